Source: an optimization exercise on an open RTL-to-GDS flow (aim: a short achievable clock period and few clock cycles). Production flows keep margins and buffers that such runs may drop. Where RTL was checked, it was by simulation tests only, not by an equivalence proof against the original. Runs are listed by start time; runs that overlapped did not see each other's results, and the first one shown may already differ from the original design. The series may have gaps, and a smaller design here may also do less where the tests do not look. The RTL of run 3 was laid out without a check of its function. Power is estimated from default activity; no workload was simulated.

==> flow/design.v <==
localparam
    ZERO        = 32'd0,
    OPAND       = 5'd0,
    OPOR        = 5'd1,
    OPXOR       = 5'd2,
    OPADD       = 5'd3,
    OPSUB       = 5'd4,
    OPSLT       = 5'd5,
    OPSLTU      = 5'd6,
    OPSLL       = 5'd7,
    OPSRL       = 5'd8,
    OPSRA       = 5'd9,
    OPLUI       = 5'd10,
    OPMUL       = 5'd11,
    OPMULH      = 5'd12,
    OPMULHU     = 5'd13,
    OPMULHSU    = 5'd14,
    OPDIV       = 5'd15,
    OPDIVU      = 5'd16,
    OPREM       = 5'd17,
    OPREMU      = 5'd18,
    OPNULL      = 5'd31,  
    OPC_LOAD        = 7'b0000011,
    OPC_OPIMM       = 7'b0010011,
    OPC_STORE       = 7'b0100011,
    OPC_RTYPE       = 7'b0110011,
    OPC_BRANCH      = 7'b1100011,
    OPC_JALR        = 7'b1100111,
    OPC_JAL         = 7'b1101111,
    OPC_LUI         = 7'b0110111,
    FUNCT7_ADD      = 7'b0000000,
    FUNCT7_SUB      = 7'b0100000,
    FUNCT7_SLT      = 7'b0000000,
    FUNCT7_OR       = 7'b0000000,
    FUNCT7_AND      = 7'b0000000,
    FUNCT3_LW       = 3'b010,
    FUNCT3_SW       = 3'b010,
    FUNCT3_ADD      = 3'b000,
    FUNCT3_SUB      = 3'b000,
    FUNCT3_SLT      = 3'b010,
    FUNCT3_OR       = 3'b110,
    FUNCT3_AND      = 3'b111,
    FUNCT3_BEQ      = 3'b000,
    FUNCT3_JALR     = 3'b000,
    TEXT_ADDRESS    = 32'h0040_0000,
    DATA_ADDRESS    = 32'h1001_0000,
    STACK_ADDRESS   = 32'h1001_03FC,
    GP              = DATA_ADDRESS;
module mux4 (
   input  wire [31:0] entr0, entr1, entr2, entr3,
   input  wire [1:0]  sel,
   output reg  [31:0] saida
);
always @(*)
begin
   case (sel)
      2'b00:
         saida <= entr0;
      2'b01:
         saida <= entr1;
      2'b10:
         saida <= entr2;
      2'b11:
         saida <= entr3;
   endcase
end
endmodule
module adder (
   input  wire [31:0] iA,
   input  wire [31:0] iB,
   output reg  [31:0] out
);
always @(*)
begin
   out <= iA + iB;
end
endmodule
module ALU (
    input        [4:0]  iControl,
    input signed [31:0] iA, iB,
    output logic [31:0] oResult,
    output logic        Zero
    );
localparam
    ZERO        = 32'd0,
    OPAND       = 5'd0,
    OPOR        = 5'd1,
    OPXOR       = 5'd2,
    OPADD       = 5'd3,
    OPSUB       = 5'd4,
    OPSLT       = 5'd5,
    OPSLTU      = 5'd6,
    OPSLL       = 5'd7,
    OPSRL       = 5'd8,
    OPSRA       = 5'd9,
    OPLUI       = 5'd10,
    OPMUL       = 5'd11,
    OPMULH      = 5'd12,
    OPMULHU     = 5'd13,
    OPMULHSU    = 5'd14,
    OPDIV       = 5'd15,
    OPDIVU      = 5'd16,
    OPREM       = 5'd17,
    OPREMU      = 5'd18,
    OPNULL      = 5'd31,  
    OPC_LOAD        = 7'b0000011,
    OPC_OPIMM       = 7'b0010011,
    OPC_STORE       = 7'b0100011,
    OPC_RTYPE       = 7'b0110011,
    OPC_BRANCH      = 7'b1100011,
    OPC_JALR        = 7'b1100111,
    OPC_JAL         = 7'b1101111,
    OPC_LUI         = 7'b0110111,
    FUNCT7_ADD      = 7'b0000000,
    FUNCT7_SUB      = 7'b0100000,
    FUNCT7_SLT      = 7'b0000000,
    FUNCT7_OR       = 7'b0000000,
    FUNCT7_AND      = 7'b0000000,
    FUNCT3_LW       = 3'b010,
    FUNCT3_SW       = 3'b010,
    FUNCT3_ADD      = 3'b000,
    FUNCT3_SUB      = 3'b000,
    FUNCT3_SLT      = 3'b010,
    FUNCT3_OR       = 3'b110,
    FUNCT3_AND      = 3'b111,
    FUNCT3_BEQ      = 3'b000,
    FUNCT3_JALR     = 3'b000,
    TEXT_ADDRESS    = 32'h0040_0000,
    DATA_ADDRESS    = 32'h1001_0000,
    STACK_ADDRESS   = 32'h1001_03FC,
    GP              = DATA_ADDRESS;
    assign Zero = (oResult==32'b0);
always @(*)
begin
    case (iControl)
        OPAND:
            oResult  = iA & iB;
        OPOR:
            oResult  = iA | iB;
        OPADD:
            oResult  = iA + iB;
        OPSUB:
            oResult  = iA - iB;
        OPSLT:
            oResult  = {31'b0, iA < iB};
        OPLUI:
            oResult  = iB;
        default:
            oResult  = ZERO;
    endcase
end
endmodule
module ImmGen (
    input        [31:0] iInstrucao,
    output logic [31:0] oImm
);
localparam
    ZERO        = 32'd0,
    OPAND       = 5'd0,
    OPOR        = 5'd1,
    OPXOR       = 5'd2,
    OPADD       = 5'd3,
    OPSUB       = 5'd4,
    OPSLT       = 5'd5,
    OPSLTU      = 5'd6,
    OPSLL       = 5'd7,
    OPSRL       = 5'd8,
    OPSRA       = 5'd9,
    OPLUI       = 5'd10,
    OPMUL       = 5'd11,
    OPMULH      = 5'd12,
    OPMULHU     = 5'd13,
    OPMULHSU    = 5'd14,
    OPDIV       = 5'd15,
    OPDIVU      = 5'd16,
    OPREM       = 5'd17,
    OPREMU      = 5'd18,
    OPNULL      = 5'd31,  
    OPC_LOAD        = 7'b0000011,
    OPC_OPIMM       = 7'b0010011,
    OPC_STORE       = 7'b0100011,
    OPC_RTYPE       = 7'b0110011,
    OPC_BRANCH      = 7'b1100011,
    OPC_JALR        = 7'b1100111,
    OPC_JAL         = 7'b1101111,
    OPC_LUI         = 7'b0110111,
    FUNCT7_ADD      = 7'b0000000,
    FUNCT7_SUB      = 7'b0100000,
    FUNCT7_SLT      = 7'b0000000,
    FUNCT7_OR       = 7'b0000000,
    FUNCT7_AND      = 7'b0000000,
    FUNCT3_LW       = 3'b010,
    FUNCT3_SW       = 3'b010,
    FUNCT3_ADD      = 3'b000,
    FUNCT3_SUB      = 3'b000,
    FUNCT3_SLT      = 3'b010,
    FUNCT3_OR       = 3'b110,
    FUNCT3_AND      = 3'b111,
    FUNCT3_BEQ      = 3'b000,
    FUNCT3_JALR     = 3'b000,
    TEXT_ADDRESS    = 32'h0040_0000,
    DATA_ADDRESS    = 32'h1001_0000,
    STACK_ADDRESS   = 32'h1001_03FC,
    GP              = DATA_ADDRESS;
always @ (*)
    case (iInstrucao[6:0])
        OPC_LOAD,
        OPC_OPIMM,
        OPC_JALR:
            oImm <= {{20{iInstrucao[31]}}, iInstrucao[31:20]};
        OPC_STORE:
            oImm <= {{20{iInstrucao[31]}}, iInstrucao[31:25], iInstrucao[11:7]};
        OPC_BRANCH:
            oImm <= {{20{iInstrucao[31]}}, iInstrucao[7], iInstrucao[30:25], iInstrucao[11:8], 1'b0};
        OPC_JAL:
            oImm <= {{12{iInstrucao[31]}}, iInstrucao[19:12], iInstrucao[20], iInstrucao[30:21], 1'b0};
        OPC_LUI:
            oImm <= {iInstrucao[31:12], {12{1'b0}}};		
        default:
            oImm <= ZERO;
    endcase
endmodule
module ControleULA (
   input  wire [1:0] opULA,
   input  wire [2:0] funct3,
   input  wire [6:0] funct7,
   output reg  [4:0] codULA
);
localparam
    ZERO        = 32'd0,
    OPAND       = 5'd0,
    OPOR        = 5'd1,
    OPXOR       = 5'd2,
    OPADD       = 5'd3,
    OPSUB       = 5'd4,
    OPSLT       = 5'd5,
    OPSLTU      = 5'd6,
    OPSLL       = 5'd7,
    OPSRL       = 5'd8,
    OPSRA       = 5'd9,
    OPLUI       = 5'd10,
    OPMUL       = 5'd11,
    OPMULH      = 5'd12,
    OPMULHU     = 5'd13,
    OPMULHSU    = 5'd14,
    OPDIV       = 5'd15,
    OPDIVU      = 5'd16,
    OPREM       = 5'd17,
    OPREMU      = 5'd18,
    OPNULL      = 5'd31,  
    OPC_LOAD        = 7'b0000011,
    OPC_OPIMM       = 7'b0010011,
    OPC_STORE       = 7'b0100011,
    OPC_RTYPE       = 7'b0110011,
    OPC_BRANCH      = 7'b1100011,
    OPC_JALR        = 7'b1100111,
    OPC_JAL         = 7'b1101111,
    OPC_LUI         = 7'b0110111,
    FUNCT7_ADD      = 7'b0000000,
    FUNCT7_SUB      = 7'b0100000,
    FUNCT7_SLT      = 7'b0000000,
    FUNCT7_OR       = 7'b0000000,
    FUNCT7_AND      = 7'b0000000,
    FUNCT3_LW       = 3'b010,
    FUNCT3_SW       = 3'b010,
    FUNCT3_ADD      = 3'b000,
    FUNCT3_SUB      = 3'b000,
    FUNCT3_SLT      = 3'b010,
    FUNCT3_OR       = 3'b110,
    FUNCT3_AND      = 3'b111,
    FUNCT3_BEQ      = 3'b000,
    FUNCT3_JALR     = 3'b000,
    TEXT_ADDRESS    = 32'h0040_0000,
    DATA_ADDRESS    = 32'h1001_0000,
    STACK_ADDRESS   = 32'h1001_03FC,
    GP              = DATA_ADDRESS;
always @(*)
begin
   case (opULA)
      2'b00:
         codULA <= OPADD;    
      2'b01:
         codULA <= OPSUB;    
      2'b10:
         case (funct3)            
            3'b000:
            begin
               if (funct7 == 7'b0)
                  codULA <= OPADD;
               else
                  codULA <= OPSUB;
            end
            3'b010:
                  codULA    <= OPSLT;
            3'b110:
                  codULA    <= OPOR;
            3'b111:
                  codULA    <= OPAND;
            default:
                  codULA    <= OPNULL;
         endcase
      2'b11:
         codULA <= OPLUI;    
      default:
         codULA <= OPNULL;
   endcase
end
endmodule
module Controle (
   input  wire [6:0] opcode,
   output reg        Mem2Reg, LeMem, EscreveMem, Branch, OrigULA, EscreveReg,
   output reg        Jal, Jalr,
   output reg  [1:0] opULA
);
localparam
    ZERO        = 32'd0,
    OPAND       = 5'd0,
    OPOR        = 5'd1,
    OPXOR       = 5'd2,
    OPADD       = 5'd3,
    OPSUB       = 5'd4,
    OPSLT       = 5'd5,
    OPSLTU      = 5'd6,
    OPSLL       = 5'd7,
    OPSRL       = 5'd8,
    OPSRA       = 5'd9,
    OPLUI       = 5'd10,
    OPMUL       = 5'd11,
    OPMULH      = 5'd12,
    OPMULHU     = 5'd13,
    OPMULHSU    = 5'd14,
    OPDIV       = 5'd15,
    OPDIVU      = 5'd16,
    OPREM       = 5'd17,
    OPREMU      = 5'd18,
    OPNULL      = 5'd31,  
    OPC_LOAD        = 7'b0000011,
    OPC_OPIMM       = 7'b0010011,
    OPC_STORE       = 7'b0100011,
    OPC_RTYPE       = 7'b0110011,
    OPC_BRANCH      = 7'b1100011,
    OPC_JALR        = 7'b1100111,
    OPC_JAL         = 7'b1101111,
    OPC_LUI         = 7'b0110111,
    FUNCT7_ADD      = 7'b0000000,
    FUNCT7_SUB      = 7'b0100000,
    FUNCT7_SLT      = 7'b0000000,
    FUNCT7_OR       = 7'b0000000,
    FUNCT7_AND      = 7'b0000000,
    FUNCT3_LW       = 3'b010,
    FUNCT3_SW       = 3'b010,
    FUNCT3_ADD      = 3'b000,
    FUNCT3_SUB      = 3'b000,
    FUNCT3_SLT      = 3'b010,
    FUNCT3_OR       = 3'b110,
    FUNCT3_AND      = 3'b111,
    FUNCT3_BEQ      = 3'b000,
    FUNCT3_JALR     = 3'b000,
    TEXT_ADDRESS    = 32'h0040_0000,
    DATA_ADDRESS    = 32'h1001_0000,
    STACK_ADDRESS   = 32'h1001_03FC,
    GP              = DATA_ADDRESS;
always @(*)
begin
   Jal         <= 1'b0;
   Jalr        <= 1'b0;
   case (opcode)
      OPC_RTYPE:  begin        
         EscreveReg  <= 1'b1;
         Mem2Reg     <= 1'b0;
         LeMem       <= 1'b0;
         EscreveMem  <= 1'b0;
         Branch      <= 1'b0;
         OrigULA     <= 1'b0;
         opULA       <= 2'b10;
      end
      OPC_OPIMM:  begin        
         EscreveReg  <= 1'b1;
         Mem2Reg     <= 1'b0;
         LeMem       <= 1'b0;
         EscreveMem  <= 1'b0;
         Branch      <= 1'b0;
         OrigULA     <= 1'b1;
         opULA       <= 2'b00;
      end
      OPC_LUI:    begin        
         EscreveReg  <= 1'b1;
         Mem2Reg     <= 1'b0;
         LeMem       <= 1'b0;
         EscreveMem  <= 1'b0;
         Branch      <= 1'b0;
         OrigULA     <= 1'b1;
         opULA       <= 2'b11;
      end
      OPC_LOAD:   begin        
         EscreveReg  <= 1'b1;
         Mem2Reg     <= 1'b1;
         LeMem       <= 1'b1;
         EscreveMem  <= 1'b0;
         Branch      <= 1'b0;
         OrigULA     <= 1'b1;
         opULA       <= 2'b00;
      end
      OPC_STORE:  begin        
         EscreveReg  <= 1'b0;
         Mem2Reg     <= 1'b0;
         LeMem       <= 1'b0;
         EscreveMem  <= 1'b1;
         Branch      <= 1'b0;
         OrigULA     <= 1'b1;
         opULA       <= 2'b00;
      end
      OPC_BRANCH: begin        
         EscreveReg  <= 1'b0;
         Mem2Reg     <= 1'b0;
         LeMem       <= 1'b0;
         EscreveMem  <= 1'b0;
         Branch      <= 1'b1;
         OrigULA     <= 1'b0;
         opULA       <= 2'b01;
      end
      OPC_JALR:   begin        
         EscreveReg  <= 1'b1;
         Mem2Reg     <= 1'b0;
         LeMem       <= 1'b0;
         EscreveMem  <= 1'b0;
         Branch      <= 1'b0;
         OrigULA     <= 1'b1;
         opULA       <= 2'b00;
         Jalr        <= 1'b1;
      end
      OPC_JAL:    begin        
         EscreveReg  <= 1'b1;
         Mem2Reg     <= 1'b0;
         LeMem       <= 1'b0;
         EscreveMem  <= 1'b0;
         Branch      <= 1'b0;
         OrigULA     <= 1'b0;
         opULA       <= 2'b00;
         Jal         <= 1'b1;     
      end
      default:    begin
         EscreveReg  <= 1'b0;
         Mem2Reg     <= 1'b0;
         LeMem       <= 1'b0;
         EscreveMem  <= 1'b0;
         Branch      <= 1'b0;
         OrigULA     <= 1'b0;
         opULA       <= 2'b00;
      end
   endcase
end
endmodule
module Registers (
    input wire          iCLK, iRST, iRegWrite,
    input wire  [4:0]   iReadRegister1, iReadRegister2, iWriteRegister,
    input wire  [31:0]  iWriteData,
    output wire [31:0]  oReadData1, oReadData2,
    input wire  [4:0]   iRegDispSelect,      
    output wire [31:0]  oRegDisp             
    );
localparam
    ZERO        = 32'd0,
    OPAND       = 5'd0,
    OPOR        = 5'd1,
    OPXOR       = 5'd2,
    OPADD       = 5'd3,
    OPSUB       = 5'd4,
    OPSLT       = 5'd5,
    OPSLTU      = 5'd6,
    OPSLL       = 5'd7,
    OPSRL       = 5'd8,
    OPSRA       = 5'd9,
    OPLUI       = 5'd10,
    OPMUL       = 5'd11,
    OPMULH      = 5'd12,
    OPMULHU     = 5'd13,
    OPMULHSU    = 5'd14,
    OPDIV       = 5'd15,
    OPDIVU      = 5'd16,
    OPREM       = 5'd17,
    OPREMU      = 5'd18,
    OPNULL      = 5'd31,  
    OPC_LOAD        = 7'b0000011,
    OPC_OPIMM       = 7'b0010011,
    OPC_STORE       = 7'b0100011,
    OPC_RTYPE       = 7'b0110011,
    OPC_BRANCH      = 7'b1100011,
    OPC_JALR        = 7'b1100111,
    OPC_JAL         = 7'b1101111,
    OPC_LUI         = 7'b0110111,
    FUNCT7_ADD      = 7'b0000000,
    FUNCT7_SUB      = 7'b0100000,
    FUNCT7_SLT      = 7'b0000000,
    FUNCT7_OR       = 7'b0000000,
    FUNCT7_AND      = 7'b0000000,
    FUNCT3_LW       = 3'b010,
    FUNCT3_SW       = 3'b010,
    FUNCT3_ADD      = 3'b000,
    FUNCT3_SUB      = 3'b000,
    FUNCT3_SLT      = 3'b010,
    FUNCT3_OR       = 3'b110,
    FUNCT3_AND      = 3'b111,
    FUNCT3_BEQ      = 3'b000,
    FUNCT3_JALR     = 3'b000,
    TEXT_ADDRESS    = 32'h0040_0000,
    DATA_ADDRESS    = 32'h1001_0000,
    STACK_ADDRESS   = 32'h1001_03FC,
    GP              = DATA_ADDRESS;
reg [31:0] registers[31:0];
parameter SPR=5'd2;                          
integer i;
assign oReadData1 = registers[iReadRegister1];
assign oReadData2 = registers[iReadRegister2];
assign oRegDisp   = registers[iRegDispSelect];
always @(posedge iCLK or posedge iRST)
begin
    if (iRST)
        begin            
            for (i = 0; i <= 31; i = i + 1)
                registers[i] <= (i == {27'b0, SPR}) ? STACK_ADDRESS : 32'b0;
        end
    else
        begin
            if(iRegWrite && (iWriteRegister != 5'b0))
                    registers[iWriteRegister] <= iWriteData;
        end
end
endmodule
module Uniciclo (
    input  logic        clockCPU,
    input  logic        reset,
    input  logic [4:0]  RegIn,
    output logic [31:0] PC,
    input  logic [31:0] Instr,
    output logic [31:0] MemAddr, MemWrData,
    output logic        MemWrEn,
    input  logic [31:0] MemRdData,
    output logic [31:0] RegOut
    );
localparam
    ZERO        = 32'd0,
    OPAND       = 5'd0,
    OPOR        = 5'd1,
    OPXOR       = 5'd2,
    OPADD       = 5'd3,
    OPSUB       = 5'd4,
    OPSLT       = 5'd5,
    OPSLTU      = 5'd6,
    OPSLL       = 5'd7,
    OPSRL       = 5'd8,
    OPSRA       = 5'd9,
    OPLUI       = 5'd10,
    OPMUL       = 5'd11,
    OPMULH      = 5'd12,
    OPMULHU     = 5'd13,
    OPMULHSU    = 5'd14,
    OPDIV       = 5'd15,
    OPDIVU      = 5'd16,
    OPREM       = 5'd17,
    OPREMU      = 5'd18,
    OPNULL      = 5'd31,  
    OPC_LOAD        = 7'b0000011,
    OPC_OPIMM       = 7'b0010011,
    OPC_STORE       = 7'b0100011,
    OPC_RTYPE       = 7'b0110011,
    OPC_BRANCH      = 7'b1100011,
    OPC_JALR        = 7'b1100111,
    OPC_JAL         = 7'b1101111,
    OPC_LUI         = 7'b0110111,
    FUNCT7_ADD      = 7'b0000000,
    FUNCT7_SUB      = 7'b0100000,
    FUNCT7_SLT      = 7'b0000000,
    FUNCT7_OR       = 7'b0000000,
    FUNCT7_AND      = 7'b0000000,
    FUNCT3_LW       = 3'b010,
    FUNCT3_SW       = 3'b010,
    FUNCT3_ADD      = 3'b000,
    FUNCT3_SUB      = 3'b000,
    FUNCT3_SLT      = 3'b010,
    FUNCT3_OR       = 3'b110,
    FUNCT3_AND      = 3'b111,
    FUNCT3_BEQ      = 3'b000,
    FUNCT3_JALR     = 3'b000,
    TEXT_ADDRESS    = 32'h0040_0000,
    DATA_ADDRESS    = 32'h1001_0000,
    STACK_ADDRESS   = 32'h1001_03FC,
    GP              = DATA_ADDRESS;
wire [6:0] opcode = Instr[6:0];
wire [2:0] funct3 = Instr[14:12];
wire [6:0] funct7 = Instr[31:25];
wire [4:0] rs1    = Instr[19:15];
wire [4:0] rs2    = Instr[24:20];
wire [4:0] rd     = Instr[11:7];
wire Mem2Reg, LeMem, EscreveMem, Branch, OrigULA, EscreveReg, Jal, Jalr;
wire [1:0] ALUop;
wire [4:0] codULA;
wire [31:0] Imm;
wire [31:0] DadoEscrita, PCEscrita, OperadorULA;
wire [31:0] PC4, PCImm;
wire Zero;
wire [31:0] SaidaULA;
wire [31:0] Dado1, Dado2;
wire [31:0] MemData = MemRdData;
wire [31:0] RegMonitorado;
Registers bancoReg (
   .iCLK(clockCPU), .iRST(reset), .iRegWrite(EscreveReg), .iReadRegister1(rs1),
   .iReadRegister2(rs2), .iWriteData(DadoEscrita), .iWriteRegister(rd),
   .oReadData1(Dado1), .oReadData2(Dado2),
   .iRegDispSelect(RegIn), .oRegDisp(RegOut)       
);
Controle controle (
   .opcode(opcode), .Mem2Reg(Mem2Reg), .LeMem(LeMem), .EscreveMem(EscreveMem),
   .Branch(Branch), .OrigULA(OrigULA), .EscreveReg(EscreveReg), .Jal(Jal), .Jalr(Jalr),
   .opULA(ALUop)
);
ControleULA controleULA (
   .opULA(ALUop), .funct3(funct3), .funct7(funct7), .codULA(codULA)
);
ImmGen GeraImm(.iInstrucao(Instr), .oImm(Imm));
mux4 muxOrigULA (.entr0(Dado2), .entr1(Imm), .entr2(32'b0), .entr3(32'b0),
                 .sel({1'b0, OrigULA}), .saida(OperadorULA));
mux4 muxEscrReg (.entr0(SaidaULA), .entr1(MemData), .entr2(PC4), .entr3(32'b0),
                 .sel({Jal | Jalr, Mem2Reg}), .saida(DadoEscrita));
mux4 muxOrigPC  (.entr0(PC4), .entr1(PCImm), .entr2({SaidaULA[31:1], 1'b0}), .entr3(32'b0),
                 .sel({Jalr, (Branch & Zero) | Jal}), .saida(PCEscrita));
adder SomaPC4   (.iA(PC), .iB(32'd4), .out(PC4));
adder SomaPCImm (.iA(PC), .iB(Imm), .out(PCImm));
ALU ULA (
   .iControl(codULA), .iA(Dado1), .iB(OperadorULA), .oResult(SaidaULA), .Zero(Zero)
);
assign MemAddr   = SaidaULA;
assign MemWrData = Dado2;
assign MemWrEn   = EscreveMem;
always @(posedge clockCPU  or posedge reset)
begin
if(reset)
   PC <= 32'h0040_0000;
else
   PC <= PCEscrita;
end
endmodule
==> flow/run.sh <==
#!/bin/bash
# synth_recipe.tcl (not shown) runs the flow's synth.tcl, then flattens the netlist and writes it again
# the make line also repeats each setting of config.mk as NAME=value (left out here)
make -C /OpenROAD-flow-scripts/flow DESIGN_CONFIG=/design/flow/config.mk WORK_HOME=/design/flow/orfs CLKGATE_MAP_FILE= SYNTH_SCRIPT=/design/flow/synth_recipe.tcl finish
==> flow/config.mk <==
export PLATFORM = sky130hd
export DESIGN_NAME = Uniciclo
export DESIGN_NICKNAME = Uniciclo
export VERILOG_FILES = /design/flow/design.v
export SDC_FILE = /design/flow/constraint.sdc
export NUM_CORES = 8
export LEC_CHECK = 0
export CAP_MARGIN = 20
export CORE_MARGIN = 2
export CORE_UTILIZATION = 30
export PLACE_DENSITY = 0.45
export SETUP_SLACK_MARGIN = 0.6
export SLEW_MARGIN = 20
==> flow/constraint.sdc <==
create_clock -name core_clock -period 10.0 [get_ports {clockCPU}]
set_input_delay 2.0000 -clock core_clock [delete_from_list [all_inputs] [get_ports {clockCPU}]]
set_output_delay 2.0000 -clock core_clock [all_outputs]
set_load 0.01 [all_outputs]
==> results of run 1 <==
## flip-flops by register name (all words and copies together), names as in the netlist
name                cells
PC                     32
bancoReg.registers   1024
## cells by family (layout without fill, tap and decap cells)
kind of cell,after synthesis,count (layout)
AO/OA/AOI/OAI,3186,3186
AND/OR/NAND/NOR,2097,2097
flip-flops,1056,1056
buffers and inverters,862,1642
adder cells (fa/ha/maj),131,131
XOR/XNOR,78,78
multiplexers,15,15
other,0,21
## path summary, 6_finish.rpt
check                                       endpoint                 startpoint  slack, ns
max reg2reg                                   PC[23]  bancoReg.registers[26][0]       3.40
min                        bancoReg.registers[0][23]  bancoReg.registers[0][23]       0.44
min in group asynchronous                      PC[6]                      reset       1.56
max in group asynchronous  bancoReg.registers[7][17]                      reset       6.55
max                                      MemAddr[25]                  Instr[19]       0.64
min reg2reg                bancoReg.registers[0][23]  bancoReg.registers[0][23]       0.44
## critical path, stage by stage
cell,delay [ns]
dlygate4sd2_1,0.24
buf_12,0.15
nand2b_4,0.15
buf_12,0.11
buf_12,0.14
nor2_4,0.09
buf_12,0.14
a22o_1,0.24
a221oi_2,0.19
nand3_1,0.12
or4_4,0.58
o21ai_4,0.18
buf_6,0.17
inv_1,0.07
buf_4,0.14
ha_1,0.21
or2_4,0.27
o221ai_4,0.20
a211oi_2,0.10
buf_4,0.17
a311o_1,0.31
buf_4,0.17
o21bai_4,0.19
a211oi_2,0.11
o2111a_1,0.28
a2111o_1,0.43
buf_2,0.18
## metal layers
layer | vias to the layer above | track usage [%] | part of all wire [%] | routed length (um)
li1 | 29475 | - | - | -
met1 | 37685 | 58.4 | 39 | 199000
met2 | 6633 | 64.9 | 40 | 204000
met3 | 2255 | 17.6 | 13 | 64900
met4 | 50 | 30.0 | 8.6 | 43900
met5 | - | 0.312 | 0.091 | 467
## cells in the final DEF (no fill, tap or decap), drive strengths merged, types with 17 or more instances in the layout
cell type and instances:
nand2 1208, diode 21, dlygate4sd2 17, buf 1061
o21ai 1147, nor2 277, a221o 19, nor4 24
nor3 53, a21o 28, inv 149, ha 128
o22a 23, clkdlybuf4s50 168, a221oi 416, dfrtp 1045
a22oi 623, nand3 188, and3 18, nand2b 26
a211oi 24, or4 31, nand4 170, clkbuf 185
clkinv 30, a22o 418, nor2b 21, o21a 35
xnor2 48, xor2 30, o32a 64, a21oi 258
## cell type report
cell class	count	area share (%)
Sequential cell	1056	31.6
Tap cell	2805	4.20
Multi-Input combinational cell	5507	43.3
Clock buffer	181	4.53
Timing Repair Buffer	1259	14.6
Inverter	137	0.620
Clock inverter	65	1.02
Antenna cell	21	0.0629
## power by group
group | switching (mW) | total (mW) | internal (mW)
clock network | 2.26 | 5.27 | 3.01
registers | 0.198 | 4.56 | 4.37
logic | 1.04 | 1.65 | 0.616
## synthesized netlist by cell type (16+ instances only)
master    number  share of area (%)
nand2_1     1208                7.2
o21ai_0     1137                9.0
dfrtp_1     1045                 41
clkbuf_1     669                4.0
a22oi_1      623                7.4
a22o_1       418                5.8
a221oi_1     415                5.7
nor2_1       276                1.6
a21oi_1      258                2.0
nand3_1      188                1.5
nand4_1      170                1.7
inv_1        136               0.81
ha_1         128                2.5
o32a_1        64                1.0
nor3_1        53               0.42
xnor2_1       48               0.66
o21a_1        35               0.42
buf_1         34               0.20
or4_1         31               0.37
xor2_1        30               0.42
a21o_1        28               0.33
nand2b_1      26               0.26
nor4_1        24               0.24
a211oi_1      23               0.27
o22a_1        23               0.32
nor2b_1       21               0.21
a221o_1       19               0.30
and3_1        18               0.18
buf_2         18               0.14
o211ai_1      16               0.19
## what timing repair did
action / in CTS / in global routing
pin swaps: 68 / 81
setup buffers: 55 / 25
gates resized for setup: 305 / 136
gates cloned: 4 / 1
endpoints found under the setup margin: 30 / 26
==> results.toml, run 1 <==
[floorplan]
fp.dieH_um = 463
die_x_um = 463
start_util_pct = 30.2
core_area_sq_um = 210000
dieArea_sq_um = 215000
core.rowCount = 168
ioPinCount = 200

[placed_design]
dpl.hpwl_mm = 348
place_inst = 10677
io_buffers = 199
post-place-ws_ns = -0.841
gp_congestion = 1.05
placed_cell_area_sq_um = 76300

[sta]
hold_violations = 0
slew_headroom_pct = 12.3
rsz0062_at_grt = "true"
whs_ns = 0.440
tns_ns = 0
setup_viol = 0
post-route-period-util_pct = 93.6
tightest_slew_ns = 1.31
clock_skew_ns = 0.0389
slew_violations = 0
fmax_mhz = 107
layout_setup_ws_ns = 0.640
fin_crit_ns = 9.36

[grt]
grt_overflow_total = 0
track_usage_pct = 46.1
grt_max_degree = 156
grt_pass1_vias = 71360
grt_pass1_wl_mm = 674
antenna_found_initial = 55

[power_and_ir_drop]
power_leakage_nw = 35.4
vdd_drop_max_mv = 0.202
powerDensity_nw_per_um2 = 137
p_total_mw = 11.5

[synthesis]
syn-mean-instance-area_sq_um = 8.52
synth_xor_area_share_pct = 1.08
synth_seq_cells = 1056
netlist_area_sq_um = 63300
yosysSeqAreaShare_pct = 41.8
synthCells = 7425
synth_edf_count = 0
yosys.cell_types.count = 90
ys.flop_type = "dfrtp_1"
synth_fa_ha_area_share_pct = 2.63
ys_warn_count = 9
async_reset_ff_share_pct = 100
synthMuxAreaShare_pct = 0.241
synth_top_family_by_area = "compound AO/OA/AOI/OAI gates"
synth_compound_area_share_pct = 34.5
synth-simple-area-share_pct = 14.6

[clocking]
clk_pin_slew_ns = 0.06
cts-htree-levels = 4
cts_tree = "done"
clock_sinks = 1056
worstSkewPairLatency_ns = 0.86
numCtsBuffers = 134
holdBufCountCts = 0
cts_max_path_buffers = 3
cts_root_buffer = "clkbuf_16"

[detailed_routing]
drc = 0
drt-initial-drc-count = 12570
drtAntennaViolNets = 0
via_per_inst = 6.90
wl_per_cell_um = 46.4
wirelength_mm = 512
vias = 76098
firstDrtPassIters = 15

[setup_path]
cp-start-kind = "primary input"
crit_required_ns = 8.00
critPathMaxFanout = 6
end_kind = "output pin"
path_class = "primary input to output pin"
cp.arrival_ns = 7.36
reg2reg_depth = 28

[run_status]
outcome = "no timing/DRC/antenna violations"

[finish]
final-instance-count-excl-fill = 11031
ff_latch_area_sq_um = 26400
fillCellCount = 20990
syn2layout_area_growth_pct = 32.1
fin_util_pct = 39.9
final_area_sq_um = 83600
final_nets = 8297
multi_input_area_sq_um = 36200
drive_above_1_share_pct = 20.7

[run]
maxCapViolCount = 0

[min_path]
worstHoldPathCells = 0
hp-class = "flip-flop to flip-flop"
Testbench counts, summed over its fixed seeds: cycles 83,995.
==> run 2: changes to the inputs <==
--- a/flow/design.v
+++ b/flow/design.v
@@ -588,3 +588,21 @@
     GP              = DATA_ADDRESS;
-wire [6:0] opcode = Instr[6:0];
+reg         e_valid;
+reg  [31:0] e_a, e_b, e_sd;             
+reg         e_fwa, e_fwb, e_fws;        
+reg  [31:0] e_link;                     
+reg  [31:0] e_tgt;                      
+reg  [31:0] e_ptgt;                     
+reg         e_pred;                     
+reg  [4:0]  e_rd;
+reg         e_wr, e_load, e_store, e_beq, e_jal, e_jalr;
+reg         e_add, e_sub, e_and, e_or, e_slt, e_selb, e_link_sel;
+reg  [9:0]  e_pcidx;                    
+reg         m_valid;
+reg  [31:0] m_res;
+reg  [4:0]  m_rd;
+reg         m_wr, m_load, m_store;
+reg  [31:0] m_addr, m_wdata;
+reg  [31:0] rf [1:31];
+reg  [31:1] rf_ok;
+wire [6:0] opc    = Instr[6:0];
 wire [2:0] funct3 = Instr[14:12];
@@ -594,48 +612,227 @@
 wire [4:0] rd     = Instr[11:7];
-wire Mem2Reg, LeMem, EscreveMem, Branch, OrigULA, EscreveReg, Jal, Jalr;
-wire [1:0] ALUop;
-wire [4:0] codULA;
-wire [31:0] Imm;
-wire [31:0] DadoEscrita, PCEscrita, OperadorULA;
-wire [31:0] PC4, PCImm;
-wire Zero;
-wire [31:0] SaidaULA;
-wire [31:0] Dado1, Dado2;
-wire [31:0] MemData = MemRdData;
-wire [31:0] RegMonitorado;
-Registers bancoReg (
-   .iCLK(clockCPU), .iRST(reset), .iRegWrite(EscreveReg), .iReadRegister1(rs1),
-   .iReadRegister2(rs2), .iWriteData(DadoEscrita), .iWriteRegister(rd),
-   .oReadData1(Dado1), .oReadData2(Dado2),
-   .iRegDispSelect(RegIn), .oRegDisp(RegOut)       
-);
-Controle controle (
-   .opcode(opcode), .Mem2Reg(Mem2Reg), .LeMem(LeMem), .EscreveMem(EscreveMem),
-   .Branch(Branch), .OrigULA(OrigULA), .EscreveReg(EscreveReg), .Jal(Jal), .Jalr(Jalr),
-   .opULA(ALUop)
-);
-ControleULA controleULA (
-   .opULA(ALUop), .funct3(funct3), .funct7(funct7), .codULA(codULA)
-);
-ImmGen GeraImm(.iInstrucao(Instr), .oImm(Imm));
-mux4 muxOrigULA (.entr0(Dado2), .entr1(Imm), .entr2(32'b0), .entr3(32'b0),
-                 .sel({1'b0, OrigULA}), .saida(OperadorULA));
-mux4 muxEscrReg (.entr0(SaidaULA), .entr1(MemData), .entr2(PC4), .entr3(32'b0),
-                 .sel({Jal | Jalr, Mem2Reg}), .saida(DadoEscrita));
-mux4 muxOrigPC  (.entr0(PC4), .entr1(PCImm), .entr2({SaidaULA[31:1], 1'b0}), .entr3(32'b0),
-                 .sel({Jalr, (Branch & Zero) | Jal}), .saida(PCEscrita));
-adder SomaPC4   (.iA(PC), .iB(32'd4), .out(PC4));
-adder SomaPCImm (.iA(PC), .iB(Imm), .out(PCImm));
-ALU ULA (
-   .iControl(codULA), .iA(Dado1), .iB(OperadorULA), .oResult(SaidaULA), .Zero(Zero)
-);
-assign MemAddr   = SaidaULA;
-assign MemWrData = Dado2;
-assign MemWrEn   = EscreveMem;
-always @(posedge clockCPU  or posedge reset)
-begin
-if(reset)
-   PC <= 32'h0040_0000;
-else
-   PC <= PCEscrita;
+wire d_r     = (opc == OPC_RTYPE);
+wire d_addi  = (opc == OPC_OPIMM);
+wire d_lui   = (opc == OPC_LUI);
+wire d_lw    = (opc == OPC_LOAD);
+wire d_sw    = (opc == OPC_STORE);
+wire d_beq   = (opc == OPC_BRANCH);
+wire d_jal   = (opc == OPC_JAL);
+wire d_jalr  = (opc == OPC_JALR);
+wire d_wr    = d_r | d_addi | d_lui | d_lw | d_jal | d_jalr;
+wire d_use1  = d_r | d_addi | d_lw | d_sw | d_beq | d_jalr;
+wire d_use2  = d_r | d_sw | d_beq;
+wire d_useimm = d_addi | d_lui | d_lw | d_sw | d_jalr;
+wire d_radd  = d_r & (funct3 == 3'b000) & (funct7 == 7'b0);
+wire d_rsub  = d_r & (funct3 == 3'b000) & (funct7 != 7'b0);
+wire d_add   = d_addi | d_lw | d_sw | d_radd;
+wire d_and   = d_r & (funct3 == 3'b111);
+wire d_or    = d_r & (funct3 == 3'b110);
+wire d_slt   = d_r & (funct3 == 3'b010);
+wire d_ret   = d_jalr & (rd == 5'd0) & (rs1 == 5'd1);
+wire d_call  = (d_jal | d_jalr) & (rd == 5'd1);
+wire [31:0] immI = {{20{Instr[31]}}, Instr[31:20]};
+wire [31:0] immS = {{20{Instr[31]}}, Instr[31:25], Instr[11:7]};
+wire [31:0] immB = {{20{Instr[31]}}, Instr[7], Instr[30:25], Instr[11:8], 1'b0};
+wire [31:0] immJ = {{12{Instr[31]}}, Instr[19:12], Instr[20], Instr[30:21], 1'b0};
+wire [31:0] immU = {Instr[31:12], 12'b0};
+wire [31:0] d_imm = d_sw  ? immS :
+                    d_lui ? immU : immI;
+wire [31:0] d_bimm = d_jal ? immJ : immB;
+wire [31:0] d_link = PC + 32'd4;
+wire [31:0] d_tgt  = PC + d_bimm;
+wire [31:0] m_wb   = m_load ? MemRdData : m_res;
+wire        m_wen  = m_valid & m_wr & (m_rd != 5'd0);
+function [31:0] rf_read;
+    input [4:0] r;
+    begin
+        if (r == 5'd0)
+            rf_read = 32'b0;
+        else if (rf_ok[r])
+            rf_read = rf[r];
+        else if (r == 5'd2)
+            rf_read = STACK_ADDRESS;
+        else
+            rf_read = 32'b0;
+    end
+endfunction
+wire [31:0] d_rv1 = (m_wen && m_rd == rs1) ? m_wb : rf_read(rs1);
+wire [31:0] d_rv2 = (m_wen && m_rd == rs2) ? m_wb : rf_read(rs2);
+wire e_ldhz = e_valid & e_load & (e_rd != 5'd0);
+wire d_stall = e_ldhz & ((d_use1 & (rs1 == e_rd)) | (d_use2 & (rs2 == e_rd)));
+wire e_fwd_ok = e_valid & e_wr & (e_rd != 5'd0);
+reg  [63:0] btb_v;
+reg  [3:0]  btb_tag [0:63];
+reg  [9:0]  btb_tgt [0:63];
+reg  [1:0]  btb_ctr [0:63];
+wire [5:0]  f_idx = PC[7:2];
+wire        btb_hit = btb_v[f_idx] & (btb_tag[f_idx] == PC[11:8]);
+wire        btb_taken = btb_hit & btb_ctr[f_idx][1];
+reg  [31:0] ras [0:3];
+reg  [1:0]  ras_sp;                     
+reg  [2:0]  ras_n;                      
+wire [1:0]  ras_top_i = ras_sp - 2'd1;
+wire [31:0] ras_top = ras[ras_top_i];
+wire        f_pred_ret = d_ret & (ras_n != 3'd0);
+wire        f_pred = f_pred_ret | btb_taken;
+wire [31:0] f_ptgt = f_pred_ret ? ras_top : {PC[31:12], btb_tgt[f_idx], 2'b00};
+wire [31:0] A  = e_fwa ? m_res : e_a;
+wire [31:0] B  = e_fwb ? m_res : e_b;
+wire [31:0] SD = e_fws ? m_res : e_sd;
+wire [31:0] sum  = A + B;
+wire [31:0] diff = A - B;
+wire        lt   = (A[31] != B[31]) ? A[31] : diff[31];
+wire [31:0] res = ({32{e_add}}  & sum)  |
+                  ({32{e_sub}}  & diff) |
+                  ({32{e_and}}  & (A & B)) |
+                  ({32{e_or}}   & (A | B)) |
+                  ({32{e_slt}}  & {31'b0, lt}) |
+                  ({32{e_selb}} & B) |
+                  ({32{e_link_sel}} & e_link);
+wire        eq     = (A == B);
+wire        tgt_ok = (e_ptgt == e_tgt);
+wire [31:0] jx   = A ^ B ^ e_ptgt;
+wire [31:0] jc   = (A & B) | ((A ^ B) & ~e_ptgt);
+wire        j_ok = (jx[31:1] == {jc[30:1], A[0] & B[0]}) & (e_ptgt[0] == 1'b0);
+wire        e_taken = e_jal | e_jalr | (e_beq & eq);
+wire        e_tok   = e_jalr ? j_ok : tgt_ok;
+wire        e_mis   = e_valid & (e_taken ? ~(e_pred & e_tok) : e_pred);
+wire [31:0] e_jtgt  = {sum[31:1], 1'b0};
+wire [31:0] e_ntgt  = e_jalr ? e_jtgt : (e_taken ? e_tgt : e_link);
+wire d_adv = ~e_mis & ~d_stall;         
+always @(posedge clockCPU or posedge reset)
+begin
+    if (reset)
+        PC <= TEXT_ADDRESS;
+    else if (e_mis)
+        PC <= e_ntgt;
+    else if (d_stall)
+        PC <= PC;
+    else if (f_pred)
+        PC <= f_ptgt;
+    else
+        PC <= d_link;
+end
+always @(posedge clockCPU or posedge reset)
+begin
+    if (reset) begin
+        e_valid <= 1'b0;
+        m_valid <= 1'b0;
+    end else begin
+        e_valid <= d_adv;
+        m_valid <= e_valid;
+    end
+end
+always @(posedge clockCPU)
+begin
+    e_a      <= d_rv1;
+    e_b      <= d_useimm ? d_imm : d_rv2;
+    e_sd     <= d_rv2;
+    e_fwa    <= e_fwd_ok & (e_rd == rs1);
+    e_fwb    <= e_fwd_ok & (e_rd == rs2) & ~d_useimm;
+    e_fws    <= e_fwd_ok & (e_rd == rs2);
+    e_link   <= d_link;
+    e_tgt    <= d_tgt;
+    e_ptgt   <= f_ptgt;
+    e_pred   <= f_pred;
+    e_rd     <= rd;
+    e_wr     <= d_wr;
+    e_load   <= d_lw;
+    e_store  <= d_sw;
+    e_beq    <= d_beq;
+    e_jal    <= d_jal;
+    e_jalr   <= d_jalr;
+    e_add    <= d_add;
+    e_sub    <= d_rsub;
+    e_and    <= d_and;
+    e_or     <= d_or;
+    e_slt    <= d_slt;
+    e_selb   <= d_lui;
+    e_link_sel <= d_jal | d_jalr;
+    e_pcidx  <= PC[11:2];
+    m_res    <= res;
+    m_rd     <= e_rd;
+    m_wr     <= e_wr;
+    m_load   <= e_load;
+    m_store  <= e_store;
+    if (e_load | e_store)
+        m_addr <= sum;
+    if (e_store)
+        m_wdata <= SD;
+end
+assign MemAddr   = m_addr;
+assign MemWrData = m_wdata;
+assign MemWrEn   = m_valid & m_store;
+always @(posedge clockCPU)
+begin
+    if (m_wen)
+        rf[m_rd] <= m_wb;
+end
+always @(posedge clockCPU or posedge reset)
+begin
+    if (reset)
+        rf_ok <= 31'b0;
+    else if (m_wen)
+        rf_ok[m_rd] <= 1'b1;
+end
+always @(posedge clockCPU)
+    RegOut <= rf_read(RegIn);
+reg        u_v, u_taken;
+reg  [9:0] u_pcidx;
+reg  [9:0] u_tgt;
+always @(posedge clockCPU or posedge reset)
+begin
+    if (reset)
+        u_v <= 1'b0;
+    else
+        u_v <= e_valid & (e_beq | e_jal | e_jalr);
+end
+always @(posedge clockCPU)
+begin
+    u_taken <= e_taken;
+    u_pcidx <= e_pcidx;
+    u_tgt   <= e_ntgt[11:2];
+end
+wire [5:0] u_idx = u_pcidx[5:0];
+wire [3:0] u_tag = u_pcidx[9:6];
+wire       u_hit = btb_v[u_idx] & (btb_tag[u_idx] == u_tag);
+always @(posedge clockCPU or posedge reset)
+begin
+    if (reset)
+        btb_v <= 64'b0;
+    else if (u_v & u_taken)
+        btb_v[u_idx] <= 1'b1;
+end
+always @(posedge clockCPU)
+begin
+    if (u_v) begin
+        if (u_taken) begin
+            btb_tag[u_idx] <= u_tag;
+            btb_tgt[u_idx] <= u_tgt;
+            btb_ctr[u_idx] <= u_hit ? ((btb_ctr[u_idx] == 2'b11) ? 2'b11 : btb_ctr[u_idx] + 2'b01) : 2'b11;
+        end else if (u_hit) begin
+            btb_ctr[u_idx] <= (btb_ctr[u_idx] == 2'b00) ? 2'b00 : btb_ctr[u_idx] - 2'b01;
+        end
+    end
+end
+wire ras_push = d_adv & d_call;
+wire ras_pop  = d_adv & d_ret & (ras_n != 3'd0);
+always @(posedge clockCPU or posedge reset)
+begin
+    if (reset) begin
+        ras_sp <= 2'd0;
+        ras_n  <= 3'd0;
+    end else if (ras_push & ~ras_pop) begin
+        ras_sp <= ras_sp + 2'd1;
+        ras_n  <= (ras_n == 3'd4) ? 3'd4 : ras_n + 3'd1;
+    end else if (ras_pop & ~ras_push) begin
+        ras_sp <= ras_sp - 2'd1;
+        ras_n  <= ras_n - 3'd1;
+    end
+end
+always @(posedge clockCPU)
+begin
+    if (ras_push & ras_pop)
+        ras[ras_top_i] <= d_link;
+    else if (ras_push)
+        ras[ras_sp] <= d_link;
 end
==> results.toml, run 2 <==
[run_status]
outcome = "no timing/DRC/antenna violations"

[floorplan]
ioPinCount = 200
dieArea_sq_um = 438000
die_x_um = 662
fp.dieH_um = 662
core.rowCount = 241
core_area_sq_um = 431000
start_util_pct = 30.1

[synthesis]
syn-mean-instance-area_sq_um = 16.3
synth_top_area_cell = "edfxtp_1"
yosys.cell_types.count = 88
ys_warn_count = 1
ys.flop_type = "edfxtp_1"
synth_edf_count = 2208
yosysSeqAreaShare_pct = 58.6
netlist_top_cells_area = "edfxtp_1 (51%), mux4_2 (20%), dfxtp_1 (4.9%)"
synthCells = 7973
synthTopCellsByCount = "edfxtp_1 (2208), mux4_2 (1165), mux2i_1 (429)"
synth_top_area_share_pct = 51.1
async_reset_ff_share_pct = 5.08
netlist_area_sq_um = 130000
synth_seq_cells = 2659
synth_most_common_cell = "edfxtp_1"

[power_and_ir_drop]
power_frac_seq_pct = 39.6
internal_power_mw = 22.9
power_leakage_nw = 50.0
powerDensity_nw_per_um2 = 230
clkPwrFrac_pct = 33.9
combPwrFrac_pct = 26.6
p_total_mw = 34.4
switching_share_pct = 33.5
vdd_drop_max_mv = 0.225
switchingPower_mw = 11.5

[sta]
whs_ns = 0.324
tightest_slew_ns = 1.24
setup_viol = 0
fmax_mhz = 137
tns_ns = 0
layout_setup_ws_ns = 2.71
fin_crit_ns = 7.29
slew_violations = 0
rsz0062_at_grt = "false"
clock_skew_ns = 0.0417
hold_violations = 0
post-route-period-util_pct = 72.9
slew_headroom_pct = 14.8

[detailed_routing]
wirelength_mm = 492
drt-initial-drc-count = 9064
wl_per_cell_um = 34.7
drc = 0
firstDrtPassIters = 6
via_per_inst = 5.74
drtAntennaViolNets = 0
vias = 81365

[setup_path]
critPathMostFrequentCell = "buf_4"
cp.arrival_ns = 7.92
cpLargestDelayFamily = "buffers and inverters"
cp.buffers_inverters = 8
crit_slowest_cell = "nor4_1"
cp-start-kind = "flip-flop"
path_class = "flip-flop to flip-flop"
end_kind = "flip-flop"
r2r_end = "ras[1][21]"
crit_required_ns = 10.64
critical_path.startpoint = "e_fwb"
r2r-start = "e_fwb"
reg2reg_depth = 19
path_cells = "buf_4 -> mux2_2 -> inv_1 -> ha_1 -> nor4_1 -> nand3_1 -> o31ai_4 -> buf_4 -> o211ai_1 -> buf_4 -> nand2_1 -> buf_4 -> inv_1 -> nand4_1 -> inv_1 -> ha_1 -> or3b_2 -> a21oi_4 -> buf_4"
cp_slowest_stage_delay_ns = 0.68
critPathMaxFanout = 35
r2r_slack_ns = 2.71

[clocking]
cts-resized-gates = 0
cts_root_buffer = "clkbuf_16"
clk_pin_slew_ns = 0.06
cts_tree = "done"
worstSkewPairLatency_ns = 0.94
post_cts_buffers = 0
numCtsBuffers = 314
clock_sinks = 2659
cts_max_path_buffers = 4
cts-htree-levels = 5
holdBufCountCts = 0

[grt]
grt_pass1_wl_mm = 677
grt_max_degree = 117
grt_pass1_vias = 81237
antenna_found_initial = 27
grt_overflow_total = 0
track_usage_pct = 22.0

[finish]
mostFrequentLayoutCells = "edfxtp_1 (2208), mux4_2 (1165), mux2i_1 (426)"
largest_register_ffs = 992
final-instance-count-excl-fill = 14169
regMostFlops = "rf"
final_area_sq_um = 149000
fin_util_pct = 34.7
reg_top3 = "rf x992, btb_tgt x640, btb_tag x256"
final_common_cell = "edfxtp_1"
drive_above_1_share_pct = 26.2
syn2layout_area_growth_pct = 15.2
final_nets = 8449

[placed_design]
place_inst = 13582
post-place-ws_ns = 2.74
dpl.hpwl_mm = 314
gp_congestion = 0.885
placed_cell_area_sq_um = 139000
io_buffers = 199

[min_path]
min_to = "u_pcidx[0]"
min_from = "e_pcidx[0]"
hp-class = "flip-flop to flip-flop"
worstHoldPathCells = 0

[run]
maxCapViolCount = 0
## run 2: cell types whose count changed in the layout (fill, tap and decap cells not counted), sizes merged, moves of 543 or more
cell / before / now
a22oi: 623 / 80
buf: 1061 / 292
dfrtp: 1045 / 134
edfxtp: 0 / 2208
mux4: 0 / 1165
nand2: 1208 / 359
o21ai: 1147 / 168
## run 2: final cells by class
class | count | area [sq um]
timing repair buffer | 477 | 4190
tap | 5710 | 7140
clock inverter | 162 | 1750
antenna | 9 | 22.5
multi-input combinational | 4530 | 50900
sequential | 2659 | 76100
clock buffer | 415 | 8590
inverter | 207 | 787
fill | 40611 | 281000
## run 2: power groups by stage
stage / sequential [mW] / combinational [mW] / clock, mW
after global routing: 13.6 / 9.55 / 12.3
final: 13.6 / 9.14 / 11.7
after global placement: 13.8 / 9.07 / 0
after detailed placement: 13.8 / 9.10 / 0
after floorplan: 13.6 / 5.33 / 0
after CTS: 13.6 / 9.13 / 11.9
## run 2: layer usage
layer | wire length [um] | up-vias | GRT usage [%]
li1 | - | 33061 | -
met3 | 34400 | 814 | 3.49
met2 | 229000 | 3824 | 35.0
met5 | 73 | - | 0
met1 | 205000 | 43652 | 29.9
met4 | 23500 | 14 | 9.33
## run 2: worst max-delay path by stage
stage	end	slack, ns	cells after the start
after floorplan	ras[2][0]	2.45	14
after global placement	ras[1][19]	2.79	19
after detailed placement	ras[1][21]	2.74	19
after CTS	ras[1][21]	2.73	19
after global routing	ras[1][21]	2.38	19
final	ras[1][21]	2.71	19
## run 2: kinds of logic (layout without fill, tap and decap cells)
family                     Yosys count  in the layout  share of synthesized area, %
and+or+nand+nor                   1167           1167                          4.08
AOI/OAI and AO/OA                 1258           1258                          6.90
muxes                             1709           1709                          24.5
adders and majority gates          189            189                          2.02
buffers and inverters              784           1261                          2.50
xor gates and xnor gates           207            207                          1.40
other                                0              9                             0
DFF                               2659           2659                          58.6
Testbench counts for the RTL of run 2, summed over its fixed seeds: cycles 95,078.
==> run 3: changes to the inputs <==
--- a/flow/design.v
+++ b/flow/design.v
@@ -592,3 +592,4 @@
 reg  [31:0] e_link;                     
-reg  [31:0] e_tgt;                      
+reg  [31:0] e_pc;                       
+reg  [31:0] e_bimm;                     
 reg  [31:0] e_ptgt;                     
@@ -596,3 +597,3 @@
 reg  [4:0]  e_rd;
-reg         e_wr, e_load, e_store, e_beq, e_jal, e_jalr;
+reg         e_wr, e_load, e_store, e_beq, e_jal, e_jalr, e_call, e_ret;
 reg         e_add, e_sub, e_and, e_or, e_slt, e_selb, e_link_sel;
@@ -602,3 +603,3 @@
 reg  [4:0]  m_rd;
-reg         m_wr, m_load, m_store;
+reg         m_wr, m_load, m_we;
 reg  [31:0] m_addr, m_wdata;
@@ -639,7 +640,8 @@
                     d_lui ? immU : immI;
-wire [31:0] d_bimm = d_jal ? immJ : immB;
+wire [31:0] d_bimm = Instr[3] ? immJ : immB;
 wire [31:0] d_link = PC + 32'd4;
-wire [31:0] d_tgt  = PC + d_bimm;
+wire [9:0]  d_tidx = PC[11:2] + d_bimm[11:2];
+wire [31:0] d_tgt  = {PC[31:12], d_tidx, 2'b00};
 wire [31:0] m_wb   = m_load ? MemRdData : m_res;
-wire        m_wen  = m_valid & m_wr & (m_rd != 5'd0);
+wire        m_wen  = m_valid & m_wr;            
 function [31:0] rf_read;
@@ -659,20 +661,21 @@
 wire [31:0] d_rv2 = (m_wen && m_rd == rs2) ? m_wb : rf_read(rs2);
-wire e_ldhz = e_valid & e_load & (e_rd != 5'd0);
+wire e_ldhz  = e_valid & e_load & e_wr;
 wire d_stall = e_ldhz & ((d_use1 & (rs1 == e_rd)) | (d_use2 & (rs2 == e_rd)));
-wire e_fwd_ok = e_valid & e_wr & (e_rd != 5'd0);
-reg  [63:0] btb_v;
-reg  [3:0]  btb_tag [0:63];
-reg  [9:0]  btb_tgt [0:63];
-reg  [1:0]  btb_ctr [0:63];
-wire [5:0]  f_idx = PC[7:2];
-wire        btb_hit = btb_v[f_idx] & (btb_tag[f_idx] == PC[11:8]);
+wire e_fwd_ok = e_valid & e_wr;
+reg  [15:0] btb_v;
+reg  [5:0]  btb_tag [0:15];
+reg  [9:0]  btb_tgt [0:15];
+reg  [1:0]  btb_ctr [0:15];
+wire [3:0]  f_idx = PC[5:2];
+wire        btb_hit = btb_v[f_idx] & (btb_tag[f_idx] == PC[11:6]);
 wire        btb_taken = btb_hit & btb_ctr[f_idx][1];
-reg  [31:0] ras [0:3];
-reg  [1:0]  ras_sp;                     
-reg  [2:0]  ras_n;                      
-wire [1:0]  ras_top_i = ras_sp - 2'd1;
-wire [31:0] ras_top = ras[ras_top_i];
-wire        f_pred_ret = d_ret & (ras_n != 3'd0);
-wire        f_pred = f_pred_ret | btb_taken;
-wire [31:0] f_ptgt = f_pred_ret ? ras_top : {PC[31:12], btb_tgt[f_idx], 2'b00};
+reg  [31:0] ras [0:1];
+reg         ras_sp;                     
+reg  [1:0]  ras_n;                      
+wire [31:0] ras_top = ras[~ras_sp];
+wire        f_sure = d_jal | (d_beq & (rs1 == rs2));
+wire        f_pred_ret = d_ret & (ras_n != 2'd0);
+wire        f_pred = f_sure | f_pred_ret | btb_taken;
+wire [31:0] f_btgt = f_pred_ret ? ras_top : {PC[31:12], btb_tgt[f_idx], 2'b00};
+wire [31:0] f_ptgt = f_sure ? d_tgt : f_btgt;
 wire [31:0] A  = e_fwa ? m_res : e_a;
@@ -691,3 +694,6 @@
 wire        eq     = (A == B);
-wire        tgt_ok = (e_ptgt == e_tgt);
+wire [31:0] e_tgt  = e_pc + e_bimm;
+wire [31:0] tx     = e_pc ^ e_bimm ^ e_ptgt;
+wire [31:0] tc     = (e_pc & e_bimm) | ((e_pc ^ e_bimm) & ~e_ptgt);
+wire        tgt_ok = (tx == {tc[30:0], 1'b0});
 wire [31:0] jx   = A ^ B ^ e_ptgt;
@@ -719,2 +725,3 @@
         m_valid <= 1'b0;
+        m_we    <= 1'b0;
     end else begin
@@ -722,2 +729,3 @@
         m_valid <= e_valid;
+        m_we    <= e_valid & e_store;
     end
@@ -733,3 +741,4 @@
     e_link   <= d_link;
-    e_tgt    <= d_tgt;
+    e_pc     <= PC;
+    e_bimm   <= d_bimm;
     e_ptgt   <= f_ptgt;
@@ -737,3 +746,3 @@
     e_rd     <= rd;
-    e_wr     <= d_wr;
+    e_wr     <= d_wr & (rd != 5'd0);
     e_load   <= d_lw;
@@ -743,2 +752,4 @@
     e_jalr   <= d_jalr;
+    e_call   <= d_call;
+    e_ret    <= d_ret;
     e_add    <= d_add;
@@ -755,3 +766,2 @@
     m_load   <= e_load;
-    m_store  <= e_store;
     if (e_load | e_store)
@@ -763,3 +773,3 @@
 assign MemWrData = m_wdata;
-assign MemWrEn   = m_valid & m_store;
+assign MemWrEn   = m_we;
 always @(posedge clockCPU)
@@ -786,3 +796,3 @@
     else
-        u_v <= e_valid & (e_beq | e_jal | e_jalr);
+        u_v <= e_valid & (e_beq | e_jalr) & ~e_ret;
 end
@@ -794,4 +804,4 @@
 end
-wire [5:0] u_idx = u_pcidx[5:0];
-wire [3:0] u_tag = u_pcidx[9:6];
+wire [3:0] u_idx = u_pcidx[3:0];
+wire [5:0] u_tag = u_pcidx[9:4];
 wire       u_hit = btb_v[u_idx] & (btb_tag[u_idx] == u_tag);
@@ -800,3 +810,3 @@
     if (reset)
-        btb_v <= 64'b0;
+        btb_v <= 16'b0;
     else if (u_v & u_taken)
@@ -816,4 +826,4 @@
 end
-wire ras_push = d_adv & d_call;
-wire ras_pop  = d_adv & d_ret & (ras_n != 3'd0);
+wire ras_push = e_valid & e_call;
+wire ras_pop  = e_valid & e_ret & (ras_n != 2'd0);
 always @(posedge clockCPU or posedge reset)
@@ -821,10 +831,10 @@
     if (reset) begin
-        ras_sp <= 2'd0;
-        ras_n  <= 3'd0;
+        ras_sp <= 1'b0;
+        ras_n  <= 2'd0;
     end else if (ras_push & ~ras_pop) begin
-        ras_sp <= ras_sp + 2'd1;
-        ras_n  <= (ras_n == 3'd4) ? 3'd4 : ras_n + 3'd1;
+        ras_sp <= ~ras_sp;
+        ras_n  <= (ras_n == 2'd2) ? 2'd2 : ras_n + 2'd1;
     end else if (ras_pop & ~ras_push) begin
-        ras_sp <= ras_sp - 2'd1;
-        ras_n  <= ras_n - 3'd1;
+        ras_sp <= ~ras_sp;
+        ras_n  <= ras_n - 2'd1;
     end
@@ -834,5 +844,5 @@
     if (ras_push & ras_pop)
-        ras[ras_top_i] <= d_link;
+        ras[~ras_sp] <= e_link;
     else if (ras_push)
-        ras[ras_sp] <= d_link;
+        ras[ras_sp] <= e_link;
 end
==> flow/flow/run.sh (new file) <==
#!/bin/bash
set -euo pipefail
MARGIN=6.8
sed -E "s/SETUP_SLACK_MARGIN=[^ ]+/SETUP_SLACK_MARGIN=${MARGIN}/" standard.sh > std_margin.sh
grep -q "SETUP_SLACK_MARGIN=${MARGIN}" std_margin.sh
bash std_margin.sh > flow_make.log 2>&1
==> flow/standard.sh (new file) <==
#!/bin/bash
# synth_recipe.tcl (not shown) runs the flow's synth.tcl, then flattens the netlist and writes it again
# the make line also repeats each setting of config.mk as NAME=value (left out here)
make -C /OpenROAD-flow-scripts/flow DESIGN_CONFIG=/design/flow/config.mk WORK_HOME=/design/flow/orfs CLKGATE_MAP_FILE= SYNTH_SCRIPT=/design/flow/synth_recipe.tcl "${@:-finish}"
removed: flow/run.sh
==> results.toml, run 3 <==
[grt]
grt_pass1_vias = 66338
track_usage_pct = 25.0
antenna_found_initial = 24
grt_overflow_total = 0
grt_pass1_wl_mm = 563
grt_max_degree = 58

[setup_path]
critPathMaxFanout = 5
end_kind = "flip-flop"
path_class = "flip-flop to flip-flop"
cp.arrival_ns = 5.13
crit_required_ns = 10.80
cp-start-kind = "flip-flop"

[synthesis]
synth_seq_cells = 1820
async_reset_ff_share_pct = 4.73
synthCells = 6337
ys.flop_type = "edfxtp_1"
yosysSeqAreaShare_pct = 53.3
ys_warn_count = 1
synth_top_area_share_pct = 44.2
syn-mean-instance-area_sq_um = 15.1
synth_top_area_cell = "edfxtp_1"
yosys.cell_types.count = 89
synth_most_common_cell = "edfxtp_1"
netlist_area_sq_um = 95600
netlist_top_cells_area = "edfxtp_1 (44%), mux4_2 (21%), dfxtp_1 (6.8%)"
synthTopCellsByCount = "edfxtp_1 (1408), mux4_2 (875), mux2i_1 (381)"
synth_edf_count = 1408

[floorplan]
core_area_sq_um = 318000
dieArea_sq_um = 323000
fp.dieH_um = 568
die_x_um = 568
start_util_pct = 30.1
core.rowCount = 207
ioPinCount = 200

[detailed_routing]
wirelength_mm = 416
drt-initial-drc-count = 7456
vias = 66451
drc = 0
wl_per_cell_um = 36.9
drtAntennaViolNets = 0
via_per_inst = 5.90
firstDrtPassIters = 5

[sta]
layout_setup_ws_ns = 5.67
post-route-period-util_pct = 43.3
hold_violations = 0
tns_ns = 0
rsz0062_at_grt = "true"
fin_crit_ns = 4.33
fmax_mhz = 231
tightest_slew_ns = 1.21
slew_headroom_pct = 19.2
setup_viol = 0
slew_violations = 0
clock_skew_ns = 0.0770
whs_ns = 0.392

[power_and_ir_drop]
power_leakage_nw = 42.0
powerDensity_nw_per_um2 = 198
vdd_drop_max_mv = 0.169

[finish]
final_common_cell = "edfxtp_1"
drive_above_1_share_pct = 40.2
mostFrequentLayoutCells = "edfxtp_1 (1408), mux4_2 (875), mux2i_1 (322)"
syn2layout_area_growth_pct = 26.9
reg_top3 = "rf x992, btb_tgt x160, btb_tag x96"
fillCellCount = 29411
final-instance-count-excl-fill = 11265
fin_util_pct = 38.2
final_nets = 7192
regMostFlops = "rf"
largest_register_ffs = 992

[placed_design]
dpl.hpwl_mm = 232
io_buffers = 199
place_inst = 10410
post-place-ws_ns = 3.89
gp_congestion = 0.870

[clocking]
cts_tree = "done"
clock_sinks = 1820
cts_root_buffer = "clkbuf_16"
worstSkewPairLatency_ns = 0.95
cts_max_path_buffers = 4
numCtsBuffers = 216
clk_pin_slew_ns = 0.06
cts-htree-levels = 4

[run]
maxCapViolCount = 0

[run_status]
outcome = "no timing/DRC/antenna violations"

[min_path]
hp-class = "flip-flop to flip-flop"
## run 3: cell types whose count changed in the layout (fill, tap and decap cells not counted), moves of 59 or more
cell | previous run | this run
nand2_1 | 354 | 246
clkbuf_16 | 323 | 223
clkdlybuf4s50_1 | 185 | 40
a22oi_1 | 80 | 21
edfxtp_1 | 2208 | 1408
nor2_1 | 364 | 203
mux4_2 | 1165 | 875
mux2i_1 | 426 | 322
dfrtp_1 | 127 | 54
buf_16 | 0 | 63
buf_12 | 7 | 68
buf_6 | 4 | 169
## run 3: logic make-up (layout without fill, tap and decap cells)
kind of cell	count (synthesis)	count (layout)	share of synthesized area [%]
multiplexers	1401	1401	26.3
adder cells (fa/ha/maj)	230	230	3.52
AO/OA/AOI/OAI	1073	1074	7.47
buffers and inverters	662	1400	2.85
flip-flops	1820	1820	53.3
AND/OR/NAND/NOR	937	941	4.54
XOR/XNOR	214	214	1.96
other	0	5	0
## run 3: path summary, 6_finish.rpt
check / start / end / slack, ns / cells after the start
worst max register to register: e_fwa / m_res[31] / 5.67 / 16
worst min register to register: e_load / m_load / 0.39 / 0
worst min-delay path: e_load / m_load / 0.39 / 0
min in group asynchronous: reset / rf_ok[24] / 1.64 / 2
worst max-delay path: e_fwa / m_res[31] / 5.67 / 16
max in group asynchronous: reset / PC[24] / 7.17 / 3
## run 3: final cells by class
cell class | instances | area, sq um | area share (%)
Sequential cell | 1820 | 51100 | 42.1
Multi-Input combinational cell | 3860 | 47000 | 38.7
Timing Repair Buffer | 772 | 9580 | 7.90
Clock buffer | 292 | 5990 | 4.94
Tap cell | 4180 | 5230 | 4.31
Clock inverter | 114 | 1270 | 1.05
Inverter | 206 | 987 | 0.814
Timing Repair inverter | 16 | 115 | 0.0949
Antenna cell | 5 | 12.5 | 0.0103
## run 3: stage by stage
stage	power [mW]	instance area (sq um)
finish	24.0	121000
global route	24.8	121000
CTS	23.9	119000
detailed placement	14.6	103000
global placement	14.6	103000
floorplan	12.6	97300
## run 3: metal layers
layer / vias to the layer above / wire (um) / track usage (%)
met5: - / 94 / 0
met4: 14 / 22200 / 11.3
met3: 778 / 30700 / 4.23
met2: 3228 / 198000 / 41.3
met1: 35698 / 165000 / 32.1
li1: 26733 / - / -
## run 3: power by group
part	internal [mW]	switching, mW
clock	4.71	3.43
combinational	2.88	3.73
sequential	8.75	0.547
## run 3: critical path, stage by stage, from the launching register on
cell	delay [ns]
dfxtp_4	0.42
mux2i_1	0.45
inv_1	0.18
ha_2	0.24
or2_2	0.27
a221o_1	0.33
a31o_4	0.27
a21oi_4	0.17
o211ai_1	0.17
a21oi_2	0.21
o21bai_1	0.10
a21o_1	0.22
fa_2	0.44
nand2_1	0.06
o21ai_1	0.07
a221o_1	0.27
a221o_1	0.32
## run 3: what timing repair did
item,in CTS,in global routing
cloned,80,12
gates resized for setup,1517,299
pin swaps,130,130
setup endpoints to repair,959,869
hold buffers,0,0
setup buffers,277,75
==> run 4: changes to the inputs <==
--- a/flow/design.v
+++ b/flow/design.v
@@ -77,2 +77,29 @@
 endmodule
+module ks_adder #(parameter W = 32, parameter L = 5) (
+   input  wire [W-1:0] iA,
+   input  wire [W-1:0] iB,
+   input  wire         iCin,
+   output wire [W-1:0] oSum
+);
+wire [W-1:0] p0 = iA ^ iB;
+wire [W-1:0] g [0:L];
+wire [W-1:0] p [0:L];
+assign g[0] = (iA & iB) | {{(W-1){1'b0}}, p0[0] & iCin};
+assign p[0] = p0;
+genvar l, i;
+generate
+   for (l = 0; l < L; l = l + 1) begin : nivel
+      for (i = 0; i < W; i = i + 1) begin : posicao
+         if (i >= (1 << l)) begin : comb
+            assign g[l+1][i] = g[l][i] | (p[l][i] & g[l][i-(1<<l)]);
+            assign p[l+1][i] = p[l][i] & p[l][i-(1<<l)];
+         end else begin : repassa
+            assign g[l+1][i] = g[l][i];
+            assign p[l+1][i] = p[l][i];
+         end
+      end
+   end
+endgenerate
+assign oSum = p0 ^ {g[L][W-2:0], iCin};
+endmodule
 module ALU (
@@ -588,7 +615,7 @@
     GP              = DATA_ADDRESS;
+reg  [31:0] pc_i;                       
 reg         e_valid;
 reg  [31:0] e_a, e_b, e_sd;             
-reg         e_fwa, e_fwb, e_fws;        
-reg  [31:0] e_link;                     
 reg  [31:0] e_pc;                       
+reg  [31:0] e_link;                     
 reg  [31:0] e_bimm;                     
@@ -599,3 +626,2 @@
 reg         e_add, e_sub, e_and, e_or, e_slt, e_selb, e_link_sel;
-reg  [9:0]  e_pcidx;                    
 reg         m_valid;
@@ -641,7 +667,5 @@
 wire [31:0] d_bimm = Instr[3] ? immJ : immB;
-wire [31:0] d_link = PC + 32'd4;
-wire [9:0]  d_tidx = PC[11:2] + d_bimm[11:2];
-wire [31:0] d_tgt  = {PC[31:12], d_tidx, 2'b00};
-wire [31:0] m_wb   = m_load ? MemRdData : m_res;
-wire        m_wen  = m_valid & m_wr;            
+wire [31:0] d_link = pc_i + 32'd4;
+wire [9:0]  d_tidx = pc_i[11:2] + d_bimm[11:2];
+wire [31:0] d_tgt  = {pc_i[31:12], d_tidx, 2'b00};
 function [31:0] rf_read;
@@ -659,7 +683,14 @@
 endfunction
-wire [31:0] d_rv1 = (m_wen && m_rd == rs1) ? m_wb : rf_read(rs1);
-wire [31:0] d_rv2 = (m_wen && m_rd == rs2) ? m_wb : rf_read(rs2);
+wire [31:0] m_wb   = m_load ? MemRdData : m_res;
+wire        m_wen  = m_valid & m_wr;            
+wire        e_fwd_ok = e_valid & e_wr;          
+wire        d_e1 = e_fwd_ok & (e_rd == rs1);
+wire        d_e2 = e_fwd_ok & (e_rd == rs2);
+wire        d_m1 = m_wen & (m_rd == rs1);
+wire        d_m2 = m_wen & (m_rd == rs2);
+wire [31:0] d_rv1_mr = d_m1 ? m_wb : rf_read(rs1);
+wire [31:0] d_rv2_mr = d_m2 ? m_wb : rf_read(rs2);
+wire [31:0] d_b_mr   = d_useimm ? d_imm : d_rv2_mr;
 wire e_ldhz  = e_valid & e_load & e_wr;
 wire d_stall = e_ldhz & ((d_use1 & (rs1 == e_rd)) | (d_use2 & (rs2 == e_rd)));
-wire e_fwd_ok = e_valid & e_wr;
 reg  [15:0] btb_v;
@@ -668,4 +699,4 @@
 reg  [1:0]  btb_ctr [0:15];
-wire [3:0]  f_idx = PC[5:2];
-wire        btb_hit = btb_v[f_idx] & (btb_tag[f_idx] == PC[11:6]);
+wire [3:0]  f_idx = pc_i[5:2];
+wire        btb_hit = btb_v[f_idx] & (btb_tag[f_idx] == pc_i[11:6]);
 wire        btb_taken = btb_hit & btb_ctr[f_idx][1];
@@ -678,19 +709,20 @@
 wire        f_pred = f_sure | f_pred_ret | btb_taken;
-wire [31:0] f_btgt = f_pred_ret ? ras_top : {PC[31:12], btb_tgt[f_idx], 2'b00};
+wire [31:0] f_btgt = f_pred_ret ? ras_top : {pc_i[31:12], btb_tgt[f_idx], 2'b00};
 wire [31:0] f_ptgt = f_sure ? d_tgt : f_btgt;
-wire [31:0] A  = e_fwa ? m_res : e_a;
-wire [31:0] B  = e_fwb ? m_res : e_b;
-wire [31:0] SD = e_fws ? m_res : e_sd;
-wire [31:0] sum  = A + B;
-wire [31:0] diff = A - B;
+wire [31:0] A = e_a;
+wire [31:0] B = e_b;
+wire [31:0] sum, diff;
+ks_adder #(32) somaULA (.iA(A), .iB(B),  .iCin(1'b0), .oSum(sum));
+ks_adder #(32) subULA  (.iA(A), .iB(~B), .iCin(1'b1), .oSum(diff));
 wire        lt   = (A[31] != B[31]) ? A[31] : diff[31];
-wire [31:0] res = ({32{e_add}}  & sum)  |
-                  ({32{e_sub}}  & diff) |
-                  ({32{e_and}}  & (A & B)) |
-                  ({32{e_or}}   & (A | B)) |
-                  ({32{e_slt}}  & {31'b0, lt}) |
-                  ({32{e_selb}} & B) |
-                  ({32{e_link_sel}} & e_link);
-wire        eq     = (A == B);
-wire [31:0] e_tgt  = e_pc + e_bimm;
+wire [31:0] res_early = ({32{e_and}}  & (A & B)) |
+                        ({32{e_or}}   & (A | B)) |
+                        ({32{e_selb}} & B) |
+                        ({32{e_link_sel}} & e_link);
+wire [31:0] res = e_add ? sum :
+                  e_sub ? diff :
+                  e_slt ? {31'b0, lt} : res_early;
+wire        eq = (A == B);
+wire [31:0] e_tgt;
+ks_adder #(32) somaAlvo (.iA(e_pc), .iB(e_bimm), .iCin(1'b0), .oSum(e_tgt));
 wire [31:0] tx     = e_pc ^ e_bimm ^ e_ptgt;
@@ -707,2 +739,5 @@
 wire d_adv = ~e_mis & ~d_stall;         
+wire [31:0] f_next  = d_stall ? pc_i :
+                      f_pred  ? f_ptgt : d_link;
+wire [31:0] pc_next = e_mis ? e_ntgt : f_next;
 always @(posedge clockCPU or posedge reset)
@@ -711,10 +746,11 @@
         PC <= TEXT_ADDRESS;
-    else if (e_mis)
-        PC <= e_ntgt;
-    else if (d_stall)
-        PC <= PC;
-    else if (f_pred)
-        PC <= f_ptgt;
     else
-        PC <= d_link;
+        PC <= pc_next;
+end
+always @(posedge clockCPU)
+begin
+    if (reset)
+        pc_i <= TEXT_ADDRESS;
+    else
+        pc_i <= pc_next;
 end
@@ -734,10 +770,7 @@
 begin
-    e_a      <= d_rv1;
-    e_b      <= d_useimm ? d_imm : d_rv2;
-    e_sd     <= d_rv2;
-    e_fwa    <= e_fwd_ok & (e_rd == rs1);
-    e_fwb    <= e_fwd_ok & (e_rd == rs2) & ~d_useimm;
-    e_fws    <= e_fwd_ok & (e_rd == rs2);
+    e_a      <= d_e1 ? res : d_rv1_mr;
+    e_b      <= (d_e2 & ~d_useimm) ? res : d_b_mr;
+    e_sd     <= d_e2 ? res : d_rv2_mr;
+    e_pc     <= pc_i;
     e_link   <= d_link;
-    e_pc     <= PC;
     e_bimm   <= d_bimm;
@@ -761,3 +794,2 @@
     e_link_sel <= d_jal | d_jalr;
-    e_pcidx  <= PC[11:2];
     m_res    <= res;
@@ -766,6 +798,4 @@
     m_load   <= e_load;
-    if (e_load | e_store)
-        m_addr <= sum;
-    if (e_store)
-        m_wdata <= SD;
+    m_addr   <= sum;
+    m_wdata  <= e_sd;
 end
@@ -801,3 +831,3 @@
     u_taken <= e_taken;
-    u_pcidx <= e_pcidx;
+    u_pcidx <= e_pc[11:2];
     u_tgt   <= e_ntgt[11:2];
==> flow/flow/run.sh (replaced) <==
#!/bin/bash
set -euo pipefail
MARGIN=6.8
sed -E "s/SETUP_SLACK_MARGIN=[^ ]+/SETUP_SLACK_MARGIN=${MARGIN} ADDER_MAP_FILE=/" standard.sh > std_margin.sh
grep -q "SETUP_SLACK_MARGIN=${MARGIN}" std_margin.sh
bash std_margin.sh > flow_make.log 2>&1
--- a/flow/config.mk
+++ b/flow/config.mk
@@ -9,4 +9,4 @@
 export CORE_MARGIN = 2
-export CORE_UTILIZATION = 30
-export PLACE_DENSITY = 0.45
+export CORE_UTILIZATION = 60
+export PLACE_DENSITY = 0.75
 export SETUP_SLACK_MARGIN = 0.6
==> results.toml, run 4 <==
[synthesis]
synth_most_common_cell = "edfxtp_1"
netlist_area_sq_um = 95900
synthCells = 6669
synth-simple-area-share_pct = 6.34
synth_top_area_cell = "edfxtp_1"
synth_top_family_by_area = "multiplexers"
netlist_top_cells_area = "edfxtp_1 (42%), mux4_2 (22%), dfxtp_1 (8.7%)"
async_reset_ff_share_pct = 4.65
yosys.cell_types.count = 106
synth_top_area_share_pct = 42.1
synthMuxAreaShare_pct = 25.9
synth_compound_area_share_pct = 7.45
ys.flop_type = "edfxtp_1"
ys_warn_count = 2
yosysSeqAreaShare_pct = 53.1
synth_seq_cells = 1849
synth_edf_count = 1344
synth_xor_area_share_pct = 3.19
syn-mean-instance-area_sq_um = 14.4
synth_fa_ha_area_share_pct = 1.14
synthTopCellsByCount = "edfxtp_1 (1344), mux4_2 (950), dfxtp_1 (419)"

[finish]
drive_above_1_share_pct = 40.6
final_common_cell = "edfxtp_1"
final_area_sq_um = 118000
regMostFlops = "rf"
largest_register_ffs = 992
syn2layout_area_growth_pct = 23.3
reg_top3 = "rf x992, btb_tgt x160, btb_tag x96"
final_nets = 7230
mostFrequentLayoutCells = "edfxtp_1 (1344), mux4_2 (950), nand2_1 (360)"

[clocking]
clk_pin_slew_ns = 0.07
cts_tree = "done"
cts_root_buffer = "clkbuf_16"
clock_sinks = 1849
holdBufCountCts = 0
numCtsBuffers = 187
cts-htree-levels = 4
cts_max_path_buffers = 3
worstSkewPairLatency_ns = 0.94

[power_and_ir_drop]
vdd_drop_max_mv = 0.237
switchingPower_mw = 5.35
internal_power_mw = 13.9
power_leakage_nw = 41.6
powerDensity_nw_per_um2 = 163
combPwrFrac_pct = 16.6
power_frac_seq_pct = 44.5
switching_share_pct = 27.8
clkPwrFrac_pct = 38.9

[setup_path]
reg2reg_depth = 13
cp.arrival_ns = 4.76
crit_required_ns = 10.73
r2r_end = "pc_i[24]"
cp-start-kind = "primary input"
cp-endpoint = "e_b[22]"
end_kind = "flip-flop"
path_class = "primary input to flip-flop"
r2r-start = "e_b[27]"
crit_slowest_cell = "mux4_2"
path_cells = "buf_16 -> mux4_2 -> mux4_2 -> o41ai_4 -> a2bb2oi_2 -> o211ai_1 -> buf_4 -> clkbuf_16 -> nor2_4 -> a21oi_4 -> o21ai_4 -> o211ai_1 -> o21ai_1"
r2r_slack_ns = 6.17
critPathMaxFanout = 7
cp_slowest_stage_delay_ns = 0.54
critical_path.startpoint = "Instr[20]"

[min_path]
worstHoldPathCells = 0
hp-class = "flip-flop to flip-flop"

[placed_design]
io_buffers = 199
dpl.hpwl_mm = 199
gp_congestion = 1.02
placed_cell_area_sq_um = 100000
post-place-ws_ns = 3.46

[sta]
slew_headroom_pct = 23.7
rsz0062_at_grt = "true"
tightest_slew_ns = 1.14
layout_setup_ws_ns = 5.97
hold_violations = 0
tns_ns = 0
fin_crit_ns = 4.03
slew_violations = 0
setup_viol = 0
clock_skew_ns = 0.0721
fmax_mhz = 248
post-route-period-util_pct = 40.3

[grt]
track_usage_pct = 45.7
grt_pass1_wl_mm = 525
grt_overflow_total = 0
antenna_found_initial = 34
grt_max_degree = 77
grt_pass1_vias = 71302

[floorplan]
die_x_um = 404
dieArea_sq_um = 163000
fp.dieH_um = 404
core.rowCount = 146
ioPinCount = 200
start_util_pct = 60.5
core_area_sq_um = 159000

[detailed_routing]
vias = 74667
wirelength_mm = 390
firstDrtPassIters = 13
drc = 0
drtAntennaViolNets = 0
drt-initial-drc-count = 14362
wl_per_cell_um = 41.5
via_per_inst = 7.93

[run_status]
outcome = "no timing/DRC/antenna violations"

[run]
maxCapViolCount = 0
## run 4: changes by cell type after synthesis, moves of 71 or more
cell / delta
a21oi_1: +99
nand2_1: +134
ha_1: -164
xnor2_1: +127
dfxtp_1: +93
mux4_2: +75
mux2i_1: -119
mux2_2: -71
maj3_1: +94
## run 4: worst min path at each step
stage	slack, ns	start	end
final	0.33	e_sd[22]	m_wdata[22]
after global routing	0.33	e_sd[2]	m_wdata[2]
after CTS	0.33	e_sd[22]	m_wdata[22]
after detailed placement	0.32	e_sd[22]	m_wdata[22]
after global placement	0.32	e_sd[8]	m_wdata[8]
after floorplan	0.31	e_sd[0]	m_wdata[0]
## run 4: power groups by stage
stage	clock network [mW]	logic [mW]	registers, mW
2_1_floorplan	0	1.67	8.58
3_3_place_gp	0	2.34	8.69
3_5_place_dp	0	2.36	8.70
4_1_cts	7.37	2.86	8.56
5_1_grt	7.74	3.25	8.59
6_report	7.48	3.20	8.58
## run 4: area by class of cell
| type | instances | area, sq um |
|---|---|---|
| sequential | 1849 | 51100 |
| multi-input combinational | 4147 | 46500 |
| fill | 8933 | 40300 |
| timing repair buffer | 816 | 10800 |
| clock buffer | 243 | 5190 |
| tap | 2072 | 2590 |
| clock inverter | 112 | 1290 |
| inverter | 153 | 686 |
| antenna | 20 | 50.0 |
| timing repair inverter | 5 | 38.8 |
## run 4: kinds of logic (layout without fill, tap and decap cells)
family,count (synthesis),in the layout
flip-flops,1849,1849
other,0,20
buffers and inverters,679,1329
multiplexers,1286,1286
AO/OA/AOI/OAI,1113,1114
XOR/XNOR,339,339
AND/OR/NAND/NOR,1295,1300
adder cells (fa/ha/maj),108,108
## run 4: metrics by stage
| stage | hold slack [ns] | util, % | cells | power [mW] |
|---|---|---|---|---|
| after floorplan | 0.310 | - | 6669 | 10.3 |
| after global placement | 0.316 | 63.2 | 8561 | 11.0 |
| after detailed placement | 0.316 | 63.2 | 8562 | 11.1 |
| after CTS | 0.330 | 72.7 | 9261 | 18.8 |
| after global routing | 0.328 | 74.6 | 9406 | 19.6 |
| final | 0.328 | 74.6 | 9417 | 19.3 |
## run 4: repair_timing
action                                  4_1_cts  5_1_grt
gates resized for setup                    1590      371
buffers inserted                            242      123
pin swaps                                   154      162
endpoints found under the setup margin      517      580
gates cloned                                102       13
## run 4: critical path, delay by kind of cell
kind	cells	cell delay, ns
and+or+nand+nor	1	0.05
muxes	2	1.07
AOI/OAI and AO/OA	7	1.13
buffers and inverters	3	0.48
## run 4: layer usage
metal | part of all wire (%) | track usage [%] | vias up
li1 | - | - | 27538
met1 | 30 | 54.9 | 36264
met2 | 43 | 67.1 | 8211
met3 | 16 | 17.0 | 2612
met4 | 11 | 35.3 | 42
met5 | 0.24 | 0.535 | -
Testbench counts for the RTL of run 4, summed over its fixed seeds: cycles 93,496.
==> run 5: changes to the inputs <==
--- a/flow/design.v
+++ b/flow/design.v
@@ -105,75 +105,22 @@
 module ALU (
-    input        [4:0]  iControl,
-    input signed [31:0] iA, iB,
-    output logic [31:0] oResult,
-    output logic        Zero
+    input  wire [31:0] iA, iB,
+    input  wire [31:0] iLink,
+    input  wire        iAdd, iSub, iAnd, iOr, iSlt, iSelB, iSelLink,
+    output wire [31:0] oResult,
+    output wire [31:0] oSum,
+    output wire        oEq
     );
-localparam
-    ZERO        = 32'd0,
-    OPAND       = 5'd0,
-    OPOR        = 5'd1,
-    OPXOR       = 5'd2,
-    OPADD       = 5'd3,
-    OPSUB       = 5'd4,
-    OPSLT       = 5'd5,
-    OPSLTU      = 5'd6,
-    OPSLL       = 5'd7,
-    OPSRL       = 5'd8,
-    OPSRA       = 5'd9,
-    OPLUI       = 5'd10,
-    OPMUL       = 5'd11,
-    OPMULH      = 5'd12,
-    OPMULHU     = 5'd13,
-    OPMULHSU    = 5'd14,
-    OPDIV       = 5'd15,
-    OPDIVU      = 5'd16,
-    OPREM       = 5'd17,
-    OPREMU      = 5'd18,
-    OPNULL      = 5'd31,  
-    OPC_LOAD        = 7'b0000011,
-    OPC_OPIMM       = 7'b0010011,
-    OPC_STORE       = 7'b0100011,
-    OPC_RTYPE       = 7'b0110011,
-    OPC_BRANCH      = 7'b1100011,
-    OPC_JALR        = 7'b1100111,
-    OPC_JAL         = 7'b1101111,
-    OPC_LUI         = 7'b0110111,
-    FUNCT7_ADD      = 7'b0000000,
-    FUNCT7_SUB      = 7'b0100000,
-    FUNCT7_SLT      = 7'b0000000,
-    FUNCT7_OR       = 7'b0000000,
-    FUNCT7_AND      = 7'b0000000,
-    FUNCT3_LW       = 3'b010,
-    FUNCT3_SW       = 3'b010,
-    FUNCT3_ADD      = 3'b000,
-    FUNCT3_SUB      = 3'b000,
-    FUNCT3_SLT      = 3'b010,
-    FUNCT3_OR       = 3'b110,
-    FUNCT3_AND      = 3'b111,
-    FUNCT3_BEQ      = 3'b000,
-    FUNCT3_JALR     = 3'b000,
-    TEXT_ADDRESS    = 32'h0040_0000,
-    DATA_ADDRESS    = 32'h1001_0000,
-    STACK_ADDRESS   = 32'h1001_03FC,
-    GP              = DATA_ADDRESS;
-    assign Zero = (oResult==32'b0);
-always @(*)
-begin
-    case (iControl)
-        OPAND:
-            oResult  = iA & iB;
-        OPOR:
-            oResult  = iA | iB;
-        OPADD:
-            oResult  = iA + iB;
-        OPSUB:
-            oResult  = iA - iB;
-        OPSLT:
-            oResult  = {31'b0, iA < iB};
-        OPLUI:
-            oResult  = iB;
-        default:
-            oResult  = ZERO;
-    endcase
-end
+wire [31:0] diff;
+ks_adder #(32, 5) soma (.iA(iA), .iB(iB),  .iCin(1'b0), .oSum(oSum));
+ks_adder #(32, 5) sub  (.iA(iA), .iB(~iB), .iCin(1'b1), .oSum(diff));
+wire        lt = (iA[31] != iB[31]) ? iA[31] : diff[31];
+wire [31:0] early = ({32{iAnd}}  & (iA & iB)) |
+                    ({32{iOr}}   & (iA | iB)) |
+                    ({32{iSelB}} & iB) |
+                    ({32{iSelLink}} & iLink);
+assign oResult = ({32{iAdd}} & oSum) |
+                 ({32{iSub}} & diff) |
+                 {31'b0, iSlt & lt} |
+                 early;
+assign oEq = (iA == iB);
 endmodule
@@ -481,8 +428,10 @@
 module Registers (
-    input wire          iCLK, iRST, iRegWrite,
-    input wire  [4:0]   iReadRegister1, iReadRegister2, iWriteRegister,
-    input wire  [31:0]  iWriteData,
-    output wire [31:0]  oReadData1, oReadData2,
-    input wire  [4:0]   iRegDispSelect,      
-    output wire [31:0]  oRegDisp             
+    input  wire         iCLK, iRST,
+    input  wire         iRegWrite,
+    input  wire  [4:0]  iWriteRegister,
+    input  wire  [31:0] iWriteData,
+    input  wire  [4:0]  iReadRegister1, iReadRegister2,
+    output wire  [31:0] oReadData1, oReadData2,
+    input  wire  [4:0]  iRegDispSelect,      
+    output reg   [31:0] oRegDisp             
     );
@@ -536,8 +485,34 @@
     GP              = DATA_ADDRESS;
-reg [31:0] registers[31:0];
-parameter SPR=5'd2;                          
-integer i;
-assign oReadData1 = registers[iReadRegister1];
-assign oReadData2 = registers[iReadRegister2];
-assign oRegDisp   = registers[iRegDispSelect];
+reg  [31:0] rf [1:31];
+reg  [31:1] rf_ok;
+wire [31:0] rf_val [0:31];
+assign rf_val[0] = 32'b0;
+genvar gi;
+generate
+    for (gi = 1; gi < 32; gi = gi + 1) begin : valor
+        assign rf_val[gi] = rf_ok[gi] ? rf[gi] : ((gi == 2) ? STACK_ADDRESS : 32'b0);
+    end
+endgenerate
+function [31:0] rf_read;
+    input [4:0] r;
+    integer j, k;
+    reg [31:0] t [0:31];
+    begin
+        for (j = 0; j < 32; j = j + 1)
+            t[j] = {32{r == j}} & rf_val[j];
+        for (k = 16; k > 0; k = k / 2)
+            for (j = 0; j < k; j = j + 1)
+                t[j] = t[2*j] | t[2*j+1];
+        rf_read = t[0];
+    end
+endfunction
+assign oReadData1 = rf_read(iReadRegister1);
+assign oReadData2 = rf_read(iReadRegister2);
+always @(posedge iCLK)
+    oRegDisp <= rf_read(iRegDispSelect);
+always @(posedge iCLK)
+begin
+    if (iRegWrite)
+        rf[iWriteRegister] <= iWriteData;
+end
 always @(posedge iCLK or posedge iRST)
@@ -545,11 +520,5 @@
     if (iRST)
-        begin            
-            for (i = 0; i <= 31; i = i + 1)
-                registers[i] <= (i == {27'b0, SPR}) ? STACK_ADDRESS : 32'b0;
-        end
-    else
-        begin
-            if(iRegWrite && (iWriteRegister != 5'b0))
-                    registers[iWriteRegister] <= iWriteData;
-        end
+        rf_ok <= 31'b0;
+    else if (iRegWrite)
+        rf_ok[iWriteRegister] <= 1'b1;
 end
@@ -616,2 +585,10 @@
 reg  [31:0] pc_i;                       
+reg  [31:0] pc_o;                       
+reg         d_valid;
+reg  [31:0] ir;                         
+reg  [31:0] d_pc;
+reg  [31:0] d_ptgt;                     
+reg         d_pred;
+reg         d_sure, d_retq;             
+reg  [9:0]  d_tidx;                     
 reg         e_valid;
@@ -624,3 +601,3 @@
 reg  [4:0]  e_rd;
-reg         e_wr, e_load, e_store, e_beq, e_jal, e_jalr, e_call, e_ret;
+reg         e_wr, e_load, e_store, e_beq, e_jal, e_jalr, e_ret;
 reg         e_add, e_sub, e_and, e_or, e_slt, e_selb, e_link_sel;
@@ -631,10 +608,59 @@
 reg  [31:0] m_addr, m_wdata;
-reg  [31:0] rf [1:31];
-reg  [31:1] rf_ok;
-wire [6:0] opc    = Instr[6:0];
-wire [2:0] funct3 = Instr[14:12];
-wire [6:0] funct7 = Instr[31:25];
-wire [4:0] rs1    = Instr[19:15];
-wire [4:0] rs2    = Instr[24:20];
-wire [4:0] rd     = Instr[11:7];
+wire [31:0] f_link = pc_i + 32'd4;
+wire [6:0] f_opc  = Instr[6:0];
+wire f_use1  = (f_opc == OPC_RTYPE) | (f_opc == OPC_OPIMM) | (f_opc == OPC_LOAD) |
+               (f_opc == OPC_STORE) | (f_opc == OPC_BRANCH) | (f_opc == OPC_JALR);
+wire f_use2  = (f_opc == OPC_RTYPE) | (f_opc == OPC_STORE) | (f_opc == OPC_BRANCH);
+wire f_sure  = (f_opc == OPC_JAL) |
+               ((f_opc == OPC_BRANCH) & (Instr[19:15] == Instr[24:20]));
+wire f_ret   = (f_opc == OPC_JALR) & (Instr[11:7] == 5'd0) & (Instr[19:15] == 5'd1);
+wire [9:0]  f_offj = {Instr[20], Instr[30:22]};
+wire [9:0]  f_offb = {Instr[7], Instr[30:25], Instr[11:9]};
+wire [9:0]  f_tidxj, f_tidxb;
+ks_adder #(10, 4) somaJ (.iA(pc_i[11:2]), .iB(f_offj), .iCin(1'b0), .oSum(f_tidxj));
+ks_adder #(10, 4) somaB (.iA(pc_i[11:2]), .iB(f_offb), .iCin(1'b0), .oSum(f_tidxb));
+wire [9:0]  f_tidx = Instr[3] ? f_tidxj : f_tidxb;
+reg  [9:0]  ras [0:1];                  
+reg         ras_sp;                     
+reg         ras_ok;                     
+reg         ras_full;
+wire [9:0]  ras_top = ras[~ras_sp];
+localparam BN = 4;                      
+localparam BT = 6;                      
+reg  [(1<<BN)-1:0] btb_v;
+reg  [BT-1:0] btb_tag [0:(1<<BN)-1];
+reg  [9:0]    btb_tgt [0:(1<<BN)-1];
+reg  [1:0]    btb_ctr [0:(1<<BN)-1];
+reg           btb_ret [0:(1<<BN)-1];
+wire [BN-1:0] f_idx = pc_i[BN+1:2];
+wire [(1<<BN)-1:0] f_sel;
+wire [9:0]  f_btgt_e [0:(1<<BN)-1];
+genvar ge;
+generate
+    for (ge = 0; ge < (1<<BN); ge = ge + 1) begin : entrada
+        assign f_sel[ge] = btb_v[ge] & btb_ctr[ge][1] & (f_idx == ge) &
+                           (btb_tag[ge] == pc_i[BN+BT+1:BN+2]);
+        assign f_btgt_e[ge] = {10{f_sel[ge]}} &
+                              ((btb_ret[ge] & ras_ok) ? ras_top : btb_tgt[ge]);
+    end
+endgenerate
+wire        btb_taken = |f_sel;
+function [9:0] or_tgt;
+    input integer n;
+    integer k;
+    begin
+        or_tgt = 10'b0;
+        for (k = 0; k < n; k = k + 1)
+            or_tgt = or_tgt | f_btgt_e[k];
+    end
+endfunction
+wire [9:0]  f_btgt = or_tgt(1<<BN);
+wire        f_pred = btb_taken;
+wire [31:0] f_ptgt = {pc_i[31:12], f_btgt, 2'b00};
+wire [6:0] opc    = ir[6:0];
+wire [2:0] funct3 = ir[14:12];
+wire [6:0] funct7 = ir[31:25];
+wire [4:0] rs1    = ir[19:15];
+wire [4:0] rs2    = ir[24:20];
+wire [4:0] rd     = ir[11:7];
 wire d_r     = (opc == OPC_RTYPE);
@@ -659,26 +685,13 @@
 wire d_call  = (d_jal | d_jalr) & (rd == 5'd1);
-wire [31:0] immI = {{20{Instr[31]}}, Instr[31:20]};
-wire [31:0] immS = {{20{Instr[31]}}, Instr[31:25], Instr[11:7]};
-wire [31:0] immB = {{20{Instr[31]}}, Instr[7], Instr[30:25], Instr[11:8], 1'b0};
-wire [31:0] immJ = {{12{Instr[31]}}, Instr[19:12], Instr[20], Instr[30:21], 1'b0};
-wire [31:0] immU = {Instr[31:12], 12'b0};
-wire [31:0] d_imm = d_sw  ? immS :
-                    d_lui ? immU : immI;
-wire [31:0] d_bimm = Instr[3] ? immJ : immB;
-wire [31:0] d_link = pc_i + 32'd4;
-wire [9:0]  d_tidx = pc_i[11:2] + d_bimm[11:2];
-wire [31:0] d_tgt  = {pc_i[31:12], d_tidx, 2'b00};
-function [31:0] rf_read;
-    input [4:0] r;
-    begin
-        if (r == 5'd0)
-            rf_read = 32'b0;
-        else if (rf_ok[r])
-            rf_read = rf[r];
-        else if (r == 5'd2)
-            rf_read = STACK_ADDRESS;
-        else
-            rf_read = 32'b0;
-    end
-endfunction
+wire [31:0] immI = {{20{ir[31]}}, ir[31:20]};
+wire [31:0] immS = {{20{ir[31]}}, ir[31:25], ir[11:7]};
+wire [31:0] immB = {{20{ir[31]}}, ir[7], ir[30:25], ir[11:8], 1'b0};
+wire [31:0] immJ = {{12{ir[31]}}, ir[19:12], ir[20], ir[30:21], 1'b0};
+wire [31:0] immU = {ir[31:12], 12'b0};
+wire [31:0] d_imm  = d_sw  ? immS :
+                     d_lui ? immU : immI;
+wire [31:0] d_bimm = d_jal ? immJ : immB;
+wire [31:0] d_link = d_pc + 32'd4;
+wire        d_redir = d_valid & ~d_stall & ~d_pred & (d_sure | (d_retq & ras_ok));
+wire [31:0] d_dtgt  = {d_pc[31:12], (d_sure ? d_tidx : ras_top), 2'b00};
 wire [31:0] m_wb   = m_load ? MemRdData : m_res;
@@ -690,39 +703,33 @@
 wire        d_m2 = m_wen & (m_rd == rs2);
-wire [31:0] d_rv1_mr = d_m1 ? m_wb : rf_read(rs1);
-wire [31:0] d_rv2_mr = d_m2 ? m_wb : rf_read(rs2);
-wire [31:0] d_b_mr   = d_useimm ? d_imm : d_rv2_mr;
-wire e_ldhz  = e_valid & e_load & e_wr;
-wire d_stall = e_ldhz & ((d_use1 & (rs1 == e_rd)) | (d_use2 & (rs2 == e_rd)));
-reg  [15:0] btb_v;
-reg  [5:0]  btb_tag [0:15];
-reg  [9:0]  btb_tgt [0:15];
-reg  [1:0]  btb_ctr [0:15];
-wire [3:0]  f_idx = pc_i[5:2];
-wire        btb_hit = btb_v[f_idx] & (btb_tag[f_idx] == pc_i[11:6]);
-wire        btb_taken = btb_hit & btb_ctr[f_idx][1];
-reg  [31:0] ras [0:1];
-reg         ras_sp;                     
-reg  [1:0]  ras_n;                      
-wire [31:0] ras_top = ras[~ras_sp];
-wire        f_sure = d_jal | (d_beq & (rs1 == rs2));
-wire        f_pred_ret = d_ret & (ras_n != 2'd0);
-wire        f_pred = f_sure | f_pred_ret | btb_taken;
-wire [31:0] f_btgt = f_pred_ret ? ras_top : {pc_i[31:12], btb_tgt[f_idx], 2'b00};
-wire [31:0] f_ptgt = f_sure ? d_tgt : f_btgt;
+wire [31:0] d_rf1, d_rf2;
+Registers bancoReg (
+    .iCLK(clockCPU), .iRST(reset),
+    .iRegWrite(m_wen), .iWriteRegister(m_rd), .iWriteData(m_wb),
+    .iReadRegister1(rs1), .iReadRegister2(rs2),
+    .oReadData1(d_rf1), .oReadData2(d_rf2),
+    .iRegDispSelect(RegIn), .oRegDisp(RegOut)
+);
+wire        s1_e  = d_e1;
+wire        s1_m  = ~d_e1 & d_m1;
+wire        s1_rf = ~d_e1 & ~d_m1;
+wire        sb_i  = d_useimm;
+wire        sb_e  = ~d_useimm & d_e2;
+wire        sb_m  = ~d_useimm & ~d_e2 & d_m2;
+wire        sb_rf = ~d_useimm & ~d_e2 & ~d_m2;
+wire        ss_e  = d_e2;
+wire        ss_m  = ~d_e2 & d_m2;
+wire        ss_rf = ~d_e2 & ~d_m2;
+reg  d_stall;
 wire [31:0] A = e_a;
 wire [31:0] B = e_b;
-wire [31:0] sum, diff;
-ks_adder #(32) somaULA (.iA(A), .iB(B),  .iCin(1'b0), .oSum(sum));
-ks_adder #(32) subULA  (.iA(A), .iB(~B), .iCin(1'b1), .oSum(diff));
-wire        lt   = (A[31] != B[31]) ? A[31] : diff[31];
-wire [31:0] res_early = ({32{e_and}}  & (A & B)) |
-                        ({32{e_or}}   & (A | B)) |
-                        ({32{e_selb}} & B) |
-                        ({32{e_link_sel}} & e_link);
-wire [31:0] res = e_add ? sum :
-                  e_sub ? diff :
-                  e_slt ? {31'b0, lt} : res_early;
-wire        eq = (A == B);
+wire [31:0] sum, res;
+wire        eq;
+ALU ULA (
+    .iA(A), .iB(B), .iLink(e_link),
+    .iAdd(e_add), .iSub(e_sub), .iAnd(e_and), .iOr(e_or), .iSlt(e_slt),
+    .iSelB(e_selb), .iSelLink(e_link_sel),
+    .oResult(res), .oSum(sum), .oEq(eq)
+);
 wire [31:0] e_tgt;
-ks_adder #(32) somaAlvo (.iA(e_pc), .iB(e_bimm), .iCin(1'b0), .oSum(e_tgt));
+ks_adder #(32, 5) somaAlvo (.iA(e_pc), .iB(e_bimm), .iCin(1'b0), .oSum(e_tgt));
 wire [31:0] tx     = e_pc ^ e_bimm ^ e_ptgt;
@@ -738,6 +745,9 @@
 wire [31:0] e_ntgt  = e_jalr ? e_jtgt : (e_taken ? e_tgt : e_link);
-wire d_adv = ~e_mis & ~d_stall;         
-wire [31:0] f_next  = d_stall ? pc_i :
-                      f_pred  ? f_ptgt : d_link;
-wire [31:0] pc_next = e_mis ? e_ntgt : f_next;
+wire d_adv = d_valid & ~e_mis & ~d_stall;       
+wire f_hold = ~e_mis & d_stall;                  
+wire [31:0] f_next  = f_pred ? f_ptgt : f_link;
+wire [31:0] pc_next = e_mis   ? e_ntgt :
+                      d_redir ? d_dtgt :
+                      f_hold  ? pc_i : f_next;
+localparam PC_FLIP = 32'h0040_0000;    
 always @(posedge clockCPU or posedge reset)
@@ -745,6 +755,7 @@
     if (reset)
-        PC <= TEXT_ADDRESS;
+        pc_o <= TEXT_ADDRESS ^ PC_FLIP;
     else
-        PC <= pc_next;
+        pc_o <= pc_next ^ PC_FLIP;
 end
+assign PC = pc_o ^ PC_FLIP;
 always @(posedge clockCPU)
@@ -756,2 +767,14 @@
 end
+always @(posedge clockCPU)
+begin
+    if (~f_hold) begin
+        ir     <= Instr;
+        d_pc   <= pc_i;
+        d_ptgt <= f_ptgt;
+        d_pred <= f_pred;
+        d_sure <= f_sure;
+        d_retq <= f_ret;
+        d_tidx <= f_tidx;
+    end
+end
 always @(posedge clockCPU or posedge reset)
@@ -759,2 +782,4 @@
     if (reset) begin
+        d_valid <= 1'b0;
+        d_stall <= 1'b0;
         e_valid <= 1'b0;
@@ -763,2 +788,6 @@
     end else begin
+        d_valid <= f_hold ? d_valid : ~(e_mis | d_redir);
+        d_stall <= ~f_hold & ~e_mis & d_valid & d_lw & (rd != 5'd0) &
+                   ((f_use1 & (Instr[19:15] == rd)) | (f_use2 & (Instr[24:20] == rd))) &
+                   ~d_redir;
         e_valid <= d_adv;
@@ -770,10 +799,11 @@
 begin
-    e_a      <= d_e1 ? res : d_rv1_mr;
-    e_b      <= (d_e2 & ~d_useimm) ? res : d_b_mr;
-    e_sd     <= d_e2 ? res : d_rv2_mr;
-    e_pc     <= pc_i;
+    e_a      <= ({32{s1_e}} & res) | ({32{s1_m}} & m_wb) | ({32{s1_rf}} & d_rf1);
+    e_b      <= ({32{sb_e}} & res) | ({32{sb_m}} & m_wb) | ({32{sb_rf}} & d_rf2) |
+                ({32{sb_i}} & d_imm);
+    e_sd     <= ({32{ss_e}} & res) | ({32{ss_m}} & m_wb) | ({32{ss_rf}} & d_rf2);
+    e_pc     <= d_pc;
     e_link   <= d_link;
     e_bimm   <= d_bimm;
-    e_ptgt   <= f_ptgt;
-    e_pred   <= f_pred;
+    e_ptgt   <= d_pred ? d_ptgt : d_dtgt;
+    e_pred   <= d_pred | d_redir;
     e_rd     <= rd;
@@ -785,3 +815,2 @@
     e_jalr   <= d_jalr;
-    e_call   <= d_call;
     e_ret    <= d_ret;
@@ -804,17 +833,4 @@
 assign MemWrEn   = m_we;
-always @(posedge clockCPU)
-begin
-    if (m_wen)
-        rf[m_rd] <= m_wb;
-end
-always @(posedge clockCPU or posedge reset)
-begin
-    if (reset)
-        rf_ok <= 31'b0;
-    else if (m_wen)
-        rf_ok[m_rd] <= 1'b1;
-end
-always @(posedge clockCPU)
-    RegOut <= rf_read(RegIn);
-reg        u_v, u_taken;
+reg        u_v, u_taken, u_ret, u_hit;
+reg  [1:0] u_ctr;
 reg  [9:0] u_pcidx;
@@ -826,3 +842,3 @@
     else
-        u_v <= e_valid & (e_beq | e_jalr) & ~e_ret;
+        u_v <= e_valid & (e_beq | e_jal | e_jalr);
 end
@@ -831,2 +847,6 @@
     u_taken <= e_taken;
+    u_ret   <= e_ret;
+    u_hit   <= e_bhit;
+    u_ctr   <= e_taken ? (e_bhit ? ((e_bctr == 2'b11) ? 2'b11 : e_bctr + 2'b01) : 2'b11)
+                       : ((e_bctr == 2'b00) ? 2'b00 : e_bctr - 2'b01);
     u_pcidx <= e_pc[11:2];
@@ -834,5 +854,7 @@
 end
-wire [3:0] u_idx = u_pcidx[3:0];
-wire [5:0] u_tag = u_pcidx[9:4];
-wire       u_hit = btb_v[u_idx] & (btb_tag[u_idx] == u_tag);
+wire [BN-1:0] u_idx = u_pcidx[BN-1:0];
+wire [BT-1:0] u_tag = u_pcidx[BN+BT-1:BN];
+wire [BN-1:0] e_bidx = e_pc[BN+1:2];
+wire       e_bhit = btb_v[e_bidx] & (btb_tag[e_bidx] == e_pc[BN+BT+1:BN+2]);
+wire [1:0] e_bctr = btb_ctr[e_bidx];
 always @(posedge clockCPU or posedge reset)
@@ -840,3 +862,3 @@
     if (reset)
-        btb_v <= 16'b0;
+        btb_v <= {(1<<BN){1'b0}};
     else if (u_v & u_taken)
@@ -850,5 +872,6 @@
             btb_tgt[u_idx] <= u_tgt;
-            btb_ctr[u_idx] <= u_hit ? ((btb_ctr[u_idx] == 2'b11) ? 2'b11 : btb_ctr[u_idx] + 2'b01) : 2'b11;
+            btb_ret[u_idx] <= u_ret;
+            btb_ctr[u_idx] <= u_ctr;
         end else if (u_hit) begin
-            btb_ctr[u_idx] <= (btb_ctr[u_idx] == 2'b00) ? 2'b00 : btb_ctr[u_idx] - 2'b01;
+            btb_ctr[u_idx] <= u_ctr;
         end
@@ -856,4 +879,5 @@
 end
-wire ras_push = e_valid & e_call;
-wire ras_pop  = e_valid & e_ret & (ras_n != 2'd0);
+wire d_go     = d_valid & ~d_stall;
+wire ras_push = d_go & d_call;
+wire ras_pop  = d_go & d_ret & ras_ok;
 always @(posedge clockCPU or posedge reset)
@@ -861,10 +885,13 @@
     if (reset) begin
-        ras_sp <= 1'b0;
-        ras_n  <= 2'd0;
+        ras_sp   <= 1'b0;
+        ras_ok   <= 1'b0;
+        ras_full <= 1'b0;
     end else if (ras_push & ~ras_pop) begin
-        ras_sp <= ~ras_sp;
-        ras_n  <= (ras_n == 2'd2) ? 2'd2 : ras_n + 2'd1;
+        ras_sp   <= ~ras_sp;
+        ras_full <= ras_ok;
+        ras_ok   <= 1'b1;
     end else if (ras_pop & ~ras_push) begin
-        ras_sp <= ~ras_sp;
-        ras_n  <= ras_n - 2'd1;
+        ras_sp   <= ~ras_sp;
+        ras_ok   <= ras_full;
+        ras_full <= 1'b0;
     end
@@ -874,5 +901,5 @@
     if (ras_push & ras_pop)
-        ras[~ras_sp] <= e_link;
+        ras[~ras_sp] <= d_link[11:2];
     else if (ras_push)
-        ras[ras_sp] <= e_link;
+        ras[ras_sp] <= d_link[11:2];
 end
==> flow/flow/run.sh (replaced) <==
#!/bin/bash
# Layout flow: the standard ORFS flow (standard.sh) with these changes:
#  - synthesis leaves adders to ABC instead of mapping full/half-adder cells;
#  - a few slow cells (4-input ORs, 4-input muxes, ...) are not used.
# Each tool's output stays in its ORFS log under orfs/logs; make's output
# goes to flow_make.log.
set -euo pipefail
MARGIN=6.8
SLOW=""
for c in or4_1 or4_2 or4_4 or4b_1 or4b_2 or4b_4 or4bb_1 or4bb_2 or4bb_4 \
         or3_1 or3_2 or3_4 or3b_1 or3b_2 or3b_4 mux4_1 mux4_2 mux4_4 \
         nor4b_1 nor4b_2 nor4b_4 nor4bb_1 nor4bb_2 nor4bb_4 \
         a2111o_1 a2111o_2 a2111o_4 o2111a_1 o2111a_2 o2111a_4 o41a_1 o41a_2 o41a_4; do
    SLOW="$SLOW sky130_fd_sc_hd__$c"
done
PLAT=$(make -s -C "$FLOW_HOME" DESIGN_CONFIG="$FLOW_CONFIG" WORK_HOME="$(pwd)/orfs" \
       print-DONT_USE_CELLS 2>/dev/null | sed -n 's/^DONT_USE_CELLS: //p')
echo "platform dont-use: $PLAT" > dont_use.log
[ -n "$PLAT" ]
DU="$PLAT$SLOW"
sed -E "s|SETUP_SLACK_MARGIN=[^ ]+|SETUP_SLACK_MARGIN=${MARGIN} ADDER_MAP_FILE= 'DONT_USE_CELLS=${DU}'|" standard.sh > std_custom.sh
grep -q "SETUP_SLACK_MARGIN=${MARGIN}" std_custom.sh
bash std_custom.sh > flow_make.log 2>&1
--- a/flow/config.mk
+++ b/flow/config.mk
@@ -13 +13,3 @@
 export SLEW_MARGIN = 20
+export SYNTH_HIERARCHICAL = 1
+export SYNTH_MINIMUM_KEEP_SIZE = 0
==> results.toml, run 5 <==
[run_status]
outcome = "did not finish"
haltStage = "5_1_grt"
error = "[ERROR GRT-0116] Global routing finished with congestion. Check the congestion regions in the DRC Viewer."

[clocking]
cts_root_buffer = "clkbuf_16"
numCtsBuffers = 195
clock_sinks = 1911
cts-htree-levels = 4
holdBufCountCts = 0
cts_max_path_buffers = 3

[synthesis]
synth_seq_cells = 1911
async_reset_ff_share_pct = 4.60
synthCells = 10232
netlist_area_sq_um = 103000
synth_most_common_cell = "nand2_1"
synth_top_area_cell = "edfxtp_1"
yosysSeqAreaShare_pct = 51.4
synth_top_area_share_pct = 41.1
synth_edf_count = 1403
yosys.cell_types.count = 120
ys.flop_type = "edfxtp_1"
syn-mean-instance-area_sq_um = 10.0
netlist_top_cells_area = "edfxtp_1 (41%), dfxtp_1 (8.2%), o22ai_1 (5.9%)"
synthTopCellsByCount = "nand2_1 (1496), edfxtp_1 (1403), o22ai_1 (960)"
ys_warn_count = 13

[placed_design]
io_buffers = 199
gp_congestion = 1.21
place_inst = 12130
dpl.hpwl_mm = 392

[grt]
track_usage_pct = 89.2
grt_pass1_wl_mm = 1100
grt_pass1_vias = 130185
grt_max_degree = 74
grt_overflow_total = 1079

[floorplan]
fp.dieH_um = 417
ioPinCount = 200
core.rowCount = 151
start_util_pct = 60.5
die_x_um = 417
## run 5: changes by cell type after synthesis, sizes merged, moves of 112 or more
cell / previous run / this run
nand4: 30 / 663
nor4: 18 / 265
o22ai: 41 / 962
mux2i: 262 / 123
xor2: 102 / 214
nand2: 409 / 1514
buf: 228 / 414
clkbuf: 298 / 441
o2111ai: 10 / 189
nand3: 83 / 199
xnor2: 237 / 397
nor3: 73 / 203
mux4: 950 / 0
nor2: 369 / 483
## run 5: kinds of logic after synthesis
group / after synthesis / share of synthesized area, %
xor+xnor: 615 / 5.36
other cells: 3 / 0.0110
fa+ha+maj: 77 / 0.770
compound gates: 2578 / 16.9
simple gates: 3770 / 18.2
flops: 1911 / 51.4
buf+inv: 995 / 4.38
mux: 283 / 2.96
## run 5: Yosys stat by module (local to each module, per instance), excerpt
module | area (sq um) | cells | times used | flip-flops and latches
Uniciclo | 37500 | 3401 | 1 | 856
Registers | 55100 | 5379 | 1 | 1055
ALU | 1510 | 235 | 1 | 0
## run 5: through the flow
stage	util [%]	setup slack [ns]	cell area, sq um	hold WS [ns]
after floorplan	-	6.29	104000	0.310
after global placement	63.1	3.67	107000	0.311
after detailed placement	63.1	3.67	107000	0.312
after CTS	77.8	6.40	132000	0.321
## run 5: routing by layer
metal | GRT overflow | global-route usage, %
met1 | 200 | 90.6
met2 | 315 | 95.9
met3 | 220 | 83.5
met4 | 297 | 83.6
met5 | 47 | 74.1
## run 5: worst max-delay path by stage
stage / from / to / slack [ns] / cells after the start
floorplan: m_rd[3] / bancoReg.rf[13][0] / 6.29 / 3
global placement: RegIn[3] / bancoReg.oRegDisp[30] / 3.67 / 8
detailed placement: RegIn[3] / bancoReg.oRegDisp[30] / 3.67 / 8
CTS: ir[21] / e_b[27] / 6.40 / 16
## run 5: power by group through the flow
stage	clock network (mW)	registers [mW]	logic (mW)
floorplan	0	8.85	1.22
global placement	0	8.98	2.17
detailed placement	0	8.99	2.18
CTS	7.78	8.79	2.87
## run 5: repair_timing
item	4_1_cts
buffers inserted	819
gates cloned	97
pin swaps	469
setup endpoints to repair	1201
gates resized for setup	2460
Testbench counts for the RTL of run 5, summed over its fixed seeds: cycles 99,804.
==> run 6: changes to the inputs <==
--- a/flow/design.v
+++ b/flow/design.v
@@ -67,2 +67,96 @@
 endmodule
+module ProxPC (
+   input  wire        iReset,
+   input  wire        iHold,            
+   input  wire        iSure,            
+   input  wire        iRet,             
+   input  wire        iBtb,             
+   input  wire [31:0] iPC,              
+   input  wire [31:0] iLink,            
+   input  wire [9:0]  iTidx,            
+   input  wire [9:0]  iRas,             
+   input  wire [9:0]  iBtgt,            
+   input  wire        iC,               
+   input  wire        iJv,              
+   input  wire        iPred,            
+   input  wire        iMisEq, iMisNe,   
+   input  wire [31:0] iJtgt,            
+   input  wire [31:0] iT1, iT0,         
+   output wire [31:0] oNext
+);
+localparam
+    ZERO        = 32'd0,
+    OPAND       = 5'd0,
+    OPOR        = 5'd1,
+    OPXOR       = 5'd2,
+    OPADD       = 5'd3,
+    OPSUB       = 5'd4,
+    OPSLT       = 5'd5,
+    OPSLTU      = 5'd6,
+    OPSLL       = 5'd7,
+    OPSRL       = 5'd8,
+    OPSRA       = 5'd9,
+    OPLUI       = 5'd10,
+    OPMUL       = 5'd11,
+    OPMULH      = 5'd12,
+    OPMULHU     = 5'd13,
+    OPMULHSU    = 5'd14,
+    OPDIV       = 5'd15,
+    OPDIVU      = 5'd16,
+    OPREM       = 5'd17,
+    OPREMU      = 5'd18,
+    OPNULL      = 5'd31,  
+    OPC_LOAD        = 7'b0000011,
+    OPC_OPIMM       = 7'b0010011,
+    OPC_STORE       = 7'b0100011,
+    OPC_RTYPE       = 7'b0110011,
+    OPC_BRANCH      = 7'b1100011,
+    OPC_JALR        = 7'b1100111,
+    OPC_JAL         = 7'b1101111,
+    OPC_LUI         = 7'b0110111,
+    FUNCT7_ADD      = 7'b0000000,
+    FUNCT7_SUB      = 7'b0100000,
+    FUNCT7_SLT      = 7'b0000000,
+    FUNCT7_OR       = 7'b0000000,
+    FUNCT7_AND      = 7'b0000000,
+    FUNCT3_LW       = 3'b010,
+    FUNCT3_SW       = 3'b010,
+    FUNCT3_ADD      = 3'b000,
+    FUNCT3_SUB      = 3'b000,
+    FUNCT3_SLT      = 3'b010,
+    FUNCT3_OR       = 3'b110,
+    FUNCT3_AND      = 3'b111,
+    FUNCT3_BEQ      = 3'b000,
+    FUNCT3_JALR     = 3'b000,
+    TEXT_ADDRESS    = 32'h0040_0000,
+    DATA_ADDRESS    = 32'h1001_0000,
+    STACK_ADDRESS   = 32'h1001_03FC,
+    GP              = DATA_ADDRESS;
+wire s_hold = iHold;
+wire s_go   = ~iHold;
+wire s_sure = s_go & iSure;
+wire s_ret  = s_go & ~iSure & iRet;
+wire s_btb  = s_go & ~iSure & ~iRet & iBtb;
+wire s_seq  = s_go & ~iSure & ~iRet & ~iBtb;
+wire [9:0] pidx = ({10{s_sure}} & iTidx) | ({10{s_ret}} & iRas) | ({10{s_btb}} & iBtgt);
+wire       s_pred = s_sure | s_ret | s_btb;
+wire [31:0] f_next = ({32{s_hold}} & iPC) |
+                     ({32{s_seq}}  & iLink) |
+                     ({32{s_pred}} & {iPC[31:12], 10'b0, 2'b00}) |
+                     {20'b0, pidx, 2'b00};
+wire c1_f = ~iReset & (iJv ? iPred : ~iMisEq);
+wire c1_j = ~iReset & iJv & ~iPred;
+wire c1_t = ~iReset & ~iJv & iMisEq;
+wire c0_f = ~iReset & ~iJv & ~iMisNe;
+wire c0_j = ~iReset & iJv;
+wire c0_t = ~iReset & ~iJv & iMisNe;
+wire u_f = iC ? c1_f : c0_f;
+wire u_j = iC ? c1_j : c0_j;
+wire [31:0] t = iC ? iT1 : iT0;
+wire u_t = iC ? c1_t : c0_t;
+assign oNext = ({32{u_f}} & f_next) |
+               ({32{u_j}} & iJtgt) |
+               ({32{u_t}} & t) |
+               ({32{iReset}} & TEXT_ADDRESS);
+endmodule
 module adder (
@@ -81,3 +175,4 @@
    input  wire         iCin,
-   output wire [W-1:0] oSum
+   output wire [W-1:0] oSum,
+   output wire [W-1:0] oCarry           
 );
@@ -103,2 +198,3 @@
 assign oSum = p0 ^ {g[L][W-2:0], iCin};
+assign oCarry = g[L];
 endmodule
@@ -109,9 +205,13 @@
     output wire [31:0] oResult,
-    output wire [31:0] oSum,
+    output wire [31:0] oSum, oDiff,      
+    output wire        oLt,              
+    output wire [31:0] oEarly,           
     output wire        oEq
     );
-wire [31:0] diff;
-ks_adder #(32, 5) soma (.iA(iA), .iB(iB),  .iCin(1'b0), .oSum(oSum));
-ks_adder #(32, 5) sub  (.iA(iA), .iB(~iB), .iCin(1'b1), .oSum(diff));
-wire        lt = (iA[31] != iB[31]) ? iA[31] : diff[31];
+wire [31:0] diff, c_sum, c_diff;
+ks_adder #(32, 5) soma (.iA(iA), .iB(iB),  .iCin(1'b0), .oSum(oSum), .oCarry(c_sum));
+ks_adder #(32, 5) sub  (.iA(iA), .iB(~iB), .iCin(1'b1), .oSum(diff), .oCarry(c_diff));
+wire        lt = (iA[31] != iB[31]) ? iA[31] : ~c_diff[30];
+assign oDiff = diff;
+assign oLt   = lt;
 wire [31:0] early = ({32{iAnd}}  & (iA & iB)) |
@@ -124,2 +224,3 @@
                  early;
+assign oEarly = early;
 assign oEq = (iA == iB);
@@ -432,6 +533,7 @@
     input  wire  [31:0] iWriteData,
-    input  wire  [4:0]  iReadRegister1, iReadRegister2,
+    input  wire  [31:0] iReadSel1, iReadSel2,    
     output wire  [31:0] oReadData1, oReadData2,
-    input  wire  [4:0]  iRegDispSelect,      
-    output reg   [31:0] oRegDisp             
+    output wire  [11:0] oReadBase,               
+    input  wire  [4:0]  iRegDispSelect,          
+    output reg   [31:0] oRegDisp                 
     );
@@ -487,4 +589,6 @@
 reg  [31:1] rf_ok;
-wire [31:0] rf_val [0:31];
-assign rf_val[0] = 32'b0;
+wire [32*32-1:0] vals;
+assign vals[31:0] = 32'b0;
+wire [32*12-1:0] vals12;
+assign vals12[11:0] = 12'b0;
 genvar gi;
@@ -492,22 +596,14 @@
     for (gi = 1; gi < 32; gi = gi + 1) begin : valor
-        assign rf_val[gi] = rf_ok[gi] ? rf[gi] : ((gi == 2) ? STACK_ADDRESS : 32'b0);
+        assign vals[32*gi +: 32]   = rf[gi];
+        assign vals12[12*gi +: 12] = rf[gi][11:0];
     end
 endgenerate
-function [31:0] rf_read;
-    input [4:0] r;
-    integer j, k;
-    reg [31:0] t [0:31];
-    begin
-        for (j = 0; j < 32; j = j + 1)
-            t[j] = {32{r == j}} & rf_val[j];
-        for (k = 16; k > 0; k = k / 2)
-            for (j = 0; j < k; j = j + 1)
-                t[j] = t[2*j] | t[2*j+1];
-        rf_read = t[0];
-    end
-endfunction
-assign oReadData1 = rf_read(iReadRegister1);
-assign oReadData2 = rf_read(iReadRegister2);
+wire [31:0] ok_all = {rf_ok, 1'b1};     
+wire [31:0] disp;
+PortaLeitura #(32) porta1 (.iSel(iReadSel1), .iVals(vals), .iOk(ok_all), .oData(oReadData1));
+PortaLeitura #(32) porta2 (.iSel(iReadSel2), .iVals(vals), .iOk(ok_all), .oData(oReadData2));
+PortaLeitura #(12) portaB (.iSel(iReadSel1), .iVals(vals12), .iOk(ok_all), .oData(oReadBase));
+PortaLeitura #(32) portaD (.iSel(32'b1 << iRegDispSelect), .iVals(vals), .iOk(ok_all), .oData(disp));
 always @(posedge iCLK)
-    oRegDisp <= rf_read(iRegDispSelect);
+    oRegDisp <= disp;
 always @(posedge iCLK)
@@ -525,2 +621,72 @@
 endmodule
+module PortaLeitura #(parameter W = 32) (
+    input  wire [31:0]     iSel,
+    input  wire [32*W-1:0] iVals,
+    input  wire [31:0]     iOk,
+    output wire [W-1:0]    oData
+    );
+localparam
+    ZERO        = 32'd0,
+    OPAND       = 5'd0,
+    OPOR        = 5'd1,
+    OPXOR       = 5'd2,
+    OPADD       = 5'd3,
+    OPSUB       = 5'd4,
+    OPSLT       = 5'd5,
+    OPSLTU      = 5'd6,
+    OPSLL       = 5'd7,
+    OPSRL       = 5'd8,
+    OPSRA       = 5'd9,
+    OPLUI       = 5'd10,
+    OPMUL       = 5'd11,
+    OPMULH      = 5'd12,
+    OPMULHU     = 5'd13,
+    OPMULHSU    = 5'd14,
+    OPDIV       = 5'd15,
+    OPDIVU      = 5'd16,
+    OPREM       = 5'd17,
+    OPREMU      = 5'd18,
+    OPNULL      = 5'd31,  
+    OPC_LOAD        = 7'b0000011,
+    OPC_OPIMM       = 7'b0010011,
+    OPC_STORE       = 7'b0100011,
+    OPC_RTYPE       = 7'b0110011,
+    OPC_BRANCH      = 7'b1100011,
+    OPC_JALR        = 7'b1100111,
+    OPC_JAL         = 7'b1101111,
+    OPC_LUI         = 7'b0110111,
+    FUNCT7_ADD      = 7'b0000000,
+    FUNCT7_SUB      = 7'b0100000,
+    FUNCT7_SLT      = 7'b0000000,
+    FUNCT7_OR       = 7'b0000000,
+    FUNCT7_AND      = 7'b0000000,
+    FUNCT3_LW       = 3'b010,
+    FUNCT3_SW       = 3'b010,
+    FUNCT3_ADD      = 3'b000,
+    FUNCT3_SUB      = 3'b000,
+    FUNCT3_SLT      = 3'b010,
+    FUNCT3_OR       = 3'b110,
+    FUNCT3_AND      = 3'b111,
+    FUNCT3_BEQ      = 3'b000,
+    FUNCT3_JALR     = 3'b000,
+    TEXT_ADDRESS    = 32'h0040_0000,
+    DATA_ADDRESS    = 32'h1001_0000,
+    STACK_ADDRESS   = 32'h1001_03FC,
+    GP              = DATA_ADDRESS;
+function [W-1:0] le;
+    input [31:0] sel;
+    integer j, k;
+    reg [W-1:0] t [0:31];
+    begin
+        for (j = 0; j < 32; j = j + 1)
+            t[j] = {W{sel[j]}} & iVals[W*j +: W];
+        for (k = 16; k > 0; k = k / 2)
+            for (j = 0; j < k; j = j + 1)
+                t[j] = t[2*j] | t[2*j+1];
+        le = t[0];
+    end
+endfunction
+wire ok = |(iSel & iOk);
+assign oData = ({W{ok}} & le(iSel)) | ({W{iSel[2] & ~iOk[2]}} & STACK_ADDRESS[W-1:0]);
+endmodule
 module Uniciclo (
@@ -584,6 +750,7 @@
     GP              = DATA_ADDRESS;
-reg  [31:0] pc_i;                       
-reg  [31:0] pc_o;                       
+reg  [31:0] pc_n;                       
+wire [31:0] pc_i = ~pc_n;
 reg         d_valid;
 reg  [31:0] ir;                         
+reg  [31:0] d_oh1, d_oh2;               
 reg  [31:0] d_pc;
@@ -591,4 +758,2 @@
 reg         d_pred;
-reg         d_sure, d_retq;             
-reg  [9:0]  d_tidx;                     
 reg         e_valid;
@@ -598,2 +763,6 @@
 reg  [31:0] e_bimm;                     
+reg  [31:0] e_tgt;                      
+reg  [31:0] e_t1, e_t0;                 
+reg  [31:0] e_jk0, e_jk1;               
+reg         e_mis_eq, e_mis_ne;         
 reg  [31:0] e_ptgt;                     
@@ -602,2 +771,3 @@
 reg         e_wr, e_load, e_store, e_beq, e_jal, e_jalr, e_ret;
+reg         e_eload;                    
 reg         e_add, e_sub, e_and, e_or, e_slt, e_selb, e_link_sel;
@@ -619,4 +789,4 @@
 wire [9:0]  f_tidxj, f_tidxb;
-ks_adder #(10, 4) somaJ (.iA(pc_i[11:2]), .iB(f_offj), .iCin(1'b0), .oSum(f_tidxj));
-ks_adder #(10, 4) somaB (.iA(pc_i[11:2]), .iB(f_offb), .iCin(1'b0), .oSum(f_tidxb));
+ks_adder #(10, 4) somaJ (.iA(pc_i[11:2]), .iB(f_offj), .iCin(1'b0), .oSum(f_tidxj), .oCarry());
+ks_adder #(10, 4) somaB (.iA(pc_i[11:2]), .iB(f_offb), .iCin(1'b0), .oSum(f_tidxb), .oCarry());
 wire [9:0]  f_tidx = Instr[3] ? f_tidxj : f_tidxb;
@@ -627,4 +797,4 @@
 wire [9:0]  ras_top = ras[~ras_sp];
-localparam BN = 4;                      
-localparam BT = 6;                      
+localparam BN = 3;                      
+localparam BT = 7;                      
 reg  [(1<<BN)-1:0] btb_v;
@@ -633,3 +803,2 @@
 reg  [1:0]    btb_ctr [0:(1<<BN)-1];
-reg           btb_ret [0:(1<<BN)-1];
 wire [BN-1:0] f_idx = pc_i[BN+1:2];
@@ -642,7 +811,6 @@
                            (btb_tag[ge] == pc_i[BN+BT+1:BN+2]);
-        assign f_btgt_e[ge] = {10{f_sel[ge]}} &
-                              ((btb_ret[ge] & ras_ok) ? ras_top : btb_tgt[ge]);
+        assign f_btgt_e[ge] = {10{f_sel[ge]}} & btb_tgt[ge];
     end
 endgenerate
-wire        btb_taken = |f_sel;
+wire        btb_taken = (|f_sel) & ((f_opc == OPC_BRANCH) | (f_opc == OPC_JALR));
 function [9:0] or_tgt;
@@ -657,4 +825,6 @@
 wire [9:0]  f_btgt = or_tgt(1<<BN);
-wire        f_pred = btb_taken;
-wire [31:0] f_ptgt = {pc_i[31:12], f_btgt, 2'b00};
+wire        f_pred_ret = f_ret & ras_ok;
+wire        f_pred = f_sure | f_pred_ret | btb_taken;
+wire [9:0]  f_pidx = f_sure ? f_tidx : f_pred_ret ? ras_top : f_btgt;
+wire [31:0] f_ptgt = {pc_i[31:12], f_pidx, 2'b00};
 wire [6:0] opc    = ir[6:0];
@@ -694,4 +864,2 @@
 wire [31:0] d_link = d_pc + 32'd4;
-wire        d_redir = d_valid & ~d_stall & ~d_pred & (d_sure | (d_retq & ras_ok));
-wire [31:0] d_dtgt  = {d_pc[31:12], (d_sure ? d_tidx : ras_top), 2'b00};
 wire [31:0] m_wb   = m_load ? MemRdData : m_res;
@@ -704,2 +872,3 @@
 wire [31:0] d_rf1, d_rf2;
+wire [11:0] d_rfb;
 Registers bancoReg (
@@ -707,4 +876,4 @@
     .iRegWrite(m_wen), .iWriteRegister(m_rd), .iWriteData(m_wb),
-    .iReadRegister1(rs1), .iReadRegister2(rs2),
-    .oReadData1(d_rf1), .oReadData2(d_rf2),
+    .iReadSel1(d_oh1), .iReadSel2(d_oh2),
+    .oReadData1(d_rf1), .oReadData2(d_rf2), .oReadBase(d_rfb),
     .iRegDispSelect(RegIn), .oRegDisp(RegOut)
@@ -721,2 +890,30 @@
 wire        ss_rf = ~d_e2 & ~d_m2;
+wire [31:0] d_tgt;
+ks_adder #(32, 5) somaAlvo (.iA(d_pc), .iB(d_bimm), .iCin(1'b0), .oSum(d_tgt), .oCarry());
+wire [31:0] tx     = d_pc ^ d_bimm ^ d_ptgt;
+wire [31:0] tc     = (d_pc & d_bimm) | ((d_pc ^ d_bimm) & ~d_ptgt);
+wire        tgt_ok = (tx == {tc[30:0], 1'b0});
+wire [31:0] d_jk0, d_jk1;
+ks_adder #(32, 5) subJalr0 (.iA(d_ptgt), .iB(~immI), .iCin(1'b1), .oSum(d_jk0), .oCarry());
+ks_adder #(32, 5) subJalr1 (.iA({d_ptgt[31:1], 1'b1}), .iB(~immI), .iCin(1'b1), .oSum(d_jk1), .oCarry());
+wire        d_mis_t = ~(d_pred & tgt_ok);
+wire        d_mis_n = d_pred;
+wire        d_early = d_valid & d_lw & ~d_e1 & ~(e_valid & (e_store | (e_load & ~e_eload)));
+wire [11:0] d_lsum_rf, d_lsum_m;
+ks_adder #(12, 4) somaEndR (.iA(d_rfb), .iB(immI[11:0]), .iCin(1'b0), .oSum(d_lsum_rf), .oCarry());
+ks_adder #(12, 4) somaEndM (.iA(m_wb[11:0]),  .iB(immI[11:0]), .iCin(1'b0), .oSum(d_lsum_m),  .oCarry());
+wire [11:0] d_lsum = s1_m ? d_lsum_m : d_lsum_rf;
+function [31:0] fwd_res;
+    input        sel;
+    input [31:0] f_sum, f_diff;
+    input        f_lt;
+    input [31:0] f_early;
+    begin
+        fwd_res = ({32{sel & e_eload}} & MemRdData) |
+                  ({32{sel & e_add}} & f_sum) |
+                  ({32{sel & e_sub}} & f_diff) |
+                  {31'b0, sel & e_slt & f_lt} |
+                  ({32{sel}} & f_early);
+    end
+endfunction
 reg  d_stall;
@@ -724,4 +921,4 @@
 wire [31:0] B = e_b;
-wire [31:0] sum, res;
-wire        eq;
+wire [31:0] sum, res, diff, early;
+wire        eq, lt;
 ALU ULA (
@@ -730,38 +927,32 @@
     .iSelB(e_selb), .iSelLink(e_link_sel),
-    .oResult(res), .oSum(sum), .oEq(eq)
+    .oResult(res), .oSum(sum), .oDiff(diff), .oLt(lt), .oEarly(early), .oEq(eq)
 );
-wire [31:0] e_tgt;
-ks_adder #(32, 5) somaAlvo (.iA(e_pc), .iB(e_bimm), .iCin(1'b0), .oSum(e_tgt));
-wire [31:0] tx     = e_pc ^ e_bimm ^ e_ptgt;
-wire [31:0] tc     = (e_pc & e_bimm) | ((e_pc ^ e_bimm) & ~e_ptgt);
-wire        tgt_ok = (tx == {tc[30:0], 1'b0});
-wire [31:0] jx   = A ^ B ^ e_ptgt;
-wire [31:0] jc   = (A & B) | ((A ^ B) & ~e_ptgt);
-wire        j_ok = (jx[31:1] == {jc[30:1], A[0] & B[0]}) & (e_ptgt[0] == 1'b0);
+wire        j_ok = (A == e_jk0) | (A == e_jk1);
 wire        e_taken = e_jal | e_jalr | (e_beq & eq);
-wire        e_tok   = e_jalr ? j_ok : tgt_ok;
-wire        e_mis   = e_valid & (e_taken ? ~(e_pred & e_tok) : e_pred);
+wire        e_jv    = e_valid & e_jalr;
+wire        e_c     = e_jalr ? j_ok : eq;
+wire        e_mis   = e_c ? (e_jv ? ~e_pred : e_mis_eq) : (e_jv | e_mis_ne);
 wire [31:0] e_jtgt  = {sum[31:1], 1'b0};
-wire [31:0] e_ntgt  = e_jalr ? e_jtgt : (e_taken ? e_tgt : e_link);
+wire [31:0] e_ntgt  = e_jalr ? e_jtgt : ((e_jal | (e_beq & eq)) ? e_tgt : e_link);
 wire d_adv = d_valid & ~e_mis & ~d_stall;       
 wire f_hold = ~e_mis & d_stall;                  
-wire [31:0] f_next  = f_pred ? f_ptgt : f_link;
-wire [31:0] pc_next = e_mis   ? e_ntgt :
-                      d_redir ? d_dtgt :
-                      f_hold  ? pc_i : f_next;
-localparam PC_FLIP = 32'h0040_0000;    
-always @(posedge clockCPU or posedge reset)
+wire [31:0] pc_next;
+ProxPC proxPC (
+    .iReset(reset),
+    .iHold(d_stall), .iSure(f_sure), .iRet(f_pred_ret), .iBtb(btb_taken),
+    .iPC(pc_i), .iLink(f_link),
+    .iTidx(f_tidx), .iRas(ras_top), .iBtgt(f_btgt),
+    .iC(e_c), .iJv(e_jv), .iPred(e_pred), .iMisEq(e_mis_eq), .iMisNe(e_mis_ne),
+    .iJtgt(e_jtgt), .iT1(e_t1), .iT0(e_t0),
+    .oNext(pc_next)
+);
+always @(posedge clockCPU)
 begin
-    if (reset)
-        pc_o <= TEXT_ADDRESS ^ PC_FLIP;
-    else
-        pc_o <= pc_next ^ PC_FLIP;
+    PC   <= pc_next;
+    pc_n <= ~pc_next;
 end
-assign PC = pc_o ^ PC_FLIP;
 always @(posedge clockCPU)
 begin
-    if (reset)
-        pc_i <= TEXT_ADDRESS;
-    else
-        pc_i <= pc_next;
+    d_oh1 <= 32'b1 << (d_stall ? ir[19:15] : Instr[19:15]);
+    d_oh2 <= 32'b1 << (d_stall ? ir[24:20] : Instr[24:20]);
 end
@@ -769,3 +960,3 @@
 begin
-    if (~f_hold) begin
+    if (~d_stall) begin                      
         ir     <= Instr;
@@ -774,5 +965,2 @@
         d_pred <= f_pred;
-        d_sure <= f_sure;
-        d_retq <= f_ret;
-        d_tidx <= f_tidx;
     end
@@ -785,12 +973,13 @@
         e_valid <= 1'b0;
+        e_mis_eq <= 1'b0;
+        e_mis_ne <= 1'b0;
         m_valid <= 1'b0;
-        m_we    <= 1'b0;
     end else begin
-        d_valid <= f_hold ? d_valid : ~(e_mis | d_redir);
-        d_stall <= ~f_hold & ~e_mis & d_valid & d_lw & (rd != 5'd0) &
-                   ((f_use1 & (Instr[19:15] == rd)) | (f_use2 & (Instr[24:20] == rd))) &
-                   ~d_redir;
+        d_valid <= f_hold ? d_valid : ~e_mis;
+        d_stall <= ~f_hold & ~e_mis & d_valid & d_lw & ~d_early & (rd != 5'd0) &
+                   ((f_use1 & (Instr[19:15] == rd)) | (f_use2 & (Instr[24:20] == rd)));
         e_valid <= d_adv;
+        e_mis_eq <= d_adv & ~d_jalr & ((d_beq | d_jal) ? d_mis_t : d_mis_n);
+        e_mis_ne <= d_adv & ~d_jalr & (d_jal ? d_mis_t : d_mis_n);
         m_valid <= e_valid;
-        m_we    <= e_valid & e_store;
     end
@@ -799,6 +988,8 @@
 begin
-    e_a      <= ({32{s1_e}} & res) | ({32{s1_m}} & m_wb) | ({32{s1_rf}} & d_rf1);
-    e_b      <= ({32{sb_e}} & res) | ({32{sb_m}} & m_wb) | ({32{sb_rf}} & d_rf2) |
-                ({32{sb_i}} & d_imm);
-    e_sd     <= ({32{ss_e}} & res) | ({32{ss_m}} & m_wb) | ({32{ss_rf}} & d_rf2);
+    e_a      <= fwd_res(s1_e, sum, diff, lt, early) |
+                ({32{s1_m}} & m_wb) | ({32{s1_rf}} & d_rf1);
+    e_b      <= fwd_res(sb_e, sum, diff, lt, early) |
+                ({32{sb_m}} & m_wb) | ({32{sb_rf}} & d_rf2) | ({32{sb_i}} & d_imm);
+    e_sd     <= fwd_res(ss_e, sum, diff, lt, early) |
+                ({32{ss_m}} & m_wb) | ({32{ss_rf}} & d_rf2);
     e_pc     <= d_pc;
@@ -806,4 +997,9 @@
     e_bimm   <= d_bimm;
-    e_ptgt   <= d_pred ? d_ptgt : d_dtgt;
-    e_pred   <= d_pred | d_redir;
+    e_tgt    <= d_tgt;
+    e_t1     <= (d_beq | d_jal) ? d_tgt : d_link;
+    e_t0     <= d_jal ? d_tgt : d_link;
+    e_jk0    <= d_jk0;
+    e_jk1    <= d_jk1;
+    e_ptgt   <= d_ptgt;
+    e_pred   <= d_pred;
     e_rd     <= rd;
@@ -811,2 +1007,3 @@
     e_load   <= d_lw;
+    e_eload  <= d_early;
     e_store  <= d_sw;
@@ -816,3 +1013,3 @@
     e_ret    <= d_ret;
-    e_add    <= d_add;
+    e_add    <= d_add & ~d_early;
     e_sub    <= d_rsub;
@@ -823,7 +1020,8 @@
     e_link_sel <= d_jal | d_jalr;
-    m_res    <= res;
+    m_res    <= e_eload ? MemRdData : res;
+    m_we     <= ~reset & e_valid & e_store;       
     m_rd     <= e_rd;
     m_wr     <= e_wr;
-    m_load   <= e_load;
-    m_addr   <= sum;
+    m_load   <= e_load & ~e_eload;
+    m_addr   <= d_early ? {20'b0, d_lsum[11:2], 2'b00} : sum;
     m_wdata  <= e_sd;
@@ -833,3 +1031,3 @@
 assign MemWrEn   = m_we;
-reg        u_v, u_taken, u_ret, u_hit;
+reg        u_v, u_taken, u_hit;
 reg  [1:0] u_ctr;
@@ -842,3 +1040,3 @@
     else
-        u_v <= e_valid & (e_beq | e_jal | e_jalr);
+        u_v <= e_valid & (e_beq | e_jalr) & ~e_ret;
 end
@@ -847,3 +1045,2 @@
     u_taken <= e_taken;
-    u_ret   <= e_ret;
     u_hit   <= e_bhit;
@@ -872,3 +1069,2 @@
             btb_tgt[u_idx] <= u_tgt;
-            btb_ret[u_idx] <= u_ret;
             btb_ctr[u_idx] <= u_ctr;
==> flow/flow/run.sh (replaced) <==
#!/bin/bash
# Layout flow: the standard ORFS flow (standard.sh) with these changes:
#  - synthesis leaves adders to ABC instead of mapping full/half-adder cells,
#    and ABC maps with a shorter script (flow/abc_speed.script: choices,
#    then delay-oriented mapping and sizing);
#  - a few slow cells (4-input ORs, 4-input muxes, majority gates, ...) are
#    not used (a222oi, which comes in one size only, too).
# Each tool's output stays in its ORFS log under orfs/logs; make's output
# goes to flow_make.log.
set -euo pipefail
MARGIN=6.8
SLOW=""
for c in or4_1 or4_2 or4_4 or4b_1 or4b_2 or4b_4 or4bb_1 or4bb_2 or4bb_4 \
         or3_1 or3_2 or3_4 or3b_1 or3b_2 or3b_4 mux4_1 mux4_2 mux4_4 \
         nor4b_1 nor4b_2 nor4b_4 nor4bb_1 nor4bb_2 nor4bb_4 \
         a2111o_1 a2111o_2 a2111o_4 o2111a_1 o2111a_2 o2111a_4 o41a_1 o41a_2 o41a_4 \
         maj3_1 maj3_2 maj3_4 a222oi_1; do
    SLOW="$SLOW sky130_fd_sc_hd__$c"
done
PLAT=$(make -s -C "$FLOW_HOME" DESIGN_CONFIG="$FLOW_CONFIG" WORK_HOME="$(pwd)/orfs" \
       print-DONT_USE_CELLS 2>/dev/null | sed -n 's/^DONT_USE_CELLS: //p')
echo "platform dont-use: $PLAT" > dont_use.log
[ -n "$PLAT" ]
DU="$PLAT$SLOW"
# ORFS's scripts, with our ABC script
rm -rf scripts_abc
cp -r "$FLOW_HOME/scripts" scripts_abc
cp flow/abc_speed.script scripts_abc/abc_speed.script
SD="$(pwd)/scripts_abc"
sed -E "s|SETUP_SLACK_MARGIN=[^ ]+|SETUP_SLACK_MARGIN=${MARGIN} ADDER_MAP_FILE= SCRIPTS_DIR=${SD} 'DONT_USE_CELLS=${DU}'|" standard.sh > std_custom.sh
grep -q "SETUP_SLACK_MARGIN=${MARGIN}" std_custom.sh
bash std_custom.sh > flow_make.log 2>&1
==> flow/flow/abc_speed.script (new file) <==
&get -n
&st
&dch
&nf 
&put
buffer -c
topo
stime -c
upsize -c 
dnsize -c 
--- a/flow/config.mk
+++ b/flow/config.mk
@@ -9,7 +9,5 @@
 export CORE_MARGIN = 2
-export CORE_UTILIZATION = 60
-export PLACE_DENSITY = 0.75
+export CORE_UTILIZATION = 38
+export PLACE_DENSITY = 0.48
 export SETUP_SLACK_MARGIN = 0.6
 export SLEW_MARGIN = 20
-export SYNTH_HIERARCHICAL = 1
-export SYNTH_MINIMUM_KEEP_SIZE = 0
==> results.toml, run 6 <==
[sta]
post-route-period-util_pct = 36.5
rsz0062_at_grt = "true"
fin_crit_ns = 3.65
setup_viol = 0
tightest_slew_ns = 1.37
clock_skew_ns = 0.0542
fmax_mhz = 274
slew_headroom_pct = 7.37
tns_ns = 0
slew_violations = 0
hold_violations = 0

[floorplan]
core.rowCount = 177
fp.dieH_um = 487
dieArea_sq_um = 237000
ioPinCount = 200
die_x_um = 487
core_area_sq_um = 232000
start_util_pct = 38.2

[synthesis]
yosys.cell_types.count = 91
synthTopCellsByCount = "edfxtp_1 (1239), dfxtp_1 (583), a22oi_1 (562)"
synth_top_area_share_pct = 42.0
ys.flop_type = "edfxtp_1"
ys_warn_count = 9
synth_edf_count = 1239
async_reset_ff_share_pct = 2.62
synth_most_common_cell = "edfxtp_1"
synthCells = 7928
synth_top_area_cell = "edfxtp_1"
syn-mean-instance-area_sq_um = 11.2
netlist_area_sq_um = 88700
synth_seq_cells = 1871
netlist_top_cells_area = "edfxtp_1 (42%), dfxtp_1 (13%), a22o_1 (5.3%)"
yosysSeqAreaShare_pct = 56.5

[placed_design]
gp_congestion = 0.988
dpl.hpwl_mm = 323
io_buffers = 199

[detailed_routing]
wirelength_mm = 552
vias = 88677
wl_per_cell_um = 46.8
firstDrtPassIters = 15
drtAntennaViolNets = 0
drt-initial-drc-count = 18103
via_per_inst = 7.51
drc = 0

[grt]
grt_pass1_vias = 79464
grt_max_degree = 68
grt_pass1_wl_mm = 718
antenna_found_initial = 58
track_usage_pct = 44.5
grt_overflow_total = 0

[finish]
syn2layout_area_growth_pct = 27.5
reg_top3 = "bancoReg.rf x992, btb_tgt x80, btb_tag x56"
final_nets = 8560
fillCellCount = 20815
largest_register_ffs = 992
mostFrequentLayoutCells = "edfxtp_1 (1239), a22oi_1 (549), a22o_1 (539)"
fin_util_pct = 48.7
regMostFlops = "bancoReg.rf"
drive_above_1_share_pct = 25.9
final_common_cell = "edfxtp_1"

[power_and_ir_drop]
switching_share_pct = 26.7
power_frac_seq_pct = 44.4
switchingPower_mw = 5.10
clkPwrFrac_pct = 43.8
powerDensity_nw_per_um2 = 169
vdd_drop_max_mv = 0.128
power_leakage_nw = 39.6
combPwrFrac_pct = 11.7
internal_power_mw = 14.0
p_total_mw = 19.1

[clocking]
cts_max_path_buffers = 3
cts_tree = "done"
cts_root_buffer = "clkbuf_16"
numCtsBuffers = 207
clock_sinks = 1871
worstSkewPairLatency_ns = 0.91
cts-htree-levels = 4
holdBufCountCts = 0
clk_pin_slew_ns = 0.06

[setup_path]
r2r_end = "PC[20]"
path_class = "primary input to flip-flop"
reg2reg_depth = 17
end_kind = "flip-flop"
r2r_slack_ns = 6.43
crit_required_ns = 10.76
r2r-start = "pc_n[11]"
cp.arrival_ns = 4.40
cp-start-kind = "primary input"
critPathMaxFanout = 5

[run_status]
outcome = "no timing/DRC/antenna violations"

[min_path]
worstHoldPathCells = 0
min_to = "m_wdata[30]"
min_from = "e_sd[30]"
hp-class = "flip-flop to flip-flop"

[run]
maxCapViolCount = 0
## run 6: cell types whose count changed after synthesis, sizes merged, moves of 180 or more
cell     previous run  this run
a221oi              8       522
a22o               21       540
buf               414       133
o2111ai           189         9
nand2            1514       525
nor4              265        67
nand4             663       291
o22ai             962        31
a22oi              44       562
## run 6: worst max path at each step
stage / cells after the start / end / startpoint
2_1_floorplan: 12 / PC[30] / Instr[3]
5_1_grt: 15 / PC[30] / Instr[17]
6_report: 15 / PC[30] / Instr[22]
4_1_cts: 15 / PC[30] / Instr[16]
3_5_place_dp: 9 / bancoReg.oRegDisp[28] / RegIn[2]
3_3_place_gp: 9 / bancoReg.oRegDisp[28] / RegIn[2]
## run 6: metrics by stage
step                hold slack, ns  area, sq um  instances  setup WS [ns]
global placement             0.314        95700      10881           3.84
floorplan                    0.310        89900       7928           6.09
finish                       0.326       113000      11810           6.35
global route                 0.330       113000      11724           6.29
CTS                          0.326       110000      11563           6.45
detailed placement           0.312        95700      10881           3.75
## run 6: what timing repair did
item / 4_1_cts / 5_1_grt
endpoints found under the setup margin: 758 / 439
gates cloned: 34 / 7
hold endpoints to repair: 0 / 0
resized for setup: 1733 / 476
pin swaps: 167 / 173
setup buffers: 255 / 146
## run 6: critical path: stages
cell	delay, ns
buf_12	0.11
xor2_2	0.17
nor4_2	0.07
nand3_1	0.15
o31ai_4	0.13
buf_6	0.14
or2_4	0.24
nor3b_4	0.21
buf_6	0.16
buf_12	0.14
and4_4	0.27
nand2_4	0.08
nor2_4	0.14
xnor2_2	0.08
a221o_1	0.30
## run 6: logic make-up (layout without fill, tap and decap cells)
logic type | after synthesis | count (layout) | share of synthesized area (%)
AO/OA/AOI/OAI | 2826 | 2827 | 23.6
AND/OR/NAND/NOR | 1916 | 1921 | 10.4
flip-flops | 1871 | 1871 | 56.5
buffers and inverters | 711 | 1438 | 3.12
XOR/XNOR | 472 | 472 | 4.77
multiplexers | 132 | 144 | 1.57
other | 0 | 94 | 0
## run 6: cell type report
| type | count | area [sq um] | share of cell area [%] |
|---|---|---|---|
| clock buffers | 264 | 5820 | 5.15 |
| multi-input cells | 5364 | 41100 | 36.4 |
| well taps | 3043 | 3810 | 3.37 |
| flip-flops and latches | 1871 | 50600 | 44.7 |
| repair buffers | 910 | 9410 | 8.32 |
| inverters | 135 | 562 | 0.497 |
| clock inverters | 129 | 1540 | 1.36 |
| diodes | 94 | 235 | 0.208 |
## run 6: power by group through the flow
| stage | Clock (mW) | Combinational, mW | Sequential [mW] |
|---|---|---|---|
| after floorplan | 0 | 0.962 | 8.56 |
| after global placement | 0 | 1.68 | 8.64 |
| after detailed placement | 0 | 1.68 | 8.64 |
| after CTS | 8.38 | 1.95 | 8.48 |
| after global routing | 8.67 | 2.27 | 8.48 |
| final | 8.37 | 2.24 | 8.48 |
## run 6: per-layer routing
metal	GRT usage [%]	share of wire [%]
met4	25.5	8.1
met5	1.59	0.23
met1	58.1	38
met3	23.6	16
met2	57.3	37
Testbench counts for the RTL of run 6, summed over its fixed seeds: cycles 91,836.
==> run 7: changes to the inputs <==
--- a/flow/config.mk
+++ b/flow/config.mk
@@ -9,4 +9,4 @@
 export CORE_MARGIN = 2
-export CORE_UTILIZATION = 38
-export PLACE_DENSITY = 0.48
+export CORE_UTILIZATION = 33
+export PLACE_DENSITY = 0.42
 export SETUP_SLACK_MARGIN = 0.6
==> results.toml, run 7 <==
[run_status]
outcome = "no timing/DRC/antenna violations"

[placed_design]
gp_congestion = 0.971
dpl.hpwl_mm = 341
io_buffers = 199

[setup_path]
critical_path.startpoint = "d_oh1[22]"
cp.arrival_ns = 4.44
path_cells = "buf_6 -> a22o_1 -> a221oi_2 -> nand4_1 -> a21oi_4 -> xnor2_2 -> a211oi_2 -> buf_4 -> o31ai_4 -> xor2_1 -> mux2i_1 -> o21ai_1"
r2r-start = "d_oh1[22]"
cp.buffers_inverters = 2
cp-endpoint = "m_addr[6]"
crit_slowest_cell = "nand4_1"
reg2reg_depth = 12
end_kind = "flip-flop"
critPathMaxFanout = 21
cpLargestDelayFamily = "compound AO/OA/AOI/OAI gates"
crit_required_ns = 10.81
r2r_slack_ns = 6.37
r2r_end = "m_addr[6]"
cp_slowest_stage_delay_ns = 0.61
cp-start-kind = "flip-flop"
path_class = "flip-flop to flip-flop"
cp.depth = 12

[finish]
mostFrequentLayoutCells = "edfxtp_1 (1239), a22oi_1 (557), a22o_1 (538)"
drive_above_1_share_pct = 26.9
final_nets = 8653
ff_latch_area_sq_um = 50600
regMostFlops = "bancoReg.rf"
reg_top3 = "bancoReg.rf x992, btb_tgt x80, btb_tag x56"
fillCellCount = 25153
syn2layout_area_growth_pct = 30.1
multi_input_area_sq_um = 41400
final_common_cell = "edfxtp_1"
largest_register_ffs = 992

[sta]
fmax_mhz = 276
tightest_slew_ns = 1.32
post-route-period-util_pct = 36.3
fin_crit_ns = 3.63
setup_viol = 0
slew_headroom_pct = 12.3
rsz0062_at_grt = "true"
tns_ns = 0
hold_violations = 0
slew_violations = 0
clock_skew_ns = 0.0793

[clocking]
cts_max_path_buffers = 4
holdBufCountCts = 0
numCtsBuffers = 221
cts_root_buffer = "clkbuf_16"
worstSkewPairLatency_ns = 0.94
cts_tree = "done"
clock_sinks = 1871
cts-htree-levels = 4
clk_pin_slew_ns = 0.06

[min_path]
min_from = "e_sd[27]"
worstHoldPathCells = 0
hp-class = "flip-flop to flip-flop"

[synthesis]
syn-mean-instance-area_sq_um = 11.2
yosys.cell_types.count = 91
netlist_top_cells_area = "edfxtp_1 (42%), dfxtp_1 (13%), a22o_1 (5.3%)"
synth_most_common_cell = "edfxtp_1"
synth_top_area_share_pct = 42.0
synth_top_family_by_area = "compound AO/OA/AOI/OAI gates"
synth-simple-area-share_pct = 10.4
ys_warn_count = 9
synth_compound_area_share_pct = 23.6
netlist_area_sq_um = 88700
synthMuxAreaShare_pct = 1.57
synth_fa_ha_area_share_pct = 0
synth_top_area_cell = "edfxtp_1"
synth_seq_cells = 1871
synth_edf_count = 1239
synth_xor_area_share_pct = 4.77
async_reset_ff_share_pct = 2.62
synthTopCellsByCount = "edfxtp_1 (1239), dfxtp_1 (583), a22oi_1 (562)"
synthCells = 7928
yosysSeqAreaShare_pct = 56.5
ys.flop_type = "edfxtp_1"

[run]
maxCapViolCount = 0

[grt]
track_usage_pct = 40.3
grt_pass1_vias = 79414
grt_overflow_total = 0
grt_pass1_wl_mm = 742
grt_max_degree = 64
antenna_found_initial = 57

[power_and_ir_drop]
powerDensity_nw_per_um2 = 167
vdd_drop_max_mv = 0.137
power_leakage_nw = 40.2
p_total_mw = 19.2

[detailed_routing]
wirelength_mm = 579
via_per_inst = 7.11
drtAntennaViolNets = 0
wl_per_cell_um = 46.8
firstDrtPassIters = 14
drc = 0
vias = 87974
drt-initial-drc-count = 16306

[floorplan]
start_util_pct = 33.1
dieArea_sq_um = 273000
fp.dieH_um = 522
core_area_sq_um = 268000
ioPinCount = 200
die_x_um = 522
core.rowCount = 190
[run 7: what timing repair did]
action / CTS / global route
pin swaps: 180 / 177
cloned: 34 / 11
buffers inserted: 299 / 153
gates resized for setup: 1779 / 508
setup endpoints to repair: 808 / 466
[run 7: area by class of cell]
cell class / instances / area share, %
sequential: 1871 / 43.9
multi-input combinational: 5358 / 35.9
timing repair buffer: 995 / 9.35
clock buffer: 296 / 5.42
tap: 3552 / 3.85
clock inverter: 103 / 1.00
inverter: 135 / 0.489
antenna: 57 / 0.124
[run 7: cells by family after synthesis]
family / after synthesis
buffers and inverters: 711
flip-flops: 1871
multiplexers: 132
XOR/XNOR: 472
AND/OR/NAND/NOR: 1916
AO/OA/AOI/OAI: 2826
[run 7: layer usage]
metal / wire length (um) / part of all wire (%) / track usage (%) / up-vias
met5: 1320 / 0.23 / 0.807 / -
li1: - / - / - / 32881
met4: 43400 / 7.5 / 23.1 / 44
met3: 87500 / 15 / 18.1 / 2449
met1: 228000 / 39 / 54.2 / 44140
met2: 219000 / 38 / 52.5 / 8460
[run 7: metrics by stage]
stage	hold WS, ns	instances	cell area [sq um]	worst slack, ns	util (%)
final	0.326	12367	115000	6.37	43.1
after global routing	0.331	12320	115000	6.42	43.0
after CTS	0.326	12145	111000	6.35	41.6
after detailed placement	0.312	11413	96600	3.77	36.1
after global placement	0.314	11412	96600	3.88	36.1
after floorplan	0.310	7928	89900	6.09	-
[run 7: power breakdown]
part	internal, mW	switching [mW]
sequential	8.31	0.181
clock	4.92	3.51
combinational	0.832	1.45
total	14.1	5.14
[run 7: worst min path at each step]
stage / to / slack (ns)
2_1_floorplan: m_wdata[0] / 0.31
3_3_place_gp: m_wdata[27] / 0.31
3_5_place_dp: m_wdata[18] / 0.31
4_1_cts: m_wdata[18] / 0.33
5_1_grt: m_wdata[18] / 0.33
6_report: m_wdata[27] / 0.33
[run 7: worst register-to-register path: stages (launching register included)]
cell	delay (ns)
dfxtp_2	0.31
buf_6	0.23
a22o_1	0.44
a221oi_2	0.20
nand4_1	0.61
a21oi_4	0.41
xnor2_2	0.20
a211oi_2	0.12
buf_4	0.17
o31ai_4	0.29
xor2_1	0.25
mux2i_1	0.12
o21ai_1	0.18
==> run 8: changes to the inputs <==
--- a/flow/design.v
+++ b/flow/design.v
@@ -536,2 +536,3 @@
     output wire  [11:0] oReadBase,               
+    output wire  [31:0] oOk,                     
     input  wire  [4:0]  iRegDispSelect,          
@@ -604,3 +605,4 @@
 PortaLeitura #(32) porta2 (.iSel(iReadSel2), .iVals(vals), .iOk(ok_all), .oData(oReadData2));
-PortaLeitura #(12) portaB (.iSel(iReadSel1), .iVals(vals12), .iOk(ok_all), .oData(oReadBase));
+PortaDados   #(12) portaB (.iSel(iReadSel1), .iVals(vals12), .oData(oReadBase));
+assign oOk = ok_all;
 PortaLeitura #(32) portaD (.iSel(32'b1 << iRegDispSelect), .iVals(vals), .iOk(ok_all), .oData(disp));
@@ -691,2 +693,22 @@
 endmodule
+module PortaDados #(parameter W = 12) (
+    input  wire [31:0]     iSel,
+    input  wire [32*W-1:0] iVals,
+    output wire [W-1:0]    oData
+    );
+function [W-1:0] le;
+    input [31:0] sel;
+    integer j, k;
+    reg [W-1:0] t [0:31];
+    begin
+        for (j = 0; j < 32; j = j + 1)
+            t[j] = {W{sel[j]}} & iVals[W*j +: W];
+        for (k = 16; k > 0; k = k / 2)
+            for (j = 0; j < k; j = j + 1)
+                t[j] = t[2*j] | t[2*j+1];
+        le = t[0];
+    end
+endfunction
+assign oData = le(iSel);
+endmodule
 module Uniciclo (
@@ -873,2 +895,4 @@
 wire [11:0] d_rfb;
+wire [31:0] rf_okv;                     
+reg         d_ok1;                      
 Registers bancoReg (
@@ -877,3 +901,3 @@
     .iReadSel1(d_oh1), .iReadSel2(d_oh2),
-    .oReadData1(d_rf1), .oReadData2(d_rf2), .oReadBase(d_rfb),
+    .oReadData1(d_rf1), .oReadData2(d_rf2), .oReadBase(d_rfb), .oOk(rf_okv),
     .iRegDispSelect(RegIn), .oRegDisp(RegOut)
@@ -900,3 +924,4 @@
 wire        d_mis_n = d_pred;
-wire        d_early = d_valid & d_lw & ~d_e1 & ~(e_valid & (e_store | (e_load & ~e_eload)));
+wire        d_early = d_valid & d_lw & ~d_e1 & (d_m1 | d_ok1) &
+                      ~(e_valid & (e_store | (e_load & ~e_eload)));
 wire [11:0] d_lsum_rf, d_lsum_m;
@@ -956,2 +981,4 @@
     d_oh1 <= 32'b1 << (d_stall ? ir[19:15] : Instr[19:15]);
+    d_ok1 <= rf_okv[d_stall ? ir[19:15] : Instr[19:15]] |
+             (m_wen & (m_rd == (d_stall ? ir[19:15] : Instr[19:15])));
     d_oh2 <= 32'b1 << (d_stall ? ir[24:20] : Instr[24:20]);
==> results.toml, run 8 <==
[grt]
grt_overflow_total = 0
track_usage_pct = 39.9
grt_pass1_wl_mm = 756
grt_pass1_vias = 80878
antenna_found_initial = 72
grt_max_degree = 62

[sta]
fmax_mhz = 283
tightest_slew_ns = 1.28
post-route-period-util_pct = 35.3
slew_violations = 0
fin_crit_ns = 3.53
setup_viol = 0
clock_skew_ns = 0.0801
tns_ns = 0
slew_headroom_pct = 14.6
hold_violations = 0
layout_setup_ws_ns = 6.47
rsz0062_at_grt = "true"

[synthesis]
netlist_area_sq_um = 90900
ys.flop_type = "edfxtp_1"
synthTopCellsByCount = "edfxtp_1 (1239), a22oi_1 (615), dfxtp_1 (584)"
yosys.cell_types.count = 99
yosysSeqAreaShare_pct = 55.2
async_reset_ff_share_pct = 2.62
netlist_top_cells_area = "edfxtp_1 (41%), dfxtp_1 (13%), a22oi_1 (5.1%)"
synth_top_area_cell = "edfxtp_1"
ys_warn_count = 9
synth_most_common_cell = "edfxtp_1"
synth_top_area_share_pct = 40.9
synth_edf_count = 1239
synthCells = 8157
synth_seq_cells = 1872
syn-mean-instance-area_sq_um = 11.1

[finish]
regMostFlops = "bancoReg.rf"
syn2layout_area_growth_pct = 27.9
final_nets = 8827
reg_top3 = "bancoReg.rf x992, btb_tgt x80, btb_tag x56"
drive_above_1_share_pct = 25.7
final_common_cell = "edfxtp_1"
largest_register_ffs = 992
mostFrequentLayoutCells = "edfxtp_1 (1239), a22oi_1 (608), buf_4 (548)"

[detailed_routing]
drt-initial-drc-count = 15803
via_per_inst = 7.10
firstDrtPassIters = 12
drc = 0
drtAntennaViolNets = 0
wirelength_mm = 586
wl_per_cell_um = 46.4
vias = 89739

[min_path]
hp-class = "flip-flop to flip-flop"

[power_and_ir_drop]
power_leakage_nw = 40.2
vdd_drop_max_mv = 0.144
powerDensity_nw_per_um2 = 167

[placed_design]
dpl.hpwl_mm = 354
gp_congestion = 0.988
post-place-ws_ns = 3.79
io_buffers = 199

[clocking]
cts_root_buffer = "clkbuf_16"
cts_max_path_buffers = 4
clock_sinks = 1872
worstSkewPairLatency_ns = 0.97
numCtsBuffers = 213
clk_pin_slew_ns = 0.06
cts_tree = "done"
holdBufCountCts = 0
cts-htree-levels = 4

[setup_path]
path_cells = "buf_6"
cp.arrival_ns = 1.53
crit_required_ns = 8.00
end_kind = "output pin"
crit_slowest_cell = "dfxtp_4"
cpLargestDelayFamily = "flip-flops"
critPathMaxFanout = 1
cp-start-kind = "flip-flop"
path_class = "flip-flop to output pin"
cp_slowest_stage_delay_ns = 0.43
cp.buffers_inverters = 1

[floorplan]
core_area_sq_um = 274000
dieArea_sq_um = 280000
ioPinCount = 200
fp.dieH_um = 529
start_util_pct = 33.2
core.rowCount = 192
die_x_um = 529

[run_status]
outcome = "no timing/DRC/antenna violations"

[run]
maxCapViolCount = 0
## run 8: cell count changes after synthesis, moves of 25 or more
cell and change:
a22o_1 -39, a21oi_1 -28, nand2b_1 +31, nor4_1 +60, buf_2 +48, o21bai_1 +25, nor2b_1 -25, clkbuf_1 -45
a22oi_1 +53
## run 8: kinds of logic (layout without fill, tap and decap cells)
family | count (synthesis) | in the layout | synth area share [%]
AO/OA/AOI/OAI | 2868 | 2868 | 23.5
multiplexers | 133 | 144 | 1.54
XOR/XNOR | 499 | 499 | 5.10
flip-flops | 1872 | 1872 | 55.2
other | 0 | 115 | 0
buffers and inverters | 723 | 1480 | 3.28
AND/OR/NAND/NOR | 2062 | 2066 | 11.4
## run 8: area by class of cell
class                      count  area, sq um
antenna                      115          288
clock buffer                 279         5860
clock inverter               109         1180
fill                       25709       158000
inverter                     121          527
multi-input combinational   5577        43100
sequential                  1872        50600
tap                         3589         4490
timing repair buffer         971        10100
## run 8: worst paths after layout
| kind | cells after the start | to | slack (ns) | from |
|---|---|---|---|---|
| setup / recovery | 1 | RegOut[2] | 6.47 | bancoReg.oRegDisp[2] |
| hold / removal | 0 | m_wdata[18] | 0.32 | e_sd[18] |
| setup reg to reg | 9 | e_b[28] | 6.62 | d_oh2[22] |
| hold reg to reg | 0 | m_wdata[18] | 0.32 | e_sd[18] |
| max in group asynchronous | 3 | btb_v[4] | 8.05 | reset |
| min in group asynchronous | 3 | e_mis_ne | 1.44 | reset |
## run 8: worst reg2reg max path: stages (launching register included)
cell and delay, ns:
dfxtp_2 0.87, buf_4 0.72, a22oi_1 0.25, nand4_1 0.14, nor2_1 0.07, nand4_1 0.24
a21oi_1 0.15, o21ai_0 0.48, a221oi_2 0.15, o21ai_1 0.21
## run 8: routing by layer
layer	wire (um)	GRT usage (%)
met5	1110	1.14
met4	58300	28.9
met1	213000	49.0
met3	80500	15.9
met2	234000	56.3
## run 8: where the power goes
part / internal, mW / switching (mW)
Clock: 4.65 / 3.50
Combinational: 0.993 / 1.73
Sequential: 8.35 / 0.236
## run 8: metrics by stage
step           area [sq um]  util, %  total power, mW  std cells  hold slack [ns]
6_report             116000     42.4             19.5      12633            0.323
2_1_floorplan         91600        -             9.81       8157            0.310
4_1_cts              112000     40.8             19.1      12324            0.325
5_1_grt              116000     42.4             19.8      12577            0.331
3_5_place_dp          98500     36.0             10.8      11655            0.312
3_3_place_gp          98400     35.9             10.8      11651            0.311
## run 8: what timing repair did
item,4_1_cts,5_1_grt
setup endpoints to repair,732,448
cloned,27,9
setup buffers,254,183
gates resized for setup,1633,537
hold endpoints to repair,0,0
pin swaps,132,160
Testbench counts for the RTL of run 8, summed over its fixed seeds: cycles 91,842.
==> run 9: changes to the inputs <==
--- a/flow/design.v
+++ b/flow/design.v
@@ -78,2 +78,5 @@
    input  wire [9:0]  iBtgt,            
+   input  wire        iWrap,            
+   input  wire        iDRedir,          
+   input  wire [31:0] iDTgt,            
    input  wire        iC,               
@@ -134,14 +137,16 @@
     GP              = DATA_ADDRESS;
+wire s_d    = iDRedir;
 wire s_hold = iHold;
-wire s_go   = ~iHold;
+wire s_go   = ~iHold & ~iDRedir;
 wire s_sure = s_go & iSure;
-wire s_ret  = s_go & ~iSure & iRet;
-wire s_btb  = s_go & ~iSure & ~iRet & iBtb;
-wire s_seq  = s_go & ~iSure & ~iRet & ~iBtb;
+wire s_ret  = s_go & iRet;
+wire s_btb  = s_go & iBtb;
+wire s_seq  = s_go & ~(iSure | iRet | iBtb);
 wire [9:0] pidx = ({10{s_sure}} & iTidx) | ({10{s_ret}} & iRas) | ({10{s_btb}} & iBtgt);
 wire       s_pred = s_sure | s_ret | s_btb;
-wire [31:0] f_next = ({32{s_hold}} & iPC) |
-                     ({32{s_seq}}  & iLink) |
-                     ({32{s_pred}} & {iPC[31:12], 10'b0, 2'b00}) |
-                     {20'b0, pidx, 2'b00};
+wire [19:0] f_up   = (iWrap & ~iHold) ? iLink[31:12] : iPC[31:12];
+wire [11:0] f_lo   = ({12{s_hold}} & iPC[11:0]) |
+                     ({12{s_seq}}  & iLink[11:0]) |
+                     {pidx, 2'b00};
+wire [31:0] f_next = s_d ? iDTgt : {f_up, f_lo};
 wire c1_f = ~iReset & (iJv ? iPred : ~iMisEq);
@@ -537,2 +542,4 @@
     output wire  [31:0] oOk,                     
+    input  wire         iWrite0, iWrite1,        
+    output wire  [31:0] oIs0, oIs1,              
     input  wire  [4:0]  iRegDispSelect,          
@@ -590,2 +597,3 @@
 reg  [31:1] rf_ok;
+reg  [31:1] rf_is0, rf_is1;             
 wire [32*32-1:0] vals;
@@ -617,7 +625,14 @@
 begin
-    if (iRST)
-        rf_ok <= 31'b0;
-    else if (iRegWrite)
-        rf_ok[iWriteRegister] <= 1'b1;
+    if (iRST) begin
+        rf_ok  <= 31'b0;
+        rf_is0 <= 31'h7FFF_FFFD;        
+        rf_is1 <= 31'b0;
+    end else if (iRegWrite) begin
+        rf_ok[iWriteRegister]  <= 1'b1;
+        rf_is0[iWriteRegister] <= iWrite0;
+        rf_is1[iWriteRegister] <= iWrite1;
+    end
 end
+assign oIs0 = {rf_is0, 1'b1};
+assign oIs1 = {rf_is1, 1'b0};
 endmodule
@@ -780,2 +795,4 @@
 reg         d_pred;
+reg         d_beqq;                     
+reg  [31:0] d_bimmq;                    
 reg         e_valid;
@@ -795,2 +812,5 @@
 reg         e_add, e_sub, e_and, e_or, e_slt, e_selb, e_link_sel;
+reg         e_addiq;                    
+reg         e_ltp, e_ltp_ok;            
+reg  [31:0] e_nimm;                     
 reg         m_valid;
@@ -808,2 +828,4 @@
 wire f_ret   = (f_opc == OPC_JALR) & (Instr[11:7] == 5'd0) & (Instr[19:15] == 5'd1);
+wire [31:0] f_immB = {{20{Instr[31]}}, Instr[7], Instr[30:25], Instr[11:8], 1'b0};
+wire [31:0] f_immJ = {{12{Instr[31]}}, Instr[19:12], Instr[20], Instr[30:21], 1'b0};
 wire [9:0]  f_offj = {Instr[20], Instr[30:22]};
@@ -849,4 +871,8 @@
 wire        f_pred = f_sure | f_pred_ret | btb_taken;
+wire        btb_only = (|f_sel) &
+                       (((f_opc == OPC_BRANCH) & (Instr[19:15] != Instr[24:20])) |
+                        ((f_opc == OPC_JALR) & ~(f_ret & ras_ok)));
 wire [9:0]  f_pidx = f_sure ? f_tidx : f_pred_ret ? ras_top : f_btgt;
-wire [31:0] f_ptgt = {pc_i[31:12], f_pidx, 2'b00};
+wire        f_wrap = (pc_i[11:2] == 10'h3FF);
+wire [31:0] f_ptgt = {(f_wrap ? f_link[31:12] : pc_i[31:12]), f_pidx, 2'b00};
 wire [6:0] opc    = ir[6:0];
@@ -884,3 +910,3 @@
                      d_lui ? immU : immI;
-wire [31:0] d_bimm = d_jal ? immJ : immB;
+wire [31:0] d_bimm = d_bimmq;
 wire [31:0] d_link = d_pc + 32'd4;
@@ -889,7 +915,10 @@
 wire        e_fwd_ok = e_valid & e_wr;          
-wire        d_e1 = e_fwd_ok & (e_rd == rs1);
-wire        d_e2 = e_fwd_ok & (e_rd == rs2);
-wire        d_m1 = m_wen & (m_rd == rs1);
-wire        d_m2 = m_wen & (m_rd == rs2);
+reg         d_e1, d_e2, d_m1, d_m2;
 wire [31:0] d_rf1, d_rf2;
+wire [31:0] rf_is0, rf_is1;             
+reg         d_is0_1, d_is1_1, d_is0_2, d_is1_2;    
+wire        m_res0 = (m_res == 32'd0);
+wire        m_res1 = (m_res == 32'd1);
+wire        m_wb0  = m_load ? (MemRdData == 32'd0) : m_res0;
+wire        m_wb1  = m_load ? (MemRdData == 32'd1) : m_res1;
 wire [11:0] d_rfb;
@@ -902,2 +931,4 @@
     .oReadData1(d_rf1), .oReadData2(d_rf2), .oReadBase(d_rfb), .oOk(rf_okv),
+    .iWrite0(m_wb0), .iWrite1(m_wb1),
+    .oIs0(rf_is0), .oIs1(rf_is1),
     .iRegDispSelect(RegIn), .oRegDisp(RegOut)
@@ -922,4 +953,2 @@
 ks_adder #(32, 5) subJalr1 (.iA({d_ptgt[31:1], 1'b1}), .iB(~immI), .iCin(1'b1), .oSum(d_jk1), .oCarry());
-wire        d_mis_t = ~(d_pred & tgt_ok);
-wire        d_mis_n = d_pred;
 wire        d_early = d_valid & d_lw & ~d_e1 & (d_m1 | d_ok1) &
@@ -930,2 +959,5 @@
 wire [11:0] d_lsum = s1_m ? d_lsum_m : d_lsum_rf;
+wire [31:0] d_pa = d_e1 ? MemRdData : m_wb;
+wire [31:0] d_pb = d_e2 ? MemRdData : m_wb;
+wire        d_ltp = (d_pa[31] != d_pb[31]) ? d_pa[31] : (d_pa < d_pb);    
 function [31:0] fwd_res;
@@ -961,2 +993,16 @@
 wire [31:0] e_ntgt  = e_jalr ? e_jtgt : ((e_jal | (e_beq & eq)) ? e_tgt : e_link);
+wire        d_o0 = d_e1 ? d_is0_2 : d_is0_1;
+wire        d_o1 = d_e1 ? d_is1_2 : d_is1_1;
+wire        e_eqn = (A == e_nimm);                           
+wire        der  = d_valid & d_beqq & ~d_stall & (d_e1 ^ d_e2) & ~(d_e1 ? d_m2 : d_m1) &
+                   (e_slt ? (e_ltp_ok & (d_o0 | d_o1)) : ((e_addiq | e_sub) & d_o0));
+wire        k_slt = der & e_slt;
+wire        k_add = der & e_addiq;
+wire        k_sub = der & e_sub;
+wire        der_t = (k_slt & (e_ltp ^ d_o0)) | (k_add & e_eqn) | (k_sub & eq);
+wire        d_pred2 = der ? der_t : d_pred;
+wire        d_redir = der & (der_t ^ d_pred);
+wire [31:0] d_rtgt  = der_t ? d_tgt : d_link;
+wire        d_mis_t = ~(d_pred2 & (d_redir | tgt_ok));
+wire        d_mis_n = d_pred2;
 wire d_adv = d_valid & ~e_mis & ~d_stall;       
@@ -966,5 +1012,6 @@
     .iReset(reset),
-    .iHold(d_stall), .iSure(f_sure), .iRet(f_pred_ret), .iBtb(btb_taken),
+    .iHold(d_stall), .iSure(f_sure), .iRet(f_pred_ret), .iBtb(btb_only),
     .iPC(pc_i), .iLink(f_link),
-    .iTidx(f_tidx), .iRas(ras_top), .iBtgt(f_btgt),
+    .iTidx(f_tidx), .iRas(ras_top), .iBtgt(f_btgt), .iWrap(f_wrap),
+    .iDRedir(d_redir), .iDTgt(d_rtgt),
     .iC(e_c), .iJv(e_jv), .iPred(e_pred), .iMisEq(e_mis_eq), .iMisNe(e_mis_ne),
@@ -978,8 +1025,22 @@
 end
+wire [4:0]  n_rs1 = d_stall ? ir[19:15] : Instr[19:15];
+wire [4:0]  n_rs2 = d_stall ? ir[24:20] : Instr[24:20];
+wire        n_m1  = m_wen & (m_rd == n_rs1);
+wire        n_m2  = m_wen & (m_rd == n_rs2);
+always @(posedge clockCPU)
+begin
+    d_e1 <= ~d_stall & d_valid & d_wr & (rd != 5'd0) & (n_rs1 == rd);
+    d_e2 <= ~d_stall & d_valid & d_wr & (rd != 5'd0) & (n_rs2 == rd);
+    d_m1 <= e_fwd_ok & (e_rd == n_rs1);
+    d_m2 <= e_fwd_ok & (e_rd == n_rs2);
+end
 always @(posedge clockCPU)
 begin
-    d_oh1 <= 32'b1 << (d_stall ? ir[19:15] : Instr[19:15]);
-    d_ok1 <= rf_okv[d_stall ? ir[19:15] : Instr[19:15]] |
-             (m_wen & (m_rd == (d_stall ? ir[19:15] : Instr[19:15])));
-    d_oh2 <= 32'b1 << (d_stall ? ir[24:20] : Instr[24:20]);
+    d_oh1   <= 32'b1 << n_rs1;
+    d_ok1   <= rf_okv[n_rs1] | n_m1;       
+    d_oh2   <= 32'b1 << n_rs2;
+    d_is0_1 <= n_m1 ? m_wb0 : rf_is0[n_rs1];
+    d_is1_1 <= n_m1 ? m_wb1 : rf_is1[n_rs1];
+    d_is0_2 <= n_m2 ? m_wb0 : rf_is0[n_rs2];
+    d_is1_2 <= n_m2 ? m_wb1 : rf_is1[n_rs2];
 end
@@ -992,2 +1053,4 @@
         d_pred <= f_pred;
+        d_beqq <= (f_opc == OPC_BRANCH);
+        d_bimmq <= Instr[3] ? f_immJ : f_immB;
     end
@@ -1004,4 +1067,4 @@
     end else begin
-        d_valid <= f_hold ? d_valid : ~e_mis;
-        d_stall <= ~f_hold & ~e_mis & d_valid & d_lw & ~d_early & (rd != 5'd0) &
+        d_valid <= f_hold ? d_valid : ~(e_mis | d_redir);
+        d_stall <= ~f_hold & ~e_mis & ~d_redir & d_valid & d_lw & ~d_early & (rd != 5'd0) &
                    ((f_use1 & (Instr[19:15] == rd)) | (f_use2 & (Instr[24:20] == rd)));
@@ -1029,4 +1092,4 @@
     e_jk1    <= d_jk1;
-    e_ptgt   <= d_ptgt;
-    e_pred   <= d_pred;
+    e_ptgt   <= d_redir ? d_tgt : d_ptgt;
+    e_pred   <= d_pred2;
     e_rd     <= rd;
@@ -1041,2 +1104,6 @@
     e_add    <= d_add & ~d_early;
+    e_addiq  <= d_addi;
+    e_ltp    <= d_ltp;
+    e_ltp_ok <= d_slt & (d_e1 ? e_eload : d_m1) & (d_e2 ? e_eload : d_m2);
+    e_nimm   <= ~d_imm + 32'd1;
     e_sub    <= d_rsub;
--- a/flow/flow/run.sh
+++ b/flow/flow/run.sh
@@ -6,3 +6,5 @@
 #  - a few slow cells (4-input ORs, 4-input muxes, majority gates, ...) are
-#    not used (a222oi, which comes in one size only, too).
+#    not used (a222oi, which comes in one size only, too);
+#  - after placement, the flip-flops that drive output ports are moved next
+#    to the ports' buffers (flow/move_out_ffs.tcl, log in move_out_ffs.log).
 # Each tool's output stays in its ORFS log under orfs/logs; make's output
@@ -31,2 +33,8 @@
 grep -q "SETUP_SLACK_MARGIN=${MARGIN}" std_custom.sh
-bash std_custom.sh > flow_make.log 2>&1
+# placement, then the output flip-flops moved next to their ports' buffers,
+# then the rest of the flow from clock tree synthesis on
+bash std_custom.sh place > flow_make.log 2>&1
+PLACED=$(ls orfs/results/*/*/*/3_place.odb)
+ODB="$PLACED" openroad -no_init -exit flow/move_out_ffs.tcl > move_out_ffs.log 2>&1
+grep -q "moved" move_out_ffs.log
+bash std_custom.sh >> flow_make.log 2>&1
==> flow/flow/move_out_ffs.tcl (new file) <==
# Moves each flip-flop that drives an output port's buffer (and nothing else)
# next to that buffer, which placement put by the port, then legalizes.
# Reads and rewrites the placed design given in ODB.
set pdir $::env(FLOW_HOME)/platforms/sky130hd
read_lef $pdir/lef/sky130_fd_sc_hd.tlef
read_lef $pdir/lef/sky130_fd_sc_hd_merged.lef
read_db $::env(ODB)

proc drv_inst {net} {
  foreach it [$net getITerms] {
    if {[$it isOutputSignal]} { return [$it getInst] }
  }
  return ""
}

set block [ord::get_db_block]
set moved 0
foreach bt [$block getBTerms] {
  if {[$bt getIoType] ne "OUTPUT"} continue
  set buf [drv_inst [$bt getNet]]
  if {$buf eq ""} continue
  set inet ""
  foreach it [$buf getITerms] {
    if {[$it isInputSignal]} { set inet [$it getNet] }
  }
  if {$inet eq ""} continue
  set ff [drv_inst $inet]
  if {$ff eq ""} continue
  if {![string match "*__df*" [[$ff getMaster] getName]]} continue
  if {[llength [$inet getITerms]] > 2} continue
  set loc [$buf getLocation]
  $ff setLocation [lindex $loc 0] [lindex $loc 1]
  incr moved
}
puts "moved $moved flip-flops next to their output buffers"
detailed_placement
check_placement
write_db $::env(ODB)
==> results.toml, run 9 <==
[finish]
syn2layout_area_growth_pct = 32.4
reg_top3 = "bancoReg.rf x992, btb_tgt x80, btb_tag x56"
final_common_cell = "edfxtp_1"
largest_register_ffs = 992
fillCellCount = 27952
multi_input_area_sq_um = 50100
mostFrequentLayoutCells = "edfxtp_1 (1273), buf_4 (709), nand2_1 (686)"
fin_util_pct = 44.0
drive_above_1_share_pct = 28.4
final_nets = 10235
ff_latch_area_sq_um = 54000
regMostFlops = "bancoReg.rf"
final_area_sq_um = 132000

[power_and_ir_drop]
combPwrFrac_pct = 14.9
switching_share_pct = 28.1
internal_power_mw = 15.7
powerDensity_nw_per_um2 = 165
clkPwrFrac_pct = 42.9
vdd_drop_max_mv = 0.155
power_frac_seq_pct = 42.2
switchingPower_mw = 6.13
power_leakage_nw = 47.2

[placed_design]
dpl.hpwl_mm = 404
io_buffers = 199
placed_cell_area_sq_um = 108000
gp_congestion = 1.00

[setup_path]
r2r_end = "m_addr[10]"
cp.buffers_inverters = 3
cp-start-kind = "flip-flop"
cpLargestDelayFamily = "compound AO/OA/AOI/OAI gates"
path_class = "flip-flop to flip-flop"
cp.arrival_ns = 4.37
r2r-start = "d_oh1[16]"
path_cells = "buf_8 -> buf_16 -> a22oi_1 -> nand4_1 -> a2111oi_4 -> buf_6 -> nand2_8 -> xnor2_4 -> o31a_1 -> nand3b_1 -> and4_4 -> o31ai_4 -> a21boi_4"
critPathMaxFanout = 17
end_kind = "flip-flop"
crit_required_ns = 10.74
r2r_slack_ns = 6.38
reg2reg_depth = 13
crit_slowest_cell = "a21boi_4"
cp_slowest_stage_delay_ns = 0.49

[synthesis]
synth_edf_count = 1273
yosys.cell_types.count = 102
syn-mean-instance-area_sq_um = 10.7
ys.flop_type = "edfxtp_1"
ys_warn_count = 9
yosysSeqAreaShare_pct = 53.7
synth_seq_cells = 2011
synth_most_common_cell = "edfxtp_1"
synth_top_area_share_pct = 38.3
netlist_top_cells_area = "edfxtp_1 (38%), dfxtp_1 (13%), a22oi_1 (4.8%)"
netlist_area_sq_um = 99900
synthCells = 9305
async_reset_ff_share_pct = 5.52
synthTopCellsByCount = "edfxtp_1 (1273), nand2_1 (707), a22oi_1 (633)"
synth_top_area_cell = "edfxtp_1"

[floorplan]
core.rowCount = 201
start_util_pct = 33.2
dieArea_sq_um = 307000
die_x_um = 554
fp.dieH_um = 554
ioPinCount = 200
core_area_sq_um = 301000

[detailed_routing]
wirelength_mm = 651
drc = 0
drtAntennaViolNets = 0
firstDrtPassIters = 11
via_per_inst = 6.92
wl_per_cell_um = 45.4
drt-initial-drc-count = 15932
vias = 99360

[clocking]
cts_max_path_buffers = 4
clk_pin_slew_ns = 0.06
cts_root_buffer = "clkbuf_16"
cts_tree = "done"
clock_sinks = 2011
cts-htree-levels = 4
worstSkewPairLatency_ns = 0.96
holdBufCountCts = 0
numCtsBuffers = 235

[sta]
slew_headroom_pct = 12.1
hold_violations = 0
clock_skew_ns = 0.0776
fmax_mhz = 276
fin_crit_ns = 3.62
setup_viol = 0
rsz0062_at_grt = "true"
tightest_slew_ns = 1.32
post-route-period-util_pct = 36.2
slew_violations = 0
tns_ns = 0

[grt]
grt_pass1_wl_mm = 842
antenna_found_initial = 59
grt_pass1_vias = 92049
grt_overflow_total = 0
grt_max_degree = 82
track_usage_pct = 40.2
met3_usage_pct = 14.0
grt_util_met2_pct = 60.8
busiest_layer = "met2"
gr-usage-met1_pct = 46.1

[min_path]
hp-class = "flip-flop to flip-flop"
min_from = "e_sd[0]"
min_to = "m_wdata[0]"
worstHoldPathCells = 0

[run_status]
outcome = "no timing/DRC/antenna violations"

[run]
maxCapViolCount = 0
==> run 9: repair_timing <==
action | in CTS | in global routing
buffers inserted | 423 | 230
cloned | 31 | 24
gates resized for setup | 2215 | 647
pin swaps | 268 | 242
endpoints found under the setup margin | 1180 | 507
==> run 9: final cells by class <==
cell class                 instances  share of cell area (%)
timing repair buffer            1280                    10.6
sequential                      2011                    40.8
inverter                         168                   0.594
multi-input combinational       6461                    37.9
antenna                           38                  0.0719
clock inverter                   135                    1.26
tap                             3958                    3.74
clock buffer                     306                    5.01
timing repair inverter             7                  0.0350
==> run 9: power by group through the flow <==
stage	logic [mW]	clock network, mW	registers, mW
2_1_floorplan	1.32	0	9.24
3_3_place_gp	2.35	0	9.40
3_5_place_dp	2.34	0	9.40
4_1_cts	2.87	9.40	9.20
5_1_grt	3.30	9.72	9.22
6_report	3.24	9.35	9.20
==> run 9: through the flow <==
stage | cells | setup slack, ns | total power, mW | hold WS, ns
detailed placement | 13176 | 4.21 | 11.7 | 0.312
global route | 14330 | 6.42 | 22.2 | 0.331
global placement | 13173 | 4.23 | 11.7 | 0.315
finish | 14364 | 6.38 | 21.8 | 0.326
floorplan | 9305 | 5.34 | 10.6 | 0.310
CTS | 14071 | 6.38 | 21.5 | 0.324
==> run 9: per-layer routing <==
layer / vias up / share of wire, % / wire length (um)
met2: 8643 / 43 / 279000
li1: 38387 / - / -
met5: - / 0.086 / 561
met1: 49228 / 35 / 226000
met4: 36 / 10 / 66700
met3: 3066 / 12 / 79100
==> run 9: logic make-up after synthesis <==
group	count (synthesis)	synth area share, %
AO/OA/AOI/OAI	3238	23.6
AND/OR/NAND/NOR	2428	12.0
flip-flops	2011	53.7
buffers and inverters	841	3.35
XOR/XNOR	604	5.51
multiplexers	183	1.92
==> run 9: worst max-delay path by stage <==
stage	cells past startpoint	to	slack (ns)	startpoint
final	13	m_addr[10]	6.38	d_oh1[16]
after global routing	12	m_addr[10]	6.42	d_oh1[3]
after CTS	12	m_addr[10]	6.38	MemRdData[7]
after detailed placement	10	bancoReg.oRegDisp[8]	4.21	RegIn[4]
after global placement	10	bancoReg.oRegDisp[8]	4.23	RegIn[4]
after floorplan	5	PC[4]	5.34	reset
Testbench counts for the RTL of run 9, summed over its fixed seeds: cycles 89,603.
==> run 10: changes to the inputs <==
--- a/flow/flow/move_out_ffs.tcl
+++ b/flow/flow/move_out_ffs.tcl
@@ -1,3 +1,4 @@
 # Moves each flip-flop that drives an output port's buffer (and nothing else)
-# next to that buffer, which placement put by the port, then legalizes.
+# next to that buffer, which placement put by the port (MemAddr's half way
+# only), then legalizes.
 # Reads and rewrites the placed design given in ODB.
@@ -31,3 +32,10 @@
   set loc [$buf getLocation]
-  $ff setLocation [lindex $loc 0] [lindex $loc 1]
+  if {[string match "MemAddr*" [$bt getName]]} {
+    # MemAddr's go half way only: their inputs come from a long path too
+    set f [$ff getLocation]
+    $ff setLocation [expr {([lindex $loc 0] + [lindex $f 0]) / 2}] \
+                    [expr {([lindex $loc 1] + [lindex $f 1]) / 2}]
+  } else {
+    $ff setLocation [lindex $loc 0] [lindex $loc 1]
+  }
   incr moved
==> results.toml, run 10 <==
[sta]
setup_viol = 0
slew_violations = 0
hold_violations = 0
post-route-period-util_pct = 35.0
tns_ns = 0
fin_crit_ns = 3.50
tightest_slew_ns = 1.22
slew_headroom_pct = 18.4
clock_skew_ns = 0.0748
fmax_mhz = 286
rsz0062_at_grt = "true"

[min_path]
worstHoldPathCells = 0
hp-class = "flip-flop to flip-flop"
min_from = "e_sd[0]"

[synthesis]
synth_top_area_share_pct = 38.3
ys.flop_type = "edfxtp_1"
synth_top_family_by_area = "compound AO/OA/AOI/OAI gates"
async_reset_ff_share_pct = 5.52
netlist_top_cells_area = "edfxtp_1 (38%), dfxtp_1 (13%), a22oi_1 (4.8%)"
ys_warn_count = 9
synth_xor_area_share_pct = 5.51
yosys.cell_types.count = 102
syn-mean-instance-area_sq_um = 10.7
synth_fa_ha_area_share_pct = 0
yosysSeqAreaShare_pct = 53.7
synthMuxAreaShare_pct = 1.92
synth-simple-area-share_pct = 12.0
synth_seq_cells = 2011
synth_edf_count = 1273
synthCells = 9305
synth_most_common_cell = "edfxtp_1"
synth_top_area_cell = "edfxtp_1"
netlist_area_sq_um = 99900
synth_compound_area_share_pct = 23.6
synthTopCellsByCount = "edfxtp_1 (1273), nand2_1 (707), a22oi_1 (633)"

[setup_path]
path_cells = "buf_6 -> nor2b_1 -> a31oi_1 -> o21ai_2 -> o211ai_1 -> and3_1 -> o32a_1 -> a32o_2 -> a211oi_2 -> a211o_1"
cp_slowest_stage_delay_ns = 0.38
r2r_end = "m_addr[10]"
critPathMaxFanout = 7
crit_required_ns = 10.82
reg2reg_depth = 12
cp.buffers_inverters = 1
cp.arrival_ns = 4.32
end_kind = "flip-flop"
crit_slowest_cell = "o32a_1"
cp-endpoint = "PC[7]"
critical_path.startpoint = "Instr[23]"
cp.depth = 10
path_class = "primary input to flip-flop"
r2r-start = "d_oh1[26]"
r2r_slack_ns = 6.50
cpLargestDelayFamily = "compound AO/OA/AOI/OAI gates"
cp-start-kind = "primary input"

[power_and_ir_drop]
switchingPower_mw = 6.09
vdd_drop_max_mv = 0.160
powerDensity_nw_per_um2 = 166
clkPwrFrac_pct = 43.1
internal_power_mw = 15.7
switching_share_pct = 28.0
power_frac_seq_pct = 42.4
power_leakage_nw = 46.6
combPwrFrac_pct = 14.5

[detailed_routing]
drt-initial-drc-count = 15197
drc = 0
vias = 98206
via_per_inst = 6.88
wl_per_cell_um = 45.2
firstDrtPassIters = 10
wirelength_mm = 645
drtAntennaViolNets = 0

[floorplan]
die_x_um = 554
ioPinCount = 200
dieArea_sq_um = 307000
core.rowCount = 201
core_area_sq_um = 301000
start_util_pct = 33.2
fp.dieH_um = 554

[finish]
regMostFlops = "bancoReg.rf"
final_nets = 10148
final_common_cell = "edfxtp_1"
mostFrequentLayoutCells = "edfxtp_1 (1273), nand2_1 (686), buf_4 (653)"
reg_top3 = "bancoReg.rf x992, btb_tgt x80, btb_tag x56"
drive_above_1_share_pct = 27.8
final-instance-count-excl-fill = 14271
largest_register_ffs = 992
syn2layout_area_growth_pct = 31.1

[clocking]
clock_sinks = 2011
cts_max_path_buffers = 4
holdBufCountCts = 0
cts_tree = "done"
clk_pin_slew_ns = 0.06
numCtsBuffers = 234
cts-htree-levels = 4
cts_root_buffer = "clkbuf_16"
worstSkewPairLatency_ns = 0.97

[placed_design]
gp_congestion = 1.00
dpl.hpwl_mm = 404
place_inst = 13176
io_buffers = 199

[run_status]
outcome = "no timing/DRC/antenna violations"

[run]
maxCapViolCount = 0

[grt]
grt_overflow_total = 0
antenna_found_initial = 49
track_usage_pct = 40.0
grt_pass1_vias = 91509
grt_pass1_wl_mm = 839
grt_max_degree = 82
==> run 10: cell counts after synthesis <==
No cell type changed its count.
==> run 10: final cells by class <==
cell class | instances | area, sq um
fillers | 28031 | 170000
multi-input cells | 6460 | 49900
diodes | 34 | 85.1
clock inverters | 129 | 1630
clock buffers | 309 | 6710
inverters | 168 | 776
well taps | 3958 | 4950
flip-flops and latches | 2011 | 54000
repair inverters | 3 | 20.0
repair buffers | 1199 | 12900
==> run 10: power groups by stage <==
stage,logic (mW),clock network (mW),registers [mW]
2_1_floorplan,1.32,0,9.24
3_3_place_gp,2.35,0,9.40
3_5_place_dp,2.34,0,9.40
4_1_cts,2.82,9.43,9.21
5_1_grt,3.22,9.75,9.22
6_report,3.16,9.38,9.21
==> run 10: cell families (layout without fill, tap and decap cells) <==
logic type / Yosys count / in the layout
buffers and inverters: 841 / 1808
AOI/OAI and AO/OA: 3238 / 3239
muxes: 183 / 186
xor gates and xnor gates: 604 / 604
DFF: 2011 / 2011
other: 0 / 34
and+or+nand+nor: 2428 / 2431
==> run 10: how the worst min path moves through the flow <==
| stage | endpoint | slack, ns |
|---|---|---|
| 3_3_place_gp | m_wdata[9] | 0.31 |
| 2_1_floorplan | m_wdata[0] | 0.31 |
| 5_1_grt | m_wdata[5] | 0.34 |
| 4_1_cts | m_wdata[19] | 0.34 |
| 6_report | m_wdata[0] | 0.33 |
| 3_5_place_dp | m_wdata[7] | 0.31 |
==> run 10: metrics by stage <==
step | total power [mW] | util [%] | hold WS, ns | cell area [sq um] | worst slack (ns)
CTS | 21.5 | 42.0 | 0.339 | 126000 | 6.50
detailed placement | 11.7 | 36.1 | 0.312 | 108000 | 4.21
global route | 22.2 | 43.5 | 0.341 | 131000 | 6.44
global placement | 11.7 | 36.0 | 0.315 | 108000 | 4.23
finish | 21.8 | 43.6 | 0.334 | 131000 | 6.50
floorplan | 10.6 | - | 0.310 | 101000 | 5.34
==> run 10: what timing repair did <==
item / 4_1_cts / 5_1_grt
setup endpoints to repair: 1165 / 470
setup buffers: 382 / 196
cloned: 26 / 18
pin swaps: 285 / 254
gates resized for setup: 2218 / 604
==> run 10: metal layers <==
layer / track usage, % / routed length, um
met1: 45.9 / 224000
met2: 60.7 / 275000
met3: 13.7 / 77100
met4: 32.1 / 68100
met5: 1.16 / 391
==> run 11: changes to the inputs <==
--- a/flow/design.v
+++ b/flow/design.v
@@ -540,2 +540,3 @@
     output wire  [31:0] oReadData1, oReadData2,
+    input  wire  [31:0] iReadSelB,               
     output wire  [11:0] oReadBase,               
@@ -613,3 +614,3 @@
 PortaLeitura #(32) porta2 (.iSel(iReadSel2), .iVals(vals), .iOk(ok_all), .oData(oReadData2));
-PortaDados   #(12) portaB (.iSel(iReadSel1), .iVals(vals12), .oData(oReadBase));
+PortaDados   #(12) portaB (.iSel(iReadSelB), .iVals(vals12), .oData(oReadBase));
 assign oOk = ok_all;
@@ -923,3 +924,4 @@
 wire        m_wb1  = m_load ? (MemRdData == 32'd1) : m_res1;
-wire [11:0] d_rfb;
+wire [11:0] n_rfb;                      
+reg  [11:0] d_rfb;                      
 wire [31:0] rf_okv;                     
@@ -930,3 +932,4 @@
     .iReadSel1(d_oh1), .iReadSel2(d_oh2),
-    .oReadData1(d_rf1), .oReadData2(d_rf2), .oReadBase(d_rfb), .oOk(rf_okv),
+    .oReadData1(d_rf1), .oReadData2(d_rf2), .iReadSelB(32'b1 << n_rs1), .oReadBase(n_rfb),
+    .oOk(rf_okv),
     .iWrite0(m_wb0), .iWrite1(m_wb1),
@@ -1040,2 +1043,3 @@
     d_ok1   <= rf_okv[n_rs1] | n_m1;       
+    d_rfb   <= n_m1 ? m_wb[11:0] : n_rfb;
     d_oh2   <= 32'b1 << n_rs2;
==> results.toml, run 11 <==
[sta]
tns_ns = 0
slew_violations = 0
hold_violations = 0
slew_headroom_pct = 11.3
fin_crit_ns = 3.48
rsz0062_at_grt = "true"
fmax_mhz = 287
tightest_slew_ns = 1.33
clock_skew_ns = 0.0749
setup_viol = 0
post-route-period-util_pct = 34.8

[grt]
grt_pass1_wl_mm = 926
gr-usage-met1_pct = 50.1
grt_pass1_vias = 97402
track_usage_pct = 43.4
busiest_layer = "met2"
grt_util_met2_pct = 64.2
antenna_found_initial = 88
grt_overflow_total = 0
met3_usage_pct = 17.6
grt_max_degree = 75

[synthesis]
yosys.cell_types.count = 94
yosysSeqAreaShare_pct = 52.5
synthCells = 9708
synth_seq_cells = 2023
synth_most_common_cell = "edfxtp_1"
synthTopCellsByCount = "edfxtp_1 (1273), nand2_1 (733), a22o_1 (656)"
ys_warn_count = 9
async_reset_ff_share_pct = 5.49
synth_top_area_share_pct = 37.3
syn-mean-instance-area_sq_um = 10.6
netlist_area_sq_um = 103000
netlist_top_cells_area = "edfxtp_1 (37%), dfxtp_1 (12%), a22o_1 (5.6%)"
synth_edf_count = 1273
ys.flop_type = "edfxtp_1"
synth_top_area_cell = "edfxtp_1"

[setup_path]
critPathMaxFanout = 13
crit_required_ns = 10.83
cp.buffers_inverters = 3
path_cells = "buf_6 -> mux2_4 -> nand2_8 -> buf_4 -> nor4_4 -> buf_6 -> a221oi_2 -> nand4_1 -> nor3_4 -> a21oi_2"
crit_slowest_cell = "nor3_4"
end_kind = "flip-flop"
cpLargestDelayFamily = "simple AND/OR/NAND/NOR gates"
critPathMostFrequentCell = "buf_6"
cp-start-kind = "primary input"
cp.arrival_ns = 4.31
path_class = "primary input to flip-flop"
cp_slowest_stage_delay_ns = 0.56
r2r_slack_ns = 6.52

[min_path]
hp-class = "flip-flop to flip-flop"

[detailed_routing]
drtAntennaViolNets = 0
vias = 107446
firstDrtPassIters = 14
wl_per_cell_um = 48.1
drc = 0
wirelength_mm = 723
drt-initial-drc-count = 18012
via_per_inst = 7.15

[floorplan]
die_x_um = 561
ioPinCount = 200
dieArea_sq_um = 315000
fp.dieH_um = 561
core.rowCount = 204
core_area_sq_um = 309000
start_util_pct = 33.2

[placed_design]
placed_cell_area_sq_um = 112000
io_buffers = 199
dpl.hpwl_mm = 432
gp_congestion = 1.01
place_inst = 13715

[finish]
final_area_sq_um = 137000
final_common_cell = "edfxtp_1"
regMostFlops = "bancoReg.rf"
reg_top3 = "bancoReg.rf x992, btb_tgt x80, btb_tag x56"
mostFrequentLayoutCells = "edfxtp_1 (1273), buf_4 (739), nand2_1 (699)"
largest_register_ffs = 992
syn2layout_area_growth_pct = 33.4
drive_above_1_share_pct = 28.7
final_nets = 10695
final-instance-count-excl-fill = 15033

[power_and_ir_drop]
power_leakage_nw = 48.1
vdd_drop_max_mv = 0.173
p_total_mw = 21.9
powerDensity_nw_per_um2 = 160

[clocking]
clk_pin_slew_ns = 0.06
numCtsBuffers = 237
holdBufCountCts = 0
cts_tree = "done"
cts-htree-levels = 4
clock_sinks = 2023
worstSkewPairLatency_ns = 1.00
cts_max_path_buffers = 4
cts_root_buffer = "clkbuf_16"

[run]
maxCapViolCount = 0

[run_status]
outcome = "no timing/DRC/antenna violations"
[run 11: changes by cell type in the layout (fill, tap and decap cells not counted), moves of 23 or more]
| cell | delta |
|---|---|
| buf_12 | +25 |
| nor4_4 | +27 |
| a221oi_1 | +68 |
| xnor2_1 | +60 |
| a22o_1 | +119 |
| nand4_1 | +70 |
| buf_6 | +59 |
| nand3_1 | -23 |
| a22oi_1 | -32 |
| buf_4 | +86 |
| diode_2 | +48 |
[run 11: logic make-up after synthesis]
group	synth area share [%]
buffers and inverters	3.50
DFF	52.5
AOI/OAI and AO/OA	24.8
muxes	1.65
xor gates and xnor gates	5.54
and+or+nand+nor	12.0
[run 11: worst reg2reg max path, stage by stage (launching register included)]
cell	delay, ns
dfxtp_2	0.33
buf_8	0.17
buf_16	0.36
buf_12	0.17
a221oi_1	0.30
nand4_1	0.19
o21ai_2	1.05
o2111ai_1	0.43
a221o_1	0.38
[run 11: final cells by class]
class                   count  area [sq um]
fillers                 28761        172000
diodes                     82           205
flip-flops and latches   2023         54200
clock inverters           128          1390
repair inverters            7          52.6
repair buffers           1396         15600
clock buffers             318          6640
multi-input cells        6781         52600
inverters                 178           850
well taps                4120          5150
[run 11: path summary, 6_finish.rpt]
path	endpoint	from	depth (start not counted)
max reg2reg	e_a[16]	d_oh1[20]	8
min reg2reg	m_wdata[27]	e_sd[27]	0
max in group asynchronous	bancoReg.rf_ok[2]	reset	4
max	d_rfb[5]	Instr[16]	10
min	m_wdata[27]	e_sd[27]	0
min in group asynchronous	e_mis_ne	reset	3
[run 11: repair_timing]
item	CTS	global route
gates resized for setup	2088	785
gates cloned	46	23
setup buffers	470	248
setup endpoints to repair	1262	753
pin swaps	236	254
[run 11: metrics by stage]
stage / hold WS, ns / setup WS [ns] / util, %
final: 0.332 / 6.52 / 44.2
after global routing: 0.330 / 6.52 / 44.2
after CTS: 0.332 / 6.53 / 42.3
after detailed placement: 0.315 / 3.75 / 36.3
after global placement: 0.311 / 3.52 / 36.3
after floorplan: 0.310 / 5.49 / -
[run 11: power breakdown]
part | internal [mW] | switching (mW)
sequential | 9.04 | 0.281
clock | 5.24 | 3.93
combinational | 1.24 | 2.19
[run 11: routing by layer]
layer | vias up | wire length [um] | part of all wire [%]
li1 | 40389 | - | -
met1 | 53196 | 253000 | 35
met2 | 10165 | 304000 | 42
met3 | 3632 | 93700 | 13
met4 | 64 | 72100 | 10
met5 | - | 805 | 0.11
Testbench counts for the RTL of run 11, summed over its fixed seeds: cycles 89,603.
==> run 12: changes to the inputs <==
--- a/flow/config.mk
+++ b/flow/config.mk
@@ -9,4 +9,4 @@
 export CORE_MARGIN = 2
-export CORE_UTILIZATION = 33
-export PLACE_DENSITY = 0.42
+export CORE_UTILIZATION = 37
+export PLACE_DENSITY = 0.47
 export SETUP_SLACK_MARGIN = 0.6
==> results.toml, run 12 <==
[detailed_routing]
wl_per_cell_um = 49.2
firstDrtPassIters = 15
via_per_inst = 7.50
vias = 109316
drtAntennaViolNets = 0
drt-initial-drc-count = 20359
wirelength_mm = 718
drc = 0

[grt]
grt_pass1_wl_mm = 918
antenna_found_initial = 86
track_usage_pct = 48.5
grt_max_degree = 68
grt_pass1_vias = 97089
grt_overflow_total = 0

[clocking]
holdBufCountCts = 0
cts_tree = "done"
worstSkewPairLatency_ns = 0.99
clock_sinks = 2023
cts_max_path_buffers = 4
cts-htree-levels = 4
clk_pin_slew_ns = 0.07
numCtsBuffers = 230
cts_root_buffer = "clkbuf_16"

[setup_path]
r2r_slack_ns = 6.34
end_kind = "flip-flop"
path_class = "flip-flop to flip-flop"
cp-start-kind = "flip-flop"
reg2reg_depth = 11
cp-endpoint = "PC[24]"
critPathMaxFanout = 9
crit_required_ns = 10.71
r2r-start = "e_a[29]"
cp.arrival_ns = 4.37
critical_path.startpoint = "e_a[29]"
r2r_end = "PC[24]"

[placed_design]
placed_cell_area_sq_um = 112000
dpl.hpwl_mm = 435
gp_congestion = 1.04
io_buffers = 199
post-place-ws_ns = 3.66
place_inst = 13305

[floorplan]
core_area_sq_um = 276000
start_util_pct = 37.1
fp.dieH_um = 530
dieArea_sq_um = 281000
core.rowCount = 193
die_x_um = 530
ioPinCount = 200

[synthesis]
async_reset_ff_share_pct = 5.49
synthTopCellsByCount = "edfxtp_1 (1273), nand2_1 (733), a22o_1 (656)"
ys.flop_type = "edfxtp_1"
yosysSeqAreaShare_pct = 52.5
yosys.cell_types.count = 94
syn-mean-instance-area_sq_um = 10.6
synth_seq_cells = 2023
netlist_top_cells_area = "edfxtp_1 (37%), dfxtp_1 (12%), a22o_1 (5.6%)"
synth_most_common_cell = "edfxtp_1"
netlist_area_sq_um = 103000
synth_top_area_cell = "edfxtp_1"
synth_top_area_share_pct = 37.3
synth_edf_count = 1273
synthCells = 9708
ys_warn_count = 9

[power_and_ir_drop]
powerDensity_nw_per_um2 = 161
p_total_mw = 21.7
power_leakage_nw = 47.6
vdd_drop_max_mv = 0.152

[finish]
mostFrequentLayoutCells = "edfxtp_1 (1273), buf_4 (739), nand2_1 (704)"
final_common_cell = "edfxtp_1"
drive_above_1_share_pct = 27.8
multi_input_area_sq_um = 52600
reg_top3 = "bancoReg.rf x992, btb_tgt x80, btb_tag x56"
final_area_sq_um = 135000
regMostFlops = "bancoReg.rf"
fin_util_pct = 48.9
largest_register_ffs = 992
fillCellCount = 24977
syn2layout_area_growth_pct = 31.7
final_nets = 10635
ff_latch_area_sq_um = 54200
final-instance-count-excl-fill = 14583

[sta]
fin_crit_ns = 3.66
rsz0062_at_grt = "true"
fmax_mhz = 273
slew_violations = 0
layout_setup_ws_ns = 6.34
whs_ns = 0.329
post-route-period-util_pct = 36.6
setup_viol = 0
hold_violations = 0
tns_ns = 0
clock_skew_ns = 0.0827
slew_headroom_pct = 10.3
tightest_slew_ns = 1.35

[run_status]
outcome = "no timing/DRC/antenna violations"

[run]
maxCapViolCount = 0

[min_path]
worstHoldPathCells = 0
hp-class = "flip-flop to flip-flop"
## run 12: cells by family after synthesis
logic type,share of synthesized area [%]
AO/OA/AOI/OAI,24.8
XOR/XNOR,5.54
multiplexers,1.65
AND/OR/NAND/NOR,12.0
flip-flops,52.5
buffers and inverters,3.50
## run 12: area by class of cell
type / count / share of cell area [%]
flip-flops and latches: 2023 / 40.2
multi-input cells: 6779 / 38.9
repair buffers: 1345 / 10.8
clock buffers: 301 / 4.68
well taps: 3705 / 3.43
clock inverters: 131 / 1.09
inverters: 178 / 0.629
diodes: 114 / 0.211
repair inverters: 7 / 0.0306
## run 12: where the power goes
group,total [mW],internal [mW],switching [mW]
Combinational,3.38,1.21,2.18
Clock,9.01,5.12,3.90
Sequential,9.34,9.04,0.296
## run 12: how the worst min path moves through the flow
stage	startpoint	endpoint	slack, ns
after global placement	e_sd[23]	m_wdata[23]	0.31
after detailed placement	e_sd[1]	m_wdata[1]	0.31
after global routing	e_sd[14]	m_wdata[14]	0.33
after CTS	e_sd[26]	m_wdata[26]	0.33
final	e_sd[14]	m_wdata[14]	0.33
after floorplan	e_sd[0]	m_wdata[0]	0.31
## run 12: what timing repair did
| item | CTS | global route |
|---|---|---|
| gates resized for setup | 1891 | 942 |
| setup buffers | 374 | 301 |
| pin swaps | 166 | 281 |
| setup endpoints to repair | 1578 | 662 |
| cloned | 37 | 18 |
## run 12: worst max-delay path: stages, from the launching register on
cell and delay (ns):
dfxtp_2 0.32, buf_6 0.14, buf_4 0.15, xor2_1 0.16, nor4_2 0.34, nand4_1 0.36
o21ai_2 0.28, o22ai_4 0.11, clkbuf_16 0.19, buf_4 0.24, mux2i_1 0.18, o211ai_1 0.92
## run 12: metal layers
layer / part of all wire [%] / vias to the layer above / track usage, %
li1: - / 40295 / -
met1: 34 / 53722 / 55.7
met2: 41 / 11284 / 69.8
met3: 14 / 3959 / 21.7
met4: 11 / 56 / 38.3
met5: 0.12 / - / 1.42

-- what the ideal ports hide --
Ports are ideal in the flow. The routed layouts listed here were re-timed in OpenROAD.
Step 1, drivers: a clkbuf_16 drives clockCPU and a buf_2 each remaining input, both assumed.
Step 2 moves the port delays by t, midway between the first and last clock arrival at a register: inputs arrive t later, outputs are due t later. That takes back most of the time a late clock gives input paths.
a / b / c = ideal ports / drivers / drivers and shift; a / b = the first two.
| run | t, ns | setup slack, ns | hold WS [ns] | latest minus earliest clock arrival (ns) |
|---|---|---|---|---|
| run 1 | 0.933 | 0.640 / 0.585 / 0.585 | 0.440 / 0.440 / 0.440 | 0.039 / 0.039 |
| run 2 | 1.042 | 2.711 / 2.710 / 2.687 | 0.324 / 0.324 / 0.324 | 0.066 / 0.066 |
| run 3 | 1.010 | 5.673 / 5.673 / 4.891 | 0.392 / 0.392 / 0.392 | 0.083 / 0.083 |
| run 4 | 0.988 | 5.968 / 5.753 / 4.765 | 0.328 / 0.328 / 0.328 | 0.094 / 0.094 |
| run 6 | 0.983 | 6.352 / 6.409 / 5.425 | 0.326 / 0.326 / 0.326 | 0.058 / 0.059 |
| run 7 | 0.997 | 6.371 / 6.371 / 5.548 | 0.326 / 0.326 / 0.326 | 0.083 / 0.083 |
| run 8 | 1.019 | 6.470 / 6.378 / 5.566 | 0.323 / 0.323 / 0.323 | 0.100 / 0.099 |
| run 9 | 1.033 | 6.379 / 6.379 / 5.513 | 0.326 / 0.326 / 0.326 | 0.079 / 0.080 |
| run 10 | 1.035 | 6.499 / 6.469 / 5.528 | 0.334 / 0.334 / 0.334 | 0.091 / 0.091 |
| run 11 | 1.053 | 6.517 / 6.448 / 5.497 | 0.332 / 0.332 / 0.332 | 0.080 / 0.080 |
| run 12 | 1.070 | 6.340 / 6.340 / 5.483 | 0.329 / 0.329 / 0.329 | 0.091 / 0.091 |
After both steps setup and hold are still met in every run listed. The setup slack of run 4, which loses most, moves by -0.215 ns with the drivers and by -1.203 ns with both steps.
